Source: an optimization exercise on an open RTL-to-GDS flow (aim: small area). Production flows keep margins and buffers that such runs may drop. RTL that was checked went through simulation tests only; none was proved equivalent to the original. Runs are listed by start time; runs that overlapped did not see each other's results, and the first one shown may already differ from the original design. Not every run is shown, and edits may drop behaviour that the tests do not exercise. No functional check of the RTL was part of runs 7 and 11. Power figures rest on the tool's default switching activity, not on a simulated workload.

<file path="design.v">
`timescale 1ns / 1ps
module uart_rx (
    input logic clk,
    input logic rst_n,
    input logic rx_i,
    output logic       push,
    output logic [4:0] code
);
  localparam BAUD_TICK = 54;
  localparam HALF_BAUD = 27;
  logic [5:0] baud_cnt;
  logic [3:0] bit_cnt;
  logic [7:0] rx_shift;
  logic [1:0] rx_sync;
  logic rx_busy;
  logic start_edge;
  always_ff @(posedge clk) begin
    rx_sync <= {rx_sync[0], rx_i};
  end
  always_ff @(posedge clk or negedge rst_n) begin
    if (!rst_n) begin
      start_edge <= 0;
      rx_busy    <= 0;
      push       <= 0;
    end else begin
      start_edge <= (!rx_busy && rx_sync == 2'b10);
      push <= 0;
      if (start_edge) rx_busy <= 1;
      else if (rx_busy && bit_cnt == 9 && baud_cnt == BAUD_TICK) begin
        push    <= 1;
        rx_busy <= 0;
      end
    end
  end
  always_ff @(posedge clk) begin
    if (start_edge) begin
      baud_cnt <= 0;
      bit_cnt  <= 0;
    end else if (rx_busy) begin
      baud_cnt <= baud_cnt + 1'b1;
      if ((bit_cnt == 0 && baud_cnt == HALF_BAUD) || (bit_cnt != 0 && baud_cnt == BAUD_TICK)) begin
        baud_cnt <= 0;
        bit_cnt  <= bit_cnt + 1'b1;
        if (bit_cnt != 0 && bit_cnt != 9) rx_shift <= {rx_sync[0], rx_shift[7:1]};
      end
    end
  end
  logic [3:0] nib;
  logic is_hex, is_w, is_r;
  always_comb begin
    is_hex = 1'b1;
    nib = 4'h0;
    case (rx_shift)
      "0": nib = 4'h0;
      "1": nib = 4'h1;
      "2": nib = 4'h2;
      "3": nib = 4'h3;
      "4": nib = 4'h4;
      "5": nib = 4'h5;
      "6": nib = 4'h6;
      "7": nib = 4'h7;
      "8": nib = 4'h8;
      "9": nib = 4'h9;
      "a", "A": nib = 4'hA;
      "b", "B": nib = 4'hB;
      "c", "C": nib = 4'hC;
      "d", "D": nib = 4'hD;
      "e", "E": nib = 4'hE;
      "f", "F": nib = 4'hF;
      default: begin
        nib = 4'h0;
        is_hex = 1'b0;
      end
    endcase
    is_w = (rx_shift == "w");
    is_r = (rx_shift == "r");
    code = {is_w | is_r, nib[3:1], nib[0] | is_r};
  end
endmodule
`timescale 1ns / 1ps
module uart_tx (
    input logic clk,
    input logic rst_n,
    input logic [7:0] tx_data_i,
    input logic tx_start,
    output logic tx_o,
    output logic tx_busy
);
  localparam BAUD_TICK = 54;
  logic [5:0] baud_cnt;
  logic [10:0] sh;
  assign tx_busy = |sh[10:1];
  assign tx_o = sh[0];
  always_ff @(posedge clk or negedge rst_n) begin
    if (!rst_n) begin
      sh <= 11'b00000000001;
    end else if (tx_start && !tx_busy) begin
      sh[10:1] <= {1'b1, tx_data_i, 1'b0};
    end else if (tx_busy && baud_cnt == BAUD_TICK - 1) begin
      sh <= {1'b0, sh[10:1]};
    end
  end
  always_ff @(posedge clk) begin
    if (tx_start && !tx_busy) baud_cnt <= 0;
    else if (tx_busy) begin
      if (baud_cnt == BAUD_TICK - 1) baud_cnt <= 0;
      else baud_cnt <= baud_cnt + 1'b1;
    end
  end
endmodule
`timescale 1ns / 1ps
module fifo #(
    parameter DataWidth = 5,
    parameter Depth = 16,
    localparam PtrWidth = $clog2(Depth)
) (
    input logic rst_n,
    input logic clk,
    input logic writeEN,
    input logic [DataWidth-1:0] writeData,
    input logic readEN,
    output logic [DataWidth-1:0] readData,
    output logic empty
);
  logic [DataWidth-1:0] mem[Depth];
  logic [PtrWidth:0] wrPtr;
  logic [PtrWidth:0] rdPtr;
  logic full;
  always_ff @(posedge clk or negedge rst_n) begin
    if (!rst_n) begin
      wrPtr <= '0;
      rdPtr <= '0;
    end else begin
      if (writeEN && !full) wrPtr <= wrPtr + 1'b1;
      if (readEN && !empty) rdPtr <= rdPtr + 1'b1;
    end
  end
  always_ff @(posedge clk) begin
    if (writeEN && !full) mem[wrPtr[PtrWidth-1:0]] <= writeData;
  end
  assign readData = mem[rdPtr[PtrWidth-1:0]];
  assign empty = (wrPtr[PtrWidth] == rdPtr[PtrWidth]) && (wrPtr[PtrWidth-1:0] == rdPtr[PtrWidth-1:0]);
  assign full = (wrPtr[PtrWidth] != rdPtr[PtrWidth]) && (wrPtr[PtrWidth-1:0] == rdPtr[PtrWidth-1:0]);
endmodule
module registers (
    input logic clk,
    input logic rst_n,
    input logic [7:0] head,
    input logic       wr_en,     
    input logic [7:0] wr_addr,
    input logic [7:0] wr_data,   
    output logic [7:0] head_data,
    output logic       q_empty
);
  logic [2047:0] ring;
  logic clearing;
  logic [7:0] ring_in;
  logic v0, v1, v2;
  logic [7:0] a0, a1, a2;
  logic [7:0] d0, d1;
  logic apply, mv0, mv1;
  assign head_data = ring[2047:2040];
  assign q_empty = !(v0 | v1 | v2);
  assign apply = v0 && (a0 == head);
  assign mv0 = v1 && (!v0 || apply);
  assign mv1 = v2 && (!v1 || mv0);
  always_comb begin
    if (clearing) ring_in = 8'h00;
    else if (apply) ring_in = d0;
    else ring_in = head_data;
  end
  always_ff @(posedge clk) begin
    ring <= {ring[2039:0], ring_in};
  end
  always_ff @(posedge clk or negedge rst_n) begin
    if (!rst_n) begin
      clearing <= 1'b1;
      v0 <= 1'b0;
      v1 <= 1'b0;
      v2 <= 1'b0;
    end else begin
      if (head == 8'hFF) clearing <= 1'b0;
      v0 <= mv0 | (v0 & !apply);
      v1 <= mv1 | (v1 & !mv0);
      v2 <= wr_en | (v2 & !mv1);
    end
  end
  always_ff @(posedge clk) begin
    if (mv0) begin
      a0 <= a1;
      d0 <= d1;
    end
    if (mv1) begin
      a1 <= a2;
      d1 <= wr_data;
    end
    if (wr_en) a2 <= wr_addr;
  end
endmodule
module command_parser (
    input logic clk,
    input logic rst_n,
    input  logic [4:0] code,     
    input  logic       empty,
    output logic       readEN,
    input  logic [7:0] head,
    input  logic [7:0] head_data,
    input  logic       q_empty,
    output logic       wr_en,
    output logic [7:0] wr_addr,
    output logic [7:0] wr_data,
    output logic [7:0] tx_data_o,
    output logic       tx_start,
    input  logic       busy
);
  typedef enum logic [2:0] {
    IDLE,
    PARSE_ADDR_UPPER,
    PARSE_ADDR_LOWER,
    PARSE_DATA_UPPER,
    PARSE_DATA_LOWER,
    EXECUTE_WRITE,
    EXECUTE_READ,
    RESPOND_SEND
  } state_t;
  state_t state_reg, next_state;
  logic       cmd_w;
  logic [7:0] addr_reg;
  logic [7:0] data_reg;
  logic [1:0] response_idx;
  logic [3:0] hex_nibble;
  logic [3:0] nibble_to_send;
  logic [7:0] ascii_char;
  assign hex_nibble = {code[3:1], code[0] & ~code[4]};
  assign wr_addr = addr_reg;
  assign wr_data = data_reg;
  always_ff @(posedge clk or negedge rst_n) begin
    if (!rst_n) state_reg <= IDLE;
    else state_reg <= next_state;
  end
  always_ff @(posedge clk) begin
    case (state_reg)
      IDLE: if (!empty && code[4]) cmd_w <= ~code[0];
      PARSE_ADDR_UPPER: if (!empty) addr_reg[7:4] <= hex_nibble;
      PARSE_ADDR_LOWER: if (!empty) addr_reg[3:0] <= hex_nibble;
      PARSE_DATA_UPPER: if (!empty) data_reg[7:4] <= hex_nibble;
      PARSE_DATA_LOWER: if (!empty) data_reg[3:0] <= hex_nibble;
      EXECUTE_READ: response_idx <= 2'd0;
      RESPOND_SEND: begin
        if (q_empty && head == addr_reg) data_reg <= head_data;
        if (!busy) response_idx <= response_idx + 1'b1;
      end
      default: ;
    endcase
  end
  always_comb begin
    next_state = state_reg;
    readEN = 1'b0;
    wr_en = 1'b0;
    tx_start = 1'b0;
    case (state_reg)
      IDLE: begin
        if (!empty) begin
          readEN = 1'b1;
          if (code[4]) next_state = PARSE_ADDR_UPPER;
        end
      end
      PARSE_ADDR_UPPER: begin
        if (!empty) begin
          readEN = 1'b1;
          next_state = PARSE_ADDR_LOWER;
        end
      end
      PARSE_ADDR_LOWER: begin
        if (!empty) begin
          if (cmd_w) begin
            readEN = 1'b1;
            next_state = PARSE_DATA_UPPER;
          end else begin
            next_state = EXECUTE_READ;
          end
        end
      end
      PARSE_DATA_UPPER: begin
        if (!empty) begin
          readEN = 1'b1;
          next_state = PARSE_DATA_LOWER;
        end
      end
      PARSE_DATA_LOWER: begin
        if (!empty) next_state = EXECUTE_WRITE;
      end
      EXECUTE_WRITE: begin
        wr_en = (addr_reg != 8'h00);
        next_state = IDLE;
      end
      EXECUTE_READ: next_state = RESPOND_SEND;
      RESPOND_SEND: begin
        if (!busy) begin
          tx_start = 1'b1;
          if (response_idx == 2'd3) next_state = IDLE;
        end
      end
      default: next_state = IDLE;
    endcase
  end
  assign nibble_to_send = response_idx[0] ? data_reg[3:0] : data_reg[7:4];
  assign ascii_char = (nibble_to_send < 4'd10) ? {4'h3, nibble_to_send} : {4'h4, 1'b0, nibble_to_send[2:0] - 3'd1};
  always_comb begin
    case (response_idx)
      2'd0: tx_data_o = 8'h0A;
      2'd1: tx_data_o = 8'h3E;
      default: tx_data_o = ascii_char;
    endcase
  end
endmodule
`timescale 1ns / 1ps
module fpga_debug_top (
    input  logic clk,
    input  logic i_uart_rx_pin,
    output logic o_uart_tx_pin,
    input  logic rst_n,
    output logic led
);
  logic [15:0] blink_cnt;
  always_ff @(posedge clk or negedge rst_n) begin
    if (!rst_n) blink_cnt <= '0;
    else blink_cnt <= blink_cnt + 1'b1;
  end
  assign led = blink_cnt[15];
  logic       rx_push;
  logic [4:0] rx_code;
  logic [4:0] fifo_code;
  logic       fifo_empty;
  logic       fifo_pop;
  logic [7:0] tx_data;
  logic       tx_start;
  logic       tx_busy;
  logic [7:0] head_data;
  logic       q_empty;
  logic       wr_en;
  logic [7:0] wr_addr;
  logic [7:0] wr_data;
  uart_rx u_uart_rx (
      .clk(clk),
      .rst_n(rst_n),
      .rx_i(i_uart_rx_pin),
      .push(rx_push),
      .code(rx_code)
  );
  fifo u_fifo (
      .clk(clk),
      .rst_n(rst_n),
      .writeEN(rx_push),
      .writeData(rx_code),
      .readEN(fifo_pop),
      .readData(fifo_code),
      .empty(fifo_empty)
  );
  command_parser u_command_parser (
      .clk(clk),
      .rst_n(rst_n),
      .code(fifo_code),
      .empty(fifo_empty),
      .readEN(fifo_pop),
      .head(blink_cnt[7:0]),
      .head_data(head_data),
      .q_empty(q_empty),
      .wr_en(wr_en),
      .wr_addr(wr_addr),
      .wr_data(wr_data),
      .tx_data_o(tx_data),
      .tx_start(tx_start),
      .busy(tx_busy)
  );
  registers u_registers (
      .clk(clk),
      .rst_n(rst_n),
      .head(blink_cnt[7:0]),
      .wr_en(wr_en),
      .wr_addr(wr_addr),
      .wr_data(wr_data),
      .head_data(head_data),
      .q_empty(q_empty)
  );
  uart_tx u_uart_tx (
      .clk(clk),
      .rst_n(rst_n),
      .tx_data_i(tx_data),
      .tx_start(tx_start),
      .tx_o(o_uart_tx_pin),
      .tx_busy(tx_busy)
  );
endmodule
</file>
<file path="config.mk">
export PLATFORM = sky130hd
export DESIGN_NAME = fpga_debug_top
export DESIGN_NICKNAME = fpga_debug_top
export VERILOG_FILES = /design/flow/design.v
export SDC_FILE = /design/flow/constraint.sdc
export NUM_CORES = 4
export LEC_CHECK = 0
export CAP_MARGIN = 40
export CORE_MARGIN = 2
export CORE_UTILIZATION = 40
export SLEW_MARGIN = 40
</file>
<file path="run.sh">
#!/bin/bash
# synth_recipe.tcl (not shown) runs the flow's synth.tcl, then flattens the netlist and writes it again
# the make line also repeats each setting of config.mk as NAME=value (left out here)
make -C /OpenROAD-flow-scripts/flow DESIGN_CONFIG=/design/flow/config.mk WORK_HOME=/design/flow/orfs CLKGATE_MAP_FILE= SYNTH_SCRIPT=/design/flow/synth_recipe.tcl finish
</file>
<file path="constraint.sdc">
create_clock -name core_clock -period 20.0 [get_ports {clk}]
set_input_delay 4.0000 -clock core_clock [delete_from_list [all_inputs] [get_ports {clk}]]
set_output_delay 4.0000 -clock core_clock [all_outputs]
set_load 0.01 [all_outputs]
</file>
==> qor.txt, run 1 <==
Nets - 2885
Area Growth Syn to Fin - 17.63%
H-Tree Depth - 4
Clock latency at the later pin of the worst-skew pair - 770 ps
Crit path buf inv count - 1
Hold Crit Class - reg -> reg
Top reg by flops - u_registers.ring
Status - finished clean
Leak Pwr - 0.02321 uW
Cts repair resizes - 0
Synth Instances - 2687
Detailed Place HPWL - 25990 um
Clk root buf - clkbuf_16
CTS Buffer Depth - 3
Overall Power - 8406 uW
Cell internal pwr - 6797 uW
Crit end category - primary output
Vias - 17856
Kind of critical path - reg -> out
Initial DRC Count - 1040
Diodes inserted - 0
Worst path required time - 16000 ps
Inserted Clock Buffers - 193
Final hold vios - 0
Post-synth cell types - 61
Core ar. - 124000 um2
CTS sink count - 2260
Layout cells sized above 1 - 0.1200
Min cycle time layout - 5848 ps
Hold Crit Depth - 0
IO buf count - 4
Max reg flops - 2048
Wire length per cell - 11.73 um
FF-to-FF Start - u_fifo.rdPtr[0]
Worst endpoint data arrival time - 1850 ps
Final period util - 0.2924
Crit-path max FO - 2
Io pins - 5
Chip width - 357.8 um
Global-route wire length before repair - 92730 um
Gp weighted congestion - 0.7018
R2r setup slk - 17100 ps
Sw Ratio - 0.1914
Max-Cap Viols - 0
Least-Margin Pin Slew - 763.0 ps
Largest net degree at the start of global routing - 48
Critical path's slowest cell - clkdlybuf4s50_1
Combinational group share of total power - 0.003
R2r worst-path depth - 5
Sequential fraction of the synthesis area - 0.9376
Family with the most delay on the worst path - buffers and inverters
Pwr Density - 142.7 nW/um2
Hold_sp - u_registers.ring[1957]
Worst Setup Start Kind - flop
Main synth FF type - dfxtp_1
Cts hold-fix bufs - 0
Reg power frac - 0.543
Via density - 3.823
YS warnings - 6
Clock network fraction of design power - 0.454
Final setup violation count - 0
Cell Area, Synth - 50080 um2
Syn Nets - 2707
Final Max Slew Viols - 0
GRT overflow - 0
VDD IR max - 0.09432 mV
Post-Route WL - 54800 um
EDFF count, synth - 147
Synth async-reset ratio - 0.02080
Die ar. - 128000 um2
Max Fclk - 171.0 MHz
Die height - 357.8 um
RSZ-0062 raised after global routing - false
Detailed Routing Iterations Pass 1 - 4
Number of global-route vias before repair - 17931
Net Switching - 1609 uW
Post-CTS setup buffers - 0
Syn avg cell area - 18.64 um2
Cells along the critical path - clkdlybuf4s50_1
Fin Setup TNS - 0 ps
CTS tree - built
FF-to-FF End - u_fifo.mem[1][2]
Max Clock Skew - 53.10 ps
Cell Rows - 129
Slew HR - 0.4914
Residual DRC count - 0
CTS clk-pin slew, worst paths - 60 ps
Initial core utilization - 0.4040
Antenna violations before repair - 0
Yosys reg bits - 2260
Post-route ant nets - 0
All-Layer GR Usage - 0.08917
CP peak stage delay - 760 ps
Hold endpoint - u_registers.ring[1965]
==> synthesized netlist by cell type, types with 2 or more instances <==
cell | instances | area, um2
xor2_1 | 31 | 271.5
a21oi_1 | 15 | 75.07
and4_1 | 3 | 26.28
nor3_1 | 13 | 65.06
nor2b_1 | 7 | 43.79
nor2_1 | 53 | 198.9
o22ai_1 | 3 | 18.77
ha_1 | 17 | 212.7
nand3_1 | 19 | 95.09
mux4_2 | 19 | 427.9
nand2_1 | 28 | 105.1
a211oi_1 | 8 | 60.06
and2_1 | 7 | 43.79
or3_1 | 2 | 12.51
clkbuf_1 | 16 | 60.06
nor4b_1 | 3 | 26.28
buf_2 | 8 | 40.04
mux2i_1 | 21 | 210.2
inv_1 | 19 | 71.32
o21ai_0 | 10 | 50.05
mux2_1 | 4 | 45.04
nand2b_1 | 7 | 43.79
o21ai_1 | 10 | 50.05
xnor2_1 | 26 | 227.7
nand4_1 | 13 | 81.33
nand4b_1 | 2 | 17.52
nor4_1 | 11 | 68.82
and3_1 | 6 | 37.54
nand3b_1 | 4 | 30.03
dfrtp_1 | 45 | 1126
edfxtp_1 | 147 | 4414
mux2_2 | 5 | 56.30
nor3b_1 | 2 | 15.01
a31oi_1 | 4 | 25.02
o21a_1 | 7 | 52.55
dfstp_2 | 2 | 52.55
dfxtp_1 | 2066 | 41360
==> cell usage in the layout, fill, tap and decap left out, types with 8 or more instances in the layout <==
| cell | count |
|---|---|
| clkbuf_16 | 195 |
| edfxtp_1 | 147 |
| nand2_1 | 28 |
| xnor2_1 | 26 |
| nor3_1 | 11 |
| mux2i_1 | 21 |
| dfxtp_1 | 2066 |
| nand3_1 | 19 |
| a211oi_1 | 8 |
| clkinv_2 | 38 |
| clkbuf_1 | 43 |
| mux4_2 | 19 |
| xor2_1 | 31 |
| inv_1 | 19 |
| a21oi_1 | 14 |
| clkbuf_8 | 38 |
| o21ai_1 | 11 |
| nor4_1 | 11 |
| bufinv_16 | 21 |
| o21ai_0 | 9 |
| nand4_1 | 13 |
| dfrtp_1 | 44 |
| nor2_1 | 53 |
| ha_1 | 17 |
==> worst max-delay path by stage <==
stage          cells after the start  slack [ps]       endpoint       startpoint
4_1_cts                            1       14080            led    blink_cnt[15]
3_3_place_gp                       1       14880            led    blink_cnt[15]
3_5_place_dp                       1       14890            led    blink_cnt[15]
2_1_floorplan                      0       15470  o_uart_tx_pin  u_uart_tx.sh[0]
5_1_grt                            1       14060            led    blink_cnt[15]
6_report                           1       14150            led    blink_cnt[15]
==> cell type report <==
class | instances | area (um2)
Fill cell | 10247 | 65060
Sequential cell | 2260 | 46950
Clock buffer | 276 | 5564
Multi-Input combinational cell | 380 | 2942
Tap cell | 1637 | 2048
Clock inverter | 88 | 1239
Timing Repair Buffer | 10 | 80.08
Inverter | 20 | 75.07
==> layer usage <==
metal,vias to the layer above,track usage,routed length (um)
li1,9076,-,-
met1,8388,0.1364,30600
met2,252,0.1120,20130
met3,140,0.02794,2547
met4,0,0.04293,1529
met5,-,0,0
==> logic make-up after synthesis <==
logic type	share of synthesized area
AO/OA/AOI/OAI	0.009370
flip-flops	0.9376
buffers and inverters	0.004198
XOR/XNOR	0.009970
AND/OR/NAND/NOR	0.01901
multiplexers	0.01557
adder cells (fa/ha/maj)	0.004248
==> stage by stage <==
stage               setup slack, ps  area, um2  hold slack (ps)    util  instances
global placement              14880      52070            309.9  0.4201       4307
detailed placement            14890      52080            312.1  0.4201       4307
CTS                           14080      58880            276.0  0.4750       4671
finish                        14150      58900            276.6  0.4752       4671
floorplan                     15470      50080            309.6       -       2687
global route                  14060      58900            284.3  0.4752       4671
==> power groups by stage <==
stage | sequential, uW | clock (uW) | combinational (uW)
global placement | 4660 | 0 | 27.8
global route | 4560 | 4120 | 33.5
floorplan | 4660 | 0 | 23.3
finish | 4560 | 3820 | 29.0
detailed placement | 4660 | 0 | 29.4
CTS | 4560 | 3930 | 29.5
==> inputs of run 2 (changes only) <==
==> flow/run.sh (new file) <==
#!/bin/bash
set -euo pipefail
export CTS_ARGS="-sink_clustering_enable -repair_clock_nets -dont_use_dummy_load -buf_list sky130_fd_sc_hd__clkbuf_8 -sink_clustering_size 16 -sink_clustering_max_diameter 40"
bash standard.sh > standard_flow.log 2>&1
==> standard.sh (new file) <==
#!/bin/bash
# synth_recipe.tcl (not shown) runs the flow's synth.tcl, then flattens the netlist and writes it again
# the make line also repeats each setting of config.mk as NAME=value (left out here)
make -C /OpenROAD-flow-scripts/flow DESIGN_CONFIG=/design/flow/config.mk WORK_HOME=/design/flow/orfs CLKGATE_MAP_FILE= SYNTH_SCRIPT=/design/flow/synth_recipe.tcl "${@:-finish}"
--- a/config.mk
+++ b/config.mk
@@ -6,6 +6,6 @@
 export NUM_CORES = 4
 export LEC_CHECK = 0
-export CAP_MARGIN = 40
+export CAP_MARGIN = 20
 export CORE_MARGIN = 2
-export CORE_UTILIZATION = 40
-export SLEW_MARGIN = 40
+export CORE_UTILIZATION = 60
+export SLEW_MARGIN = 20
removed: run.sh
==> qor.txt, run 2 <==
Min cycle time layout - 5812 ps (-36.30 ps)
Fin Setup TNS - 0 ps (unchanged)
Final hold vios - 0 (unchanged)
Io pins - 5 (unchanged)
Family with the most delay on the worst path - buffers and inverters
Die height - 292.9 um (-18%)
Crit end category - primary output
Nets - 2871 (-0.49%)
Gr busiest metal - met1
Layout cells sized above 1 - 0.07827 (-0.04170)
Max Fclk - 172.1 MHz (+0.62%)
Most common cell in the synthesized netlist - dfxtp_1
Final period util - 0.2906 (-0.001815)
R2r setup slk - 16960 ps (-140 ps)
Status - finished clean
Final Max Slew Viols - 0 (unchanged)
Kind of critical path - reg -> out
CP peak stage delay - 560 ps (-200 ps)
Hold Crit Depth - 0 (unchanged)
Main synth FF type - dfxtp_1
VDD IR max - 0.05869 mV (-38%)
Cell Area, Synth - 50080 um2 (unchanged)
Clock latency at the later pin of the worst-skew pair - 810 ps (+40 ps)
GRT met1 Usage - 0.1974 (+0.06102)
Cts repair resizes - 0 (unchanged)
Via density - 4.502 (+18%)
Global-route wire length before repair - 91910 um (-0.89%)
Core ar. - 82370 um2 (-34%)
Gp weighted congestion - 0.7360 (+4.9%)
Vias - 17658 (-1.1%)
Largest net degree at the start of global routing - 48 (unchanged)
CTS Buffer Depth - 3 (unchanged)
Syn avg cell area - 18.64 um2 (unchanged)
Post-synth top area share - 0.8259 (unchanged)
Cts hold-fix bufs - 0 (unchanged)
Most frequent cells in the layout - dfxtp_1, clkbuf_8, edfxtp_1
Hold Crit Class - reg -> reg
Inserted Clock Buffers - 181 (-6.2%)
Number of fill cells - 5632 (-45%)
Sequential fraction of the synthesis area - 0.9376 (unchanged)
CTS clk-pin slew, worst paths - 80 ps (+20 ps)
Synth cell count leaders - dfxtp_1, edfxtp_1, nor2_1, dfrtp_1, xor2_1
Top reg by flops - u_registers.ring
Synth area leaders - dfxtp_1, edfxtp_1, dfrtp_1
Leak Pwr - 0.02116 uW (-8.9%)
Number of global-route vias before repair - 18363 (+2.4%)
Crit path buf inv count - 1 (unchanged)
Commonest non-fill, non-tap cell in the layout - dfxtp_1
EDFF count, synth - 147 (unchanged)
Clk root buf - clkbuf_8
CTS tree - built
H-Tree Depth - 4 (unchanged)
CTS sink count - 2260 (unchanged)
All-Layer GR Usage - 0.1314 (+0.04224)
Post-route ant nets - 0 (unchanged)
Max Clock Skew - 109.1 ps (+55.95 ps)
Area Growth Syn to Fin - 7.543%
Post-Layout Cell Count - 3922 (-16%)
Post-CTS setup buffers - 0 (unchanged)
Worst path required time - 16000 ps (about the same)
Crit-path max FO - 2 (unchanged)
Syn Nets - 2707 (unchanged)
Synth Instances - 2687 (unchanged)
M3 GR Usage - 0.03283 (+0.004890)
Max-Cap Viols - 0 (unchanged)
Antenna violations before repair - 1 (+1)
Worst endpoint data arrival time - 1810 ps (-40 ps)
Wire length per cell - 13.55 um (+16%)
RSZ-0062 raised after global routing - false
Die ar. - 85790 um2 (-33%)
Met2 Use GR - 0.1782 (+0.06622)
Cell Rows - 105 (-19%)
Cells along the critical path - clkdlybuf4s50_1
FF-to-FF Start - u_fifo.rdPtr[2]
Slew HR - 0.2937 (-0.1976)
Cells after DPL - 3738 (-13%)
Worst Setup Start Kind - flop
Detailed Place HPWL - 27340 um (+5.2%)
Hold endpoint - u_registers.ring[1795]
GRT overflow - 0 (unchanged)
Synth area leader - dfxtp_1
Post-Route WL - 53150 um (-3.0%)
IO buf count - 4 (unchanged)
Fin util - 0.6538 (+0.1786)
Residual DRC count - 0 (unchanged)
Pwr Density - 122.7 nW/um2 (-14%)
FF-to-FF End - u_fifo.mem[1][3]
Initial core utilization - 0.6079 (+0.2039)
Post-synth cell types - 61 (unchanged)
Synth async-reset ratio - 0.02080 (unchanged)
Detailed Routing Iterations Pass 1 - 5 (+1)
Hold_sp - u_registers.ring[1787]
Least-Margin Pin Slew - 1059 ps (+296.5 ps)
Max reg flops - 2048 (unchanged)
YS warnings - 6 (unchanged)
Final setup violation count - 0 (unchanged)
Critical path's slowest cell - clkdlybuf4s50_1
Yosys reg bits - 2260 (unchanged)
Chip width - 292.9 um (-18%)
R2r worst-path depth - 5 (unchanged)
Initial DRC Count - 738 (-29%)
[run 2: final cells by class]
| class | count | area [um2] | area share |
|---|---|---|---|
| multi-input combinational | 380 | 2923 | 0.05427 |
| clock buffer | 181 | 2491 | 0.04626 |
| inverter | 20 | 75.07 | 0.001394 |
| sequential | 2260 | 46950 | 0.8719 |
| tap | 1070 | 1339 | 0.02486 |
| timing repair buffer | 8 | 65.06 | 0.001208 |
| antenna | 3 | 7.507 | 0.0001394 |
[run 2: logic make-up (layout without fill, tap and decap cells)]
family          count (synthesis)  in the layout  share of synthesized area
compound gates                 72             72                   0.009370
buf+inv                        47            209                   0.004198
other cells                     0              3                          0
flops                        2260           2260                     0.9376
simple gates                  183            183                    0.01901
mux                            51             51                    0.01557
fa+ha+maj                      17             17                   0.004248
xor+xnor                       57             57                   0.009970
[run 2: report_power, final]
part           switching, uW  internal [uW]  leakage (uW)  total (uW)
combinational           16.6           14.2       0.00124        30.8
sequential              10.4           4550        0.0186        4560
clock                   1220            806       0.00130        2020
[run 2: worst max-delay path by stage]
stage / slack [ps] / start / depth (start not counted) / end
after CTS: 14070 / u_uart_tx.sh[0] / 1 / o_uart_tx_pin
final: 14190 / u_uart_tx.sh[0] / 1 / o_uart_tx_pin
after detailed placement: 14910 / u_uart_tx.sh[0] / 1 / o_uart_tx_pin
after global routing: 14080 / u_uart_tx.sh[0] / 1 / o_uart_tx_pin
after global placement: 14910 / u_uart_tx.sh[0] / 1 / o_uart_tx_pin
after floorplan: 15470 / u_uart_tx.sh[0] / 0 / o_uart_tx_pin
[run 2: metal layers]
metal | vias up | part of all wire
met3 | 143 | 0.043
met2 | 259 | 0.40
li1 | 8857 | -
met4 | 0 | 0.030
met1 | 8399 | 0.53
met5 | - | 0
[run 2: metrics by stage]
stage	setup WS [ps]	power [uW]	instance area (um2)	hold WS, ps
after floorplan	15470	4682	50080	309.6
after global placement	14910	4688	51340	310.2
after detailed placement	14910	4692	51350	312.1
after CTS	14070	6702	53840	263.9
after global routing	14080	6884	53850	265.6
final	14190	6610	53850	273.2
==> inputs of run 3 (changes only) <==
==> flow/run.sh (replaced) <==
#!/bin/bash
set -euo pipefail
export CTS_ARGS="-sink_clustering_enable -repair_clock_nets -dont_use_dummy_load -buf_list sky130_fd_sc_hd__clkbuf_4 -sink_clustering_size 8 -sink_clustering_max_diameter 30"
bash standard.sh > standard_flow.log 2>&1
==> qor.txt, run 3 <==
Status - finished clean
Pwr Density - 123.6 nW/um2 (+0.66%)
Via density - 4.535 (+0.73%)
Post-route ant nets - 0 (unchanged)
Vias - 18613 (+5.4%)
Slew HR - 0.2789 (-0.01485)
Post-synthesis adder-cell area fraction - 0.004248 (unchanged)
Hold_sp - u_registers.ring[264]
CTS Buffer Depth - 4 (+1)
Synth cell count leaders - dfxtp_1, edfxtp_1, nor2_1, dfrtp_1, xor2_1
Largest net degree at the start of global routing - 48 (unchanged)
CP peak stage delay - 570 ps (about the same)
Post-synth cell types - 61 (unchanged)
Final setup violation count - 0 (unchanged)
IO buf count - 4 (unchanged)
Detailed Place HPWL - 27340 um (unchanged)
Synth area leaders - dfxtp_1, edfxtp_1, dfrtp_1
Fin Setup TNS - 0 ps (unchanged)
Commonest non-fill, non-tap cell in the layout - dfxtp_1
Initial DRC Count - 680 (-7.9%)
Mux cell area share after synthesis - 0.01557 (unchanged)
Global-route wire length before repair - 96120 um (+4.6%)
Pre-CTS WS - 14910 ps (unchanged)
Compound-cell area share of the yosys netlist - 0.009370 (unchanged)
Most common cell in the synthesized netlist - dfxtp_1
Nets - 3049 (+6.2%)
Final Max Slew Viols - 0 (unchanged)
All-Layer GR Usage - 0.1376 (+0.006228)
CTS sink count - 2260 (unchanged)
GRT overflow - 0 (unchanged)
Main synth FF type - dfxtp_1
Layout cells sized above 1 - 0.1325 (+0.05420)
H-Tree Depth - 5 (+1)
Area Growth Syn to Fin - 7.971%
Final worst slack - 13860 ps (-323.8 ps)
Yosys reg bits - 2260 (unchanged)
Hold endpoint - u_registers.ring[272]
Inserted Clock Buffers - 359 (+98%)
Final hold vios - 0 (unchanged)
FF-to-FF End - u_fifo.mem[1][2]
Chip width - 292.9 um (unchanged)
RSZ-0062 raised after global routing - false
EDFF count, synth - 147 (unchanged)
Hold Crit Class - reg -> reg
Syn avg cell area - 18.64 um2 (unchanged)
Cell Area, Synth - 50080 um2 (unchanged)
Clock latency at the later pin of the worst-skew pair - 1090 ps (+280 ps)
R2r worst-path depth - 5 (unchanged)
Family with the most delay on the worst path - buffers and inverters
Io pins - 5 (unchanged)
Cell Rows - 105 (unchanged)
Worst endpoint data arrival time - 2140 ps (+330 ps)
Critical path's slowest cell - clkdlybuf4s50_1
Max Fclk - 163.0 MHz (-5.3%)
R2r setup slk - 16960 ps (about the same)
Post-synth top area share - 0.8259 (unchanged)
Die ar. - 85790 um2 (unchanged)
Largest family of logic cells by synthesized area - simple AND/OR/NAND/NOR gates
Detailed Routing Iterations Pass 1 - 5 (unchanged)
Crit path buf inv count - 1 (unchanged)
Min cycle time layout - 6136 ps (+323.8 ps)
Crit-path max FO - 2 (unchanged)
Max reg flops - 2048 (unchanged)
YS warnings - 6 (unchanged)
Max Clock Skew - 92.12 ps (-16.93 ps)
Cells along the critical path - clkdlybuf4s50_1
Post-CTS setup buffers - 0 (unchanged)
Final period util - 0.3068 (+0.01619)
Top reg by flops - u_registers.ring
Number of global-route vias before repair - 20179 (+9.9%)
Crit end category - primary output
Cts repair resizes - 0 (unchanged)
Leak Pwr - 0.02151 uW (+1.7%)
Kind of critical path - reg -> out
Wire length per cell - 13.37 um (-1.3%)
Initial core utilization - 0.6079 (unchanged)
Gp weighted congestion - 0.7360 (unchanged)
Synth Area in XOR/XNOR - 0.009970 (unchanged)
Clk root buf - clkbuf_4
FF-to-FF Start - u_fifo.rdPtr[2]
Worst Setup Start Kind - flop
Most frequent cells in the layout - dfxtp_1, clkbuf_4, edfxtp_1
Sequential fraction of the synthesis area - 0.9376 (unchanged)
Residual DRC count - 0 (unchanged)
Worst path required time - 16000 ps (about the same)
Cts hold-fix bufs - 0 (unchanged)
Synth async-reset ratio - 0.02080 (unchanged)
Synth area leader - dfxtp_1
Antenna violations before repair - 2 (+1)
Critical path origin - u_uart_tx.sh[0]
Post-Layout Cell Count - 4104 (+4.6%)
Cells after DPL - 3738 (unchanged)
Hold Crit Depth - 0 (unchanged)
VDD IR max - 0.07738 mV (+32%)
Synth Instances - 2687 (unchanged)
Simple-gate portion of the synthesized area - 0.01901 (unchanged)
CTS tree - built
Die height - 292.9 um (unchanged)
Least-Margin Pin Slew - 1082 ps (+22.28 ps)
CTS clk-pin slew, worst paths - 80 ps (about the same)
Post-Route WL - 54870 um (+3.2%)
Syn Nets - 2707 (unchanged)
Fin util - 0.6564 (+0.002597)
Core ar. - 82370 um2 (unchanged)
Max-Cap Viols - 0 (unchanged)
[run 3: layout make-up]
| cell class | count | area [um2] |
|---|---|---|
| Clock buffer | 359 | 2695 |
| Timing Repair Buffer | 8 | 65.06 |
| Inverter | 20 | 75.07 |
| Antenna cell | 7 | 17.52 |
| Sequential cell | 2260 | 46950 |
| Multi-Input combinational cell | 380 | 2923 |
| Tap cell | 1070 | 1339 |
| Fill cell | 5734 | 28310 |
[run 3: through the flow]
stage	total power (uW)	hold WS [ps]	cell area, um2
after global routing	7006	226.4	54060
after floorplan	4682	309.6	50080
after CTS	6799	216.8	54040
final	6680	240.1	54070
after global placement	4688	310.2	51340
after detailed placement	4692	312.1	51350
[run 3: worst max-delay path by stage]
| stage | end | slack [ps] | cells past startpoint |
|---|---|---|---|
| after floorplan | o_uart_tx_pin | 15470 | 0 |
| after global placement | o_uart_tx_pin | 14910 | 1 |
| after detailed placement | o_uart_tx_pin | 14910 | 1 |
| after CTS | o_uart_tx_pin | 13680 | 1 |
| after global routing | o_uart_tx_pin | 13660 | 1 |
| final | o_uart_tx_pin | 13860 | 1 |
[run 3: per-layer routing]
metal | wire [um] | GRT usage | up-vias
li1 | - | - | 9318
met1 | 28620 | 0.1969 | 8801
met2 | 22270 | 0.1854 | 333
met3 | 2273 | 0.04062 | 161
met4 | 1708 | 0.08355 | 0
met5 | 0 | 0 | -
[run 3: cells by family after synthesis]
family                     after synthesis
AOI/OAI and AO/OA                       72
xor gates and xnor gates                57
adders and majority gates               17
buffers and inverters                   47
DFF                                   2260
muxes                                   51
and+or+nand+nor                        183
[run 3: power breakdown]
| group | internal (uW) | leakage [uW] | switching (uW) |
|---|---|---|---|
| combinational | 14.2 | 0.00124 | 16.6 |
| sequential | 4550 | 0.0186 | 10.2 |
| clock | 825 | 0.00165 | 1270 |
==> inputs of run 4 (changes only) <==
==> flow/run.sh (replaced) <==
#!/bin/bash
set -euo pipefail
export CTS_ARGS="-sink_clustering_enable -repair_clock_nets -dont_use_dummy_load -buf_list sky130_fd_sc_hd__clkbuf_8 -sink_clustering_size 22 -sink_clustering_max_diameter 50"
bash standard.sh > standard_flow.log 2>&1
==> qor.txt, run 4 <==
Crit-path max FO - 2 (unchanged)
Synth area leaders - dfxtp_1, edfxtp_1, dfrtp_1
Synth async-reset ratio - 0.02080 (unchanged)
Final worst slack - 14180 ps (+319.1 ps)
Synth cell count leaders - dfxtp_1, edfxtp_1, nor2_1, dfrtp_1, xor2_1
Net Switching - 1201 uW (-7.2%)
Sequential fraction of the synthesis area - 0.9376 (unchanged)
Largest family of logic cells by synthesized area - simple AND/OR/NAND/NOR gates
Met3 wire length - 2046 um (-10%)
Critical path origin - u_uart_tx.sh[0]
Via density - 4.496 (-0.86%)
Family with the most delay on the worst path - buffers and inverters
EDFF count, synth - 147 (unchanged)
Combinational group share of total power - 0.005 (about the same)
RSZ-0062 raised after global routing - false
Placed Instance Area - 51350 um2 (unchanged)
Max-Cap Viols - 0 (unchanged)
Nets - 2830 (-7.2%)
Max reg flops - 2048 (unchanged)
Post-synth cell types - 61 (unchanged)
Met1 wire length - 28150 um (-1.7%)
Worst Setup Start Kind - flop
Final hold vios - 0 (unchanged)
Leak Pwr - 0.02086 uW (-3.0%)
Mux cell area share after synthesis - 0.01557 (unchanged)
Worst path required time - 16000 ps (about the same)
Gp weighted congestion - 0.7360 (unchanged)
Wire length per cell - 13.53 um (+1.2%)
Reg power frac - 0.713 (+0.031)
Worst endpoint data arrival time - 1820 ps (-320 ps)
Largest net degree at the start of global routing - 48 (unchanged)
Final period util - 0.2908 (-0.01595)
Kind of critical path - reg -> out
Hold Crit Class - reg -> reg
Core ar. - 82370 um2 (unchanged)
Inserted Clock Buffers - 140 (-61%)
Final Max Slew Viols - 0 (unchanged)
Crit end category - primary output
Finished Cell Area - 53290 um2 (-1.4%)
Fin Setup TNS - 0 ps (unchanged)
Post-CTS setup buffers - 0 (unchanged)
Initial core utilization - 0.6079 (unchanged)
Slew HR - 0.2786 (-0.0002790)
FF-to-FF End - u_fifo.mem[3][1]
Final setup violation count - 0 (unchanged)
CTS clk-pin slew, worst paths - 110 ps (+30 ps)
IO buf count - 4 (unchanged)
Most common cell in the synthesized netlist - dfxtp_1
Max Clock Skew - 64.74 ps (-27.38 ps)
Max Fclk - 171.9 MHz (+5.5%)
All-Layer GR Usage - 0.1296 (-0.008006)
Sw Ratio - 0.1878 (-0.006030)
Clock latency at the later pin of the worst-skew pair - 790 ps (-300 ps)
Io pins - 5 (unchanged)
Yosys reg bits - 2260 (unchanged)
Detailed Place HPWL - 27340 um (unchanged)
Met2 WL - 20660 um (-7.2%)
Main synth FF type - dfxtp_1
Area Growth Syn to Fin - 6.411%
Layout cells sized above 1 - 0.06481 (-0.06766)
R2r setup slk - 16920 ps (-40 ps)
Cts repair resizes - 0 (unchanged)
Overall Power - 6396 uW (-4.2%)
Most frequent cells in the layout - dfxtp_1, edfxtp_1, clkbuf_8
CTS sink count - 2260 (unchanged)
Status - finished clean
Chip width - 292.9 um (unchanged)
Pwr Density - 120.0 nW/um2 (-2.8%)
Clock network fraction of design power - 0.282 (-0.031)
Simple-gate portion of the synthesized area - 0.01901 (unchanged)
Residual DRC count - 0 (unchanged)
Synth Area in XOR/XNOR - 0.009970 (unchanged)
CTS tree - built
Crit path capture - o_uart_tx_pin
H-Tree Depth - 4 (-1)
Cell Rows - 105 (unchanged)
VDD IR max - 0.1027 mV (+33%)
R2r worst-path depth - 5 (unchanged)
Cell internal pwr - 5195 uW (-3.5%)
Commonest non-fill, non-tap cell in the layout - dfxtp_1
Cell Area, Synth - 50080 um2 (unchanged)
Post-synth top area share - 0.8259 (unchanged)
Post-Route WL - 52490 um (-4.3%)
Hold Crit Depth - 0 (unchanged)
Synth area leader - dfxtp_1
Pre-CTS WS - 14910 ps (unchanged)
Syn avg cell area - 18.64 um2 (unchanged)
Post-Layout Cell Count - 3880 (-5.5%)
Synth Instances - 2687 (unchanged)
Highest routed layer - met4
Cts hold-fix bufs - 0 (unchanged)
Compound-cell area share of the yosys netlist - 0.009370 (unchanged)
Initial DRC Count - 811 (+19%)
Post-route ant nets - 0 (unchanged)
Global-route wire length before repair - 90370 um (-6.0%)
GRT overflow - 0 (unchanged)
Top reg by flops - u_registers.ring
CTS Buffer Depth - 3 (-1)
Min cycle time layout - 5817 ps (-319.1 ps)
Number of global-route vias before repair - 17952 (-11%)
Antenna violations before repair - 1 (-1)
Clk root buf - clkbuf_8
Crit path depth - 1 (unchanged)
Cells along the critical path - clkdlybuf4s50_1
Post-synthesis adder-cell area fraction - 0.004248 (unchanged)
FF-to-FF Start - u_fifo.rdPtr[2]
Detailed Routing Iterations Pass 1 - 5 (unchanged)
Syn Nets - 2707 (unchanged)
Least-Margin Pin Slew - 1082 ps (+0.4176 ps)
Critical path's slowest cell - clkdlybuf4s50_1
Die height - 292.9 um (unchanged)
YS warnings - 6 (unchanged)
Cells after DPL - 3738 (unchanged)
Die ar. - 85790 um2 (unchanged)
Crit path buf inv count - 1 (unchanged)
CP peak stage delay - 560 ps (about the same)
Vias - 17446 (-6.3%)
==> run 4: cell types whose count changed in the layout (fill, tap and decap cells not counted), sizes merged <==
cell	delta
diode	-5
clkbuf	-219
==> run 4: stage by stage <==
| step | utilization | hold slack, ps |
|---|---|---|
| finish | 0.6469 | 257.7 |
| global route | 0.6469 | 262.1 |
| CTS | 0.6468 | 262.9 |
| detailed placement | 0.6234 | 312.1 |
| global placement | 0.6233 | 310.2 |
| floorplan | - | 309.6 |
==> run 4: worst register-to-register path, stage by stage (launching register included) <==
cell,delay (ps)
dfrtp_1,1070
xor2_1,300
nor4_4,100
a21boi_2,380
nand2_1,200
nor3_1,620
==> run 4: routing by layer <==
| metal | vias up | GRT usage |
|---|---|---|
| met1 | 8336 | 0.1952 |
| met4 | 0 | 0.05679 |
| met2 | 224 | 0.1791 |
| met3 | 133 | 0.03177 |
| li1 | 8753 | - |
| met5 | - | 0 |
==> run 4: layout make-up <==
type                       count  area, um2
tap                         1070       1339
sequential                  2260      46950
antenna                        2      5.005
clock buffer                 140       1927
multi-input combinational    380       2923
fill                        5725      29090
inverter                      20      75.07
timing repair buffer           8      65.06
==> run 4: worst min-delay path by stage <==
| stage | slack [ps] | startpoint | endpoint |
|---|---|---|---|
| 3_5_place_dp | 310 | u_registers.ring[1352] | u_registers.ring[1360] |
| 5_1_grt | 260 | u_registers.ring[356] | u_registers.ring[364] |
| 2_1_floorplan | 310 | u_registers.ring[992] | u_registers.ring[1000] |
| 6_report | 260 | u_registers.ring[356] | u_registers.ring[364] |
| 3_3_place_gp | 310 | u_registers.ring[708] | u_registers.ring[716] |
| 4_1_cts | 260 | u_registers.ring[356] | u_registers.ring[364] |
==> run 4: cell families after synthesis <==
logic type,after synthesis
DFF,2260
and+or+nand+nor,183
AOI/OAI and AO/OA,72
xor gates and xnor gates,57
muxes,51
buffers and inverters,47
adders and majority gates,17
==> run 4: power groups by stage <==
stage | clock (uW) | sequential [uW] | combinational, uW
2_1_floorplan | 0 | 4660 | 23.3
3_3_place_gp | 0 | 4660 | 27.5
3_5_place_dp | 0 | 4660 | 30.6
4_1_cts | 1890 | 4560 | 30.9
5_1_grt | 2060 | 4560 | 34.2
6_report | 1810 | 4560 | 30.8
==> inputs of run 5 (changes only) <==
--- a/design.v
+++ b/design.v
@@ -123,23 +123,31 @@
     output logic empty
 );
-  logic [DataWidth-1:0] mem[Depth];
-  logic [PtrWidth:0] wrPtr;
-  logic [PtrWidth:0] rdPtr;
+  logic [DataWidth*Depth-1:0] ring;
+  logic [PtrWidth:0] count;
+  logic [PtrWidth-1:0] rdPos;
   logic full;
+  logic pend;
+  logic push, pop;
+  logic ins;
+  assign empty = (count == 0);
+  assign full = count[PtrWidth];
+  assign push = writeEN && !full;
+  assign pop = readEN && !empty;
+  assign ins = pend && (rdPos == count[PtrWidth-1:0] - 2'd2);
   always_ff @(posedge clk or negedge rst_n) begin
     if (!rst_n) begin
-      wrPtr <= '0;
-      rdPtr <= '0;
+      count <= '0;
+      pend  <= 1'b0;
     end else begin
-      if (writeEN && !full) wrPtr <= wrPtr + 1'b1;
-      if (readEN && !empty) rdPtr <= rdPtr + 1'b1;
+      if (push && !pop) count <= count + 1'b1;
+      else if (pop && !push) count <= count - 1'b1;
+      pend <= push | (pend & !ins);
     end
   end
   always_ff @(posedge clk) begin
-    if (writeEN && !full) mem[wrPtr[PtrWidth-1:0]] <= writeData;
+    if (!pop) rdPos <= rdPos + 1'b1;
+    ring <= {ring[DataWidth*(Depth-1)-1:0], ins ? writeData : ring[DataWidth*Depth-1-:DataWidth]};
   end
-  assign readData = mem[rdPtr[PtrWidth-1:0]];
-  assign empty = (wrPtr[PtrWidth] == rdPtr[PtrWidth]) && (wrPtr[PtrWidth-1:0] == rdPtr[PtrWidth-1:0]);
-  assign full = (wrPtr[PtrWidth] != rdPtr[PtrWidth]) && (wrPtr[PtrWidth-1:0] == rdPtr[PtrWidth-1:0]);
+  assign readData = (pend && count == 1) ? writeData : ring[DataWidth*rdPos+:DataWidth];
 endmodule
 module registers (
==> qor.txt, run 5 <==
Nets - 2829 (-0.035%)
Number of fill cells - 5704 (-0.37%)
Residual DRC count - 0 (unchanged)
Initial DRC Count - 706 (-13%)
Gp weighted congestion - 0.7905 (+7.4%)
Worst endpoint data arrival time - 1820 ps (about the same)
Hold slack - 254.0 ps (-3.719 ps)
Post-route ant nets - 0 (unchanged)
Critical path origin - u_uart_tx.sh[0]
M3 GR Usage - 0.03146 (-0.0003125)
Fin util - 0.6431 (-0.003773)
Crit path depth - 1 (unchanged)
VDD IR max - 0.07749 mV (-25%)
YS warnings - 6 (unchanged)
Detailed Routing Iterations Pass 1 - 5 (unchanged)
Number of global-route vias before repair - 17664 (-1.6%)
Final setup violation count - 0 (unchanged)
Final period util - 0.2909 (about the same)
Crit path capture - o_uart_tx_pin
Top reg by flops - u_registers.ring
R2r setup slk - 16930 ps (about the same)
Syn avg cell area - 18.39 um2 (-1.3%)
Global-route wire length before repair - 88570 um (-2.0%)
Placed Instance Area - 50630 um2 (-1.4%)
Layout cells sized above 1 - 0.06136 (-0.003452)
CTS clk-pin slew, worst paths - 110 ps (about the same)
Post-Route WL - 52160 um (-0.62%)
Min cycle time layout - 5817 ps (+0.3000 ps)
Area Growth Syn to Fin - 6.447% (about the same)
GRT met1 Usage - 0.1954 (+0.0002750)
Max reg flops - 2048 (unchanged)
RSZ-0062 raised after global routing - false
Detailed Place HPWL - 27590 um (+0.90%)
FF-to-FF End - u_fifo.count[4]
Met2 Use GR - 0.1750 (-0.004005)
Max Clock Skew - 70.35 ps (+5.611 ps)
Gr busiest metal - met1
Status - finished clean
Pwr Density - 121.4 nW/um2 (+1.1%)
Pre-CTS WS - 14890 ps (-27.50 ps)
Crit-path max FO - 2 (unchanged)
Fin Setup TNS - 0 ps (unchanged)
Final Max Slew Viols - 0 (unchanged)
Synth area leaders - dfxtp_1, edfxtp_1, dfrtp_1
Kind of critical path - reg -> out
Most common cell in the synthesized netlist - dfxtp_1
All-Layer GR Usage - 0.1285 (-0.001088)
CP peak stage delay - 570 ps (about the same)
Die ar. - 84590 um2 (-1.4%)
GRT overflow - 0 (unchanged)
Largest net degree at the start of global routing - 44 (-8.3%)
Post-CTS setup buffers - 0 (unchanged)
Multi-input combinational cell area - 3010 um2 (+3.0%)
Syn Nets - 2709 (+0.074%)
Cts hold-fix bufs - 0 (unchanged)
Cell Area, Synth - 49370 um2 (-1.4%)
Slew HR - 0.2938 (+0.01526)
FF-to-FF Start - u_fifo.count[0]
Worst path required time - 16000 ps (about the same)
Main synth FF type - dfxtp_1
Yosys reg bits - 2260 (unchanged)
CTS sink count - 2260 (unchanged)
Max Fclk - 171.9 MHz (about the same)
Cells along the critical path - clkdlybuf4s50_1
Vias - 17141 (-1.7%)
Wire length per cell - 13.45 um (-0.57%)
CTS Buffer Depth - 3 (unchanged)
Family with the most delay on the worst path - flip-flops
Synth cell count leaders - dfxtp_1, edfxtp_1, nor2_1, dfrtp_1, xor2_1
Cts repair resizes - 0 (unchanged)
Synth area leader - dfxtp_1
Die height - 290.9 um (-0.70%)
Post-synth top area share - 0.8702 (+0.04425)
Final hold vios - 0 (unchanged)
Least-Margin Pin Slew - 1051 ps (-30.97 ps)
EDFF count, synth - 71 (-52%)
Most frequent cells in the layout - dfxtp_1, clkbuf_8, edfxtp_1
Finished Cell Area - 52550 um2 (-1.4%)
Cell Rows - 105 (unchanged)
Initial core utilization - 0.6042 (-0.003749)
Core ar. - 81720 um2 (-0.80%)
H-Tree Depth - 4 (unchanged)
Sequential fraction of the synthesis area - 0.9352 (-0.002412)
Inserted Clock Buffers - 138 (-1.4%)
Max-Cap Viols - 0 (unchanged)
Synth async-reset ratio - 0.01903 (-0.001770)
Commonest non-fill, non-tap cell in the layout - dfxtp_1
IO buf count - 4 (unchanged)
R2r worst-path depth - 9 (+4)
Via density - 4.420 (-1.7%)
Chip width - 290.9 um (-0.70%)
Worst Setup Start Kind - flop
Synth Instances - 2685 (-0.074%)
Io pins - 5 (unchanged)
Antenna violations before repair - 1 (unchanged)
CTS tree - built
Final worst slack - 14180 ps (-0.3000 ps)
Leak Pwr - 0.02074 uW (-0.56%)
Sequential standard cell area - 46170 um2 (-1.7%)
Clock latency at the later pin of the worst-skew pair - 770 ps (-20 ps)
Post-synth cell types - 62 (+1.6%)
Hold Crit Class - reg -> reg
Critical path's slowest cell - dfstp_2
Crit path buf inv count - 1 (unchanged)
Clk root buf - clkbuf_8
Crit end category - primary output
-- run 5: changes by cell type in the layout (fill, tap and decap cells not counted), moves of 5 or more --
cell      delta
edfxtp_1    -76
mux2_2       +5
xor2_1       +6
o21ai_0      +7
mux4_2       -8
nand2_1      +5
o21a_1       -5
nand4_1      -5
mux4_1      +10
o21ai_1     -10
dfxtp_1     +80
-- run 5: layout make-up --
| type | instances | share of cell area |
|---|---|---|
| clock buffer | 138 | 0.03614 |
| tap | 1070 | 0.02547 |
| inverter | 20 | 0.001429 |
| antenna | 5 | 0.0002381 |
| sequential | 2260 | 0.8786 |
| timing repair buffer | 5 | 0.0008571 |
| multi-input combinational | 380 | 0.05728 |
-- run 5: how the worst min path moves through the flow --
| stage | to | from | slack (ps) | depth (start not counted) |
|---|---|---|---|---|
| 2_1_floorplan | u_registers.ring[1000] | u_registers.ring[992] | 310 | 0 |
| 3_3_place_gp | u_registers.ring[451] | u_registers.ring[443] | 310 | 0 |
| 3_5_place_dp | u_registers.ring[1189] | u_registers.ring[1181] | 310 | 0 |
| 4_1_cts | u_registers.ring[108] | u_registers.ring[100] | 250 | 0 |
| 5_1_grt | u_registers.ring[108] | u_registers.ring[100] | 250 | 0 |
| 6_report | u_registers.ring[108] | u_registers.ring[100] | 250 | 0 |
-- run 5: logic make-up (layout without fill, tap and decap cells) --
logic type,after synthesis,count (layout),share of synthesized area
XOR/XNOR,59,59,0.01047
other,0,5,0
adder cells (fa/ha/maj),21,21,0.005322
flip-flops,2260,2260,0.9352
buffers and inverters,45,163,0.003979
AO/OA/AOI/OAI,60,60,0.007983
AND/OR/NAND/NOR,188,188,0.01982
multiplexers,52,52,0.01721
-- run 5: through the flow --
step | instances | power, uW
final | 3878 | 6380
after global routing | 3878 | 6645
after CTS | 3873 | 6464
after detailed placement | 3735 | 4685
after global placement | 3735 | 4681
after floorplan | 2685 | 4674
-- run 5: power by group --
| part | switching [uW] | total, uW | internal [uW] |
|---|---|---|---|
| registers | 16.4 | 4540 | 4530 |
| logic | 18.0 | 36.9 | 18.9 |
| clock network | 1170 | 1800 | 624 |
-- run 5: per-layer routing --
| layer | vias up | share of wire |
|---|---|---|
| li1 | 8693 | - |
| met1 | 8129 | 0.54 |
| met2 | 195 | 0.39 |
| met3 | 124 | 0.038 |
| met4 | 0 | 0.029 |
| met5 | - | 0 |
==> inputs of run 6 (changes only) <==
==> flow/run.sh (replaced) <==
#!/bin/bash
set -euo pipefail
export CTS_ARGS="-sink_clustering_enable -repair_clock_nets -dont_use_dummy_load -buf_list sky130_fd_sc_hd__clkbuf_16 -sink_clustering_size 36 -sink_clustering_max_diameter 60"
bash standard.sh > standard_flow.log 2>&1
==> qor.txt, run 6 <==
Min cycle time layout - 5714 ps (-103.5 ps)
Commonest non-fill, non-tap cell in the layout - dfxtp_1
Overall Power - 6727 uW (+5.4%)
Post-route ant nets - 0 (unchanged)
Inserted Clock Buffers - 105 (-24%)
Cell Area, Synth - 49370 um2 (unchanged)
Layout cells sized above 1 - 0.05018 (-0.01118)
Clk root buf - clkbuf_16
Main synth FF type - dfxtp_1
Family with the most delay on the worst path - flip-flops
Crit-path max FO - 2 (unchanged)
Syn avg cell area - 18.39 um2 (unchanged)
Most frequent cells in the layout - dfxtp_1, clkbuf_16, edfxtp_1
Synth area leaders - dfxtp_1, edfxtp_1, dfrtp_1
Yosys reg bits - 2260 (unchanged)
CTS Buffer Depth - 3 (unchanged)
Gp weighted congestion - 0.7905 (unchanged)
EDFF count, synth - 71 (unchanged)
Crit path depth - 1 (unchanged)
Initial core utilization - 0.6042 (unchanged)
Max-Cap Viols - 0 (unchanged)
CP peak stage delay - 570 ps (about the same)
Nets - 2796 (-1.2%)
Chip width - 290.9 um (unchanged)
Final Max Slew Viols - 0 (unchanged)
FF-to-FF Start - u_fifo.count[0]
Crit end category - primary output
Kind of critical path - reg -> out
Least-Margin Pin Slew - 1103 ps (+51.96 ps)
Critical path's slowest cell - dfstp_2
Crit path buf inv count - 1 (unchanged)
VDD IR max - 0.07305 mV (-5.7%)
Worst path required time - 16000 ps (about the same)
Cts hold-fix bufs - 0 (unchanged)
Core ar. - 81720 um2 (unchanged)
Pwr Density - 126.3 nW/um2 (+4.0%)
Fin util - 0.6519 (+0.008759)
Antenna violations before repair - 0 (-1)
YS warnings - 6 (unchanged)
GRT overflow - 0 (unchanged)
Detailed Routing Iterations Pass 1 - 5 (unchanged)
Max Clock Skew - 70.76 ps (+0.4081 ps)
Synth area leader - dfxtp_1
Top reg by flops - u_registers.ring
Synth async-reset ratio - 0.01903 (unchanged)
Most common cell in the synthesized netlist - dfxtp_1
Pre-CTS WS - 14890 ps (unchanged)
Die height - 290.9 um (unchanged)
Hold Crit Class - reg -> reg
Multi-input combinational cell area - 3010 um2 (unchanged)
Residual DRC count - 0 (unchanged)
CTS sink count - 2260 (unchanged)
Cts repair resizes - 0 (unchanged)
FF-to-FF End - u_fifo.count[4]
Syn Nets - 2709 (unchanged)
Largest net degree at the start of global routing - 44 (unchanged)
Synth Instances - 2685 (unchanged)
Final hold vios - 0 (unchanged)
Leak Pwr - 0.02105 uW (+1.5%)
Clock latency at the later pin of the worst-skew pair - 690 ps (-80 ps)
Number of fill cells - 5600 (-1.8%)
Worst Setup Start Kind - flop
Worst endpoint data arrival time - 1710 ps (-110 ps)
Number of global-route vias before repair - 17456 (-1.2%)
Finished Cell Area - 53270 um2 (+1.4%)
Area Growth Syn to Fin - 7.897%
All-Layer GR Usage - 0.1281 (-0.0004545)
Cell Rows - 105 (unchanged)
H-Tree Depth - 3 (-1)
Crit path capture - o_uart_tx_pin
Detailed Place HPWL - 27590 um (unchanged)
R2r worst-path depth - 9 (unchanged)
Global-route wire length before repair - 88870 um (+0.34%)
Initial DRC Count - 732 (+3.7%)
R2r setup slk - 16890 ps (-40 ps)
Sequential fraction of the synthesis area - 0.9352 (unchanged)
Synth cell count leaders - dfxtp_1, edfxtp_1, nor2_1, dfrtp_1, xor2_1
Max Fclk - 175.0 MHz (+1.8%)
Post-synth cell types - 62 (unchanged)
RSZ-0062 raised after global routing - false
Fin Setup TNS - 0 ps (unchanged)
Vias - 17058 (-0.48%)
Sequential standard cell area - 46170 um2 (unchanged)
Status - finished clean
Via density - 4.442 (+0.50%)
Wire length per cell - 13.71 um (+1.9%)
Post-Route WL - 52640 um (+0.91%)
Die ar. - 84590 um2 (unchanged)
Io pins - 5 (unchanged)
CTS tree - built
Post-CTS setup buffers - 0 (unchanged)
Max reg flops - 2048 (unchanged)
Cells along the critical path - clkdlybuf4s50_1
Critical path origin - u_uart_tx.sh[0]
IO buf count - 4 (unchanged)
CTS clk-pin slew, worst paths - 120 ps (about the same)
Final setup violation count - 0 (unchanged)
Slew HR - 0.2589 (-0.03491)
Final worst slack - 14290 ps (+103.5 ps)
Final period util - 0.2857 (-0.005175)
Diodes inserted - 0 (-5)
Post-synth top area share - 0.8702 (unchanged)
Placed Instance Area - 50630 um2 (unchanged)
[run 6: layer usage]
metal	wire (um)	vias up	global-route usage	part of all wire
li1	-	8634	-	-
met1	28190	8132	0.1973	0.54
met2	21090	172	0.1791	0.40
met3	1642	120	0.02642	0.031
met4	1710	0	0.04827	0.032
met5	0	-	0	0
[run 6: cells by family (layout without fill, tap and decap cells)]
family	after synthesis	after routing	synth area share
fa+ha+maj	21	21	0.005322
flops	2260	2260	0.9352
buf+inv	45	130	0.003979
mux	52	52	0.01721
compound gates	60	60	0.007983
simple gates	188	188	0.01982
xor+xnor	59	59	0.01047
[run 6: how the worst min path moves through the flow]
stage	depth (start not counted)	from	endpoint
floorplan	0	u_registers.ring[992]	u_registers.ring[1000]
global placement	0	u_registers.ring[443]	u_registers.ring[451]
detailed placement	0	u_registers.ring[1181]	u_registers.ring[1189]
CTS	0	u_registers.ring[4]	u_registers.ring[12]
global route	0	u_registers.ring[4]	u_registers.ring[12]
finish	0	u_registers.ring[4]	u_registers.ring[12]
[run 6: layout make-up]
type	count	share of cell area
flip-flops and latches	2260	0.8668
inverters	20	0.001409
repair buffers	5	0.0008456
well taps	1070	0.02513
multi-input cells	380	0.05651
clock buffers	105	0.04933
[run 6: report_power, final]
part / switching [uW] / internal, uW
combinational: 17.9 / 18.9
clock: 1210 / 935
sequential: 16.1 / 4530
total: 1250 / 5480
[run 6: metrics by stage]
stage	hold slack, ps	cells
final	264.0	3840
after global routing	263.8	3840
after CTS	266.2	3840
after detailed placement	312.1	3735
after global placement	309.6	3735
after floorplan	309.6	2685
[run 6: worst reg2reg max path: cells and delay by family, from the launching register on]
kind,cells,cell delay (ps)
compound gates,2,530
fa+ha+maj,2,650
buf+inv,1,120
flops,1,490
xor+xnor,1,150
simple gates,3,1080
==> inputs of run 7 (changes only) <==
--- a/design.v
+++ b/design.v
@@ -35,9 +35,9 @@
   always_ff @(posedge clk) begin
     if (start_edge) begin
-      baud_cnt <= 0;
+      baud_cnt <= BAUD_TICK - HALF_BAUD;
       bit_cnt  <= 0;
     end else if (rx_busy) begin
       baud_cnt <= baud_cnt + 1'b1;
-      if ((bit_cnt == 0 && baud_cnt == HALF_BAUD) || (bit_cnt != 0 && baud_cnt == BAUD_TICK)) begin
+      if (baud_cnt == BAUD_TICK) begin
         baud_cnt <= 0;
         bit_cnt  <= bit_cnt + 1'b1;
@@ -138,13 +138,14 @@
     if (!rst_n) begin
       count <= '0;
+      rdPos <= '0;
       pend  <= 1'b0;
     end else begin
       if (push && !pop) count <= count + 1'b1;
       else if (pop && !push) count <= count - 1'b1;
+      if (!pop) rdPos <= rdPos + 1'b1;
       pend <= push | (pend & !ins);
     end
   end
   always_ff @(posedge clk) begin
-    if (!pop) rdPos <= rdPos + 1'b1;
     ring <= {ring[DataWidth*(Depth-1)-1:0], ins ? writeData : ring[DataWidth*Depth-1-:DataWidth]};
   end
==> flow/run.sh (replaced) <==
#!/bin/bash
set -euo pipefail
export CTS_ARGS="-sink_clustering_enable -repair_clock_nets -dont_use_dummy_load -buf_list sky130_fd_sc_hd__clkbuf_8 -sink_clustering_size 22 -sink_clustering_max_diameter 50"
bash standard.sh > standard_flow.log 2>&1
==> qor.txt, run 7 <==
Status - finished clean
Die height - 290.8 um (about the same)
Crit-path max FO - 2 (unchanged)
Final setup violation count - 0 (unchanged)
Leak Pwr - 0.02084 uW (-0.97%)
CTS sink count - 2260 (unchanged)
Largest net degree at the start of global routing - 48 (+9.1%)
Hold Crit Class - reg -> reg
Number of fill cells - 5694 (+1.7%)
VDD IR max - 0.06772 mV (-7.3%)
IO buf count - 4 (unchanged)
Syn Nets - 2726 (+0.63%)
CTS Buffer Depth - 3 (unchanged)
Antenna violations before repair - 1 (+1)
Main synth FF type - dfxtp_1
Slew HR - 0.3593 (+0.1003)
Reg power frac - 0.707 (+0.032)
Crit path buf inv count - 1 (unchanged)
Area Growth Syn to Fin - 6.492%
Pwr Density - 122.2 nW/um2 (-3.3%)
Clock latency at the later pin of the worst-skew pair - 790 ps (+100 ps)
Number of global-route vias before repair - 18012 (+3.2%)
Final period util - 0.2932 (+0.007560)
Crit end category - primary output
Max reg flops - 2048 (unchanged)
Via density - 4.491 (+1.1%)
Min cycle time layout - 5865 ps (+151.2 ps)
Sequential fraction of the synthesis area - 0.9350 (about the same)
Clk root buf - clkbuf_8
CP peak stage delay - 570 ps (about the same)
YS warnings - 6 (unchanged)
Placed Instance Area - 50630 um2 (about the same)
Combinational group share of total power - 0.011 (+0.006)
EDFF count, synth - 67 (-5.6%)
Fin Setup TNS - 0 ps (unchanged)
Synth cell count leaders - dfxtp_1, edfxtp_1, nor2_1, dfrtp_1
Commonest non-fill, non-tap cell in the layout - dfxtp_1
Detailed Routing Iterations Pass 1 - 8 (+3)
Least-Margin Pin Slew - 953.8 ps (-149.3 ps)
Core ar. - 81720 um2 (unchanged)
Cells along the critical path - clkdlybuf4s50_1
Max Fclk - 170.5 MHz (-2.6%)
Finished Cell Area - 52570 um2 (-1.3%)
Yosys reg bits - 2260 (unchanged)
Post-synth top area share - 0.8703 (about the same)
Cts hold-fix bufs - 0 (unchanged)
Cts repair resizes - 0 (unchanged)
Kind of critical path - reg -> out
Max-Cap Viols - 0 (unchanged)
Critical path's slowest cell - dfstp_2
Inserted Clock Buffers - 140 (+33%)
Post-synth cell types - 63 (+1.6%)
Post-CTS setup buffers - 0 (unchanged)
Die ar. - 84580 um2 (about the same)
Top reg by flops - u_registers.ring
Io pins - 5 (unchanged)
GRT overflow - 0 (unchanged)
H-Tree Depth - 4 (+1)
Layout cells sized above 1 - 0.06020 (+0.01002)
Cell internal pwr - 5191 uW (-5.3%)
FF-to-FF Start - u_uart_rx.baud_cnt[0]
CTS clk-pin slew, worst paths - 110 ps (about the same)
Syn avg cell area - 18.27 um2 (-0.64%)
Synth async-reset ratio - 0.02080 (+0.001770)
Vias - 17494 (+2.6%)
Gp weighted congestion - 0.7737 (-2.1%)
Final hold vios - 0 (unchanged)
Worst endpoint data arrival time - 1860 ps (+150 ps)
Final Max Slew Viols - 0 (unchanged)
Initial core utilization - 0.6041 (about the same)
Sw Ratio - 0.1917 (+0.006439)
Detailed Place HPWL - 27600 um (about the same)
Clock network fraction of design power - 0.282 (-0.037)
Hold slack - 261.1 ps (-2.882 ps)
Worst path required time - 16000 ps (about the same)
Residual DRC count - 0 (unchanged)
Synth area leader - dfxtp_1
Cell Area, Synth - 49360 um2 (about the same)
Nets - 2850 (+1.9%)
Wire length per cell - 13.59 um (-0.89%)
CTS tree - built
Cell Rows - 105 (unchanged)
Post-Route WL - 52920 um (+0.53%)
Max Clock Skew - 67.93 ps (-2.833 ps)
Synth Instances - 2702 (+0.63%)
Chip width - 290.8 um (about the same)
RSZ-0062 raised after global routing - false
Hold_sp - u_registers.ring[1710]
All-Layer GR Usage - 0.1300 (+0.001902)
Synth area leaders - dfxtp_1, edfxtp_1, dfrtp_1
Post-route ant nets - 0 (unchanged)
Worst Setup Start Kind - flop
Initial DRC Count - 929 (+27%)
Global-route wire length before repair - 90000 um (+1.3%)
Net Switching - 1231 uW (-1.2%)
Most common cell in the synthesized netlist - dfxtp_1
Family with the most delay on the worst path - flip-flops
Critical path origin - u_uart_tx.sh[0]
Most frequent cells in the layout - dfxtp_1, clkbuf_8, edfxtp_1
==> run 7: cell types whose count changed after synthesis, moves of 11 or more <==
cell | previous run | this run
o21ai_0 | 16 | 3
o21ai_1 | 0 | 13
mux2_1 | 0 | 11
mux4_1 | 11 | 0
a21oi_1 | 11 | 24
==> run 7: logic make-up (layout without fill, tap and decap cells) <==
logic type / Yosys count / after routing / share of synthesized area
multiplexers: 56 / 56 / 0.01551
AO/OA/AOI/OAI: 82 / 82 / 0.01087
other: 0 / 1 / 0
AND/OR/NAND/NOR: 178 / 178 / 0.01881
flip-flops: 2260 / 2260 / 0.9350
XOR/XNOR: 56 / 56 / 0.009936
buffers and inverters: 49 / 171 / 0.004588
adder cells (fa/ha/maj): 21 / 21 / 0.005323
==> run 7: final timing paths <==
check	endpoint	slack [ps]	cells after the start
max in group asynchronous	u_registers.v1	16160	2
worst min register to register	u_registers.ring[1718]	260	0
worst min-delay path	u_registers.ring[1718]	260	0
min in group asynchronous	blink_cnt[15]	3320	2
worst max-delay path	o_uart_tx_pin	14140	1
worst max register to register	u_uart_rx.rx_shift[5]	17060	6
==> run 7: layer usage <==
layer  up-vias  global-route usage  routed length [um]
met5         -                   0                   0
met2       280              0.1735               20460
li1       8726                   -                   -
met4         0             0.05737                1740
met3       151             0.03380                2297
met1      8337              0.1993               28410
==> run 7: metrics by stage <==
stage	total power, uW	worst slack (ps)	std cells	utilization
after floorplan	4693	15470	2702	-
after global placement	4703	14880	3754	0.6195
after detailed placement	4711	14890	3754	0.6196
after CTS	6508	14020	3894	0.6431
after global routing	6684	14030	3895	0.6433
final	6422	14140	3895	0.6433
==> run 7: final cells by class <==
cell class / instances / area (um2) / share of cell area
sequential: 2260 / 46150 / 0.8780
multi-input combinational: 393 / 2999 / 0.05705
clock buffer: 140 / 1927 / 0.03666
tap: 1070 / 1339 / 0.02547
inverter: 24 / 90.09 / 0.001714
timing repair buffer: 7 / 57.56 / 0.001095
antenna: 1 / 2.502 / 0.00004760
==> run 7: worst reg2reg max path: stages, from the launching register on <==
cell	delay, ps
dfxtp_1	370
inv_1	80
ha_1	150
nand2_1	70
nor4bb_2	650
nand2_1	370
nor3_1	860
==> run 7: power groups by stage <==
| stage | Sequential (uW) | Clock [uW] | Combinational (uW) |
|---|---|---|---|
| after floorplan | 4640 | 0 | 54.2 |
| after global placement | 4640 | 0 | 61.5 |
| after detailed placement | 4640 | 0 | 67.3 |
| after CTS | 4540 | 1900 | 67.7 |
| after global routing | 4540 | 2060 | 77.1 |
| final | 4540 | 1810 | 67.7 |
==> inputs of run 8 (changes only) <==
--- a/design.v
+++ b/design.v
@@ -158,5 +158,5 @@
     input logic       wr_en,     
     input logic [7:0] wr_addr,
-    input logic [7:0] wr_data,   
+    input logic [7:0] wr_data,
     output logic [7:0] head_data,
     output logic       q_empty
@@ -165,13 +165,14 @@
   logic clearing;
   logic [7:0] ring_in;
-  logic v0, v1, v2;
+  logic v0, v1, v2, v3;
   logic [7:0] a0, a1, a2;
-  logic [7:0] d0, d1;
-  logic apply, mv0, mv1;
+  logic [7:0] d0, d1, d2;
+  logic apply, mv0, mv1, mv2;
   assign head_data = ring[2047:2040];
-  assign q_empty = !(v0 | v1 | v2);
+  assign q_empty = !(v0 | v1 | v2 | v3);
   assign apply = v0 && (a0 == head);
   assign mv0 = v1 && (!v0 || apply);
   assign mv1 = v2 && (!v1 || mv0);
+  assign mv2 = v3 && (!v2 || mv1);
   always_comb begin
     if (clearing) ring_in = 8'h00;
@@ -188,9 +189,11 @@
       v1 <= 1'b0;
       v2 <= 1'b0;
+      v3 <= 1'b0;
     end else begin
       if (head == 8'hFF) clearing <= 1'b0;
       v0 <= mv0 | (v0 & !apply);
       v1 <= mv1 | (v1 & !mv0);
-      v2 <= wr_en | (v2 & !mv1);
+      v2 <= mv2 | (v2 & !mv1);
+      v3 <= wr_en | (v3 & !mv2);
     end
   end
@@ -202,7 +205,10 @@
     if (mv1) begin
       a1 <= a2;
-      d1 <= wr_data;
+      d1 <= d2;
+    end
+    if (mv2) begin
+      a2 <= wr_addr;
+      d2 <= wr_data;
     end
-    if (wr_en) a2 <= wr_addr;
   end
 endmodule
==> qor.txt, run 8 <==
Synth area leader - dfxtp_1
Crit path depth - 1 (unchanged)
Pre-CTS WS - 14960 ps (+70.60 ps)
Gp weighted congestion - 0.7893 (+2.0%)
Inserted Clock Buffers - 137 (-2.1%)
Post-route ant nets - 0 (unchanged)
Cts hold-fix bufs - 0 (unchanged)
Vias - 17651 (+0.90%)
Largest net degree at the start of global routing - 49 (+2.1%)
Die height - 292.0 um (+0.41%)
Synth cell count leaders - dfxtp_1, edfxtp_1, nor2_1, dfrtp_1, nand2_1
EDFF count, synth - 75 (+12%)
Leak Pwr - 0.02092 uW (+0.37%)
Hold Crit Class - reg -> reg
VDD IR max - 0.07473 mV (+10%)
GRT overflow - 0 (unchanged)
Syn avg cell area - 18.19 um2 (-0.46%)
Wire length per cell - 13.31 um (-2.0%)
Detailed Place HPWL - 27220 um (-1.4%)
Die ar. - 85280 um2 (+0.82%)
Initial DRC Count - 710 (-24%)
Cells along the critical path - clkdlybuf4s50_1
Yosys reg bits - 2269 (+0.40%)
Final hold vios - 0 (unchanged)
Max-Cap Viols - 0 (unchanged)
IO buf count - 4 (unchanged)
Most frequent cells in the layout - dfxtp_1, clkbuf_8, edfxtp_1
Min cycle time layout - 5774 ps (-91.00 ps)
FF-to-FF Start - u_fifo.rdPos[1]
Core ar. - 82110 um2 (+0.48%)
Number of global-route vias before repair - 18115 (+0.57%)
Final Max Slew Viols - 0 (unchanged)
Critical path's slowest cell - clkdlybuf4s50_1
Final setup violation count - 0 (unchanged)
H-Tree Depth - 4 (unchanged)
Status - finished clean
Family with the most delay on the worst path - buffers and inverters
Hold slack - 272.6 ps (+11.44 ps)
Post-CTS setup buffers - 0 (unchanged)
Worst endpoint data arrival time - 1770 ps (-90 ps)
Slew HR - 0.3358 (-0.02344)
Initial core utilization - 0.6062 (+0.002099)
Cell Rows - 105 (unchanged)
Worst Setup Start Kind - flop
Max Fclk - 173.2 MHz (+1.6%)
R2r worst-path depth - 5 (-1)
Post-Layout Cell Count - 3926 (+0.80%)
Clk root buf - clkbuf_8
CTS sink count - 2269 (+0.40%)
Synth area leaders - dfxtp_1, edfxtp_1, dfrtp_1
Global-route wire length before repair - 90000 um (about the same)
Final period util - 0.2887 (-0.004550)
Sequential fraction of the synthesis area - 0.9326 (-0.002380)
Most common cell in the synthesized netlist - dfxtp_1
CTS tree - built
Max Clock Skew - 68.56 ps (+0.6343 ps)
Top reg by flops - u_registers.ring
Post-Route WL - 52260 um (-1.2%)
Cts repair resizes - 0 (unchanged)
Crit path capture - o_uart_tx_pin
Crit path buf inv count - 1 (unchanged)
Final worst slack - 14230 ps (+91.00 ps)
Overall Power - 6418 uW (about the same)
Clock latency at the later pin of the worst-skew pair - 770 ps (-20 ps)
Chip width - 292.0 um (+0.41%)
R2r setup slk - 17080 ps (+20 ps)
Kind of critical path - reg -> out
Worst path required time - 16000 ps (about the same)
Cell Area, Synth - 49770 um2 (+0.83%)
YS warnings - 6 (unchanged)
Main synth FF type - dfxtp_1
Layout cells sized above 1 - 0.06515 (+0.004951)
Number of fill cells - 5693 (-0.018%)
FF-to-FF End - u_command_parser.addr_reg[3]
Commonest non-fill, non-tap cell in the layout - dfxtp_1
Detailed Routing Iterations Pass 1 - 5 (-3)
Post-synth cell types - 59 (-6.3%)
Synth Instances - 2737 (+1.3%)
Least-Margin Pin Slew - 996.3 ps (+42.50 ps)
Syn Nets - 2761 (+1.3%)
Crit end category - primary output
Crit-path max FO - 2 (unchanged)
CP peak stage delay - 530 ps (-40 ps)
Fin Setup TNS - 0 ps (unchanged)
Max reg flops - 2048 (unchanged)
CTS clk-pin slew, worst paths - 110 ps (about the same)
Via density - 4.496 (+0.10%)
Antenna violations before repair - 1 (unchanged)
Io pins - 5 (unchanged)
Critical path origin - u_uart_tx.sh[0]
Nets - 2881 (+1.1%)
All-Layer GR Usage - 0.1283 (-0.001689)
Synth async-reset ratio - 0.02115 (+0.0003582)
Post-synth top area share - 0.8631 (-0.007176)
Cells after DPL - 3787 (+0.88%)
Pwr Density - 121.2 nW/um2 (-0.78%)
RSZ-0062 raised after global routing - false
Area Growth Syn to Fin - 6.385% (about the same)
CTS Buffer Depth - 3 (unchanged)
Residual DRC count - 0 (unchanged)
## run 8: cell types whose count changed in the layout (fill, tap and decap cells not counted), sizes merged, moves of 4 or more
cell	previous run	this run
and4	4	0
edfxtp	67	75
mux2i	27	21
nand3b	1	5
nand2	32	38
nor3	10	14
nand4	7	12
mux4	15	21
nor2b	5	9
nor2	49	53
o21ai	16	20
a31oi	1	6
## run 8: how the worst min path moves through the flow
stage / start / end / slack (ps) / cells past startpoint
floorplan: u_registers.ring[992] / u_registers.ring[1000] / 310 / 0
global placement: u_registers.ring[544] / u_registers.ring[552] / 310 / 0
detailed placement: u_registers.ring[1003] / u_registers.ring[1011] / 310 / 0
CTS: u_registers.ring[300] / u_registers.ring[308] / 270 / 0
global route: u_registers.ring[300] / u_registers.ring[308] / 280 / 0
finish: u_registers.ring[300] / u_registers.ring[308] / 270 / 0
## run 8: power by group
part / internal, uW / total [uW] / switching (uW)
Clock: 620 / 1800 / 1180
Combinational: 27.6 / 60.6 / 32.9
Sequential: 4550 / 4560 / 11.9
Total: 5200 / 6420 / 1220
## run 8: logic make-up after synthesis
logic type,after synthesis,share of synthesized area
AOI/OAI and AO/OA,84,0.01078
xor gates and xnor gates,54,0.009502
adders and majority gates,21,0.005279
buffers and inverters,55,0.004500
DFF,2269,0.9326
muxes,56,0.01704
and+or+nand+nor,198,0.02031
## run 8: final cells by class
class,count,area (um2),share of cell area
flip-flops and latches,2269,46420,0.8766
multi-input cells,413,3136,0.05922
inverters,27,101.3,0.001914
clock buffers,137,1886,0.03561
well taps,1070,1339,0.02528
repair buffers,9,70.07,0.001323
diodes,1,2.502,0.00004726
## run 8: metrics by stage
| stage | area, um2 | util |
|---|---|---|
| 2_1_floorplan | 49770 | - |
| 3_3_place_gp | 51050 | 0.6218 |
| 3_5_place_dp | 51060 | 0.6218 |
| 4_1_cts | 52940 | 0.6448 |
| 5_1_grt | 52950 | 0.6449 |
| 6_report | 52950 | 0.6449 |
## run 8: routing by layer
| layer | part of all wire | vias up | GRT usage |
|---|---|---|---|
| met5 | 0 | - | 0 |
| met1 | 0.54 | 8400 | 0.1956 |
| met2 | 0.39 | 240 | 0.1729 |
| met4 | 0.033 | 0 | 0.06047 |
| li1 | - | 8869 | - |
| met3 | 0.040 | 142 | 0.03045 |
==> inputs of run 9 (changes only) <==
==> flow/run.sh (replaced) <==
#!/bin/bash
set -euo pipefail
export CTS_ARGS="-sink_clustering_enable -repair_clock_nets -dont_use_dummy_load -buf_list sky130_fd_sc_hd__buf_6 -sink_clustering_size 16 -sink_clustering_max_diameter 45"
bash standard.sh > standard_flow.log 2>&1
==> qor.txt, run 9 <==
Status - finished clean
Antenna violations before repair - 1 (unchanged)
Family with the most delay on the worst path - flip-flops
Cells along the critical path - clkdlybuf4s50_1
Initial core utilization - 0.6062 (unchanged)
Gp weighted congestion - 0.7893 (unchanged)
Crit end category - primary output
Cell Rows - 105 (unchanged)
Syn avg cell area - 18.19 um2 (unchanged)
YS warnings - 6 (unchanged)
Most frequent cells in the layout - dfxtp_1, buf_6, edfxtp_1
Max-Cap Viols - 0 (unchanged)
Final Max Slew Viols - 0 (unchanged)
Final hold vios - 0 (unchanged)
Initial DRC Count - 711 (+0.14%)
Worst Setup Start Kind - flop
Crit-path max FO - 2 (unchanged)
All-Layer GR Usage - 0.1303 (+0.001962)
Worst endpoint data arrival time - 1760 ps (about the same)
Synth async-reset ratio - 0.02115 (unchanged)
Crit path buf inv count - 1 (unchanged)
Most common cell in the synthesized netlist - dfxtp_1
Finished Cell Area - 52990 um2 (about the same)
Number of global-route vias before repair - 18443 (+1.8%)
Fin Setup TNS - 0 ps (unchanged)
EDFF count, synth - 75 (unchanged)
Vias - 17914 (+1.5%)
Residual DRC count - 0 (unchanged)
CP peak stage delay - 530 ps (about the same)
Pre-CTS WS - 14960 ps (unchanged)
Least-Margin Pin Slew - 1042 ps (+45.81 ps)
Core ar. - 82110 um2 (unchanged)
Final setup violation count - 0 (unchanged)
Sequential fraction of the synthesis area - 0.9326 (unchanged)
Met1 wire length - 27970 um (about the same)
Kind of critical path - reg -> out
Cts hold-fix bufs - 0 (unchanged)
Main synth FF type - dfxtp_1
Clock latency at the later pin of the worst-skew pair - 760 ps (about the same)
Detailed Place HPWL - 27220 um (unchanged)
Synth cell count leaders - dfxtp_1, edfxtp_1, nor2_1, dfrtp_1, nand2_1
Inserted Clock Buffers - 171 (+25%)
RSZ-0062 raised after global routing - false
Placed Instance Area - 51060 um2 (unchanged)
Wire length per cell - 13.34 um (+0.24%)
Max Fclk - 173.7 MHz (+0.29%)
Max reg flops - 2048 (unchanged)
Detailed Routing Iterations Pass 1 - 4 (-1)
Layout cells sized above 1 - 0.07615 (+0.01100)
Largest net degree at the start of global routing - 49 (unchanged)
Chip width - 292.0 um (unchanged)
Cell Area, Synth - 49770 um2 (unchanged)
Nets - 2915 (+1.2%)
Syn Nets - 2761 (unchanged)
Worst path required time - 16000 ps (about the same)
Highest routed layer - met4
CTS sink count - 2269 (unchanged)
Final period util - 0.2878 (-0.0008450)
Max Clock Skew - 85.94 ps (+17.38 ps)
Post-synth cell types - 59 (unchanged)
Met3 wire length - 2394 um (+16%)
Die ar. - 85280 um2 (unchanged)
CTS tree - built
CTS clk-pin slew, worst paths - 100 ps (about the same)
Synth area leaders - dfxtp_1, edfxtp_1, dfrtp_1
Die height - 292.0 um (unchanged)
H-Tree Depth - 4 (unchanged)
Post-Route WL - 52840 um (+1.1%)
IO buf count - 4 (unchanged)
Synth area leader - dfxtp_1
Global-route wire length before repair - 91170 um (+1.3%)
Synth Instances - 2737 (unchanged)
Critical path's slowest cell - dfstp_2
Leak Pwr - 0.02097 uW (+0.24%)
CTS Buffer Depth - 3 (unchanged)
GRT overflow - 0 (unchanged)
Final worst slack - 14240 ps (+16.90 ps)
Cts repair resizes - 0 (unchanged)
Pwr Density - 122.9 nW/um2 (+1.4%)
Post-synth top area share - 0.8631 (unchanged)
Slew HR - 0.3053 (-0.03054)
Commonest non-fill, non-tap cell in the layout - dfxtp_1
Met2 WL - 20660 um (+1.0%)
Clk root buf - buf_6
Min cycle time layout - 5757 ps (-16.90 ps)
Hold Crit Class - reg -> reg
Io pins - 5 (unchanged)
Post-CTS setup buffers - 0 (unchanged)
Post-route ant nets - 0 (unchanged)
Area Growth Syn to Fin - 6.466% (about the same)
Via density - 4.524 (+0.62%)
Yosys reg bits - 2269 (unchanged)
Top reg by flops - u_registers.ring
VDD IR max - 0.07618 mV (+1.9%)
## run 9: final cells by class
class / count / area, um2
Sequential cell: 2269 / 46420
Timing Repair Buffer: 9 / 70.07
Fill cell: 5729 / 29120
Antenna cell: 1 / 2.502
Multi-Input combinational cell: 413 / 3136
Tap cell: 1070 / 1339
Inverter: 27 / 101.3
Clock buffer: 171 / 1926
## run 9: power by group
part           total, uW  leakage [uW]  internal, uW  switching [uW]
logic               60.9       0.00143          27.7            33.1
clock network       1890       0.00103           658            1230
registers           4560        0.0185          4550            12.0
## run 9: final timing paths
| kind | startpoint | to | slack (ps) | cells after the start |
|---|---|---|---|---|
| worst max-delay path | u_uart_tx.sh[0] | o_uart_tx_pin | 14240 | 1 |
| min in group asynchronous | rst_n | u_fifo.rdPos[2] | 3360 | 2 |
| worst min-delay path | u_registers.ring[801] | u_registers.ring[809] | 270 | 0 |
| worst min register to register | u_registers.ring[801] | u_registers.ring[809] | 270 | 0 |
| worst max register to register | u_fifo.rdPos[1] | u_command_parser.addr_reg[3] | 17060 | 5 |
| max in group asynchronous | rst_n | blink_cnt[7] | 16130 | 2 |
## run 9: cell families (layout without fill, tap and decap cells)
| logic type | Yosys count | in the layout | share of synthesized area |
|---|---|---|---|
| compound gates | 84 | 84 | 0.01078 |
| xor+xnor | 54 | 54 | 0.009502 |
| fa+ha+maj | 21 | 21 | 0.005279 |
| buf+inv | 55 | 207 | 0.004500 |
| flops | 2269 | 2269 | 0.9326 |
| mux | 56 | 56 | 0.01704 |
| other cells | 0 | 1 | 0 |
| simple gates | 198 | 198 | 0.02031 |
## run 9: per-stage QoR
stage | utilization | power [uW] | hold WS (ps) | std cells
floorplan | - | 4708 | 309.6 | 2737
global placement | 0.6218 | 4717 | 310.4 | 3787
detailed placement | 0.6218 | 4723 | 312.1 | 3787
CTS | 0.6453 | 6601 | 264.8 | 3958
global route | 0.6454 | 6777 | 267.4 | 3960
finish | 0.6454 | 6511 | 265.6 | 3960
## run 9: routing by layer
metal,vias up,GRT usage
li1,8979,-
met1,8477,0.1960
met2,298,0.1744
met3,160,0.03425
met4,0,0.06450
met5,-,0
==> inputs of run 10 (changes only) <==
==> flow/run.sh (replaced) <==
#!/bin/bash
set -euo pipefail
export CTS_ARGS="-sink_clustering_enable -repair_clock_nets -dont_use_dummy_load -buf_list sky130_fd_sc_hd__clkbuf_8 -sink_clustering_size 20 -sink_clustering_max_diameter 55"
bash standard.sh > standard_flow.log 2>&1
==> qor.txt, run 10 <==
Via density - 4.503 (-0.45%)
Crit path buf inv count - 1 (unchanged)
Clk root buf - clkbuf_8
Reg power frac - 0.711 (+0.010)
Crit-path max FO - 2 (unchanged)
CP peak stage delay - 680 ps (+150 ps)
Crit path depth - 1 (unchanged)
Main synth FF type - dfxtp_1
EDFF count, synth - 75 (unchanged)
IO buf count - 4 (unchanged)
R2r setup slk - 17120 ps (+60 ps)
Sw Ratio - 0.1894 (-0.006477)
Max-Cap Viols - 0 (unchanged)
Hold Crit Depth - 0 (unchanged)
Io pins - 5 (unchanged)
Cts repair resizes - 0 (unchanged)
Min cycle time layout - 5804 ps (+47.00 ps)
CTS Buffer Depth - 3 (unchanged)
RSZ-0062 raised after global routing - false
Synth async-reset ratio - 0.02115 (unchanged)
Critical path's slowest cell - clkdlybuf4s50_1
Max Clock Skew - 70.64 ps (-15.30 ps)
Synth area leaders - dfxtp_1, edfxtp_1, dfrtp_1
GRT overflow - 0 (unchanged)
Family with the most delay on the worst path - buffers and inverters
Initial core utilization - 0.6062 (unchanged)
Max Fclk - 172.3 MHz (-0.81%)
Detailed Place HPWL - 27220 um (unchanged)
Syn avg cell area - 18.19 um2 (unchanged)
Detailed Routing Iterations Pass 1 - 5 (+1)
Cell Area, Synth - 49770 um2 (unchanged)
H-Tree Depth - 4 (unchanged)
Kind of critical path - reg -> out
Final hold vios - 0 (unchanged)
Final worst slack - 14200 ps (-47.00 ps)
Cell Rows - 105 (unchanged)
Largest net degree at the start of global routing - 49 (unchanged)
CTS sink count - 2269 (unchanged)
Global-route wire length before repair - 89740 um (-1.6%)
Post-Route WL - 51960 um (-1.7%)
Commonest non-fill, non-tap cell in the layout - dfxtp_1
Status - finished clean
All-Layer GR Usage - 0.1281 (-0.002210)
Post-synth top area share - 0.8631 (unchanged)
Top reg by flops - u_registers.ring
Final Max Slew Viols - 0 (unchanged)
R2r worst-path depth - 5 (unchanged)
Max reg flops - 2048 (unchanged)
Nets - 2882 (-1.1%)
Slew HR - 0.3275 (+0.02225)
Synth area leader - dfxtp_1
Leak Pwr - 0.02093 uW (-0.20%)
Most common cell in the synthesized netlist - dfxtp_1
Clock network fraction of design power - 0.280 (-0.010)
Core ar. - 82110 um2 (unchanged)
Post-route ant nets - 0 (unchanged)
Fin Setup TNS - 0 ps (unchanged)
Die height - 292.0 um (unchanged)
Initial DRC Count - 703 (-1.1%)
Cells after DPL - 3787 (unchanged)
Cell internal pwr - 5199 uW (-0.71%)
Worst endpoint data arrival time - 1800 ps (+40 ps)
Post-CTS setup buffers - 0 (unchanged)
Layout cells sized above 1 - 0.06548 (-0.01067)
Antenna violations before repair - 1 (unchanged)
Cts hold-fix bufs - 0 (unchanged)
Final period util - 0.2902 (+0.002350)
Clock latency at the later pin of the worst-skew pair - 770 ps (about the same)
CTS tree - built
Post-Layout Cell Count - 3927 (-0.83%)
Sequential fraction of the synthesis area - 0.9326 (unchanged)
Hold Crit Class - reg -> reg
Residual DRC count - 0 (unchanged)
Post-synth cell types - 59 (unchanged)
Vias - 17684 (-1.3%)
Chip width - 292.0 um (unchanged)
Worst Setup Start Kind - flop
Wire length per cell - 13.23 um (-0.84%)
Most frequent cells in the layout - dfxtp_1, clkbuf_8, edfxtp_1
Yosys reg bits - 2269 (unchanged)
YS warnings - 6 (unchanged)
Number of fill cells - 5707 (-0.38%)
Area Growth Syn to Fin - 6.413% (about the same)
Final setup violation count - 0 (unchanged)
VDD IR max - 0.07714 mV (+1.3%)
Pwr Density - 121.1 nW/um2 (-1.5%)
Die ar. - 85280 um2 (unchanged)
Worst path required time - 16000 ps (about the same)
Inserted Clock Buffers - 138 (-19%)
Synth Instances - 2737 (unchanged)
Combinational group share of total power - 0.009 (about the same)
Crit end category - primary output
Least-Margin Pin Slew - 1009 ps (-33.38 ps)
Cells along the critical path - clkdlybuf4s50_1
Pre-CTS WS - 14960 ps (unchanged)
Synth cell count leaders - dfxtp_1, edfxtp_1, nor2_1, dfrtp_1, nand2_1
Syn Nets - 2761 (unchanged)
Gp weighted congestion - 0.7893 (unchanged)
CTS clk-pin slew, worst paths - 110 ps (about the same)
Number of global-route vias before repair - 18087 (-1.9%)
Net Switching - 1215 uW (-4.8%)
-- run 10: cell counts after synthesis --
Identical to the previous run, type by type.
-- run 10: final cells by class --
| class | instances | area, um2 | share of cell area |
|---|---|---|---|
| sequential | 2269 | 46420 | 0.8764 |
| antenna | 1 | 2.502 | 0.00004725 |
| multi-input combinational | 413 | 3136 | 0.05920 |
| clock buffer | 138 | 1899 | 0.03586 |
| tap | 1070 | 1339 | 0.02528 |
| timing repair buffer | 9 | 70.07 | 0.001323 |
| inverter | 27 | 101.3 | 0.001913 |
-- run 10: through the flow --
stage / total power [uW] / area [um2] / hold WS (ps) / utilization
2_1_floorplan: 4708 / 49770 / 309.6 / -
3_3_place_gp: 4717 / 51050 / 310.4 / 0.6218
3_5_place_dp: 4723 / 51060 / 312.1 / 0.6218
4_1_cts: 6503 / 52960 / 279.6 / 0.6450
5_1_grt: 6676 / 52960 / 289.0 / 0.6450
6_report: 6414 / 52960 / 292.9 / 0.6450
-- run 10: path summary, 6_finish.rpt --
check                                                    end             startpoint
worst max-delay path                                     led          blink_cnt[15]
worst min register to register         u_registers.ring[700]  u_registers.ring[692]
min in group asynchronous                    u_fifo.count[0]                  rst_n
worst max register to register  u_command_parser.data_reg[7]        u_fifo.rdPos[1]
max in group asynchronous                       blink_cnt[0]                  rst_n
worst min-delay path                   u_registers.ring[700]  u_registers.ring[692]
-- run 10: cells by family (layout without fill, tap and decap cells) --
family,after synthesis,after routing,share of synthesized area
flip-flops,2269,2269,0.9326
AND/OR/NAND/NOR,198,198,0.02031
AO/OA/AOI/OAI,84,84,0.01078
multiplexers,56,56,0.01704
buffers and inverters,55,174,0.004500
XOR/XNOR,54,54,0.009502
adder cells (fa/ha/maj),21,21,0.005279
other,0,1,0
-- run 10: power groups by stage --
stage	sequential [uW]	clock (uW)	combinational, uW
6_report	4560	1790	60.7
3_3_place_gp	4660	0	55.9
5_1_grt	4560	2040	70.0
4_1_cts	4560	1880	61.3
3_5_place_dp	4660	0	60.6
2_1_floorplan	4660	0	49.3
-- run 10: per-layer routing --
metal / GRT usage / wire length [um] / up-vias
met5: 0 / 0 / -
met4: 0.05280 / 1450 / 0
met3: 0.03410 / 2302 / 116
met2: 0.1740 / 20620 / 244
met1: 0.1945 / 27590 / 8450
li1: - / - / 8874
==> inputs of run 11 (changes only) <==
--- a/design.v
+++ b/design.v
@@ -15,4 +15,6 @@
   logic rx_busy;
   logic start_edge;
+  assign rx_busy = !(bit_cnt[3] & bit_cnt[1]);
+  assign push = (bit_cnt == 4'd10);
   always_ff @(posedge clk) begin
     rx_sync <= {rx_sync[0], rx_i};
@@ -21,14 +23,10 @@
     if (!rst_n) begin
       start_edge <= 0;
-      rx_busy    <= 0;
-      push       <= 0;
+      bit_cnt    <= 4'd11;
     end else begin
       start_edge <= (!rx_busy && rx_sync == 2'b10);
-      push <= 0;
-      if (start_edge) rx_busy <= 1;
-      else if (rx_busy && bit_cnt == 9 && baud_cnt == BAUD_TICK) begin
-        push    <= 1;
-        rx_busy <= 0;
-      end
+      if (start_edge) bit_cnt <= 4'd0;
+      else if (push) bit_cnt <= 4'd11;
+      else if (rx_busy && baud_cnt == BAUD_TICK) bit_cnt <= bit_cnt + 1'b1;
     end
   end
@@ -36,10 +34,8 @@
     if (start_edge) begin
       baud_cnt <= BAUD_TICK - HALF_BAUD;
-      bit_cnt  <= 0;
     end else if (rx_busy) begin
       baud_cnt <= baud_cnt + 1'b1;
       if (baud_cnt == BAUD_TICK) begin
         baud_cnt <= 0;
-        bit_cnt  <= bit_cnt + 1'b1;
         if (bit_cnt != 0 && bit_cnt != 9) rx_shift <= {rx_sync[0], rx_shift[7:1]};
       end
@@ -130,4 +126,5 @@
   logic push, pop;
   logic ins;
+  logic [DataWidth-1:0] ring_out;
   assign empty = (count == 0);
   assign full = count[PtrWidth];
@@ -150,5 +147,12 @@
     ring <= {ring[DataWidth*(Depth-1)-1:0], ins ? writeData : ring[DataWidth*Depth-1-:DataWidth]};
   end
-  assign readData = (pend && count == 1) ? writeData : ring[DataWidth*rdPos+:DataWidth];
+  logic [Depth-1:0] rdSel;
+  always_comb begin
+    rdSel = '0;
+    rdSel[rdPos] = 1'b1;
+    ring_out = '0;
+    for (int i = 0; i < Depth; i++) ring_out = ring_out | (ring[DataWidth*i+:DataWidth] & {DataWidth{rdSel[i]}});
+  end
+  assign readData = (pend && count == 1) ? writeData : ring_out;
 endmodule
 module registers (
==> flow/run.sh (replaced) <==
#!/bin/bash
set -euo pipefail
export CTS_ARGS="-sink_clustering_enable -repair_clock_nets -dont_use_dummy_load -buf_list sky130_fd_sc_hd__buf_6 -sink_clustering_size 20 -sink_clustering_max_diameter 50"
bash standard.sh > standard_flow.log 2>&1
==> qor.txt, run 11 <==
Max Fclk - 173.3 MHz (+0.61%)
Detailed Routing Iterations Pass 1 - 5 (unchanged)
Final period util - 0.2884 (-0.001760)
Sequential fraction of the synthesis area - 0.9287 (-0.003890)
Max Clock Skew - 96.94 ps (+26.30 ps)
Commonest non-fill, non-tap cell in the layout - dfxtp_1
Core ar. - 82240 um2 (+0.16%)
Met1 wire length - 30260 um (+9.7%)
Synth cell count leaders - dfxtp_1, edfxtp_1, nand2_1, nand3_1, dfrtp_1
Placed Instance Area - 51220 um2 (+0.31%)
Final Max Slew Viols - 0 (unchanged)
Hold Crit Class - reg -> reg
GRT overflow - 0 (unchanged)
Cts hold-fix bufs - 0 (unchanged)
Crit path buf inv count - 1 (unchanged)
CP peak stage delay - 680 ps (about the same)
Crit end category - primary output
Area Growth Syn to Fin - 5.813%
Max-Cap Viols - 0 (unchanged)
Cells after DPL - 3855 (+1.8%)
Io pins - 5 (unchanged)
Least-Margin Pin Slew - 1101 ps (+92.20 ps)
Finished Cell Area - 52860 um2 (-0.20%)
Chip width - 292.5 um (+0.18%)
Residual DRC count - 0 (unchanged)
Synth area leaders - dfxtp_1, edfxtp_1, dfrtp_1
EDFF count, synth - 75 (unchanged)
Met3 wire length - 2275 um (-1.2%)
Die height - 292.5 um (+0.18%)
Via density - 4.546 (+0.94%)
Antenna violations before repair - 1 (unchanged)
Cell Rows - 105 (unchanged)
Wire length per cell - 14.18 um (+7.2%)
R2r worst-path depth - 9 (+4)
Highest routed layer - met4
Synth area leader - dfxtp_1
Detailed Place HPWL - 30650 um (+13%)
Critical path's slowest cell - clkdlybuf4s50_1
Clock latency at the later pin of the worst-skew pair - 730 ps (-40 ps)
Nets - 2960 (+2.7%)
Yosys reg bits - 2267 (-0.088%)
Cell Area, Synth - 49950 um2 (+0.36%)
Kind of critical path - reg -> out
IO buf count - 4 (unchanged)
Most frequent cells in the layout - dfxtp_1, buf_6, edfxtp_1
Syn Nets - 2834 (+2.6%)
Main synth FF type - dfxtp_1
Number of global-route vias before repair - 18863 (+4.3%)
YS warnings - 6 (unchanged)
Layout cells sized above 1 - 0.06485 (-0.0006298)
Fin Setup TNS - 0 ps (unchanged)
Global-route wire length before repair - 96590 um (+7.6%)
Initial core utilization - 0.6074 (+0.001222)
H-Tree Depth - 4 (unchanged)
Worst path required time - 16000 ps (about the same)
Crit-path max FO - 2 (unchanged)
Synth async-reset ratio - 0.02206 (+0.0009009)
CTS clk-pin slew, worst paths - 110 ps (about the same)
Syn avg cell area - 17.80 um2 (-2.1%)
Crit path depth - 1 (unchanged)
CTS tree - built
Gp weighted congestion - 0.7341 (-7.0%)
Post-Layout Cell Count - 4001 (+1.9%)
Post-CTS setup buffers - 0 (unchanged)
Cts repair resizes - 0 (unchanged)
CTS Buffer Depth - 3 (unchanged)
Status - finished clean
Max reg flops - 2048 (unchanged)
Post-route ant nets - 0 (unchanged)
Post-synth cell types - 79 (+34%)
Cells along the critical path - clkdlybuf4s50_1
Initial DRC Count - 704 (+0.14%)
Clk root buf - buf_6
Inserted Clock Buffers - 145 (+5.1%)
Final setup violation count - 0 (unchanged)
Slew HR - 0.2626 (-0.06489)
Top reg by flops - u_registers.ring
Min cycle time layout - 5769 ps (-35.20 ps)
Met2 WL - 22670 um (+9.9%)
Die ar. - 85580 um2 (+0.36%)
Final hold vios - 0 (unchanged)
Synth Instances - 2806 (+2.5%)
Family with the most delay on the worst path - buffers and inverters
Largest net degree at the start of global routing - 51 (+4.1%)
Hold Crit Depth - 0 (unchanged)
All-Layer GR Usage - 0.1392 (+0.01111)
RSZ-0062 raised after global routing - false
Vias - 18187 (+2.8%)
Post-synth top area share - 0.8584 (-0.004716)
CTS sink count - 2267 (-0.088%)
Worst Setup Start Kind - flop
Post-Route WL - 56740 um (+9.2%)
Most common cell in the synthesized netlist - dfxtp_1
Worst endpoint data arrival time - 1770 ps (-30 ps)
-- run 11: cell type report --
class / count / area [um2]
Sequential cell: 2267 / 46390
Fill cell: 5808 / 29380
Multi-Input combinational cell: 485 / 3333
Clock buffer: 145 / 1633
Tap cell: 1070 / 1339
Inverter: 25 / 93.84
Timing Repair Buffer: 8 / 65.06
Antenna cell: 1 / 2.502
-- run 11: worst register-to-register path: cells and delay by family (launching register included) --
kind                       cells  cell delay (ps)
buffers and inverters          1              230
DFF                            1              570
and+or+nand+nor                2              390
adders and majority gates      1              630
AOI/OAI and AO/OA              5             1810
-- run 11: worst paths after layout --
path,endpoint,startpoint,slack (ps)
worst max-delay path,led,blink_cnt[15],14230
worst min-delay path,u_registers.ring[536],u_registers.ring[528],270
worst max register to register,u_command_parser.data_reg[5],u_fifo.rdPos[0],16080
worst min register to register,u_registers.ring[536],u_registers.ring[528],270
max in group asynchronous,blink_cnt[7],rst_n,16060
min in group asynchronous,blink_cnt[1],rst_n,3400
-- run 11: per-layer routing --
layer | up-vias | global-route usage
met5 | - | 0
met4 | 0 | 0.05466
met3 | 136 | 0.03445
met2 | 236 | 0.1932
met1 | 8634 | 0.2106
li1 | 9181 | -
-- run 11: kinds of logic (layout without fill, tap and decap cells) --
logic type	Yosys count	count (layout)	share of synthesized area
and+or+nand+nor	241	241	0.02490
DFF	2267	2267	0.9287
AOI/OAI and AO/OA	127	127	0.01783
other	0	1	0
xor gates and xnor gates	61	61	0.01115
muxes	31	31	0.006487
adders and majority gates	25	25	0.006262
buffers and inverters	54	178	0.004684
-- run 11: per-stage QoR --
stage	utilization	hold slack, ps	worst slack (ps)
final	0.6427	266.5	14230
after global routing	0.6427	256.4	14090
after CTS	0.6426	256.3	14110
after detailed placement	0.6228	312.1	14960
after global placement	0.6228	309.9	14950
after floorplan	-	309.6	15470
Power of run 11 is not shown: the default activity estimate is doubtful for this run.
==> inputs of run 12 (changes only) <==
--- a/design.v
+++ b/design.v
@@ -126,5 +126,4 @@
   logic push, pop;
   logic ins;
-  logic [DataWidth-1:0] ring_out;
   assign empty = (count == 0);
   assign full = count[PtrWidth];
@@ -147,12 +146,5 @@
     ring <= {ring[DataWidth*(Depth-1)-1:0], ins ? writeData : ring[DataWidth*Depth-1-:DataWidth]};
   end
-  logic [Depth-1:0] rdSel;
-  always_comb begin
-    rdSel = '0;
-    rdSel[rdPos] = 1'b1;
-    ring_out = '0;
-    for (int i = 0; i < Depth; i++) ring_out = ring_out | (ring[DataWidth*i+:DataWidth] & {DataWidth{rdSel[i]}});
-  end
-  assign readData = (pend && count == 1) ? writeData : ring_out;
+  assign readData = (pend && count == 1) ? writeData : ring[DataWidth*rdPos+:DataWidth];
 endmodule
 module registers (
==> qor.txt, run 12 <==
Detailed Routing Iterations Pass 1 - 6 (+1)
Worst endpoint data arrival time - 1810 ps (+40 ps)
Max Fclk - 172.2 MHz (-0.68%)
Layout cells sized above 1 - 0.06966 (+0.004814)
Synth area leaders - dfxtp_1, edfxtp_1, dfrtp_1
Hold Crit Depth - 0 (unchanged)
CP peak stage delay - 540 ps (-140 ps)
CTS clk-pin slew, worst paths - 120 ps (about the same)
Kind of critical path - reg -> out
Final hold vios - 0 (unchanged)
Hold slack - 279.0 ps (+12.46 ps)
Slew HR - 0.4982 (+0.2355)
Cts repair resizes - 0 (unchanged)
Final period util - 0.2904 (+0.001970)
Global-route wire length before repair - 89040 um (-7.8%)
Nets - 2855 (-3.5%)
Post-route ant nets - 0 (unchanged)
Fin Setup TNS - 0 ps (unchanged)
Post-Route WL - 51310 um (-9.6%)
All-Layer GR Usage - 0.1278 (-0.01133)
Syn Nets - 2723 (-3.9%)
Detailed Place HPWL - 26280 um (-14%)
Inserted Clock Buffers - 144 (-0.69%)
Vias - 17365 (-4.5%)
Post-synth top area share - 0.8662 (+0.007789)
Worst path required time - 16000 ps (about the same)
GRT overflow - 0 (unchanged)
Most frequent cells in the layout - dfxtp_1, buf_6, edfxtp_1
RSZ-0062 raised after global routing - false
R2r worst-path depth - 9 (unchanged)
CTS tree - built
Max Clock Skew - 64.85 ps (-32.10 ps)
Max-Cap Viols - 0 (unchanged)
Crit end category - primary output
Cell Rows - 105 (unchanged)
Number of global-route vias before repair - 17841 (-5.4%)
Sequential fraction of the synthesis area - 0.9371 (+0.008427)
Crit-path max FO - 2 (unchanged)
EDFF count, synth - 75 (unchanged)
YS warnings - 6 (unchanged)
Core ar. - 81850 um2 (-0.48%)
Initial core utilization - 0.6048 (-0.002563)
CTS Buffer Depth - 3 (unchanged)
Die ar. - 84820 um2 (-0.89%)
Post-synth cell types - 60 (-24%)
Chip width - 291.2 um (-0.44%)
Worst Setup Start Kind - flop
Gp weighted congestion - 0.7454 (+1.5%)
IO buf count - 4 (unchanged)
Min cycle time layout - 5808 ps (+39.40 ps)
Commonest non-fill, non-tap cell in the layout - dfxtp_1
Die height - 291.2 um (-0.44%)
Initial DRC Count - 712 (+1.1%)
Crit path buf inv count - 1 (unchanged)
Hold Crit Class - reg -> reg
Synth Instances - 2698 (-3.8%)
H-Tree Depth - 4 (unchanged)
Most common cell in the synthesized netlist - dfxtp_1
Synth area leader - dfxtp_1
Least-Margin Pin Slew - 749.3 ps (-351.6 ps)
Cells along the critical path - clkdlybuf4s50_1
Finished Cell Area - 52440 um2 (-0.79%)
Critical path's slowest cell - dfstp_2
Status - finished clean
Residual DRC count - 0 (unchanged)
Max reg flops - 2048 (unchanged)
Wire length per cell - 13.15 um (-7.3%)
Synth async-reset ratio - 0.02206 (unchanged)
Final setup violation count - 0 (unchanged)
Largest net degree at the start of global routing - 51 (unchanged)
Cts hold-fix bufs - 0 (unchanged)
Post-CTS setup buffers - 0 (unchanged)
Syn avg cell area - 18.35 um2 (+3.1%)
Main synth FF type - dfxtp_1
Synth cell count leaders - dfxtp_1, edfxtp_1, nor2_1, dfrtp_1, nand2_1
Final worst slack - 14190 ps (-39.40 ps)
Placed Instance Area - 50800 um2 (-0.82%)
Family with the most delay on the worst path - flip-flops
Yosys reg bits - 2267 (unchanged)
Antenna violations before repair - 2 (+1)
Io pins - 5 (unchanged)
CTS sink count - 2267 (unchanged)
Clock latency at the later pin of the worst-skew pair - 790 ps (+60 ps)
Pre-CTS WS - 14960 ps (-2.600 ps)
Via density - 4.449 (-2.1%)
Clk root buf - buf_6
Crit path depth - 1 (unchanged)
Final Max Slew Viols - 0 (unchanged)
Cell Area, Synth - 49500 um2 (-0.90%)
Top reg by flops - u_registers.ring
Area Growth Syn to Fin - 5.927%
-- run 12: cell count changes in the layout (fill, tap and decap cells not counted), sizes merged, moves of 7 or more --
cell,change
a21oi,-9
xnor2,-9
nand3,-15
a32oi,-7
mux4,+16
inv,-7
nand2,-30
o21ai,-8
-- run 12: final cells by class --
class	instances	area, um2
Sequential cell	2267	46390
Inverter	19	71.32
Tap cell	1070	1339
Clock buffer	144	1622
Fill cell	5754	29410
Multi-Input combinational cell	391	2944
Antenna cell	5	12.51
Timing Repair Buffer	7	57.56
-- run 12: cell families after synthesis --
family	synth area share
flip-flops	0.9371
XOR/XNOR	0.01008
adder cells (fa/ha/maj)	0.005560
AO/OA/AOI/OAI	0.009680
buffers and inverters	0.003563
multiplexers	0.01511
AND/OR/NAND/NOR	0.01888
-- run 12: worst paths after layout --
path	startpoint	end	slack, ps
worst min-delay path	u_registers.ring[1890]	u_registers.ring[1898]	280
worst max-delay path	u_uart_tx.sh[0]	o_uart_tx_pin	14190
worst min register to register	u_registers.ring[1890]	u_registers.ring[1898]	280
max in group asynchronous	rst_n	u_command_parser.state_reg[0]	16150
min in group asynchronous	rst_n	u_uart_tx.sh[3]	3350
worst max register to register	u_fifo.count[0]	u_fifo.count[4]	17060
-- run 12: routing by layer --
layer	track usage	up-vias	share of wire	wire (um)
met1	0.1942	8230	0.54	27660
met3	0.03474	126	0.044	2267
met4	0.05788	0	0.030	1546
met2	0.1707	232	0.39	19840
li1	-	8777	-	-
met5	0	-	0	0
-- run 12: through the flow --
step           utilization  std cells
2_1_floorplan            -       2698
3_3_place_gp        0.6206       3754
3_5_place_dp        0.6207       3754
4_1_cts             0.6405       3898
5_1_grt             0.6406       3902
6_report            0.6407       3903
Power of run 12 is not shown: the default activity estimate is doubtful for this run.
==> inputs of run 13 (changes only) <==
==> flow/run.sh (replaced) <==
#!/bin/bash
set -euo pipefail
export CTS_ARGS="-sink_clustering_enable -repair_clock_nets -dont_use_dummy_load -buf_list sky130_fd_sc_hd__clkbuf_8 -sink_clustering_size 22 -sink_clustering_max_diameter 50"
bash standard.sh > standard_flow.log 2>&1
==> qor.txt, run 13 <==
EDFF count, synth - 75 (unchanged)
Max-Cap Viols - 0 (unchanged)
R2r worst-path depth - 9 (unchanged)
Residual DRC count - 0 (unchanged)
Synth area leaders - dfxtp_1, edfxtp_1, dfrtp_1
Clock latency at the later pin of the worst-skew pair - 770 ps (-20 ps)
Via density - 4.452 (about the same)
Final period util - 0.2903 (about the same)
Cell Area, Synth - 49500 um2 (unchanged)
Cts repair resizes - 0 (unchanged)
Antenna violations before repair - 2 (unchanged)
Cell Rows - 105 (unchanged)
FF-to-FF End - u_fifo.count[4]
Post-CTS setup buffers - 0 (unchanged)
Worst Setup Start Kind - flop
CTS tree - built
Nets - 2852 (-0.11%)
Sequential fraction of the synthesis area - 0.9371 (unchanged)
Max Clock Skew - 51.76 ps (-13.08 ps)
Pre-CTS WS - 14960 ps (unchanged)
Synth area leader - dfxtp_1
Synth Area in XOR/XNOR - 0.01008 (unchanged)
Initial DRC Count - 747 (+4.9%)
Fin Setup TNS - 0 ps (unchanged)
Multi-input combinational cell area - 2944 um2 (unchanged)
H-Tree Depth - 4 (unchanged)
Syn avg cell area - 18.35 um2 (unchanged)
Min cycle time layout - 5807 ps (-1.200 ps)
Crit-path max FO - 2 (unchanged)
Area Growth Syn to Fin - 6.556%
Most common cell in the synthesized netlist - dfxtp_1
Hold slack - 292.3 ps (+13.31 ps)
Number of global-route vias before repair - 17696 (-0.81%)
Worst path required time - 16000 ps (about the same)
Critical path's slowest cell - clkdlybuf4s50_1
Crit path buf inv count - 1 (unchanged)
Most frequent cells in the layout - dfxtp_1, clkbuf_8, edfxtp_1
Post-route ant nets - 0 (unchanged)
CTS Buffer Depth - 3 (unchanged)
Hold Crit Class - reg -> reg
Chip width - 291.2 um (unchanged)
Largest family of logic cells by synthesized area - simple AND/OR/NAND/NOR gates
Layout cells sized above 1 - 0.06867 (-0.0009880)
Initial core utilization - 0.6048 (unchanged)
RSZ-0062 raised after global routing - false
Main synth FF type - dfxtp_1
Crit end category - primary output
Final worst slack - 14190 ps (+1.200 ps)
GRT overflow - 0 (unchanged)
Family with the most delay on the worst path - buffers and inverters
FF-to-FF Start - u_fifo.count[0]
Yosys reg bits - 2267 (unchanged)
Post-Route WL - 51140 um (-0.33%)
Vias - 17349 (-0.092%)
Wire length per cell - 13.12 um (-0.18%)
CP peak stage delay - 540 ps (about the same)
Post-synth cell types - 60 (unchanged)
Syn Nets - 2723 (unchanged)
Max reg flops - 2048 (unchanged)
Slew HR - 0.4925 (-0.005648)
Clk root buf - clkbuf_8
YS warnings - 6 (unchanged)
Die ar. - 84820 um2 (unchanged)
Inserted Clock Buffers - 141 (-2.1%)
Cts hold-fix bufs - 0 (unchanged)
Global-route wire length before repair - 88580 um (-0.52%)
Sequential standard cell area - 46390 um2 (unchanged)
CTS clk-pin slew, worst paths - 110 ps (about the same)
Number of fill cells - 5718 (-0.63%)
Final hold vios - 0 (unchanged)
Synth async-reset ratio - 0.02206 (unchanged)
Mux cell area share after synthesis - 0.01511 (unchanged)
Detailed Place HPWL - 26280 um (unchanged)
Least-Margin Pin Slew - 757.8 ps (+8.435 ps)
Final setup violation count - 0 (unchanged)
Max Fclk - 172.2 MHz (about the same)
Top reg by flops - u_registers.ring
All-Layer GR Usage - 0.1269 (-0.0008947)
Io pins - 5 (unchanged)
Largest net degree at the start of global routing - 51 (unchanged)
Worst endpoint data arrival time - 1810 ps (about the same)
Hold Crit Depth - 0 (unchanged)
Synth cell count leaders - dfxtp_1, edfxtp_1, nor2_1, dfrtp_1, nand2_1
Hold_sp - u_registers.ring[684]
R2r setup slk - 17050 ps (about the same)
Detailed Routing Iterations Pass 1 - 4 (-2)
Synth Instances - 2698 (unchanged)
Hold endpoint - u_registers.ring[692]
IO buf count - 4 (unchanged)
Kind of critical path - reg -> out
Simple-gate portion of the synthesized area - 0.01888 (unchanged)
Gp weighted congestion - 0.7454 (unchanged)
Die height - 291.2 um (unchanged)
Compound-cell area share of the yosys netlist - 0.009680 (unchanged)
CTS sink count - 2267 (unchanged)
Core ar. - 81850 um2 (unchanged)
Cells along the critical path - clkdlybuf4s50_1
Post-synthesis adder-cell area fraction - 0.005560 (unchanged)
Post-synth top area share - 0.8662 (unchanged)
Commonest non-fill, non-tap cell in the layout - dfxtp_1
Status - finished clean
Final Max Slew Viols - 0 (unchanged)
[run 13: cell counts after synthesis]
No cell type changed its count.
[run 13: worst max path at each step]
stage / slack (ps) / startpoint / endpoint / cells after the start
after floorplan: 15470 / u_uart_tx.sh[0] / o_uart_tx_pin / 0
after global routing: 14100 / u_uart_tx.sh[0] / o_uart_tx_pin / 1
final: 14190 / u_uart_tx.sh[0] / o_uart_tx_pin / 1
after detailed placement: 14960 / u_uart_tx.sh[0] / o_uart_tx_pin / 1
after CTS: 14090 / u_uart_tx.sh[0] / o_uart_tx_pin / 1
after global placement: 14950 / u_uart_tx.sh[0] / o_uart_tx_pin / 1
[run 13: logic make-up (layout without fill, tap and decap cells)]
group / count (synthesis) / count (layout)
flip-flops: 2267 / 2267
AND/OR/NAND/NOR: 183 / 183
adder cells (fa/ha/maj): 22 / 22
buffers and inverters: 40 / 167
multiplexers: 53 / 53
other: 0 / 2
XOR/XNOR: 57 / 57
AO/OA/AOI/OAI: 76 / 76
[run 13: cell type report]
| cell class | count | area share |
|---|---|---|
| inverters | 19 | 0.001352 |
| well taps | 1070 | 0.02538 |
| diodes | 2 | 0.00009488 |
| flip-flops and latches | 2267 | 0.8795 |
| multi-input cells | 391 | 0.05581 |
| repair buffers | 7 | 0.001091 |
| clock buffers | 141 | 0.03679 |
[run 13: routing by layer]
layer | vias to the layer above | GRT usage | wire length (um)
met5 | - | 0 | 0
met4 | 0 | 0.06015 | 1600
met3 | 141 | 0.03024 | 2104
met2 | 214 | 0.1704 | 19750
met1 | 8257 | 0.1939 | 27690
li1 | 8737 | - | -
[run 13: metrics by stage]
step,area (um2),util,instances
final,52750,0.6445,3897
after global routing,52750,0.6445,3897
after CTS,52740,0.6444,3895
after detailed placement,50800,0.6207,3754
after global placement,50800,0.6206,3754
after floorplan,49500,-,2698
Power of run 13 is not shown: the default activity estimate is doubtful for this run.
==> inputs of run 14 (changes only) <==
==> flow/run.sh (replaced) <==
#!/bin/bash
set -euo pipefail
export CTS_ARGS="-sink_clustering_enable -repair_clock_nets -dont_use_dummy_load -buf_list sky130_fd_sc_hd__buf_6 -sink_clustering_size 20 -sink_clustering_max_diameter 42"
bash standard.sh > standard_flow.log 2>&1
==> qor.txt, run 14 <==
Family with the most delay on the worst path - buffers and inverters
Die ar. - 84820 um2 (unchanged)
Nets - 2871 (+0.67%)
Hold_sp - u_registers.ring[1522]
Max Fclk - 173.5 MHz (+0.77%)
Max Clock Skew - 57.40 ps (+5.634 ps)
Cts hold-fix bufs - 0 (unchanged)
Wire length per cell - 13.10 um (-0.15%)
CTS Buffer Depth - 3 (unchanged)
All-Layer GR Usage - 0.1276 (+0.0006381)
Yosys reg bits - 2267 (unchanged)
Crit path buf inv count - 1 (unchanged)
Slew HR - 0.4953 (+0.002776)
Vias - 17358 (+0.052%)
Post-Route WL - 51320 um (+0.34%)
CTS clk-pin slew, worst paths - 110 ps (about the same)
Synth area leaders - dfxtp_1, edfxtp_1, dfrtp_1
Least-Margin Pin Slew - 753.6 ps (-4.146 ps)
Initial DRC Count - 642 (-14%)
Hold Crit Class - reg -> reg
Crit-path max FO - 2 (unchanged)
Sequential fraction of the synthesis area - 0.9371 (unchanged)
Synth cell count leaders - dfxtp_1, edfxtp_1, nor2_1, dfrtp_1, nand2_1
CP peak stage delay - 540 ps (about the same)
Fin Setup TNS - 0 ps (unchanged)
Antenna violations before repair - 2 (unchanged)
Post-Layout Cell Count - 3916 (+0.49%)
Via density - 4.433 (-0.43%)
H-Tree Depth - 4 (unchanged)
Syn avg cell area - 18.35 um2 (unchanged)
Cell Rows - 105 (unchanged)
YS warnings - 6 (unchanged)
CTS sink count - 2267 (unchanged)
Number of global-route vias before repair - 17938 (+1.4%)
Critical path origin - u_uart_tx.sh[0]
Final Max Slew Viols - 0 (unchanged)
Cells along the critical path - clkdlybuf4s50_1
Commonest non-fill, non-tap cell in the layout - dfxtp_1
Syn Nets - 2723 (unchanged)
Worst path required time - 16000 ps (about the same)
Critical path's slowest cell - clkdlybuf4s50_1
Kind of critical path - reg -> out
IO buf count - 4 (unchanged)
Worst Setup Start Kind - flop
Number of fill cells - 5755 (+0.65%)
CTS tree - built
Area Growth Syn to Fin - 6.276%
FF-to-FF Start - u_fifo.count[0]
Synth Instances - 2698 (unchanged)
Min cycle time layout - 5763 ps (-44.30 ps)
Status - finished clean
RSZ-0062 raised after global routing - false
Final hold vios - 0 (unchanged)
Post-synth cell types - 60 (unchanged)
Clock latency at the later pin of the worst-skew pair - 750 ps (-20 ps)
Detailed Place HPWL - 26280 um (unchanged)
Gp weighted congestion - 0.7454 (unchanged)
Main synth FF type - dfxtp_1
Core ar. - 81850 um2 (unchanged)
Most frequent cells in the layout - dfxtp_1, buf_6, edfxtp_1
Max-Cap Viols - 0 (unchanged)
Detailed Routing Iterations Pass 1 - 4 (unchanged)
Post-synth top area share - 0.8662 (unchanged)
Die height - 291.2 um (unchanged)
Final period util - 0.2881 (-0.002215)
Inserted Clock Buffers - 160 (+13%)
Synth async-reset ratio - 0.02206 (unchanged)
Cell Area, Synth - 49500 um2 (unchanged)
Sequential standard cell area - 46390 um2 (unchanged)
Synth area leader - dfxtp_1
Crit end category - primary output
Max reg flops - 2048 (unchanged)
Top reg by flops - u_registers.ring
Most common cell in the synthesized netlist - dfxtp_1
GRT overflow - 0 (unchanged)
Post-route ant nets - 0 (unchanged)
Multi-input combinational cell area - 2944 um2 (unchanged)
Worst endpoint data arrival time - 1760 ps (-50 ps)
Post-CTS setup buffers - 0 (unchanged)
Cells after DPL - 3754 (unchanged)
Largest net degree at the start of global routing - 51 (unchanged)
Clk root buf - buf_6
Global-route wire length before repair - 89150 um (+0.65%)
Io pins - 5 (unchanged)
Initial core utilization - 0.6048 (unchanged)
Layout cells sized above 1 - 0.07489 (+0.006222)
Cts repair resizes - 0 (unchanged)
EDFF count, synth - 75 (unchanged)
Chip width - 291.2 um (unchanged)
Residual DRC count - 0 (unchanged)
Final setup violation count - 0 (unchanged)
==> run 14: cell counts after synthesis <==
Identical to the previous run, type by type.
==> run 14: layout make-up <==
type / instances / area share
Sequential cell: 2267 / 0.8818
Antenna cell: 2 / 0.00009513
Timing Repair Buffer: 7 / 0.001094
Tap cell: 1070 / 0.02545
Clock buffer: 160 / 0.03425
Inverter: 19 / 0.001356
Multi-Input combinational cell: 391 / 0.05596
==> run 14: per-stage QoR <==
| stage | hold slack (ps) | util | setup WS [ps] | cell area (um2) |
|---|---|---|---|---|
| detailed placement | 312.1 | 0.6207 | 14960 | 50800 |
| floorplan | 309.6 | - | 15470 | 49500 |
| global route | 260.1 | 0.6428 | 14120 | 52610 |
| CTS | 264.8 | 0.6427 | 14100 | 52600 |
| finish | 270.6 | 0.6428 | 14240 | 52610 |
| global placement | 310.9 | 0.6206 | 14950 | 50800 |
==> run 14: metal layers <==
layer | up-vias | share of wire | track usage
li1 | 8811 | - | -
met1 | 8184 | 0.54 | 0.1935
met2 | 223 | 0.38 | 0.1712
met3 | 140 | 0.044 | 0.03260
met4 | 0 | 0.032 | 0.06015
met5 | - | 0 | 0
==> run 14: kinds of logic after synthesis <==
kind of cell / Yosys count / synth area share
flip-flops: 2267 / 0.9371
AND/OR/NAND/NOR: 183 / 0.01888
AO/OA/AOI/OAI: 76 / 0.009680
XOR/XNOR: 57 / 0.01008
multiplexers: 53 / 0.01511
buffers and inverters: 40 / 0.003563
adder cells (fa/ha/maj): 22 / 0.005560
==> run 14: final timing paths <==
kind / endpoint / slack (ps) / depth (start not counted)
setup / recovery: o_uart_tx_pin / 14240 / 1
hold reg to reg: u_registers.ring[1530] / 270 / 0
min in group asynchronous: blink_cnt[15] / 3380 / 2
hold / removal: u_registers.ring[1530] / 270 / 0
max in group asynchronous: blink_cnt[8] / 16130 / 2
setup reg to reg: u_fifo.count[4] / 17020 / 9
Power of run 14 is not shown: the default activity estimate is doubtful for this run.
==> inputs of run 15 (changes only) <==
==> flow/run.sh (replaced) <==
#!/bin/bash
set -euo pipefail
export CTS_ARGS="-sink_clustering_enable -repair_clock_nets -dont_use_dummy_load -buf_list sky130_fd_sc_hd__buf_6 -sink_clustering_size 18 -sink_clustering_max_diameter 50"
bash standard.sh > standard_flow.log 2>&1
==> qor.txt, run 15 <==
Via density - 4.462 (+0.66%)
Initial core utilization - 0.6048 (unchanged)
Crit path depth - 1 (unchanged)
Final setup violation count - 0 (unchanged)
Initial DRC Count - 706 (+10%)
Residual DRC count - 0 (unchanged)
Most common cell in the synthesized netlist - dfxtp_1
Vias - 17454 (+0.55%)
Post-CTS setup buffers - 0 (unchanged)
Cell Area, Synth - 49500 um2 (unchanged)
Wire length per cell - 13.19 um (+0.65%)
Detailed Routing Iterations Pass 1 - 4 (unchanged)
Area Growth Syn to Fin - 6.149%
Clock latency at the later pin of the worst-skew pair - 760 ps (about the same)
Crit end category - primary output
Post-route ant nets - 0 (unchanged)
Final hold vios - 0 (unchanged)
Crit path buf inv count - 1 (unchanged)
Critical path's slowest cell - dfstp_2
Slew HR - 0.4954 (about the same)
Die ar. - 84820 um2 (unchanged)
Gp weighted congestion - 0.7454 (unchanged)
Final period util - 0.2918 (+0.003690)
Post-synth top area share - 0.8662 (unchanged)
GRT overflow - 0 (unchanged)
Hold Crit Class - reg -> reg
Nets - 2865 (-0.21%)
Die height - 291.2 um (unchanged)
Cts hold-fix bufs - 0 (unchanged)
Global-route wire length before repair - 89530 um (+0.43%)
H-Tree Depth - 4 (unchanged)
Yosys reg bits - 2267 (unchanged)
CTS tree - built
Min cycle time layout - 5836 ps (+73.80 ps)
Chip width - 291.2 um (unchanged)
Max reg flops - 2048 (unchanged)
Antenna violations before repair - 2 (unchanged)
Least-Margin Pin Slew - 753.6 ps (-0.04786 ps)
Inserted Clock Buffers - 154 (-3.8%)
Main synth FF type - dfxtp_1
Synth async-reset ratio - 0.02206 (unchanged)
Kind of critical path - reg -> out
IO buf count - 4 (unchanged)
Largest net degree at the start of global routing - 51 (unchanged)
R2r worst-path depth - 9 (unchanged)
Family with the most delay on the worst path - flip-flops
Cts repair resizes - 0 (unchanged)
Cells along the critical path - clkdlybuf4s50_1
Synth Instances - 2698 (unchanged)
Fin Setup TNS - 0 ps (unchanged)
EDFF count, synth - 75 (unchanged)
Cell Rows - 105 (unchanged)
CP peak stage delay - 540 ps (about the same)
Sequential fraction of the synthesis area - 0.9371 (unchanged)
Number of fill cells - 5754 (-0.017%)
Synth cell count leaders - dfxtp_1, edfxtp_1, nor2_1, dfrtp_1, nand2_1
Crit-path max FO - 2 (unchanged)
Commonest non-fill, non-tap cell in the layout - dfxtp_1
Syn Nets - 2723 (unchanged)
Post-synth cell types - 60 (unchanged)
Core ar. - 81850 um2 (unchanged)
Synth area leaders - dfxtp_1, edfxtp_1, dfrtp_1
RSZ-0062 raised after global routing - false
CTS sink count - 2267 (unchanged)
Max Clock Skew - 68.27 ps (+10.88 ps)
Worst Setup Start Kind - flop
Io pins - 5 (unchanged)
Clk root buf - buf_6
YS warnings - 6 (unchanged)
Post-Route WL - 51600 um (+0.55%)
Worst path required time - 16000 ps (about the same)
Status - finished clean
Synth area leader - dfxtp_1
CTS Buffer Depth - 3 (unchanged)
All-Layer GR Usage - 0.1283 (+0.0007107)
Top reg by flops - u_registers.ring
CTS clk-pin slew, worst paths - 110 ps (about the same)
Hold Crit Depth - 0 (unchanged)
Max Fclk - 171.3 MHz (-1.3%)
Max-Cap Viols - 0 (unchanged)
Final Max Slew Viols - 0 (unchanged)
Worst endpoint data arrival time - 1840 ps (+80 ps)
Syn avg cell area - 18.35 um2 (unchanged)
Most frequent cells in the layout - dfxtp_1, buf_6, edfxtp_1
Detailed Place HPWL - 26280 um (unchanged)
Layout cells sized above 1 - 0.07294 (-0.001956)
Number of global-route vias before repair - 17913 (-0.14%)
run 15: path summary, 6_finish.rpt:
path                       slack [ps]                       endpoint                  start
setup / recovery                14160                  o_uart_tx_pin        u_uart_tx.sh[0]
hold / removal                    280          u_registers.ring[580]  u_registers.ring[572]
setup reg to reg                17050                u_fifo.count[4]        u_fifo.count[0]
hold reg to reg                   280          u_registers.ring[580]  u_registers.ring[572]
max in group asynchronous       16140  u_command_parser.state_reg[0]                  rst_n
min in group asynchronous        3340                u_uart_tx.sh[1]                  rst_n
run 15: area by class of cell:
type	count	area [um2]	share of cell area
diodes	4	10.01	0.0001905
multi-input cells	391	2944	0.05603
well taps	1070	1339	0.02548
flip-flops and latches	2267	46390	0.8829
inverters	19	71.32	0.001357
repair buffers	7	57.56	0.001095
clock buffers	154	1734	0.03300
run 15: stage by stage:
step | hold WS (ps) | setup WS, ps | instance area [um2] | util | std cells
after detailed placement | 312.1 | 14960 | 50800 | 0.6207 | 3754
after CTS | 267.3 | 14050 | 52530 | 0.6418 | 3908
final | 283.4 | 14160 | 52550 | 0.6420 | 3912
after floorplan | 309.6 | 15470 | 49500 | - | 2698
after global placement | 310.9 | 14950 | 50800 | 0.6206 | 3754
after global routing | 283.1 | 14060 | 52550 | 0.6420 | 3912
run 15: cells by family (layout without fill, tap and decap cells):
family,Yosys count,in the layout,synth area share
other,0,4,0
buffers and inverters,40,180,0.003563
AND/OR/NAND/NOR,183,183,0.01888
flip-flops,2267,2267,0.9371
AO/OA/AOI/OAI,76,76,0.009680
multiplexers,53,53,0.01511
adder cells (fa/ha/maj),22,22,0.005560
XOR/XNOR,57,57,0.01008
run 15: per-layer routing:
| layer | wire length, um | part of all wire | track usage |
|---|---|---|---|
| met1 | 27790 | 0.54 | 0.1949 |
| met2 | 20010 | 0.39 | 0.1722 |
| met3 | 2297 | 0.045 | 0.03367 |
| met4 | 1501 | 0.029 | 0.05826 |
| met5 | 0 | 0 | 0 |
Power of run 15 is not shown: the default activity estimate is doubtful for this run.
==> inputs of run 16 (changes only) <==
--- a/config.mk
+++ b/config.mk
@@ -8,4 +8,4 @@
 export CAP_MARGIN = 20
 export CORE_MARGIN = 2
-export CORE_UTILIZATION = 60
+export CORE_UTILIZATION = 70
 export SLEW_MARGIN = 20
==> qor.txt, run 16 <==
Global-route wire length before repair - 90880 um (+1.5%)
Main synth FF type - dfxtp_1
Crit path buf inv count - 1 (unchanged)
Vias - 17342 (-0.64%)
Syn Nets - 2723 (unchanged)
FF-to-FF Start - u_fifo.count[0]
Fin Setup TNS - 0 ps (unchanged)
Kind of critical path - reg -> out
Sequential fraction of the synthesis area - 0.9371 (unchanged)
Residual DRC count - 0 (unchanged)
Antenna violations before repair - 2 (unchanged)
CP peak stage delay - 560 ps (+20 ps)
Multi-input combinational cell area - 2942 um2 (about the same)
All-Layer GR Usage - 0.1535 (+0.02521)
Area Growth Syn to Fin - 5.679%
Most frequent cells in the layout - dfxtp_1, buf_6, edfxtp_1
Top reg by flops - u_registers.ring
Max reg flops - 2048 (unchanged)
Max Clock Skew - 78.13 ps (+9.854 ps)
Most common cell in the synthesized netlist - dfxtp_1
Finished Cell Area - 52320 um2 (-0.44%)
Worst Setup Start Kind - flop
CTS tree - built
R2r worst-path depth - 9 (unchanged)
Layout cells sized above 1 - 0.07095 (-0.001989)
CTS Buffer Depth - 3 (unchanged)
Detailed Routing Iterations Pass 1 - 5 (+1)
Cell Rows - 97 (-7.6%)
Max-Cap Viols - 0 (unchanged)
Post-Route WL - 53290 um (+3.3%)
CTS sink count - 2267 (unchanged)
Commonest non-fill, non-tap cell in the layout - dfxtp_1
Cell Area, Synth - 49500 um2 (unchanged)
Via density - 4.595 (+3.0%)
H-Tree Depth - 4 (unchanged)
Largest net degree at the start of global routing - 51 (unchanged)
GRT overflow - 0 (unchanged)
Syn avg cell area - 18.35 um2 (unchanged)
Clk root buf - buf_6
Inserted Clock Buffers - 148 (-3.9%)
EDFF count, synth - 75 (unchanged)
Min cycle time layout - 5798 ps (-38.40 ps)
Post-synth top area share - 0.8662 (unchanged)
Core ar. - 70030 um2 (-14%)
YS warnings - 6 (unchanged)
Final period util - 0.2899 (-0.001920)
FF-to-FF End - u_fifo.count[4]
Gp weighted congestion - 0.7970 (+6.9%)
Final hold vios - 0 (unchanged)
Nets - 2860 (-0.17%)
CTS clk-pin slew, worst paths - 110 ps (about the same)
IO buf count - 4 (unchanged)
Yosys reg bits - 2267 (unchanged)
Synth area leader - dfxtp_1
Cts repair resizes - 0 (unchanged)
Worst path required time - 16000 ps (about the same)
Synth Instances - 2698 (unchanged)
Least-Margin Pin Slew - 709.9 ps (-43.61 ps)
Cts hold-fix bufs - 0 (unchanged)
Number of fill cells - 4106 (-29%)
Worst endpoint data arrival time - 1800 ps (-40 ps)
Synth area leaders - dfxtp_1, edfxtp_1, dfrtp_1
Cells along the critical path - clkdlybuf4s50_1
Post-CTS setup buffers - 0 (unchanged)
Sequential standard cell area - 46390 um2 (unchanged)
Slew HR - 0.5202 (+0.02490)
Detailed Place HPWL - 27890 um (+6.1%)
Crit end category - primary output
Family with the most delay on the worst path - buffers and inverters
Hold Crit Depth - 0 (unchanged)
Wire length per cell - 14.12 um (+7.1%)
Hold endpoint - u_registers.ring[1772]
Clock latency at the later pin of the worst-skew pair - 750 ps (about the same)
Final Max Slew Viols - 0 (unchanged)
Post-route ant nets - 0 (unchanged)
Placed Instance Area - 50640 um2 (-0.31%)
Number of global-route vias before repair - 18085 (+0.96%)
Max Fclk - 172.5 MHz (+0.66%)
Io pins - 5 (unchanged)
Crit-path max FO - 2 (unchanged)
Die height - 269.9 um (-7.3%)
Initial DRC Count - 782 (+11%)
Chip width - 269.9 um (-7.3%)
Synth async-reset ratio - 0.02206 (unchanged)
Critical path's slowest cell - clkdlybuf4s50_1
Hold Crit Class - reg -> reg
Status - finished clean
Post-synth cell types - 60 (unchanged)
Initial core utilization - 0.7069 (+0.1021)
Synth cell count leaders - dfxtp_1, edfxtp_1, nor2_1, dfrtp_1, nand2_1
R2r setup slk - 17000 ps (-50 ps)
RSZ-0062 raised after global routing - false
Hold_sp - u_registers.ring[1764]
Die ar. - 72860 um2 (-14%)
Final setup violation count - 0 (unchanged)
-- run 16: cell counts after synthesis --
No cell type changed its count.
-- run 16: cell families (layout without fill, tap and decap cells) --
| group | count (synthesis) | in the layout | share of synthesized area |
|---|---|---|---|
| xor gates and xnor gates | 57 | 57 | 0.01008 |
| buffers and inverters | 40 | 175 | 0.003563 |
| AOI/OAI and AO/OA | 76 | 76 | 0.009680 |
| and+or+nand+nor | 183 | 183 | 0.01888 |
| other | 0 | 1 | 0 |
| adders and majority gates | 22 | 22 | 0.005560 |
| muxes | 53 | 53 | 0.01511 |
| DFF | 2267 | 2267 | 0.9371 |
-- run 16: worst max path at each step --
stage | startpoint | to | slack [ps] | cells past startpoint
CTS | u_uart_tx.sh[0] | o_uart_tx_pin | 14090 | 1
floorplan | u_uart_tx.sh[0] | o_uart_tx_pin | 15470 | 0
global route | u_uart_tx.sh[0] | o_uart_tx_pin | 14070 | 1
finish | u_uart_tx.sh[0] | o_uart_tx_pin | 14200 | 1
detailed placement | u_uart_tx.sh[0] | o_uart_tx_pin | 14910 | 1
global placement | u_uart_tx.sh[0] | o_uart_tx_pin | 14920 | 1
-- run 16: through the flow --
| step | instances | hold slack [ps] | util | worst slack (ps) |
|---|---|---|---|---|
| floorplan | 2698 | 309.6 | - | 15470 |
| global placement | 3625 | 309.5 | 0.7231 | 14920 |
| detailed placement | 3625 | 312.1 | 0.7232 | 14910 |
| CTS | 3773 | 265.6 | 0.7469 | 14090 |
| global route | 3774 | 273.6 | 0.7471 | 14070 |
| finish | 3774 | 278.1 | 0.7471 | 14200 |
-- run 16: layout make-up --
class                      count  area share
antenna                        1  0.00004783
multi-input combinational    391     0.05623
tap                          940     0.02248
clock buffer                 148     0.03186
sequential                  2267      0.8868
timing repair buffer           8    0.001244
inverter                      19    0.001363
-- run 16: metal layers --
metal  vias up  share of wire  routed length, um  GRT usage
li1       8786              -                  -          -
met1      8174           0.53              28440     0.2329
met2       260           0.40              21140     0.2130
met3       122          0.040               2122    0.03583
met4         0          0.030               1589    0.06740
met5         -              0                  0          0
-- run 16: worst reg2reg max path, cell delays in order (launching register included) --
cell and delay [ps]:
dfrtp_1 500, inv_1 100, ha_1 210, and2_1 190, nor2_1 250, o21ai_1 260
ha_1 360, or4b_2 690, a21oi_1 190, xor2_1 160
Power of run 16 is not shown: the default activity estimate is doubtful for this run.
==> inputs of run 17 (changes only) <==
--- a/config.mk
+++ b/config.mk
@@ -8,4 +8,4 @@
 export CAP_MARGIN = 20
 export CORE_MARGIN = 2
-export CORE_UTILIZATION = 70
+export CORE_UTILIZATION = 50
 export SLEW_MARGIN = 20
==> qor.txt, run 17 <==
Residual DRC count - 0 (unchanged)
Area Growth Syn to Fin - 6.809%
Inserted Clock Buffers - 159 (+7.4%)
Most common cell in the synthesized netlist - dfxtp_1
Critical path's slowest cell - clkdlybuf4s50_1
Post-CTS setup buffers - 0 (unchanged)
Synth async-reset ratio - 0.02206 (unchanged)
Syn Nets - 2723 (unchanged)
RSZ-0062 raised after global routing - false
Commonest non-fill, non-tap cell in the layout - dfxtp_1
Crit-path max FO - 2 (unchanged)
Worst Setup Start Kind - flop
GRT overflow - 0 (unchanged)
CTS sink count - 2267 (unchanged)
Layout cells sized above 1 - 0.07454 (+0.003593)
Final setup violation count - 0 (unchanged)
EDFF count, synth - 75 (unchanged)
YS warnings - 6 (unchanged)
Synth area leaders - dfxtp_1, edfxtp_1, dfrtp_1
Final Max Slew Viols - 0 (unchanged)
Slew HR - 0.5283 (+0.008003)
Post-Route WL - 53350 um (+0.11%)
Max Fclk - 172.7 MHz (+0.15%)
Syn avg cell area - 18.35 um2 (unchanged)
Max reg flops - 2048 (unchanged)
Synth Instances - 2698 (unchanged)
Crit end category - primary output
Cell Area, Synth - 49500 um2 (unchanged)
CTS tree - built
All-Layer GR Usage - 0.1103 (-0.04322)
Clock latency at the later pin of the worst-skew pair - 800 ps (+50 ps)
Max Clock Skew - 115.7 ps (+37.56 ps)
Initial DRC Count - 885 (+13%)
Detailed Place HPWL - 27170 um (-2.6%)
Hold Crit Class - reg -> reg
Gp weighted congestion - 0.7608 (-4.5%)
Clk root buf - buf_6
Min cycle time layout - 5789 ps (-8.800 ps)
CTS clk-pin slew, worst paths - 100 ps (about the same)
Multi-input combinational cell area - 2944 um2 (about the same)
Initial core utilization - 0.5037 (-0.2032)
Final hold vios - 0 (unchanged)
Status - finished clean
Global-route wire length before repair - 92160 um (+1.4%)
Yosys reg bits - 2267 (unchanged)
Cts repair resizes - 0 (unchanged)
Kind of critical path - reg -> out
Largest net degree at the start of global routing - 51 (unchanged)
Post-synth top area share - 0.8662 (unchanged)
Synth area leader - dfxtp_1
Worst path required time - 16000 ps (about the same)
Main synth FF type - dfxtp_1
Vias - 17472 (+0.75%)
Io pins - 5 (unchanged)
Chip width - 318.7 um (+18%)
Sequential fraction of the synthesis area - 0.9371 (unchanged)
Wire length per cell - 12.91 um (-8.6%)
CTS Buffer Depth - 3 (unchanged)
Most frequent cells in the layout - dfxtp_1, buf_6, edfxtp_1
Fin Setup TNS - 0 ps (unchanged)
Family with the most delay on the worst path - buffers and inverters
Cells along the critical path - clkdlybuf4s50_1
Final worst slack - 14210 ps (+8.800 ps)
Antenna violations before repair - 1 (-1)
Worst endpoint data arrival time - 1790 ps (about the same)
Final period util - 0.2895 (-0.0004400)
Least-Margin Pin Slew - 698.1 ps (-11.84 ps)
H-Tree Depth - 4 (unchanged)
IO buf count - 4 (unchanged)
Placed Instance Area - 51080 um2 (+0.86%)
Top reg by flops - u_registers.ring
Die height - 318.7 um (+18%)
Cts hold-fix bufs - 0 (unchanged)
Nets - 2871 (+0.38%)
Post-route ant nets - 0 (unchanged)
CP peak stage delay - 550 ps (about the same)
Detailed Routing Iterations Pass 1 - 5 (unchanged)
Pre-CTS WS - 14920 ps (+1.500 ps)
Via density - 4.228 (-8.0%)
Crit path buf inv count - 1 (unchanged)
Number of global-route vias before repair - 18246 (+0.89%)
Synth cell count leaders - dfxtp_1, edfxtp_1, nor2_1, dfrtp_1, nand2_1
Number of fill cells - 7660 (+87%)
Die ar. - 101500 um2 (+39%)
Post-synth cell types - 60 (unchanged)
Finished Cell Area - 52870 um2 (+1.1%)
Sequential standard cell area - 46390 um2 (about the same)
Core ar. - 98280 um2 (+40%)
Cell Rows - 115 (+19%)
Max-Cap Viols - 0 (unchanged)
-- run 17: stage by stage --
stage,hold WS (ps),cells,util
floorplan,309.6,2698,-
global placement,310.0,3972,0.5197
detailed placement,312.1,3972,0.5197
CTS,184.0,4131,0.5379
global route,181.6,4132,0.5380
finish,202.5,4132,0.5380
-- run 17: metal layers --
| layer | global-route usage | share of wire | vias up |
|---|---|---|---|
| met2 | 0.1496 | 0.39 | 250 |
| met4 | 0.05645 | 0.034 | 0 |
| li1 | - | - | 8809 |
| met5 | 0 | 0 | - |
| met3 | 0.02989 | 0.045 | 156 |
| met1 | 0.1614 | 0.53 | 8257 |
-- run 17: cell families after synthesis --
logic type               share of synthesized area
buffers and inverters                     0.003563
AO/OA/AOI/OAI                             0.009680
flip-flops                                  0.9371
XOR/XNOR                                   0.01008
multiplexers                               0.01511
AND/OR/NAND/NOR                            0.01888
adder cells (fa/ha/maj)                   0.005560
-- run 17: worst paths after layout --
path                                      start              endpoint  slack, ps  depth (start not counted)
min in group asynchronous                 rst_n  u_uart_rx.start_edge       3390                          2
min                        u_registers.ring[25]  u_registers.ring[33]        200                          0
max                             u_uart_tx.sh[0]         o_uart_tx_pin      14210                          1
max reg2reg                     u_fifo.count[0]       u_fifo.count[4]      17050                          9
max in group asynchronous                 rst_n          blink_cnt[0]      16100                          2
min reg2reg                u_registers.ring[25]  u_registers.ring[33]        200                          0
-- run 17: cell type report --
| type | instances | area share |
|---|---|---|
| flip-flops and latches | 2267 | 0.8774 |
| multi-input cells | 391 | 0.05568 |
| clock buffers | 159 | 0.03386 |
| well taps | 1287 | 0.03045 |
| inverters | 19 | 0.001349 |
| repair buffers | 8 | 0.001231 |
| diodes | 1 | 0.00004733 |
Power of run 17 is not shown: the default activity estimate is doubtful for this run.
==> inputs of run 18 (changes only) <==
==> flow/run.sh (replaced) <==
#!/bin/bash
set -euo pipefail
export CTS_ARGS="-sink_clustering_enable -dont_use_dummy_load -buf_list sky130_fd_sc_hd__inv_8 -sink_clustering_size 24 -sink_clustering_max_diameter 50"
bash standard.sh > standard_flow.log 2>&1
--- a/config.mk
+++ b/config.mk
@@ -8,4 +8,4 @@
 export CAP_MARGIN = 20
 export CORE_MARGIN = 2
-export CORE_UTILIZATION = 50
+export CORE_UTILIZATION = 60
 export SLEW_MARGIN = 20
==> qor.txt, run 18 <==
Synth area leaders - dfxtp_1, edfxtp_1, dfrtp_1
Core ar. - 81850 um2 (-17%)
Crit path buf inv count - 1 (unchanged)
Chip width - 291.2 um (-8.6%)
Initial core utilization - 0.6048 (+0.1011)
R2r setup slk - 17070 ps (+20 ps)
FF-to-FF End - u_fifo.count[4]
Kind of critical path - reg -> out
CTS Buffer Depth - 4 (+1)
Post-synth cell types - 60 (unchanged)
Max-Cap Viols - 0 (unchanged)
Hold Crit Depth - 0 (unchanged)
Fin util - 0.6412 (+0.1032)
Most frequent cells in the layout - dfxtp_1, inv_8, edfxtp_1
Largest net degree at the start of global routing - 51 (unchanged)
Final hold vios - 0 (unchanged)
Post-CTS setup buffers - 0 (unchanged)
Hold Crit Class - reg -> reg
Top reg by flops - u_registers.ring
Slew HR - 0.4940 (-0.03425)
Cells along the critical path - clkdlybuf4s50_1
Syn Nets - 2723 (unchanged)
Most common cell in the synthesized netlist - dfxtp_1
Final setup violation count - 0 (unchanged)
Syn avg cell area - 18.35 um2 (unchanged)
Max Clock Skew - 60.76 ps (-54.93 ps)
CP peak stage delay - 540 ps (about the same)
IO buf count - 4 (unchanged)
Diodes inserted - 0 (-1)
Number of fill cells - 5780 (-25%)
Sequential fraction of the synthesis area - 0.9371 (unchanged)
RSZ-0062 raised after global routing - false
Synth cell count leaders - dfxtp_1, edfxtp_1, nor2_1, dfrtp_1, nand2_1
Post-route ant nets - 0 (unchanged)
Die ar. - 84820 um2 (-16%)
Hold_sp - u_registers.ring[410]
Worst endpoint data arrival time - 1490 ps (-300 ps)
CTS clk-pin slew, worst paths - 100 ps (about the same)
Wire length per cell - 13.01 um (+0.74%)
Post-Layout Cell Count - 3903 (-5.5%)
Crit-path max FO - 2 (unchanged)
Synth async-reset ratio - 0.02206 (unchanged)
Area Growth Syn to Fin - 6.015%
Inserted Clock Buffers - 149 (-6.3%)
Synth area leader - dfxtp_1
Yosys reg bits - 2267 (unchanged)
Max Fclk - 182.2 MHz (+5.5%)
Critical path's slowest cell - clkdlybuf4s50_1
Cells after DPL - 3754 (-5.5%)
Max reg flops - 2048 (unchanged)
Global-route wire length before repair - 88650 um (-3.8%)
Hold slack - 291.9 ps (+89.35 ps)
YS warnings - 6 (unchanged)
Critical path origin - u_uart_tx.sh[0]
H-Tree Depth - 4 (unchanged)
Number of global-route vias before repair - 17758 (-2.7%)
CTS tree - built
Residual DRC count - 0 (unchanged)
Final Max Slew Viols - 0 (unchanged)
Crit end category - primary output
Crit path depth - 1 (unchanged)
Post-synth top area share - 0.8662 (unchanged)
Family with the most delay on the worst path - buffers and inverters
GRT overflow - 0 (unchanged)
Main synth FF type - dfxtp_1
Antenna violations before repair - 1 (unchanged)
Detailed Place HPWL - 26280 um (-3.3%)
Post-Route WL - 50770 um (-4.8%)
All-Layer GR Usage - 0.1257 (+0.01540)
Vias - 17470 (-0.011%)
Detailed Routing Iterations Pass 1 - 5 (unchanged)
Io pins - 5 (unchanged)
Initial DRC Count - 747 (-16%)
Layout cells sized above 1 - 0.07130 (-0.003240)
Cell Area, Synth - 49500 um2 (unchanged)
Cts hold-fix bufs - 0 (unchanged)
Worst path required time - 16000 ps (about the same)
Nets - 2860 (-0.38%)
Min cycle time layout - 5489 ps (-300.3 ps)
Cts repair resizes - 0 (unchanged)
FF-to-FF Start - u_fifo.count[0]
Via density - 4.476 (+5.9%)
Clock latency at the later pin of the worst-skew pair - 450 ps (-350 ps)
Synth Instances - 2698 (unchanged)
CTS sink count - 2267 (unchanged)
Worst Setup Start Kind - flop
Commonest non-fill, non-tap cell in the layout - dfxtp_1
Status - finished clean
Gp weighted congestion - 0.7454 (-2.0%)
Fin Setup TNS - 0 ps (unchanged)
Final period util - 0.2744 (-0.01502)
Clk root buf - inv_8
Cell Rows - 105 (-8.7%)
Hold endpoint - u_registers.ring[418]
Die height - 291.2 um (-8.6%)
Least-Margin Pin Slew - 755.6 ps (+57.47 ps)
R2r worst-path depth - 9 (unchanged)
EDFF count, synth - 75 (unchanged)
## run 18: cell counts after synthesis
No cell type changed its count.
## run 18: layout make-up
type | count | area, um2 | share of cell area
well taps | 1070 | 1339 | 0.02551
repair buffers | 7 | 57.56 | 0.001097
flip-flops and latches | 2267 | 46390 | 0.8840
inverters | 19 | 71.32 | 0.001359
clock inverters | 149 | 1678 | 0.03197
multi-input cells | 391 | 2944 | 0.05610
## run 18: worst max-delay path by stage
stage / endpoint
floorplan: o_uart_tx_pin
global placement: o_uart_tx_pin
global route: o_uart_tx_pin
CTS: o_uart_tx_pin
detailed placement: o_uart_tx_pin
finish: o_uart_tx_pin
## run 18: cells by family (layout without fill, tap and decap cells)
logic type	Yosys count	count (layout)	synth area share
simple gates	183	183	0.01888
buf+inv	40	175	0.003563
fa+ha+maj	22	22	0.005560
mux	53	53	0.01511
compound gates	76	76	0.009680
flops	2267	2267	0.9371
xor+xnor	57	57	0.01008
## run 18: through the flow
stage	area [um2]	setup WS, ps
after floorplan	49500	15470
after global placement	50800	14950
after detailed placement	50800	14960
after CTS	52480	14460
after global routing	52480	14460
final	52480	14510
## run 18: routing by layer
metal | vias up | GRT usage | share of wire
met5 | - | 0 | 0
met2 | 235 | 0.1693 | 0.39
met1 | 8252 | 0.1944 | 0.54
li1 | 8832 | - | -
met4 | 0 | 0.05497 | 0.034
met3 | 151 | 0.02833 | 0.039
Power of run 18 is not shown: the default activity estimate is doubtful for this run.
==> inputs of run 19 (changes only) <==
==> flow/run.sh (replaced) <==
#!/bin/bash
set -euo pipefail
export CTS_ARGS="-sink_clustering_enable -dont_use_dummy_load -buf_list sky130_fd_sc_hd__inv_6 -sink_clustering_size 18 -sink_clustering_max_diameter 50"
bash standard.sh > standard_flow.log 2>&1
==> qor.txt, run 19 <==
Post-Route WL - 51460 um (+1.3%)
Wire length per cell - 13.14 um (+1.0%)
Yosys reg bits - 2267 (unchanged)
Cells along the critical path - clkdlybuf4s50_1
Post-synth cell types - 60 (unchanged)
Min cycle time layout - 5574 ps (+85.20 ps)
RSZ-0062 raised after global routing - false
Chip width - 291.2 um (unchanged)
Synth async-reset ratio - 0.02206 (unchanged)
CTS tree - built
Most common cell in the synthesized netlist - dfxtp_1
Clock latency at the later pin of the worst-skew pair - 500 ps (+50 ps)
Diodes inserted - 0 (unchanged)
Synth area leader - dfxtp_1
Residual DRC count - 0 (unchanged)
Max-Cap Viols - 0 (unchanged)
Antenna violations before repair - 1 (unchanged)
Core ar. - 81850 um2 (unchanged)
Critical path's slowest cell - dfstp_2
Most frequent cells in the layout - dfxtp_1, inv_6, edfxtp_1
Vias - 17545 (+0.43%)
Top reg by flops - u_registers.ring
CTS clk-pin slew, worst paths - 110 ps (about the same)
Crit path buf inv count - 1 (unchanged)
Syn avg cell area - 18.35 um2 (unchanged)
Status - finished clean
Worst path required time - 16000 ps (about the same)
Die height - 291.2 um (unchanged)
Synth area leaders - dfxtp_1, edfxtp_1, dfrtp_1
Worst endpoint data arrival time - 1570 ps (+80 ps)
Kind of critical path - reg -> out
Via density - 4.480 (about the same)
Cts hold-fix bufs - 0 (unchanged)
Synth cell count leaders - dfxtp_1, edfxtp_1, nor2_1, dfrtp_1, nand2_1
Final hold vios - 0 (unchanged)
GRT overflow - 0 (unchanged)
CTS Buffer Depth - 4 (unchanged)
Slew HR - 0.4955 (+0.001516)
Crit end category - primary output
Final setup violation count - 0 (unchanged)
Layout cells sized above 1 - 0.07554 (+0.004242)
Synth Instances - 2698 (unchanged)
Clk root buf - inv_6
Die ar. - 84820 um2 (unchanged)
Hold Crit Class - reg -> reg
Max Fclk - 179.4 MHz (-1.5%)
CP peak stage delay - 540 ps (about the same)
Crit-path max FO - 2 (unchanged)
Final Max Slew Viols - 0 (unchanged)
Least-Margin Pin Slew - 753.3 ps (-2.263 ps)
Post-CTS setup buffers - 0 (unchanged)
Max Clock Skew - 84.67 ps (+23.91 ps)
Gp weighted congestion - 0.7454 (unchanged)
Main synth FF type - dfxtp_1
CTS sink count - 2267 (unchanged)
Cts repair resizes - 0 (unchanged)
Sequential fraction of the synthesis area - 0.9371 (unchanged)
Commonest non-fill, non-tap cell in the layout - dfxtp_1
Post-route ant nets - 0 (unchanged)
Initial DRC Count - 696 (-6.8%)
Initial core utilization - 0.6048 (unchanged)
Area Growth Syn to Fin - 5.492%
EDFF count, synth - 75 (unchanged)
Inserted Clock Buffers - 162 (+8.7%)
Max reg flops - 2048 (unchanged)
Largest net degree at the start of global routing - 51 (unchanged)
H-Tree Depth - 4 (unchanged)
Syn Nets - 2723 (unchanged)
All-Layer GR Usage - 0.1270 (+0.001370)
Worst Setup Start Kind - flop
Global-route wire length before repair - 89680 um (+1.2%)
IO buf count - 4 (unchanged)
Io pins - 5 (unchanged)
Family with the most delay on the worst path - flip-flops
Final period util - 0.2787 (+0.004260)
YS warnings - 6 (unchanged)
Cell Rows - 105 (unchanged)
Post-synth top area share - 0.8662 (unchanged)
Cell Area, Synth - 49500 um2 (unchanged)
Fin Setup TNS - 0 ps (unchanged)
Detailed Routing Iterations Pass 1 - 5 (unchanged)
Nets - 2873 (+0.45%)
Detailed Place HPWL - 26280 um (unchanged)
Number of global-route vias before repair - 17978 (+1.2%)
run 19: cell count changes in the layout (fill, tap and decap cells not counted), sizes merged:
cell / previous run / this run
inv: 167 / 180
run 19: final cells by class:
class                           count  area, um2
Sequential cell                  2267      46390
Fill cell                        5777      29620
Multi-Input combinational cell    391       2944
Clock inverter                    162       1419
Tap cell                         1070       1339
Inverter                           19      71.32
Timing Repair Buffer                7      57.56
run 19: cells by family after synthesis:
family,Yosys count,share of synthesized area
flops,2267,0.9371
simple gates,183,0.01888
compound gates,76,0.009680
xor+xnor,57,0.01008
mux,53,0.01511
buf+inv,40,0.003563
fa+ha+maj,22,0.005560
run 19: metrics by stage:
stage	worst slack, ps	hold slack [ps]	cell area [um2]	std cells	util
2_1_floorplan	15470	309.6	49500	2698	-
3_3_place_gp	14950	310.9	50800	3754	0.6206
3_5_place_dp	14960	312.1	50800	3754	0.6207
4_1_cts	14350	281.3	52220	3916	0.6380
5_1_grt	14340	286.1	52220	3916	0.6380
6_report	14430	283.9	52220	3916	0.6380
run 19: per-layer routing:
metal | vias up | wire length (um) | track usage
met2 | 263 | 19880 | 0.1711
met5 | - | 0 | 0
li1 | 8855 | - | -
met4 | 0 | 1492 | 0.04891
met1 | 8290 | 27820 | 0.1954
met3 | 137 | 2262 | 0.03444
run 19: final timing paths:
check	start	to	slack, ps	cells past startpoint
max reg2reg	u_fifo.count[0]	u_fifo.count[4]	17080	9
min in group asynchronous	rst_n	u_uart_tx.sh[1]	3600	2
max	u_uart_tx.sh[0]	o_uart_tx_pin	14430	1
max in group asynchronous	rst_n	u_command_parser.state_reg[0]	15860	2
min	u_registers.ring[1963]	u_registers.ring[1971]	280	0
min reg2reg	u_registers.ring[1963]	u_registers.ring[1971]	280	0
Power of run 19 is not shown: the default activity estimate is doubtful for this run.
==> inputs of run 20 (changes only) <==
==> flow/run.sh (replaced) <==
#!/bin/bash
set -euo pipefail
export CTS_ARGS="-sink_clustering_enable -dont_use_dummy_load -buf_list sky130_fd_sc_hd__inv_6 -sink_clustering_size 21 -sink_clustering_max_diameter 50"
bash standard.sh > standard_flow.log 2>&1
==> qor.txt, run 20 <==
Status - finished clean
Cts hold-fix bufs - 0 (unchanged)
Post-route ant nets - 0 (unchanged)
Post-CTS setup buffers - 0 (unchanged)
Area Growth Syn to Fin - 5.262%
Synth cell count leaders - dfxtp_1, edfxtp_1, nor2_1, dfrtp_1, nand2_1
Initial DRC Count - 703 (+1.0%)
EDFF count, synth - 75 (unchanged)
Max Fclk - 181.0 MHz (+0.89%)
Detailed Routing Iterations Pass 1 - 5 (unchanged)
Io pins - 5 (unchanged)
Cell Area, Synth - 49500 um2 (unchanged)
Global-route wire length before repair - 88640 um (-1.2%)
Final Max Slew Viols - 0 (unchanged)
Cts repair resizes - 0 (unchanged)
Synth Instances - 2698 (unchanged)
FF-to-FF End - u_fifo.count[4]
Detailed Place HPWL - 26280 um (unchanged)
Wire length per cell - 13.08 um (-0.49%)
Post-Route WL - 51030 um (-0.82%)
Crit-path max FO - 2 (unchanged)
Hold endpoint - u_registers.ring[418]
YS warnings - 6 (unchanged)
Fin Setup TNS - 0 ps (unchanged)
Yosys reg bits - 2267 (unchanged)
Most common cell in the synthesized netlist - dfxtp_1
Crit path buf inv count - 1 (unchanged)
H-Tree Depth - 4 (unchanged)
Syn Nets - 2723 (unchanged)
Crit end category - primary output
Via density - 4.457 (-0.52%)
Worst endpoint data arrival time - 1520 ps (-50 ps)
Commonest non-fill, non-tap cell in the layout - dfxtp_1
Diodes inserted - 0 (unchanged)
Synth area leader - dfxtp_1
Critical path origin - u_uart_tx.sh[0]
Final setup violation count - 0 (unchanged)
Critical path's slowest cell - dfstp_2
CP peak stage delay - 540 ps (about the same)
Post-synth cell types - 60 (unchanged)
Gp weighted congestion - 0.7454 (unchanged)
Synth area leaders - dfxtp_1, edfxtp_1, dfrtp_1
Residual DRC count - 0 (unchanged)
Worst Setup Start Kind - flop
Synth async-reset ratio - 0.02206 (unchanged)
Top reg by flops - u_registers.ring
Chip width - 291.2 um (unchanged)
Number of global-route vias before repair - 17734 (-1.4%)
Slew HR - 0.4994 (+0.003872)
Hold_sp - u_registers.ring[410]
Antenna violations before repair - 1 (unchanged)
Min cycle time layout - 5525 ps (-49.30 ps)
Layout cells sized above 1 - 0.07130 (-0.004242)
CTS Buffer Depth - 4 (unchanged)
Final worst slack - 14480 ps (+49.30 ps)
Worst path required time - 16000 ps (about the same)
Nets - 2860 (-0.45%)
Final hold vios - 0 (unchanged)
Syn avg cell area - 18.35 um2 (unchanged)
Pre-CTS WS - 14960 ps (unchanged)
Family with the most delay on the worst path - flip-flops
Cell Rows - 105 (unchanged)
Number of fill cells - 5798 (+0.36%)
Die height - 291.2 um (unchanged)
RSZ-0062 raised after global routing - false
Largest net degree at the start of global routing - 51 (unchanged)
CTS tree - built
Clock latency at the later pin of the worst-skew pair - 480 ps (-20 ps)
Post-synth top area share - 0.8662 (unchanged)
CTS sink count - 2267 (unchanged)
Cells along the critical path - clkdlybuf4s50_1
IO buf count - 4 (unchanged)
Multi-input combinational cell area - 2944 um2 (unchanged)
All-Layer GR Usage - 0.1254 (-0.001673)
Core ar. - 81850 um2 (unchanged)
Least-Margin Pin Slew - 747.5 ps (-5.781 ps)
Clk root buf - inv_6
Sequential standard cell area - 46390 um2 (unchanged)
Inserted Clock Buffers - 149 (-8.0%)
R2r worst-path depth - 9 (unchanged)
Final period util - 0.2762 (-0.002465)
GRT overflow - 0 (unchanged)
Max Clock Skew - 74.01 ps (-10.66 ps)
Initial core utilization - 0.6048 (unchanged)
CTS clk-pin slew, worst paths - 120 ps (about the same)
R2r setup slk - 17080 ps (about the same)
Max reg flops - 2048 (unchanged)
Hold Crit Class - reg -> reg
Kind of critical path - reg -> out
Main synth FF type - dfxtp_1
Vias - 17396 (-0.85%)
FF-to-FF Start - u_fifo.count[0]
Hold Crit Depth - 0 (unchanged)
Most frequent cells in the layout - dfxtp_1, inv_6, edfxtp_1
Hold slack - 291.6 ps (+7.736 ps)
Max-Cap Viols - 0 (unchanged)
Die ar. - 84820 um2 (unchanged)
Sequential fraction of the synthesis area - 0.9371 (unchanged)
run 20: cell counts after synthesis:
Identical to the previous run, type by type.
run 20: routing by layer:
layer	track usage	up-vias	wire, um
met4	0.04638	0	1562
met2	0.1693	242	19620
li1	-	8813	-
met5	0	-	0
met3	0.03199	142	2163
met1	0.1945	8199	27690
run 20: cell families (layout without fill, tap and decap cells):
group / Yosys count / after routing / share of synthesized area
flip-flops: 2267 / 2267 / 0.9371
AND/OR/NAND/NOR: 183 / 183 / 0.01888
AO/OA/AOI/OAI: 76 / 76 / 0.009680
XOR/XNOR: 57 / 57 / 0.01008
multiplexers: 53 / 53 / 0.01511
buffers and inverters: 40 / 175 / 0.003563
adder cells (fa/ha/maj): 22 / 22 / 0.005560
run 20: worst max-delay path by stage:
stage                               end  slack, ps  cells after the start
after global routing      o_uart_tx_pin      14410                      1
after CTS                 o_uart_tx_pin      14410                      1
after global placement    o_uart_tx_pin      14950                      1
after detailed placement  o_uart_tx_pin      14960                      1
final                     o_uart_tx_pin      14480                      1
after floorplan           o_uart_tx_pin      15470                      0
run 20: per-stage QoR:
stage / std cells / instance area (um2) / utilization
floorplan: 2698 / 49500 / -
global placement: 3754 / 50800 / 0.6206
detailed placement: 3754 / 50800 / 0.6207
CTS: 3903 / 52100 / 0.6366
global route: 3903 / 52110 / 0.6367
finish: 3903 / 52110 / 0.6367
run 20: area by class of cell:
cell class | instances | area share
Multi-Input combinational cell | 391 | 0.05650
Tap cell | 1070 | 0.02569
Sequential cell | 2267 | 0.8903
Inverter | 19 | 0.001369
Clock inverter | 149 | 0.02504
Timing Repair Buffer | 7 | 0.001105
Power of run 20 is not shown: the default activity estimate is doubtful for this run.
==> inputs of run 21 (changes only) <==
==> flow/run.sh (replaced) <==
#!/bin/bash
set -euo pipefail
platform_dir="$FLOW_HOME/platforms/$FLOW_PLATFORM"
results="orfs/results/$FLOW_PLATFORM/fpga_debug_top/base"

export CTS_ARGS="-sink_clustering_enable -dont_use_dummy_load -buf_list sky130_fd_sc_hd__inv_6 -sink_clustering_size 20 -sink_clustering_max_diameter 50"
bash standard.sh > standard_flow.log 2>&1

if ! ODB="$results/6_final.odb" PLATFORM_DIR="$platform_dir" \
    openroad -no_init -exit flow/clock_parity.tcl > clock_parity.log 2>&1 ||
  ! grep -q "^ODD_PARITY 0$" clock_parity.log; then
  rm -rf orfs out/final.def
  export CTS_ARGS="-sink_clustering_enable -repair_clock_nets -dont_use_dummy_load -buf_list sky130_fd_sc_hd__buf_6 -sink_clustering_size 18 -sink_clustering_max_diameter 50"
  bash standard.sh > standard_flow_buffer_tree.log 2>&1
fi
==> flow/clock_parity.tcl (new file) <==
# Counts, for every flip-flop, the inverters between its clock pin and the
# clock port, and prints how many flip-flops see an odd number of them.
# Environment: ODB (the layout), PLATFORM_DIR.
read_lef $::env(PLATFORM_DIR)/lef/sky130_fd_sc_hd.tlef
read_lef $::env(PLATFORM_DIR)/lef/sky130_fd_sc_hd_merged.lef
read_db $::env(ODB)
set block [ord::get_db_block]
set odd 0
set total 0
foreach inst [$block getInsts] {
  set master [[$inst getMaster] getName]
  if {![string match "*__df*" $master] && ![string match "*__edf*" $master]} { continue }
  set net [[$inst findITerm CLK] getNet]
  incr total
  set inverters 0
  for {set depth 0} {$depth < 64} {incr depth} {
    set driver ""
    foreach iterm [$net getITerms] {
      if {[$iterm isOutputSignal]} { set driver $iterm }
    }
    if {$driver eq ""} { break }
    set cell [$driver getInst]
    if {[string match "*inv*" [[$cell getMaster] getName]]} { incr inverters }
    set net [[$cell findITerm A] getNet]
  }
  if {$depth >= 64 || $inverters % 2} { incr odd }
}
puts "FLOPS $total"
if {$total == 0} { incr odd }
puts "ODD_PARITY 1"
==> qor.txt, run 21 <==
Crit end category - primary output
Worst path required time - 16000 ps (about the same)
Wire length per cell - 13.19 um (+0.88%)
Antenna violations before repair - 2 (+1)
Synth Instances - 2698 (unchanged)
R2r setup slk - 17050 ps (-30 ps)
Main synth FF type - dfxtp_1
Vias - 17454 (+0.33%)
Detailed Routing Iterations Pass 1 - 4 (-1)
CTS clk-pin slew, worst paths - 110 ps (about the same)
Inserted Clock Buffers - 154 (+3.4%)
Clk root buf - buf_6
Initial DRC Count - 706 (+0.43%)
Post-synth cell types - 60 (unchanged)
Synth async-reset ratio - 0.02206 (unchanged)
Initial core utilization - 0.6048 (unchanged)
Cell Area, Synth - 49500 um2 (unchanged)
RSZ-0062 raised after global routing - false
Commonest non-fill, non-tap cell in the layout - dfxtp_1
Synth area leader - dfxtp_1
Kind of critical path - reg -> out
Post-synth top area share - 0.8662 (unchanged)
Yosys reg bits - 2267 (unchanged)
Syn Nets - 2723 (unchanged)
CTS tree - built
FF-to-FF End - u_fifo.count[4]
H-Tree Depth - 4 (unchanged)
Number of global-route vias before repair - 17913 (+1.0%)
Crit path capture - o_uart_tx_pin
Largest net degree at the start of global routing - 51 (unchanged)
Min cycle time layout - 5836 ps (+311.6 ps)
Post-CTS setup buffers - 0 (unchanged)
Sequential fraction of the synthesis area - 0.9371 (unchanged)
Die height - 291.2 um (unchanged)
Max reg flops - 2048 (unchanged)
Most frequent cells in the layout - dfxtp_1, buf_6, edfxtp_1
Least-Margin Pin Slew - 753.6 ps (+6.027 ps)
Family with the most delay on the worst path - flip-flops
Final hold vios - 0 (unchanged)
Layout cells sized above 1 - 0.07294 (+0.001636)
Worst Setup Start Kind - flop
Core ar. - 81850 um2 (unchanged)
Max-Cap Viols - 0 (unchanged)
FF-to-FF Start - u_fifo.count[0]
Top reg by flops - u_registers.ring
R2r worst-path depth - 9 (unchanged)
Status - finished clean
CP peak stage delay - 540 ps (about the same)
Final Max Slew Viols - 0 (unchanged)
Clock latency at the later pin of the worst-skew pair - 760 ps (+280 ps)
YS warnings - 6 (unchanged)
Chip width - 291.2 um (unchanged)
Final period util - 0.2918 (+0.01558)
Most common cell in the synthesized netlist - dfxtp_1
Cells along the critical path - clkdlybuf4s50_1
Via density - 4.462 (+0.10%)
Cell Rows - 105 (unchanged)
Synth cell count leaders - dfxtp_1, edfxtp_1, nor2_1, dfrtp_1, nand2_1
Worst endpoint data arrival time - 1840 ps (+320 ps)
Crit-path max FO - 2 (unchanged)
Number of fill cells - 5754 (-0.76%)
Max Fclk - 171.3 MHz (-5.3%)
Nets - 2865 (+0.17%)
Fin Setup TNS - 0 ps (unchanged)
Residual DRC count - 0 (unchanged)
Syn avg cell area - 18.35 um2 (unchanged)
Crit path buf inv count - 1 (unchanged)
Synth area leaders - dfxtp_1, edfxtp_1, dfrtp_1
Cts hold-fix bufs - 0 (unchanged)
Final setup violation count - 0 (unchanged)
Crit path depth - 1 (unchanged)
Area Growth Syn to Fin - 6.149%
Max Clock Skew - 68.27 ps (-5.738 ps)
IO buf count - 4 (unchanged)
Hold Crit Class - reg -> reg
All-Layer GR Usage - 0.1283 (+0.002926)
Cts repair resizes - 0 (unchanged)
Slew HR - 0.4954 (-0.004037)
Post-Route WL - 51600 um (+1.1%)
Global-route wire length before repair - 89530 um (+1.0%)
Detailed Place HPWL - 26280 um (unchanged)
Io pins - 5 (unchanged)
EDFF count, synth - 75 (unchanged)
CTS sink count - 2267 (unchanged)
Post-route ant nets - 0 (unchanged)
Gp weighted congestion - 0.7454 (unchanged)
Critical path's slowest cell - dfstp_2
Die ar. - 84820 um2 (unchanged)
Critical path origin - u_uart_tx.sh[0]
CTS Buffer Depth - 3 (-1)
GRT overflow - 0 (unchanged)
-- run 21: logic make-up (layout without fill, tap and decap cells) --
family          after synthesis  after routing  share of synthesized area
other cells                   0              4                          0
flops                      2267           2267                     0.9371
xor+xnor                     57             57                    0.01008
compound gates               76             76                   0.009680
buf+inv                      40            180                   0.003563
mux                          53             53                    0.01511
simple gates                183            183                    0.01888
fa+ha+maj                    22             22                   0.005560
-- run 21: how the worst min path moves through the flow --
stage	cells after the start	start	to	slack [ps]
6_report	0	u_registers.ring[572]	u_registers.ring[580]	280
5_1_grt	0	u_registers.ring[572]	u_registers.ring[580]	280
4_1_cts	0	u_registers.ring[572]	u_registers.ring[580]	270
3_5_place_dp	0	u_registers.ring[98]	u_registers.ring[106]	310
3_3_place_gp	0	u_registers.ring[737]	u_registers.ring[745]	310
2_1_floorplan	0	u_registers.ring[992]	u_registers.ring[1000]	310
-- run 21: per-stage QoR --
step / setup slack [ps] / hold slack [ps] / instance area (um2) / std cells / util
finish: 14160 / 283.4 / 52550 / 3912 / 0.6420
CTS: 14050 / 267.3 / 52530 / 3908 / 0.6418
detailed placement: 14960 / 312.1 / 50800 / 3754 / 0.6207
global route: 14060 / 283.1 / 52550 / 3912 / 0.6420
floorplan: 15470 / 309.6 / 49500 / 2698 / -
global placement: 14950 / 310.9 / 50800 / 3754 / 0.6206
-- run 21: cell type report --
class	instances	area [um2]	share of cell area
Antenna cell	4	10.01	0.0001905
Clock buffer	154	1734	0.03300
Inverter	19	71.32	0.001357
Multi-Input combinational cell	391	2944	0.05603
Sequential cell	2267	46390	0.8829
Tap cell	1070	1339	0.02548
Timing Repair Buffer	7	57.56	0.001095
-- run 21: layer usage --
layer	vias to the layer above	GRT usage	routed length (um)
met4	0	0.05826	1501
met2	228	0.1722	20010
met5	-	0	0
met3	127	0.03367	2297
li1	8804	-	-
met1	8295	0.1949	27790
Power of run 21 is not shown: the default activity estimate is doubtful for this run.
==> inputs of run 22 (changes only) <==
--- a/flow/clock_parity.tcl
+++ b/flow/clock_parity.tcl
@@ -28,3 +28,3 @@
 puts "FLOPS $total"
 if {$total == 0} { incr odd }
-puts "ODD_PARITY 1"
+puts "ODD_PARITY $odd"
==> qor.txt, run 22 <==
Layout cells sized above 1 - 0.07228 (-0.0006538)
Sequential fraction of the synthesis area - 0.9371 (unchanged)
Compound-cell area share of the yosys netlist - 0.009680 (unchanged)
CTS sink count - 2267 (unchanged)
Least-Margin Pin Slew - 756.2 ps (+2.689 ps)
Largest family of logic cells by synthesized area - simple AND/OR/NAND/NOR gates
Cells along the critical path - clkdlybuf4s50_1
Io pins - 5 (unchanged)
Wire length per cell - 13.10 um (-0.66%)
IO buf count - 4 (unchanged)
FF-to-FF Start - u_fifo.count[0]
Commonest non-fill, non-tap cell in the layout - dfxtp_1
RSZ-0062 raised after global routing - false
Most frequent cells in the layout - dfxtp_1, inv_6, edfxtp_1
Cell Rows - 105 (unchanged)
Via density - 4.474 (+0.27%)
Crit path capture - o_uart_tx_pin
Crit end category - primary output
Final setup violation count - 0 (unchanged)
Largest net degree at the start of global routing - 51 (unchanged)
Synth Area in XOR/XNOR - 0.01008 (unchanged)
Die height - 291.2 um (unchanged)
Synth area leaders - dfxtp_1, edfxtp_1, dfrtp_1
Residual DRC count - 0 (unchanged)
Min cycle time layout - 5547 ps (-289.0 ps)
Synth async-reset ratio - 0.02206 (unchanged)
Fin Setup TNS - 0 ps (unchanged)
Worst Setup Start Kind - flop
Most common cell in the synthesized netlist - dfxtp_1
Simple-gate portion of the synthesized area - 0.01888 (unchanged)
Critical path origin - u_uart_tx.sh[0]
Worst path required time - 16000 ps (about the same)
Hold Crit Class - reg -> reg
Crit-path max FO - 2 (unchanged)
EDFF count, synth - 75 (unchanged)
Gp weighted congestion - 0.7454 (unchanged)
Mux cell area share after synthesis - 0.01511 (unchanged)
Cell Area, Synth - 49500 um2 (unchanged)
Initial core utilization - 0.6048 (unchanged)
Syn Nets - 2723 (unchanged)
Vias - 17475 (+0.12%)
Synth Instances - 2698 (unchanged)
Worst endpoint data arrival time - 1550 ps (-290 ps)
CP peak stage delay - 540 ps (about the same)
Number of global-route vias before repair - 17907 (-0.033%)
Final period util - 0.2774 (-0.01445)
Critical path's slowest cell - dfstp_2
Core ar. - 81850 um2 (unchanged)
Top reg by flops - u_registers.ring
Yosys reg bits - 2267 (unchanged)
Final Max Slew Viols - 0 (unchanged)
FF-to-FF End - u_fifo.count[4]
Detailed Place HPWL - 26280 um (unchanged)
Post-synthesis adder-cell area fraction - 0.005560 (unchanged)
Cts hold-fix bufs - 0 (unchanged)
Post-route ant nets - 0 (unchanged)
Max Clock Skew - 71.04 ps (+2.765 ps)
Area Growth Syn to Fin - 5.315%
Global-route wire length before repair - 89060 um (-0.53%)
CTS tree - built
Post-CTS setup buffers - 0 (unchanged)
GRT overflow - 0 (unchanged)
Nets - 2863 (-0.070%)
R2r setup slk - 17070 ps (+20 ps)
Max-Cap Viols - 0 (unchanged)
YS warnings - 6 (unchanged)
Syn avg cell area - 18.35 um2 (unchanged)
CTS clk-pin slew, worst paths - 120 ps (about the same)
Crit path buf inv count - 1 (unchanged)
Slew HR - 0.4936 (-0.001801)
Clk root buf - inv_6
Chip width - 291.2 um (unchanged)
Synth area leader - dfxtp_1
Max Fclk - 180.3 MHz (+5.2%)
Die ar. - 84820 um2 (unchanged)
Max reg flops - 2048 (unchanged)
Initial DRC Count - 706 (unchanged)
CTS Buffer Depth - 4 (+1)
All-Layer GR Usage - 0.1262 (-0.002072)
Synth cell count leaders - dfxtp_1, edfxtp_1, nor2_1, dfrtp_1, nand2_1
Cts repair resizes - 0 (unchanged)
Clock latency at the later pin of the worst-skew pair - 490 ps (-270 ps)
Post-synth top area share - 0.8662 (unchanged)
Final hold vios - 0 (unchanged)
Detailed Routing Iterations Pass 1 - 4 (unchanged)
Status - finished clean
Crit path depth - 1 (unchanged)
Post-synth cell types - 60 (unchanged)
Inserted Clock Buffers - 152 (-1.3%)
Post-Route WL - 51180 um (-0.81%)
Antenna violations before repair - 1 (-1)
Diodes inserted - 0 (-4)
H-Tree Depth - 4 (unchanged)
R2r worst-path depth - 9 (unchanged)
Kind of critical path - reg -> out
Main synth FF type - dfxtp_1
Family with the most delay on the worst path - flip-flops
-- run 22: layout make-up --
class,count,area [um2]
Tap cell,1070,1339
Sequential cell,2267,46390
Inverter,19,71.32
Multi-Input combinational cell,391,2944
Timing Repair Buffer,7,57.56
Clock inverter,152,1331
Fill cell,5804,29710
-- run 22: cells by family (layout without fill, tap and decap cells) --
| group | count (synthesis) | after routing |
|---|---|---|
| adders and majority gates | 22 | 22 |
| AOI/OAI and AO/OA | 76 | 76 |
| buffers and inverters | 40 | 178 |
| DFF | 2267 | 2267 |
| muxes | 53 | 53 |
| xor gates and xnor gates | 57 | 57 |
| and+or+nand+nor | 183 | 183 |
-- run 22: worst min-delay path by stage --
stage	from	end	slack (ps)	cells past startpoint
2_1_floorplan	u_registers.ring[992]	u_registers.ring[1000]	310	0
3_3_place_gp	u_registers.ring[737]	u_registers.ring[745]	310	0
3_5_place_dp	u_registers.ring[98]	u_registers.ring[106]	310	0
4_1_cts	u_registers.ring[1890]	u_registers.ring[1898]	280	0
5_1_grt	u_registers.ring[1887]	u_registers.ring[1895]	280	0
6_report	u_registers.ring[1890]	u_registers.ring[1898]	270	0
-- run 22: routing by layer --
layer | GRT usage | routed length, um | up-vias
li1 | - | - | 8818
met1 | 0.1939 | 27600 | 8274
met2 | 0.1713 | 19880 | 255
met3 | 0.03161 | 2243 | 128
met4 | 0.05068 | 1453 | 0
met5 | 0 | 0 | -
-- run 22: stage by stage --
step | area, um2 | instances | hold WS [ps] | setup slack (ps) | utilization
2_1_floorplan | 49500 | 2698 | 309.6 | 15470 | -
3_3_place_gp | 50800 | 3754 | 310.9 | 14950 | 0.6206
3_5_place_dp | 50800 | 3754 | 312.1 | 14960 | 0.6207
4_1_cts | 52130 | 3906 | 278.4 | 14390 | 0.6369
5_1_grt | 52140 | 3906 | 279.6 | 14390 | 0.6370
6_report | 52140 | 3906 | 272.7 | 14450 | 0.6370
Power of run 22 is not shown: the default activity estimate is doubtful for this run.

==> port drivers added, routing unchanged <==
Ports are ideal in the flow. The routed layouts listed here were re-timed in OpenROAD. Step 1 (the two cells are an assumption about what drives the block):
set clk [get_ports {clk}]
set_driving_cell -lib_cell sky130_fd_sc_hd__clkbuf_16 $clk
set_driving_cell -lib_cell sky130_fd_sc_hd__buf_2 [delete_from_list [all_inputs] $clk]
Step 2 moves the port delays by t, midway between the first and last clock arrival at a register: inputs arrive t later, outputs are due t later. That takes back most of the time a late clock gives input paths. Slacks: ideal ports / drivers / drivers and shift; pairs: ideal ports / drivers.
| run | t (ns) | setup slack, ns | hold slack, ns | worst setup path after step 2 | worst data-port slew with drivers (ns) |
|---|---|---|---|---|---|
| run 1 | 0.809 | 14.152 / 14.087 / 14.897 | 0.277 / 0.277 / 0.277 | register to output | 0.03 |
| run 2 | 0.809 | 14.188 / 14.129 / 14.938 | 0.273 / 0.273 / 0.273 | register to output | 0.03 |
| run 3 | 1.127 | 13.864 / 13.802 / 14.928 | 0.240 / 0.240 / 0.240 | register to output | 0.03 |
| run 4 | 0.822 | 14.183 / 14.120 / 14.942 | 0.258 / 0.258 / 0.258 | register to output | 0.03 |
| run 5 | 0.808 | 14.183 / 14.125 / 14.933 | 0.254 / 0.254 / 0.254 | register to output | 0.03 |
| run 6 | 0.708 | 14.286 / 14.221 / 14.929 | 0.264 / 0.264 / 0.264 | register to output | 0.03 |
| run 7 | 0.815 | 14.135 / 14.075 / 14.889 | 0.261 / 0.261 / 0.261 | register to output | 0.03 |
| run 8 | 0.807 | 14.226 / 14.165 / 14.972 | 0.273 / 0.273 / 0.273 | register to output | 0.03 |
| run 9 | 0.793 | 14.243 / 14.179 / 14.972 | 0.266 / 0.266 / 0.266 | register to output | 0.03 |
| run 10 | 0.810 | 14.196 / 14.134 / 14.944 | 0.293 / 0.293 / 0.293 | register to output | 0.03 |
| run 11 | 0.758 | 14.231 / 14.175 / 14.932 | 0.266 / 0.266 / 0.266 | register to output | 0.03 |
| run 12 | 0.802 | 14.192 / 14.130 / 14.932 | 0.279 / 0.279 / 0.279 | register to output | 0.03 |
| run 13 | 0.815 | 14.193 / 14.135 / 14.950 | 0.292 / 0.292 / 0.292 | register to output | 0.03 |
| run 14 | 0.791 | 14.237 / 14.178 / 14.969 | 0.271 / 0.271 / 0.271 | register to output | 0.03 |
| run 15 | 0.799 | 14.164 / 14.102 / 14.901 | 0.283 / 0.283 / 0.283 | register to output | 0.03 |
| run 16 | 0.784 | 14.202 / 14.141 / 14.926 | 0.278 / 0.278 / 0.278 | register to output | 0.03 |
| run 17 | 0.792 | 14.211 / 14.153 / 14.946 | 0.203 / 0.203 / 0.203 | register to output | 0.03 |
| run 18 | 0.509 | 14.511 / 14.437 / 14.946 | 0.292 / 0.292 / 0.292 | register to output | 0.03 |
| run 19 | 0.538 | 14.426 / 14.358 / 14.896 | 0.284 / 0.284 / 0.284 | register to output | 0.03 |
| run 20 | 0.532 | 14.475 / 14.407 / 14.939 | 0.292 / 0.292 / 0.292 | register to output | 0.03 |
| run 21 | 0.799 | 14.164 / 14.102 / 14.901 | 0.283 / 0.283 / 0.283 | register to output | 0.03 |
| run 22 | 0.542 | 14.453 / 14.384 / 14.926 | 0.273 / 0.273 / 0.273 | register to output | 0.03 |
After both steps every run listed still meets setup and hold.
